This is an optimization exercise on Yosys and OpenROAD, whose aim is small area, a short achievable clock period and few clock cycles per item, not a production implementation.
Where RTL was checked, it was by simulation tests only, not by an equivalence proof against the original.
The runs stand in the order in which they began. Some may have run side by side, so a run need not build on the results above it, and the first need not be the original design.
The series may have gaps, and a smaller design here may also do less where the tests do not look.
Only the layout flow was run in runs 2 to 6, 9 and 12 to 15; the RTL was not checked for function there.

File: flow/constraint.sdc
create_clock -name core_clock -period 11.0 [get_ports {clk}]
set_input_delay 2.2000 -clock core_clock [delete_from_list [all_inputs] [get_ports {clk}]]
set_output_delay 2.2000 -clock core_clock [all_outputs]
set_load 0.01 [all_outputs]
File: flow/design.v
module tinyenc 
#(
  parameter        SHL   =  4, 
  parameter        SHR   =  5 
)
(
   input     [15:0] delta, 
   input     [ 2:0] round, 
   input     [63:0] key, 
  output            valid,
  output reg [31:0] rdata, 
   input     [31:0] wdata, 
   input            write,
   input            clk, rstb 
);
reg [7:0] i;
assign valid = i == 8'd0;
wire [7:0] i_next = i - 8'd1;
wire valid_next = i_next == 8'd0;
wire [15:0] k0, k1, k2, k3;
reg [15:0] x, y, sum;
wire [ 7:0] ROUND = 1<<round; 
always@(negedge rstb or posedge clk) begin
  if(~rstb) begin
    i <= 8'd0;
  end
  else begin
    if(valid) begin
      if(write) begin
        i <= ROUND;
        sum = 16'd0;
        x = wdata[15: 0];
        y = wdata[31:16];
      end
    end
    else begin
      i <= i_next;
      sum = sum + delta;
      x = x + (((y<<SHL) + k0) ^ (y + sum) ^ ((y>>SHR) + k1));
      y = y + (((x<<SHL) + k2) ^ (x + sum) ^ ((x>>SHR) + k3));
    end
    if(valid_next) begin
      rdata[15: 0] <= x;
      rdata[31:16] <= y;
    end
  end
end
assign {k3,k2,k1,k0} = key;
endmodule
module tinydec 
#(
  parameter        SHL   =  4, 
  parameter        SHR   =  5 
)
(
   input     [15:0] delta, 
   input     [ 2:0] round, 
   input     [63:0] key,
  output            valid,
  output reg [31:0] rdata, 
   input     [31:0] wdata, 
   input            write,
   input            clk, rstb
);
reg [1:0] psel_d;
reg [7:0] i;
assign valid = i == 8'd0;
wire [7:0] i_next = i - 8'd1;
wire valid_next = i_next == 8'd0;
wire [15:0] k0, k1, k2, k3;
reg [15:0] x, y, sum;
wire [ 7:0] ROUND = 1<<round;
always@(negedge rstb or posedge clk) begin
  if(~rstb) begin
    i <= 8'd0;
  end
  else begin
    if(valid) begin
      if(write) begin
        i <= ROUND;
        y = wdata[31:16];
        x = wdata[15: 0];
        sum = delta * ROUND;
      end
    end
    else begin
      i <= i_next;
      y = y - (((x<<SHL) + k2) ^ (x + sum) ^ ((x>>SHR) + k3));
      x = x - (((y<<SHL) + k0) ^ (y + sum) ^ ((y>>SHR) + k1));
      sum = sum - delta;
    end
    if(valid_next) begin
      rdata[31:16] <= y;
      rdata[15: 0] <= x;
    end
  end
end
assign {k3,k2,k1,k0} = key;
endmodule
module tea (
   input        clk,
   input        rstb,
   input [15:0] delta,
   input [ 2:0] round,
   input [63:0] key,
   input        enc_write,
   input [31:0] enc_wdata,
  output        enc_valid,
  output [31:0] enc_rdata,
   input        dec_write,
   input [31:0] dec_wdata,
  output        dec_valid,
  output [31:0] dec_rdata
);
tinyenc #(
  .SHL(4),
  .SHR(5)
)
u_enc (
  .delta(delta),
  .round(round),
  .key(key),
  .valid(enc_valid),
  .rdata(enc_rdata),
  .wdata(enc_wdata),
  .write(enc_write),
  .clk(clk), .rstb(rstb)
);
tinydec #(
  .SHL(4),
  .SHR(5)
)
u_dec (
  .delta(delta),
  .round(round),
  .key(key),
  .valid(dec_valid),
  .rdata(dec_rdata),
  .wdata(dec_wdata),
  .write(dec_write),
  .clk(clk), .rstb(rstb)
);
endmodule
File: flow/config.mk
export PLATFORM = sky130hd
export DESIGN_NAME = tea
export DESIGN_NICKNAME = tea
export VERILOG_FILES = /design/flow/design.v
export SDC_FILE = /design/flow/constraint.sdc
export NUM_CORES = 4
export LEC_CHECK = 0
export CAP_MARGIN = 20
export CORE_MARGIN = 2
export CORE_UTILIZATION = 40
export SLEW_MARGIN = 20
File: flow/run.sh
#!/bin/bash
# synth_recipe.tcl (not shown) runs the flow's synth.tcl, then flattens the netlist and writes it again
# the make line also repeats each setting of config.mk as NAME=value (left out here)
make -C /OpenROAD-flow-scripts/flow DESIGN_CONFIG=/design/flow/config.mk WORK_HOME=/design/flow/orfs CLKGATE_MAP_FILE= SYNTH_SCRIPT=/design/flow/synth_recipe.tcl finish
==> impl_metrics.sql, run 1 <==
INSERT INTO impl_metrics (metric_group, metric, value, unit) VALUES
('run_status', 'status', 'complete, no violations', ''),
('route', 'vias', '17490', ''),
('run', 'drv.max_cap_violation_count', '0', ''),
('floorplan', 'die_w', '233.0', 'µm'),
('placed_design', 'post-place-cells', '3165', ''),
('clocking', 'cts_tree', 'done', ''),
('route', 'routedWlPerCell', '21.37', 'µm'),
('clocking', 'cts_sinks', '176', ''),
('synth', 'synth-main-ff-cell', 'sky130_fd_sc_hd__edfxtp_1', ''),
('sta', 'timing.setup.tns', '0', 'ps'),
('placed_design', 'postPlaceCellArea', '24380', 'µm²'),
('final_layout', 'antenna_cells', '0', ''),
('synth', 'yosysWarnings', '2', ''),
('critical_path', 'critPathLaunchType', 'input pin', ''),
('synth', 'syn_inst', '2243', ''),
('critical_path', 'crit_startpoint', 'delta[0]', ''),
('sta', 'slew_viol_final', '0', ''),
('global_routing', 'antenna_found_initial', '0', ''),
('global_routing', 'largest_net_degree_at_the_start_of_global_routing', '66', ''),
('sta', 'timing.slew.headroom', '27.48', '%'),
('synth', 'netlist_area', '20990', 'µm²'),
('clocking', 'ctsHoldBuffers', '0', ''),
('critical_path', 'timing.critical_path.required', '11300', 'ps'),
('critical_path', 'worst-setup-path-type', 'in -> reg', ''),
('sta', 'rsz0062_at_grt', 'false', ''),
('final_layout', 'flow.area_growth_from_synthesis', '19.38', '%'),
('synth', 'yosys.area.top_type', 'sky130_fd_sc_hd__edfxtp_1', ''),
('synth', 'ys_seq_area_share', '24.80', '%'),
('critical_path', 'critical_path.max_stage_delay', '460', 'ps'),
('route', 'drc', '0', ''),
('synth', 'ys_types', '67', ''),
('placed_design', 'dpl.hpwl', '56530', 'µm'),
('sta', 'layout_min_cycle_time', '10440', 'ps'),
('global_routing', 'wire_length_of_the_first_global_routing_pass', '102500', 'µm'),
('critical_path', 'crit_slowest_cell', 'sky130_fd_sc_hd__clkdlybuf4s50_1', ''),
('synth', 'synthTopCellsByArea', 'sky130_fd_sc_hd__edfxtp_1 (23%), sky130_fd_sc_hd__ha_1 (16%), sky130_fd_sc_hd__xnor2_1 (12%)', ''),
('critical_path', 'type_of_element_capturing_the_critical_path', 'flip-flop', ''),
('sta', 'clock_skew', '8.299', 'ps'),
('floorplan', 'floorplan.die.height', '233.0', 'µm'),
('floorplan', 'number_of_placement_rows', '83', ''),
('sta', 'achievable-frequency', '95.76', 'MHz'),
('sta', 'worstMarginPinSlew', '1084', 'ps'),
('final_layout', 'final_layout_size_suffix_gt1_share', '5.403', '%'),
('critical_path', 'timing.critical_path.arrival', '10740', 'ps'),
('hold_path', 'worstHoldStart', 'u_enc.i[7]', ''),
('clocking', 'h_tree_depth', '4', ''),
('floorplan', 'top_ports', '217', ''),
('synth', 'synth.ff_latch_count', '176', ''),
('clocking', 'clockRootBuffer', 'sky130_fd_sc_hd__clkbuf_16', ''),
('critical_path', 'timing.critical_path.mode_cell', 'sky130_fd_sc_hd__xnor2_1', ''),
('route', 'final_wirelength', '68320', 'µm'),
('floorplan', 'dieArea', '54310', 'µm²'),
('floorplan', 'initial_utilization', '40.66', '%'),
('synth', 'synth_async_sr_flop_share', '9.091', '%'),
('critical_path', 'worst_r2r_startpoint', 'u_enc.sum[0]', ''),
('global_routing', 'grt_use_total', '25.41', '%'),
('synth', 'synth_most_common_cell', 'sky130_fd_sc_hd__xnor2_1', ''),
('placed_design', 'routabilityCongestion', '0.9233', ''),
('clocking', 'clkTransAtPathRegs', '70', 'ps'),
('synth', 'yosys-top-cells-count', 'sky130_fd_sc_hd__xnor2_1 (296), sky130_fd_sc_hd__ha_1 (274), sky130_fd_sc_hd__a21oi_1 (171)', ''),
('final_layout', 'net_count_of_the_finished_layout', '3007', ''),
('final_layout', 'utilization', '48.54', '%'),
('placed_design', 'io_buffer_count', '216', ''),
('synth', 'mappedNetlistNets', '2746', ''),
('synth', 'yosys.area.top_type_share', '22.90', '%'),
('global_routing', 'number_of_global_route_vias_before_repair', '17440', ''),
('sta', 'finalHoldViolations', '0', ''),
('route', 'drt.antenna.violating_nets', '0', ''),
('hold_path', 'worst_hold_path_type', 'reg -> reg', ''),
('route', 'post_dr_vias_cell', '5.469', ''),
('clocking', 'cts_bufs_inserted', '17', '');
[through the flow]
step	hold slack (ps)	worst slack [ps]
6_report	538.1	557.7
5_1_grt	547.9	20.09
4_1_cts	538.4	431.8
3_5_place_dp	526.4	-89.11
3_3_place_gp	510.6	105.4
2_1_floorplan	486.0	1275
[worst max-delay path: cells and delay by family]
family / cells / cell delay, ps
AOI/OAI and AO/OA: 15 / 2730
xor gates and xnor gates: 14 / 2670
adders and majority gates: 6 / 1930
buffers and inverters: 1 / 460
and+or+nand+nor: 6 / 770
[cells by family (layout without fill, tap and decap cells)]
| group | count (synthesis) | count (layout) | synth area share (%) |
|---|---|---|---|
| xor+xnor | 373 | 373 | 15.97 |
| compound gates | 569 | 569 | 17.31 |
| simple gates | 504 | 504 | 11.46 |
| buf+inv | 207 | 481 | 3.703 |
| fa+ha+maj | 352 | 352 | 23.78 |
| mux | 62 | 62 | 2.975 |
| flops | 176 | 176 | 24.80 |
[worst paths after layout]
path / end / slack [ps] / cells past startpoint
max: u_enc.y[15] / 560 / 42
min: u_enc.i[7] / 540 / 1
max reg2reg: u_enc.rdata[31] / 2410 / 41
min reg2reg: u_enc.i[7] / 540 / 1
max in group asynchronous: u_dec.i[5] / 8800 / 1
min in group asynchronous: u_enc.i[3] / 1740 / 1
[final cells by class]
class                   count  area, µm²
flip-flops and latches    176       5205
multi-input cells        1860      15070
well taps                 680      850.8
clock inverters            15      205.2
repair buffers            289       2698
clock buffers              17      425.4
inverters                 160      600.6
fillers                  4874      26560
[cells in the final DEF (no fill, tap or decap), types with 59 or more instances in the layout]
cell and count:
sky130_fd_sc_hd__xnor2_1 293, sky130_fd_sc_hd__ha_1 274, sky130_fd_sc_hd__clkdlybuf4s50_1 213, sky130_fd_sc_hd__a21oi_1 171, sky130_fd_sc_hd__nand2_1 167, sky130_fd_sc_hd__inv_1 160, sky130_fd_sc_hd__edfxtp_1 160, sky130_fd_sc_hd__o21ai_0 119
sky130_fd_sc_hd__nor2_1 117, sky130_fd_sc_hd__a21o_1 109, sky130_fd_sc_hd__fa_1 78, sky130_fd_sc_hd__buf_4 74, sky130_fd_sc_hd__xor2_1 70, sky130_fd_sc_hd__mux2i_1 59
[state kept, by name (all words and copies together), names as in the netlist]
| register | cells |
|---|---|
| u_dec.sum | 16 |
| u_dec.rdata | 32 |
| u_enc.y | 16 |
| u_enc.x | 16 |
| u_enc.rdata | 32 |
| u_enc.sum | 16 |
| u_dec.i | 8 |
| u_dec.x | 16 |
| u_enc.i | 8 |
| u_dec.y | 16 |
[timing repair]
action	in CTS	in global routing
buffers inserted	0	0
gates resized for setup	0	8
endpoints found under the setup margin	0	2
[per-layer routing]
layer | GRT usage, % | routed length (µm) | vias up
li1 | - | - | 8459
met1 | 35.09 | 31900 | 8457
met2 | 41.30 | 31150 | 498
met3 | 3.358 | 3597 | 71
met4 | 7.643 | 1669 | 0
met5 | 0 | 0 | -
Testbench counts, summed over its fixed seeds: cycles 42,852, items 2,560.
Power of run 1 is not shown: default switching activity piles up to over one toggle a cycle in this logic, so the estimate is an artifact.
==> inputs of run 2 (changes only) <==
==> flow/design.v (replaced) <==
module tinyenc
#(
  parameter        SHL   =  4,
  parameter        SHR   =  5
)
(
   input     [15:0] delta,
   input     [ 2:0] round,
   input     [31:0] kh,
   input            g,
  output            valid,
  output     [31:0] rdata,
   input     [31:0] wdata,
   input            write,
   input            clk, rstb
);
reg        busy, wt;
reg [ 7:0] cnt;
reg [15:0] p, q, sum;
assign valid = ~busy;
assign rdata = {q, p};
wire        step = busy & ~wt;
wire [15:0] ka = kh[15:0];
wire [15:0] kb = kh[31:16];
wire [15:0] f  = ((q<<SHL) + ka) ^ (q + sum) ^ ((q>>SHR) + kb);
wire [ 7:0] n2m1 = {round == 3'd7, round >= 3'd6, round >= 3'd5, round >= 3'd4,
                   round >= 3'd3, round >= 3'd2, round >= 3'd1, 1'b1};
always @(negedge rstb or posedge clk) begin
  if (~rstb) busy <= 1'b0;
  else if (~busy) busy <= write;
  else if (step & (cnt == 8'd0)) busy <= 1'b0;
end
always @(posedge clk) begin
  if (~busy) begin
    wt  <= ~g;
    cnt <= n2m1;
    if (write) begin
      p   <= wdata[15:0];
      q   <= wdata[31:16];
      sum <= delta;
    end
  end
  else begin
    wt <= 1'b0;
    if (step) begin
      cnt <= cnt - 8'd1;
      p   <= q;
      q   <= p + f;
      if (g) sum <= sum + delta;
    end
  end
end
endmodule
module tinydec
#(
  parameter        SHL   =  4,
  parameter        SHR   =  5
)
(
   input     [15:0] delta,
   input     [ 2:0] round,
   input     [31:0] kh,
   input            g,
  output            valid,
  output     [31:0] rdata,
   input     [31:0] wdata,
   input            write,
   input            clk, rstb
);
reg        busy, wt;
reg [ 7:0] cnt;
reg [15:0] p, q, sum;
assign valid = ~busy;
assign rdata = {p, q};
wire        step = busy & ~wt;
wire [15:0] ka = kh[15:0];
wire [15:0] kb = kh[31:16];
wire [15:0] f  = ((q<<SHL) + ka) ^ (q + sum) ^ ((q>>SHR) + kb);
wire [ 7:0] n2m1 = {round == 3'd7, round >= 3'd6, round >= 3'd5, round >= 3'd4,
                   round >= 3'd3, round >= 3'd2, round >= 3'd1, 1'b1};
always @(negedge rstb or posedge clk) begin
  if (~rstb) busy <= 1'b0;
  else if (~busy) busy <= write;
  else if (step & (cnt == 8'd0)) busy <= 1'b0;
end
always @(posedge clk) begin
  if (~busy) begin
    wt  <= g;
    cnt <= n2m1;
    if (write) begin
      p   <= wdata[31:16];
      q   <= wdata[15:0];
      sum <= delta << round;
    end
  end
  else begin
    wt <= 1'b0;
    if (step) begin
      cnt <= cnt - 8'd1;
      p   <= q;
      q   <= p - f;
      if (~g) sum <= sum - delta;
    end
  end
end
endmodule
module tea (
   input        clk,
   input        rstb,
   input [15:0] delta,
   input [ 2:0] round,
   input [63:0] key,
   input        enc_write,
   input [31:0] enc_wdata,
  output        enc_valid,
  output [31:0] enc_rdata,
   input        dec_write,
   input [31:0] dec_wdata,
  output        dec_valid,
  output [31:0] dec_rdata
);
reg        g;
reg [31:0] kreg;
always @(negedge rstb or posedge clk) begin
  if (~rstb) g <= 1'b0;
  else       g <= ~g;
end
always @(posedge clk) begin
  kreg <= g ? key[31:0] : key[63:32];
end
tinyenc #(
  .SHL(4),
  .SHR(5)
)
u_enc (
  .delta(delta),
  .round(round),
  .kh(kreg),
  .g(g),
  .valid(enc_valid),
  .rdata(enc_rdata),
  .wdata(enc_wdata),
  .write(enc_write),
  .clk(clk), .rstb(rstb)
);
tinydec #(
  .SHL(4),
  .SHR(5)
)
u_dec (
  .delta(delta),
  .round(round),
  .kh(kreg),
  .g(g),
  .valid(dec_valid),
  .rdata(dec_rdata),
  .wdata(dec_wdata),
  .write(dec_write),
  .clk(clk), .rstb(rstb)
);
endmodule
==> run 2 against run 1 <==
Net effect: wire length decreased by 44%; first-iteration DRC count is 35% lower; clock skew is 2.7 ps higher; worst hold slack worse by 47 ps; clock-buffer cell count is 4 higher; setup slack better by 5400 ps; non-clock buffer count shrank 65; global-route usage down 2.6 points; maximum frequency grew 110%.
==> impl_metrics.sql, run 2 <==
INSERT INTO impl_metrics (metric_group, metric, value, unit) VALUES
('run_status', 'status', 'complete, no violations', ''),
('final_layout', 'net_count_of_the_finished_layout', '1833', ''),
('route', 'vias', '10770', ''),
('clocking', 'ctsHoldBuffers', '0', ''),
('synth', 'synth-main-ff-cell', 'sky130_fd_sc_hd__edfxtp_1', ''),
('critical_path', 'critical_path.max_stage_delay', '570', 'ps'),
('synth', 'synth_most_common_cell', 'sky130_fd_sc_hd__xnor2_1', ''),
('global_routing', 'antenna_found_initial', '0', ''),
('sta', 'rsz0062_at_grt', 'false', ''),
('clocking', 'clockRootBuffer', 'sky130_fd_sc_hd__clkbuf_16', ''),
('global_routing', 'met1_usage', '31.02', '%'),
('synth', 'yosys.area.top_type', 'sky130_fd_sc_hd__edfxtp_1', ''),
('synth', 'synthTopCellsByArea', 'sky130_fd_sc_hd__edfxtp_1 (26%), sky130_fd_sc_hd__ha_1 (13%), sky130_fd_sc_hd__xnor2_1 (10%)', ''),
('placed_design', 'dpl.hpwl', '30580', 'µm'),
('final_layout', 'most-common-layout-cells', 'sky130_fd_sc_hd__clkdlybuf4s50_1 (216), sky130_fd_sc_hd__xnor2_1 (151), sky130_fd_sc_hd__ha_1 (139), sky130_fd_sc_hd__edfxtp_1 (110), sky130_fd_sc_hd__mux2_2 (89)', ''),
('synth', 'syn_inst', '1321', ''),
('critical_path', 'worstPathBufferInverterCount', '1', ''),
('clocking', 'h_tree_depth', '4', ''),
('clocking', 'clkTransAtPathRegs', '70', 'ps'),
('route', 'final_wirelength', '38580', 'µm'),
('sta', 'final-setup-viol-count', '0', ''),
('final_layout', 'antenna_cells', '0', ''),
('clocking', 'max-clock-path-buffers', '2', ''),
('final_layout', 'flip_flop_count_of_the_largest_register_after_layout', '32', ''),
('clocking', 'clk_latency', '440', 'ps'),
('synth', 'netlist_area', '12950', 'µm²'),
('global_routing', 'wire_length_of_the_first_global_routing_pass', '58650', 'µm'),
('critical_path', 'timing.critical_path.arrival', '5190', 'ps'),
('floorplan', 'number_of_placement_rows', '65', ''),
('floorplan', 'top_ports', '217', ''),
('route', 'detailed_route_iter0_violations', '766', ''),
('synth', 'mappedNetlistNets', '1621', ''),
('sta', 'slew_viol_final', '0', ''),
('clocking', 'cts_tree', 'done', ''),
('sta', 'finalHoldViolations', '0', ''),
('floorplan', 'placeable_core_region', '31720', 'µm²'),
('sta', 'clock_skew', '11.01', 'ps'),
('sta', 'timing.slew.headroom', '25.61', '%'),
('critical_path', 'timing.critical_path.required', '11190', 'ps'),
('floorplan', 'floorplan.die.height', '183.9', 'µm'),
('floorplan', 'dieArea', '33830', 'µm²'),
('synth', 'yosys-top-cells-count', 'sky130_fd_sc_hd__xnor2_1 (151), sky130_fd_sc_hd__ha_1 (139), sky130_fd_sc_hd__edfxtp_1 (110)', ''),
('critical_path', 'type_of_element_capturing_the_critical_path', 'flip-flop', ''),
('route', 'drt_pass1_iterations', '7', ''),
('synth', 'synth_async_sr_flop_share', '2.013', '%'),
('global_routing', 'grt-ovfl-total', '0', ''),
('placed_design', 'io_buffer_count', '216', ''),
('final_layout', 'final_layout_size_suffix_gt1_share', '9.638', '%'),
('synth', 'ys_seq_area_share', '31.65', '%'),
('final_layout', 'flow.area_growth_from_synthesis', '24.82', '%'),
('synth', 'synth_edf_count', '110', ''),
('synth', 'synth.ff_latch_count', '149', ''),
('final_layout', 'most_common_cell_after_layout_fill_and_taps_aside', 'sky130_fd_sc_hd__clkdlybuf4s50_1', ''),
('global_routing', 'largest_net_degree_at_the_start_of_global_routing', '69', ''),
('global_routing', 'global_routing_s_busiest_layer', 'met2', ''),
('critical_path', 'crit_slowest_cell', 'sky130_fd_sc_hd__clkdlybuf4s50_1', ''),
('floorplan', 'die_w', '183.9', 'µm'),
('critical_path', 'path_delay_family', 'compound AO/OA/AOI/OAI gates', ''),
('clocking', 'cts_setup_buffers', '0', ''),
('sta', 'timing.setup.tns', '0', 'ps'),
('global_routing', 'grt.met2_usage', '37.45', '%'),
('global_routing', 'number_of_global_route_vias_before_repair', '10460', ''),
('critical_path', 'critPathLaunchType', 'input pin', ''),
('sta', 'achievable-frequency', '199.8', 'MHz'),
('floorplan', 'initial_utilization', '40.83', '%'),
('critical_path', 'worst-setup-path-type', 'in -> reg', ''),
('route', 'post_dr_vias_cell', '5.528', ''),
('synth', 'syn_area_cell', '9.804', 'µm²'),
('placed_design', 'routabilityCongestion', '0.8801', ''),
('final_layout', 'regMostFlops', 'kreg', ''),
('hold_path', 'worst_hold_path_type', 'reg -> reg', ''),
('run', 'drv.max_cap_violation_count', '0', ''),
('route', 'drc', '0', ''),
('global_routing', 'use_met3', '3.843', '%'),
('synth', 'yosys.area.top_type_share', '25.50', '%'),
('sta', 'layout_worst_path_cycle_share', '45.50', '%'),
('clocking', 'cells_resized_by_post_cts_repair', '0', ''),
('sta', 'worstMarginPinSlew', '1112', 'ps'),
('synth', 'yosysWarnings', '3', ''),
('final_layout', 'filler_cell_count', '2969', ''),
('route', 'routedWlPerCell', '19.80', 'µm'),
('global_routing', 'grt_use_total', '22.77', '%'),
('route', 'drt.antenna.violating_nets', '0', ''),
('sta', 'layout_min_cycle_time', '5005', 'ps'),
('critical_path', 'critPathMaxFanout', '7', ''),
('clocking', 'cts_bufs_inserted', '17', ''),
('clocking', 'cts_sinks', '149', ''),
('critical_path', 'crit_path_cell_trace', 'clkdlybuf4s50_1 -> ha_1 -> fa_1 -> nor2b_1 -> o21ai_0 -> a21oi_1 -> o21ai_0 -> a21oi_1 -> o2111ai_1 -> a311oi_1 -> o2111a_1 -> nor3_1', ''),
('synth', 'ys_types', '69', '');
-- run 2: cell types whose count changed in the layout (fill, tap and decap cells not counted), moves of 50 or more --
cell,change
sky130_fd_sc_hd__ha_1,-135
sky130_fd_sc_hd__xnor2_1,-142
sky130_fd_sc_hd__fa_1,-68
sky130_fd_sc_hd__a21oi_1,-84
sky130_fd_sc_hd__mux2_2,+86
sky130_fd_sc_hd__edfxtp_1,-50
sky130_fd_sc_hd__inv_1,-95
sky130_fd_sc_hd__a21o_1,-67
sky130_fd_sc_hd__nand2_1,-89
sky130_fd_sc_hd__buf_4,-66
-- run 2: final cells by class --
type                            count  area, µm²  area share [%]
Sequential cell                   149       4101           25.37
Inverter                           66      247.7           1.533
Timing Repair Buffer              224       2222           13.75
Tap cell                          402      503.0           3.111
Multi-Input combinational cell   1075       8492           52.53
Clock inverter                     11      148.9          0.9211
Clock buffer                       21      450.4           2.786
-- run 2: cell families (layout without fill, tap and decap cells) --
family	Yosys count	after routing	synth area share (%)
compound gates	324	324	16.06
simple gates	298	298	11.19
xor+xnor	193	193	13.26
fa+ha+maj	149	149	14.97
flops	149	149	31.65
mux	111	111	10.06
buf+inv	97	322	2.811
-- run 2: worst reg2reg max path, cell delays in order, from the launching register on --
cell	delay [ps]
sky130_fd_sc_hd__edfxtp_1	490
sky130_fd_sc_hd__ha_1	280
sky130_fd_sc_hd__fa_1	420
sky130_fd_sc_hd__a21o_1	180
sky130_fd_sc_hd__a21o_1	200
sky130_fd_sc_hd__a21o_1	180
sky130_fd_sc_hd__a21oi_1	210
sky130_fd_sc_hd__o21ai_1	150
sky130_fd_sc_hd__or4_1	470
sky130_fd_sc_hd__and3_1	180
sky130_fd_sc_hd__xnor2_1	210
sky130_fd_sc_hd__xnor2_1	120
sky130_fd_sc_hd__ha_1	330
sky130_fd_sc_hd__inv_1	90
sky130_fd_sc_hd__o31a_1	290
sky130_fd_sc_hd__o311ai_0	120
sky130_fd_sc_hd__xnor3_1	290
sky130_fd_sc_hd__xnor2_1	150
sky130_fd_sc_hd__mux2_2	280
-- run 2: path summary, 6_finish.rpt --
check,startpoint,end,slack [ps],cells after the start
hold / removal,g,g,490,1
setup / recovery,delta[0],u_dec.sum[14],6000,12
setup reg to reg,u_enc.q[0],u_enc.q[15],6090,18
hold reg to reg,g,g,490,1
min in group asynchronous,rstb,g,1930,1
max in group asynchronous,rstb,u_dec.busy,8920,1
-- run 2: metal layers --
| metal | share of wire [%] | up-vias |
|---|---|---|
| met5 | 0 | - |
| met4 | 1.6 | 0 |
| met3 | 6.7 | 38 |
| met2 | 46 | 353 |
| met1 | 46 | 5080 |
| li1 | - | 5298 |
-- run 2: metrics by stage --
stage	area, µm²	setup WS [ps]	instances	utilization (%)	hold slack [ps]
2_1_floorplan	12950	6513	1321	-	470.3
3_3_place_gp	15570	5689	1916	49.08	480.9
3_5_place_dp	15570	5604	1916	49.08	487.0
4_1_cts	16170	6053	1948	50.97	495.4
6_report	16170	5995	1948	50.97	491.0
5_1_grt	16170	5748	1948	50.97	534.5
Power of run 2 is left out for the same reason.
==> inputs of run 3 (changes only) <==
--- a/flow/design.v
+++ b/flow/design.v
@@ -15,39 +15,35 @@
    input            clk, rstb
 );
 reg        busy, wt;
-reg [ 7:0] cnt;
+reg [ 6:0] c;             
 reg [15:0] p, q, sum;
 assign valid = ~busy;
 assign rdata = {q, p};
 wire        step = busy & ~wt;
+wire        rend = step & g;                  
+wire [ 6:0] mask = ~(7'h7f << round);          
+wire        last = &(c | ~mask);
 wire [15:0] ka = kh[15:0];
 wire [15:0] kb = kh[31:16];
 wire [15:0] f  = ((q<<SHL) + ka) ^ (q + sum) ^ ((q>>SHR) + kb);
-wire [ 7:0] n2m1 = {round == 3'd7, round >= 3'd6, round >= 3'd5, round >= 3'd4,
-                   round >= 3'd3, round >= 3'd2, round >= 3'd1, 1'b1};
 always @(negedge rstb or posedge clk) begin
   if (~rstb) busy <= 1'b0;
   else if (~busy) busy <= write;
-  else if (step & (cnt == 8'd0)) busy <= 1'b0;
+  else if (rend & last) busy <= 1'b0;
 end
 always @(posedge clk) begin
+  wt  <= ~busy & ~g;
+  c   <= busy ? c + {6'd0, rend} : 7'd0;
+  sum <= busy ? sum + (rend ? delta : 16'd0) : delta;
   if (~busy) begin
-    wt  <= ~g;
-    cnt <= n2m1;
     if (write) begin
-      p   <= wdata[15:0];
-      q   <= wdata[31:16];
-      sum <= delta;
+      p <= wdata[15:0];
+      q <= wdata[31:16];
     end
   end
-  else begin
-    wt <= 1'b0;
-    if (step) begin
-      cnt <= cnt - 8'd1;
-      p   <= q;
-      q   <= p + f;
-      if (g) sum <= sum + delta;
-    end
+  else if (step) begin
+    p <= q;
+    q <= p + f;
   end
 end
 endmodule
@@ -68,39 +64,35 @@
    input            clk, rstb
 );
 reg        busy, wt;
-reg [ 7:0] cnt;
+reg [ 6:0] c;             
 reg [15:0] p, q, sum;
 assign valid = ~busy;
 assign rdata = {p, q};
 wire        step = busy & ~wt;
+wire        rend = step & ~g;                 
+wire [ 6:0] mask = ~(7'h7f << round);          
+wire        last = &(c | ~mask);
 wire [15:0] ka = kh[15:0];
 wire [15:0] kb = kh[31:16];
 wire [15:0] f  = ((q<<SHL) + ka) ^ (q + sum) ^ ((q>>SHR) + kb);
-wire [ 7:0] n2m1 = {round == 3'd7, round >= 3'd6, round >= 3'd5, round >= 3'd4,
-                   round >= 3'd3, round >= 3'd2, round >= 3'd1, 1'b1};
 always @(negedge rstb or posedge clk) begin
   if (~rstb) busy <= 1'b0;
   else if (~busy) busy <= write;
-  else if (step & (cnt == 8'd0)) busy <= 1'b0;
+  else if (rend & last) busy <= 1'b0;
 end
 always @(posedge clk) begin
+  wt  <= ~busy & g;
+  c   <= busy ? c + {6'd0, rend} : 7'd0;
+  sum <= busy ? sum - (rend ? delta : 16'd0) : delta << round;
   if (~busy) begin
-    wt  <= g;
-    cnt <= n2m1;
     if (write) begin
-      p   <= wdata[31:16];
-      q   <= wdata[15:0];
-      sum <= delta << round;
+      p <= wdata[31:16];
+      q <= wdata[15:0];
     end
   end
-  else begin
-    wt <= 1'b0;
-    if (step) begin
-      cnt <= cnt - 8'd1;
-      p   <= q;
-      q   <= p - f;
-      if (~g) sum <= sum - delta;
-    end
+  else if (step) begin
+    p <= q;
+    q <= p - f;
   end
 end
 endmodule
==> flow/flow/run.sh (new file) <==
#!/bin/bash
# Standard ORFS layout, with the port buffers made of buf_1 cells instead of
# the larger, slower cell buffer_ports picks by default.
set -o pipefail
export BUFFER_PORTS_ARGS="-buffer_cell sky130_fd_sc_hd__buf_1"
bash standard.sh > standard.log 2>&1
==> flow/standard.sh (new file) <==
#!/bin/bash
# synth_recipe.tcl (not shown) runs the flow's synth.tcl, then flattens the netlist and writes it again
# the make line also repeats each setting of config.mk as NAME=value (left out here)
make -C /OpenROAD-flow-scripts/flow DESIGN_CONFIG=/design/flow/config.mk WORK_HOME=/design/flow/orfs CLKGATE_MAP_FILE= SYNTH_SCRIPT=/design/flow/synth_recipe.tcl "${@:-finish}"
removed: flow/run.sh
==> run 3 against run 2 <==
Net effect: core utilization down 3.8 points; wire length fell by 6.0%; maximum frequency up 5.3%.
==> impl_metrics.sql, run 3 <==
INSERT INTO impl_metrics (metric_group, metric, value, unit) VALUES
('critical_path', 'crit_slowest_cell', 'sky130_fd_sc_hd__or4_1', ''),
('critical_path', 'worstPathBufferInverterCount', '0', ''),
('synth', 'mappedNetlistNets', '1626', ''),
('route', 'detailed_route_iter0_violations', '640', ''),
('final_layout', 'flip_flop_count_of_the_largest_register_after_layout', '32', ''),
('clocking', 'max-clock-path-buffers', '2', ''),
('hold_path', 'hold_path_endpoint', 'u_dec.wt', ''),
('synth', 'ys_types', '75', ''),
('final_layout', 'most_common_cell_after_layout_fill_and_taps_aside', 'sky130_fd_sc_hd__buf_1', ''),
('final_layout', 'most-common-layout-cells', 'sky130_fd_sc_hd__buf_1 (216), sky130_fd_sc_hd__xnor2_1 (141), sky130_fd_sc_hd__ha_1 (141), sky130_fd_sc_hd__mux2_2 (98), sky130_fd_sc_hd__a21oi_1 (92)', ''),
('clocking', 'h_tree_depth', '4', ''),
('route', 'final_wirelength', '36250', 'µm'),
('final_layout', 'final_layout_size_suffix_gt1_share', '10.70', '%'),
('clocking', 'ctsHoldBuffers', '0', ''),
('clocking', 'clockRootBuffer', 'sky130_fd_sc_hd__clkbuf_16', ''),
('final_layout', 'flow.area_growth_from_synthesis', '15.44', '%'),
('critical_path', 'crit-reg2reg-capture', 'u_enc.q[15]', ''),
('floorplan', 'floorplan.die.height', '181.2', 'µm'),
('floorplan', 'placeable_core_region', '30750', 'µm²'),
('sta', 'finalHoldViolations', '0', ''),
('clocking', 'cts_tree', 'done', ''),
('hold_path', 'worst_hold_path_type', 'reg -> reg', ''),
('critical_path', 'worst_r2r_startpoint', 'u_enc.q[1]', ''),
('route', 'drt.antenna.violating_nets', '0', ''),
('synth', 'ys_seq_area_share', '28.66', '%'),
('synth', 'synth-main-ff-cell', 'sky130_fd_sc_hd__dfxtp_1', ''),
('final_layout', 'regMostFlops', 'kreg', ''),
('critical_path', 'rr_worst_depth', '15', ''),
('floorplan', 'initial_utilization', '40.83', '%'),
('global_routing', 'grt_use_total', '21.88', '%'),
('critical_path', 'critPathLaunchType', 'flip-flop', ''),
('synth', 'syn_area_cell', '9.482', 'µm²'),
('critical_path', 'timing.critical_path.mode_cell', 'sky130_fd_sc_hd__a21o_1', ''),
('synth', 'netlist_area', '12550', 'µm²'),
('synth', 'synth.ff_latch_count', '147', ''),
('synth', 'yosys.area.top_type', 'sky130_fd_sc_hd__edfxtp_1', ''),
('critical_path', 'type_of_element_capturing_the_critical_path', 'flip-flop', ''),
('floorplan', 'die_w', '181.2', 'µm'),
('global_routing', 'largest_net_degree_at_the_start_of_global_routing', '57', ''),
('sta', 'layout_worst_path_cycle_share', '43.23', '%'),
('global_routing', 'number_of_global_route_vias_before_repair', '10180', ''),
('global_routing', 'wire_length_of_the_first_global_routing_pass', '55480', 'µm'),
('global_routing', 'grt-ovfl-total', '0', ''),
('sta', 'layout_min_cycle_time', '4755', 'ps'),
('sta', 'worstMarginPinSlew', '999.5', 'ps'),
('route', 'post_dr_vias_cell', '5.388', ''),
('sta', 'timing.slew.headroom', '33.37', '%'),
('synth', 'yosysWarnings', '3', ''),
('floorplan', 'number_of_placement_rows', '64', ''),
('critical_path', 'timing.critical_path.required', '11200', 'ps'),
('final_layout', 'antenna_cells', '0', ''),
('sta', 'rsz0062_at_grt', 'false', ''),
('clocking', 'cells_resized_by_post_cts_repair', '0', ''),
('route', 'vias', '10490', ''),
('final_layout', 'net_count_of_the_finished_layout', '1840', ''),
('synth', 'synth_async_sr_flop_share', '2.041', '%'),
('final_layout', 'filler_cell_count', '2993', ''),
('sta', 'timing.setup.tns', '0', 'ps'),
('critical_path', 'timing.critical_path.arrival', '4960', 'ps'),
('sta', 'clock_skew', '14.64', 'ps'),
('synth', 'yosys.area.top_type_share', '15.31', '%'),
('route', 'drc', '0', ''),
('placed_design', 'io_buffer_count', '216', ''),
('critical_path', 'critical_path.max_stage_delay', '590', 'ps'),
('synth', 'synthTopCellsByArea', 'sky130_fd_sc_hd__edfxtp_1 (15%), sky130_fd_sc_hd__ha_1 (14%), sky130_fd_sc_hd__dfxtp_1 (13%)', ''),
('clocking', 'clkTransAtPathRegs', '60', 'ps'),
('synth', 'synth_edf_count', '64', ''),
('clocking', 'cts_bufs_inserted', '17', ''),
('route', 'routedWlPerCell', '18.62', 'µm'),
('run', 'drv.max_cap_violation_count', '0', ''),
('floorplan', 'top_ports', '217', ''),
('run_status', 'status', 'complete, no violations', ''),
('critical_path', 'crit_path_cell_trace', 'ha_1 -> a21o_1 -> a21o_1 -> a2111oi_4 -> nor3_2 -> a2111oi_0 -> xnor2_1 -> ha_1 -> nand2_1 -> or4_1 -> a21o_1 -> a21oi_1 -> or3_1 -> a21oi_1 -> a311o_1', ''),
('clocking', 'clk_latency', '450', 'ps'),
('placed_design', 'dpl.hpwl', '28400', 'µm'),
('clocking', 'cts_sinks', '147', ''),
('critical_path', 'reg2reg_slack', '6250', 'ps'),
('clocking', 'cts_setup_buffers', '0', ''),
('critical_path', 'critPathMaxFanout', '6', ''),
('critical_path', 'worst-setup-path-type', 'reg -> reg', ''),
('floorplan', 'dieArea', '32820', 'µm²'),
('global_routing', 'antenna_found_initial', '0', ''),
('sta', 'final-setup-viol-count', '0', ''),
('synth', 'syn_inst', '1324', ''),
('synth', 'yosys-top-cells-count', 'sky130_fd_sc_hd__ha_1 (141), sky130_fd_sc_hd__xnor2_1 (141), sky130_fd_sc_hd__mux2_2 (98)', ''),
('hold_path', 'worst_hold_path.num_cells', '1', ''),
('sta', 'achievable-frequency', '210.3', 'MHz'),
('placed_design', 'routabilityCongestion', '0.9067', ''),
('hold_path', 'worstHoldStart', 'u_dec.busy', ''),
('route', 'drt_pass1_iterations', '5', ''),
('sta', 'slew_viol_final', '0', ''),
('critical_path', 'path_delay_family', 'compound AO/OA/AOI/OAI gates', '');
run 3: worst max-delay path by stage:
stage / startpoint / to / slack (ps) / cells after the start
after global routing: delta[0] / u_enc.sum[14] / 5920 / 14
after global placement: delta[0] / u_enc.sum[14] / 6090 / 14
after detailed placement: delta[0] / u_enc.sum[14] / 5940 / 14
final: u_enc.q[1] / u_enc.q[15] / 6250 / 15
after CTS: u_enc.q[1] / u_enc.q[15] / 6260 / 15
after floorplan: dec_write / u_dec.p[0] / 6020 / 2
run 3: area by class of cell:
type / count / area [µm²] / area share, %
timing repair buffer: 226 / 905.9 / 6.251
clock inverter: 9 / 90.09 / 0.6216
sequential: 147 / 3601 / 24.85
tap: 396 / 495.5 / 3.419
inverter: 44 / 165.2 / 1.140
clock buffer: 23 / 534.3 / 3.686
multi-input combinational: 1102 / 8701 / 60.04
run 3: per-stage QoR:
step | setup WS, ps | hold slack, ps | util [%] | std cells | cell area, µm²
floorplan | 6016 | 473.9 | - | 1324 | 12550
global placement | 6088 | 437.6 | 45.00 | 1914 | 13840
detailed placement | 5935 | 433.6 | 45.00 | 1914 | 13840
CTS | 6258 | 443.5 | 47.03 | 1946 | 14460
global route | 5923 | 470.5 | 47.13 | 1947 | 14490
finish | 6245 | 446.7 | 47.13 | 1947 | 14490
run 3: metal layers:
layer / track usage, % / share of wire, % / wire [µm]
met1: 29.39 / 47 / 17190
met2: 35.94 / 46 / 16640
met3: 4.072 / 5.1 / 1841
met4: 6.081 / 1.6 / 576
met5: 0 / 0 / 0
run 3: kinds of logic after synthesis:
group                    Yosys count  share of synthesized area [%]
AO/OA/AOI/OAI                    325                          17.53
XOR/XNOR                         191                          13.55
adder cells (fa/ha/maj)          151                          15.65
buffers and inverters             75                          2.252
flip-flops                       147                          28.66
multiplexers                     113                          9.986
AND/OR/NAND/NOR                  322                          12.37
Power of run 3 is left out for the same reason.
==> inputs of run 4 (changes only) <==
--- a/flow/config.mk
+++ b/flow/config.mk
@@ -7,5 +7,8 @@
 export LEC_CHECK = 0
 export CAP_MARGIN = 20
 export CORE_MARGIN = 2
-export CORE_UTILIZATION = 40
+export CORE_UTILIZATION = 65
+export CTS_BUF_LIST = sky130_fd_sc_hd__clkbuf_8
+export CTS_CLUSTER_SIZE = 30
+export PLACE_DENSITY = 0.75
 export SLEW_MARGIN = 20
==> run 4 against run 3 <==
Net effect: die area decreased by 38%; final area decreased by 3.0%; core utilization increased by 27 points; clock-buffer cell count decreased by 5; largest cell class unchanged; area after synthesis unchanged; maximum frequency decreased by 11%; setup slack got worse by 590 ps; wire length decreased by 7.4%; sequential cell count unchanged; clock skew increased by 3.0 ps.
==> impl_metrics.sql, run 4 <==
INSERT INTO impl_metrics (metric_group, metric, value, unit) VALUES
('route', 'drt.antenna.violating_nets', '0', ''),
('critical_path', 'reg2reg_slack', '5660', 'ps'),
('synth', 'synth-main-ff-cell', 'sky130_fd_sc_hd__dfxtp_1', ''),
('critical_path', 'crit_path_cell_trace', 'buf_4 -> clkinv_1 -> nor3_1 -> buf_4 -> and2_1 -> ha_1 -> inv_1 -> fa_1 -> nor2b_1 -> o21ai_1 -> a21boi_1 -> o21ai_1 -> a21oi_1 -> o2111ai_1 -> a311oi_1 -> or4_1 -> nand3_1', ''),
('synth', 'yosys.area.top_type_share', '15.31', '%'),
('clocking', 'ctsHoldBuffers', '0', ''),
('clocking', 'cells_resized_by_post_cts_repair', '0', ''),
('synth', 'synth.ff_latch_count', '147', ''),
('hold_path', 'hold_path_endpoint', 'g', ''),
('final_layout', 'flow.area_growth_from_synthesis', '11.92', '%'),
('sta', 'slew_viol_final', '0', ''),
('route', 'drt_pass1_iterations', '5', ''),
('final_layout', 'most_common_cell_after_layout_fill_and_taps_aside', 'sky130_fd_sc_hd__buf_1', ''),
('critical_path', 'rr_worst_depth', '17', ''),
('clocking', 'cts_setup_buffers', '0', ''),
('sta', 'timing.setup.tns', '0', 'ps'),
('critical_path', 'worstPathBufferInverterCount', '4', ''),
('clocking', 'cts_tree', 'done', ''),
('sta', 'rsz0062_at_grt', 'false', ''),
('floorplan', 'dieArea', '20440', 'µm²'),
('synth', 'yosysWarnings', '3', ''),
('clocking', 'max-clock-path-buffers', '2', ''),
('hold_path', 'worstHoldStart', 'g', ''),
('synth', 'synth_edf_count', '64', ''),
('placed_design', 'dpl.hpwl', '25890', 'µm'),
('synth', 'netlist_area', '12550', 'µm²'),
('critical_path', 'worst-setup-path-type', 'reg -> reg', ''),
('final_layout', 'antenna_cells', '0', ''),
('placed_design', 'routabilityCongestion', '0.9061', ''),
('critical_path', 'crit-reg2reg-capture', 'u_enc.sum[14]', ''),
('synth', 'syn_area_cell', '9.482', 'µm²'),
('final_layout', 'flip_flop_count_of_the_largest_register_after_layout', '32', ''),
('synth', 'ys_types', '75', ''),
('final_layout', 'filler_cell_count', '1455', ''),
('critical_path', 'path_delay_family', 'buffers and inverters', ''),
('route', 'drc', '0', ''),
('synth', 'syn_inst', '1324', ''),
('clocking', 'clk_latency', '460', 'ps'),
('route', 'vias', '10670', ''),
('clocking', 'cts_bufs_inserted', '17', ''),
('global_routing', 'global_routing_s_busiest_layer', 'met2', ''),
('floorplan', 'top_ports', '217', ''),
('critical_path', 'crit_slowest_cell', 'sky130_fd_sc_hd__clkinv_1', ''),
('global_routing', 'met1_usage', '43.61', '%'),
('global_routing', 'grt.met2_usage', '54.80', '%'),
('clocking', 'cts_sinks', '147', ''),
('final_layout', 'final-seq-area', '3601', 'µm²'),
('global_routing', 'use_met3', '4.863', '%'),
('route', 'post_dr_vias_cell', '5.893', ''),
('global_routing', 'grt-ovfl-total', '0', ''),
('global_routing', 'number_of_global_route_vias_before_repair', '9706', ''),
('critical_path', 'critPathMaxFanout', '53', ''),
('route', 'final_wirelength', '33590', 'µm'),
('sta', 'final-setup-viol-count', '0', ''),
('floorplan', 'die_w', '143.0', 'µm'),
('hold_path', 'worst_hold_path.num_cells', '1', ''),
('hold_path', 'worst_hold_path_type', 'reg -> reg', ''),
('critical_path', 'type_of_element_capturing_the_critical_path', 'flip-flop', ''),
('synth', 'ys_seq_area_share', '28.66', '%'),
('clocking', 'h_tree_depth', '4', ''),
('route', 'detailed_route_iter0_violations', '721', ''),
('final_layout', 'net_count_of_the_finished_layout', '1839', ''),
('synth', 'yosys-top-cells-count', 'sky130_fd_sc_hd__ha_1 (141), sky130_fd_sc_hd__xnor2_1 (141), sky130_fd_sc_hd__mux2_2 (98)', ''),
('run', 'drv.max_cap_violation_count', '0', ''),
('global_routing', 'wire_length_of_the_first_global_routing_pass', '50640', 'µm'),
('critical_path', 'critPathLaunchType', 'flip-flop', ''),
('critical_path', 'critical_path.max_stage_delay', '810', 'ps'),
('synth', 'yosys.area.top_type', 'sky130_fd_sc_hd__edfxtp_1', ''),
('placed_design', 'io_buffer_count', '216', ''),
('floorplan', 'initial_utilization', '66.67', '%'),
('sta', 'clock_skew', '17.64', 'ps'),
('floorplan', 'number_of_placement_rows', '50', ''),
('critical_path', 'timing.critical_path.arrival', '5700', 'ps'),
('synth', 'synthTopCellsByArea', 'sky130_fd_sc_hd__edfxtp_1 (15%), sky130_fd_sc_hd__ha_1 (14%), sky130_fd_sc_hd__dfxtp_1 (13%)', ''),
('final_layout', 'multi_input_area', '8688', 'µm²'),
('final_layout', 'most-common-layout-cells', 'sky130_fd_sc_hd__buf_1 (216), sky130_fd_sc_hd__xnor2_1 (141), sky130_fd_sc_hd__ha_1 (141), sky130_fd_sc_hd__mux2_2 (98), sky130_fd_sc_hd__a21oi_1 (92)', ''),
('critical_path', 'timing.critical_path.required', '11350', 'ps'),
('synth', 'synth_async_sr_flop_share', '2.041', '%'),
('sta', 'layout_min_cycle_time', '5344', 'ps'),
('final_layout', 'regMostFlops', 'kreg', ''),
('global_routing', 'grt_use_total', '32.42', '%'),
('floorplan', 'floorplan.die.height', '143.0', 'µm'),
('sta', 'worstMarginPinSlew', '922.4', 'ps'),
('sta', 'achievable-frequency', '187.1', 'MHz'),
('run_status', 'status', 'complete, no violations', ''),
('clocking', 'clockRootBuffer', 'sky130_fd_sc_hd__clkbuf_8', ''),
('sta', 'finalHoldViolations', '0', ''),
('sta', 'timing.slew.headroom', '38.51', '%'),
('sta', 'layout_worst_path_cycle_share', '48.58', '%'),
('floorplan', 'placeable_core_region', '18830', 'µm²'),
('route', 'routedWlPerCell', '18.56', 'µm'),
('final_layout', 'final_layout_size_suffix_gt1_share', '10.32', '%'),
('synth', 'mappedNetlistNets', '1626', ''),
('global_routing', 'antenna_found_initial', '0', ''),
('critical_path', 'worst_r2r_startpoint', 'u_enc.busy', ''),
('global_routing', 'largest_net_degree_at_the_start_of_global_routing', '57', ''),
('clocking', 'clkTransAtPathRegs', '90', 'ps');
[run 4: cell types whose count changed in the layout (fill, tap and decap cells not counted), moves of 3 or more]
cell	delta
sky130_fd_sc_hd__clkbuf_16	-21
sky130_fd_sc_hd__clkbuf_8	+18
sky130_fd_sc_hd__inv_1	+5
sky130_fd_sc_hd__clkinv_4	-3
[run 4: worst max-delay path by stage]
stage               startpoint       endpoint  slack [ps]  depth (start not counted)
floorplan            dec_write     u_dec.p[0]        6020                          2
detailed placement  u_enc.busy  u_enc.sum[14]        5730                         17
CTS                 u_enc.busy  u_enc.sum[14]        5740                         17
finish              u_enc.busy  u_enc.sum[14]        5660                         17
global route        u_enc.busy  u_enc.sum[14]        5140                         17
global placement    u_enc.busy  u_enc.sum[14]        5890                         17
[run 4: worst register-to-register path, stage by stage, from the launching register on]
cell	delay (ps)
sky130_fd_sc_hd__dfrtp_2	350
sky130_fd_sc_hd__buf_4	500
sky130_fd_sc_hd__clkinv_1	850
sky130_fd_sc_hd__nor3_1	820
sky130_fd_sc_hd__buf_4	290
sky130_fd_sc_hd__and2_1	140
sky130_fd_sc_hd__ha_1	160
sky130_fd_sc_hd__inv_1	60
sky130_fd_sc_hd__fa_1	420
sky130_fd_sc_hd__nor2b_1	120
sky130_fd_sc_hd__o21ai_1	80
sky130_fd_sc_hd__a21boi_1	210
sky130_fd_sc_hd__o21ai_1	110
sky130_fd_sc_hd__a21oi_1	260
sky130_fd_sc_hd__o2111ai_1	220
sky130_fd_sc_hd__a311oi_1	420
sky130_fd_sc_hd__or4_1	180
sky130_fd_sc_hd__nand3_1	60
[run 4: layer usage]
layer	wire, µm	vias to the layer above
li1	-	5262
met1	14660	4938
met2	15810	419
met3	2502	47
met4	615	0
met5	0	-
[run 4: cell type report]
| cell class | count | share of cell area (%) |
|---|---|---|
| Multi-Input combinational cell | 1102 | 61.83 |
| Tap cell | 260 | 2.315 |
| Clock inverter | 14 | 0.8905 |
| Timing Repair Buffer | 225 | 6.394 |
| Clock buffer | 18 | 1.763 |
| Sequential cell | 147 | 25.63 |
| Inverter | 44 | 1.175 |
[run 4: logic make-up (layout without fill, tap and decap cells)]
logic type / after synthesis / count (layout) / share of synthesized area (%)
AO/OA/AOI/OAI: 325 / 325 / 17.53
AND/OR/NAND/NOR: 322 / 322 / 12.37
XOR/XNOR: 191 / 191 / 13.55
adder cells (fa/ha/maj): 151 / 151 / 15.65
flip-flops: 147 / 147 / 28.66
multiplexers: 113 / 113 / 9.986
buffers and inverters: 75 / 301 / 2.252
[run 4: per-stage QoR]
step                cell area, µm²  utilization, %  instances  setup slack [ps]  hold WS [ps]
floorplan                    12550               -       1324              6016         473.9
global placement             13650           72.49       1777              5889         469.4
detailed placement           13650           72.49       1777              5732         470.8
CTS                          14020           74.47       1809              5738         484.1
global route                 14050           74.62       1810              5140         526.9
finish                       14050           74.62       1810              5656         493.4
Power of run 4 is left out for the same reason.
==> inputs of run 5 (changes only) <==
--- a/flow/flow/run.sh
+++ b/flow/flow/run.sh
@@ -3,4 +3,5 @@
 # the larger, slower cell buffer_ports picks by default.
 set -o pipefail
 export BUFFER_PORTS_ARGS="-buffer_cell sky130_fd_sc_hd__buf_1"
+export SETUP_SLACK_MARGIN=7.5
 bash standard.sh > standard.log 2>&1
==> flow/config.mk (replaced) <==
export PLATFORM = sky130hd
export DESIGN_NAME = tea
export DESIGN_NICKNAME = tea
export VERILOG_FILES = /design/flow/design.v
export SDC_FILE = /design/flow/constraint.sdc
export NUM_CORES = 4
export LEC_CHECK = 0
export CAP_MARGIN = 20
export CORE_MARGIN = 2
export CORE_UTILIZATION = 40
export SLEW_MARGIN = 20
==> run 5 against run 4 <==
Net effect: cell count rose by 14%; clock-buffer cell count grew 2; first-iteration DRC count decreased by 23%; clock skew rose by 1.7 ps; area after synthesis unchanged; core utilization is 21 points lower; critical path depth unchanged; register-to-register slack better by 1200 ps; setup slack gained 1200 ps; die area up 61%; maximum frequency grew 29%; non-clock buffer count grew 116.
==> impl_metrics.sql, run 5 <==
INSERT INTO impl_metrics (metric_group, metric, value, unit) VALUES
('sta', 'worst_slack', '6867', 'ps'),
('synth', 'syn_area_cell', '9.482', 'µm²'),
('sta', 'finalHoldViolations', '0', ''),
('final_layout', 'flow.area_growth_from_synthesis', '31.15', '%'),
('route', 'detailed_route_iter0_violations', '558', ''),
('route', 'drt_pass1_iterations', '5', ''),
('placed_design', 'postPlaceCellArea', '14070', 'µm²'),
('synth', 'synth_area_in_simple_gates', '12.37', '%'),
('synth', 'ys_seq_area_share', '28.66', '%'),
('floorplan', 'number_of_placement_rows', '64', ''),
('floorplan', 'die_w', '181.2', 'µm'),
('critical_path', 'critPathMaxFanout', '4', ''),
('synth', 'yosys-top-cells-count', 'sky130_fd_sc_hd__ha_1 (141), sky130_fd_sc_hd__xnor2_1 (141), sky130_fd_sc_hd__mux2_2 (98)', ''),
('sta', 'timing.slew.headroom', '38.41', '%'),
('sta', 'achievable-frequency', '242.0', 'MHz'),
('floorplan', 'initial_utilization', '40.83', '%'),
('synth', 'post_synth_xor_area_fraction', '13.55', '%'),
('critical_path', 'timing.critical_path.required', '11200', 'ps'),
('final_layout', 'post-route-cell-area', '16470', 'µm²'),
('critical_path', 'rr_worst_depth', '17', ''),
('final_layout', 'net_count_of_the_finished_layout', '1955', ''),
('critical_path', 'worst_r2r_startpoint', 'u_enc.q[1]', ''),
('synth', 'synth_edf_count', '64', ''),
('synth', 'synthTopCellsByArea', 'sky130_fd_sc_hd__edfxtp_1 (15%), sky130_fd_sc_hd__ha_1 (14%), sky130_fd_sc_hd__dfxtp_1 (13%)', ''),
('route', 'vias', '11210', ''),
('synth', 'synth_async_sr_flop_share', '2.041', '%'),
('global_routing', 'antenna_found_initial', '1', ''),
('run', 'drv.max_cap_violation_count', '0', ''),
('global_routing', 'largest_net_degree_at_the_start_of_global_routing', '53', ''),
('final_layout', 'flip_flop_count_of_the_largest_register_after_layout', '32', ''),
('sta', 'layout_worst_path_cycle_share', '37.57', '%'),
('hold_path', 'worst_hold_path_type', 'reg -> reg', ''),
('synth', 'mappedNetlistNets', '1626', ''),
('synth', 'syn_inst', '1324', ''),
('route', 'routedWlPerCell', '19.13', 'µm'),
('critical_path', 'critPathLaunchType', 'flip-flop', ''),
('synth', 'yosys.area.top_type', 'sky130_fd_sc_hd__edfxtp_1', ''),
('route', 'drc', '0', ''),
('synth', 'synth_area_in_compound_gates', '17.53', '%'),
('synth', 'synth-main-ff-cell', 'sky130_fd_sc_hd__dfxtp_1', ''),
('synth', 'yosys.area_share.adder', '15.65', '%'),
('final_layout', 'final-seq-area', '3607', 'µm²'),
('clocking', 'clk_latency', '450', 'ps'),
('clocking', 'cts_bufs_inserted', '17', ''),
('run_status', 'status', 'complete, no violations', ''),
('floorplan', 'floorplan.die.height', '181.2', 'µm'),
('sta', 'layout_min_cycle_time', '4133', 'ps'),
('sta', 'slew_viol_final', '0', ''),
('global_routing', 'grt_use_total', '23.53', '%'),
('synth', 'ys_types', '75', ''),
('synth', 'yosys.area.top_type_share', '15.31', '%'),
('final_layout', 'multi_input_area', '9513', 'µm²'),
('final_layout', 'antenna_cells', '0', ''),
('critical_path', 'type_of_element_capturing_the_critical_path', 'flip-flop', ''),
('global_routing', 'number_of_global_route_vias_before_repair', '11230', ''),
('clocking', 'clockRootBuffer', 'sky130_fd_sc_hd__clkbuf_16', ''),
('global_routing', 'grt-ovfl-total', '0', ''),
('clocking', 'cts_sinks', '147', ''),
('sta', 'clock_skew', '19.30', 'ps'),
('clocking', 'max-clock-path-buffers', '2', ''),
('placed_design', 'routabilityCongestion', '0.8727', ''),
('critical_path', 'timing.critical_path.arrival', '4330', 'ps'),
('clocking', 'cts_tree', 'done', ''),
('floorplan', 'top_ports', '217', ''),
('route', 'post_dr_vias_cell', '5.438', ''),
('final_layout', 'most_common_cell_after_layout_fill_and_taps_aside', 'sky130_fd_sc_hd__buf_1', ''),
('critical_path', 'crit_startpoint', 'u_enc.q[1]', ''),
('critical_path', 'reg2reg_slack', '6870', 'ps'),
('clocking', 'h_tree_depth', '4', ''),
('floorplan', 'placeable_core_region', '30750', 'µm²'),
('final_layout', 'regMostFlops', 'kreg', ''),
('placed_design', 'io_buffer_count', '216', ''),
('route', 'drt.antenna.violating_nets', '0', ''),
('critical_path', 'crit-reg2reg-capture', 'u_enc.q[15]', ''),
('sta', 'worstMarginPinSlew', '922.8', 'ps'),
('placed_design', 'dpl.hpwl', '28860', 'µm'),
('sta', 'timing.setup.tns', '0', 'ps'),
('clocking', 'clkTransAtPathRegs', '70', 'ps'),
('route', 'final_wirelength', '39440', 'µm'),
('placed_design', 'place_ws', '6085', 'ps'),
('final_layout', 'filler_cell_count', '2834', ''),
('synth', 'post_synth_mux_area_share', '9.986', '%'),
('sta', 'final-setup-viol-count', '0', ''),
('synth', 'largest_family_of_logic_cells_by_synthesized_area', 'compound AO/OA/AOI/OAI gates', ''),
('synth', 'synth.ff_latch_count', '147', ''),
('global_routing', 'wire_length_of_the_first_global_routing_pass', '59820', 'µm'),
('final_layout', 'final_layout_size_suffix_gt1_share', '26.47', '%'),
('final_layout', 'most-common-layout-cells', 'sky130_fd_sc_hd__buf_1 (201), sky130_fd_sc_hd__xnor2_1 (131), sky130_fd_sc_hd__ha_1 (120), sky130_fd_sc_hd__mux2_2 (92), sky130_fd_sc_hd__buf_4 (91)', ''),
('critical_path', 'worst-setup-path-type', 'reg -> reg', ''),
('sta', 'rsz0062_at_grt', 'true', ''),
('floorplan', 'dieArea', '32820', 'µm²'),
('critical_path', 'timing.critical_path.to', 'u_enc.q[15]', ''),
('synth', 'netlist_area', '12550', 'µm²'),
('synth', 'yosysWarnings', '3', '');
[run 5: worst max-delay path, cell delays in order, from the launching register on]
cell and delay, ps:
sky130_fd_sc_hd__edfxtp_1 460, sky130_fd_sc_hd__buf_4 180, sky130_fd_sc_hd__fa_2 380, sky130_fd_sc_hd__a21o_1 160, sky130_fd_sc_hd__a21o_1 190, sky130_fd_sc_hd__xnor2_2 140
sky130_fd_sc_hd__xnor2_1 150, sky130_fd_sc_hd__ha_1 340, sky130_fd_sc_hd__nand3_2 90, sky130_fd_sc_hd__o21bai_2 190, sky130_fd_sc_hd__nor4_4 80, sky130_fd_sc_hd__buf_4 140
sky130_fd_sc_hd__or4_4 550, sky130_fd_sc_hd__a21o_1 190, sky130_fd_sc_hd__a21oi_2 150, sky130_fd_sc_hd__or3_4 140, sky130_fd_sc_hd__a21oi_1 50, sky130_fd_sc_hd__a311o_1 310
[run 5: kinds of logic (layout without fill, tap and decap cells)]
kind of cell	Yosys count	after routing
and+or+nand+nor	322	322
muxes	113	113
buffers and inverters	75	417
DFF	147	147
AOI/OAI and AO/OA	325	325
adders and majority gates	151	151
xor gates and xnor gates	191	191
[run 5: routing by layer]
metal | global-route usage (%) | routed length (µm) | vias up
li1 | - | - | 5489
met1 | 30.51 | 17830 | 5343
met2 | 40.21 | 18810 | 331
met3 | 3.709 | 1919 | 51
met4 | 7.122 | 878 | 0
met5 | 0 | 0 | -
[run 5: area by class of cell]
cell class	instances	area share, %
Clock buffer	20	2.713
Clock inverter	12	1.094
Inverter	44	1.140
Multi-Input combinational cell	1102	57.77
Sequential cell	147	21.91
Tap cell	396	3.009
Timing Repair Buffer	341	12.36
[run 5: stage by stage]
step | instances | util (%) | hold WS [ps]
floorplan | 1324 | - | 473.9
CTS | 2036 | 51.83 | 517.4
global placement | 1912 | 45.65 | 489.8
global route | 2062 | 53.55 | 554.7
finish | 2062 | 53.55 | 515.2
detailed placement | 1913 | 45.74 | 503.6
[run 5: timing repair]
action                     4_1_cts  5_1_grt
setup endpoints to repair       45       45
pin swaps                      107       89
hold buffers                     0        0
resized for setup              129       69
gates cloned                     2        0
buffers inserted                89       25
[run 5: how the worst min path moves through the flow]
stage | startpoint | endpoint | slack [ps] | cells after the start
6_report | u_enc.c[6] | u_enc.c[6] | 520 | 2
5_1_grt | u_enc.c[6] | u_enc.c[6] | 550 | 2
4_1_cts | u_enc.c[6] | u_enc.c[6] | 520 | 2
3_5_place_dp | u_enc.c[6] | u_enc.c[6] | 500 | 2
3_3_place_gp | u_enc.c[6] | u_enc.c[6] | 490 | 2
2_1_floorplan | u_enc.c[6] | u_enc.c[6] | 470 | 2
Power of run 5 is left out for the same reason.
==> inputs of run 6 (changes only) <==
==> flow/flow/run.sh (replaced) <==
#!/bin/bash
# Standard ORFS layout, with the port buffers made of buf_1 cells instead of
# the larger, slower cell buffer_ports picks by default.
set -o pipefail
export BUFFER_PORTS_ARGS="-buffer_cell sky130_fd_sc_hd__buf_1"
export SETUP_SLACK_MARGIN=6.9
bash standard.sh > standard.log 2>&1
==> run 6 against run 5 <==
Net effect: core utilization is 3.5 points lower; sequential cell count stayed put; cell count is 2.9% lower; critical path depth is 1 lower; via count is 3.3% lower; final area is 6.5% lower; still clean; global-route usage is 1.2 points lower.
==> impl_metrics.sql, run 6 <==
INSERT INTO impl_metrics (metric_group, metric, value, unit) VALUES
('global_routing', 'grt_use_total', '22.37', '%'),
('sta', 'layout_min_cycle_time', '4162', 'ps'),
('sta', 'timing.setup.tns', '0', 'ps'),
('synth', 'ys_types', '75', ''),
('synth', 'yosysWarnings', '3', ''),
('critical_path', 'crit_path_cell_trace', 'buf_6 -> ha_4 -> fa_2 -> a21o_1 -> a21o_1 -> a21oi_2 -> nor2b_1 -> o41a_1 -> a21o_1 -> a21oi_2 -> xnor2_1 -> xnor2_1 -> ha_1 -> a21o_1 -> or3_4 -> a311o_1', ''),
('floorplan', 'top_ports', '217', ''),
('clocking', 'max-clock-path-buffers', '2', ''),
('clocking', 'clk_latency', '440', 'ps'),
('clocking', 'h_tree_depth', '4', ''),
('route', 'drt.antenna.violating_nets', '0', ''),
('route', 'drc', '0', ''),
('synth', 'synth_edf_count', '64', ''),
('sta', 'worstMarginPinSlew', '997.5', 'ps'),
('final_layout', 'flip_flop_count_of_the_largest_register_after_layout', '32', ''),
('placed_design', 'dpl.hpwl', '28670', 'µm'),
('sta', 'finalHoldViolations', '0', ''),
('global_routing', 'largest_net_degree_at_the_start_of_global_routing', '53', ''),
('final_layout', 'net_count_of_the_finished_layout', '1896', ''),
('synth', 'mappedNetlistNets', '1626', ''),
('hold_path', 'worst_hold_path_type', 'reg -> reg', ''),
('placed_design', 'routabilityCongestion', '0.8756', ''),
('final_layout', 'most_common_cell_after_layout_fill_and_taps_aside', 'sky130_fd_sc_hd__buf_1', ''),
('route', 'detailed_route_iter0_violations', '654', ''),
('clocking', 'clockRootBuffer', 'sky130_fd_sc_hd__clkbuf_16', ''),
('critical_path', 'critPathMaxFanout', '3', ''),
('clocking', 'ctsHoldBuffers', '0', ''),
('sta', 'clock_skew', '12.64', 'ps'),
('run', 'drv.max_cap_violation_count', '0', ''),
('route', 'vias', '10840', ''),
('synth', 'syn_inst', '1324', ''),
('clocking', 'cts_bufs_inserted', '17', ''),
('floorplan', 'placeable_core_region', '30750', 'µm²'),
('floorplan', 'floorplan.die.height', '181.2', 'µm'),
('synth', 'synth_async_sr_flop_share', '2.041', '%'),
('route', 'post_dr_vias_cell', '5.412', ''),
('sta', 'achievable-frequency', '240.3', 'MHz'),
('synth', 'yosys.area.top_type', 'sky130_fd_sc_hd__edfxtp_1', ''),
('final_layout', 'antenna_cells', '0', ''),
('sta', 'rsz0062_at_grt', 'true', ''),
('synth', 'syn_area_cell', '9.482', 'µm²'),
('placed_design', 'io_buffer_count', '216', ''),
('floorplan', 'number_of_placement_rows', '64', ''),
('route', 'final_wirelength', '37590', 'µm'),
('route', 'routedWlPerCell', '18.77', 'µm'),
('floorplan', 'die_w', '181.2', 'µm'),
('sta', 'final-setup-viol-count', '0', ''),
('run_status', 'status', 'complete, no violations', ''),
('synth', 'synth.ff_latch_count', '147', ''),
('synth', 'netlist_area', '12550', 'µm²'),
('synth', 'synth-main-ff-cell', 'sky130_fd_sc_hd__dfxtp_1', ''),
('global_routing', 'grt-ovfl-total', '0', ''),
('critical_path', 'type_of_element_capturing_the_critical_path', 'flip-flop', ''),
('critical_path', 'crit_slowest_cell', 'sky130_fd_sc_hd__edfxtp_1', ''),
('route', 'drt_pass1_iterations', '5', ''),
('critical_path', 'timing.critical_path.required', '11190', 'ps'),
('floorplan', 'initial_utilization', '40.83', '%'),
('synth', 'yosys-top-cells-count', 'sky130_fd_sc_hd__ha_1 (141), sky130_fd_sc_hd__xnor2_1 (141), sky130_fd_sc_hd__mux2_2 (98)', ''),
('floorplan', 'dieArea', '32820', 'µm²'),
('final_layout', 'most-common-layout-cells', 'sky130_fd_sc_hd__buf_1 (207), sky130_fd_sc_hd__xnor2_1 (136), sky130_fd_sc_hd__ha_1 (126), sky130_fd_sc_hd__mux2_2 (98), sky130_fd_sc_hd__nand2_1 (84)', ''),
('clocking', 'cts_tree', 'done', ''),
('final_layout', 'regMostFlops', 'kreg', ''),
('synth', 'yosys.area.top_type_share', '15.31', '%'),
('sta', 'timing.slew.headroom', '33.50', '%'),
('global_routing', 'wire_length_of_the_first_global_routing_pass', '57150', 'µm'),
('clocking', 'cts_sinks', '147', ''),
('sta', 'layout_worst_path_cycle_share', '37.84', '%'),
('synth', 'synthTopCellsByArea', 'sky130_fd_sc_hd__edfxtp_1 (15%), sky130_fd_sc_hd__ha_1 (14%), sky130_fd_sc_hd__dfxtp_1 (13%)', ''),
('critical_path', 'rr_worst_depth', '16', ''),
('critical_path', 'critPathLaunchType', 'flip-flop', ''),
('critical_path', 'critical_path.max_stage_delay', '430', 'ps'),
('synth', 'ys_seq_area_share', '28.66', '%'),
('critical_path', 'worst-setup-path-type', 'reg -> reg', ''),
('global_routing', 'antenna_found_initial', '0', ''),
('sta', 'slew_viol_final', '0', ''),
('final_layout', 'flow.area_growth_from_synthesis', '22.63', '%'),
('clocking', 'clkTransAtPathRegs', '70', 'ps'),
('hold_path', 'worst_hold_path.num_cells', '1', ''),
('final_layout', 'final_layout_size_suffix_gt1_share', '19.60', '%'),
('critical_path', 'timing.critical_path.mode_cell', 'sky130_fd_sc_hd__a21o_1', ''),
('global_routing', 'number_of_global_route_vias_before_repair', '10350', ''),
('critical_path', 'timing.critical_path.arrival', '4350', 'ps');
## run 6: layout make-up
| cell class | instances | area [µm²] |
|---|---|---|
| Fill cell | 2992 | 15350 |
| Multi-Input combinational cell | 1102 | 9117 |
| Sequential cell | 147 | 3607 |
| Timing Repair Buffer | 282 | 1415 |
| Tap cell | 396 | 495.5 |
| Clock buffer | 21 | 470.5 |
| Inverter | 44 | 165.2 |
| Clock inverter | 11 | 125.1 |
## run 6: repair_timing
action                                  4_1_cts  5_1_grt
gates resized for setup                      39       69
gates cloned                                  1        0
endpoints found under the setup margin       21       21
buffers inserted                             23       32
pin swaps                                    35       65
## run 6: metrics by stage
step           area, µm²  hold slack [ps]  cells  setup slack [ps]  utilization [%]
3_5_place_dp       13950            509.6   1914              6251            45.35
2_1_floorplan      12670            473.9   1324              6746                -
5_1_grt            15400            536.5   2003              6687            50.07
3_3_place_gp       13950            496.7   1914              6304            45.35
6_report           15400            510.0   2003              6838            50.07
4_1_cts            14870            521.9   1970              6895            48.36
## run 6: final timing paths
kind	startpoint	to	slack, ps
hold / removal	u_dec.busy	u_dec.wt	510
hold reg to reg	u_dec.busy	u_dec.wt	510
max in group asynchronous	rstb	g	9200
setup / recovery	u_enc.q[0]	u_enc.q[15]	6840
setup reg to reg	u_enc.q[0]	u_enc.q[15]	6840
min in group asynchronous	rstb	u_enc.busy	1590
## run 6: cells by family after synthesis
logic type | synth area share [%]
simple gates | 12.37
compound gates | 17.53
fa+ha+maj | 15.65
xor+xnor | 13.55
flops | 28.66
buf+inv | 2.252
mux | 9.986
## run 6: critical path: cells and delay by family, from the launching register on
| family | cells | cell delay (ps) |
|---|---|---|
| AO/OA/AOI/OAI | 8 | 1680 |
| adder cells (fa/ha/maj) | 3 | 860 |
| buffers and inverters | 1 | 150 |
| flip-flops | 1 | 430 |
| XOR/XNOR | 2 | 340 |
| AND/OR/NAND/NOR | 2 | 450 |
## run 6: metal layers
metal | global-route usage, % | share of wire (%) | wire [µm] | vias up
li1 | - | - | - | 5394
met1 | 30.26 | 47 | 17800 | 5149
met2 | 37.58 | 47 | 17740 | 263
met3 | 3.568 | 4.1 | 1551 | 34
met4 | 4.846 | 1.3 | 497 | 0
met5 | 0 | 0 | 0 | -
Power of run 6 is left out for the same reason.
==> inputs of run 7 (changes only) <==
--- a/flow/design.v
+++ b/flow/design.v
@@ -25,7 +25,31 @@
 wire        last = &(c | ~mask);
 wire [15:0] ka = kh[15:0];
 wire [15:0] kb = kh[31:16];
-wire [15:0] f  = ((q<<SHL) + ka) ^ (q + sum) ^ ((q>>SHR) + kb);
+function [15:0] add16;
+  input [15:0] a, b;
+  input        ci;
+  integer i, l;
+  reg [15:0] g, p, g2, p2, x;
+  begin
+    x = a ^ b;
+    g = a & b;
+    p = x;
+    g[0] = g[0] | (p[0] & ci);
+    for (l = 0; l < 4; l = l + 1) begin
+      g2 = g;
+      p2 = p;
+      for (i = 0; i < 16; i = i + 1)
+        if ((i >> l) & 1) begin
+          g2[i] = g[i] | (p[i] & g[((i >> l) << l) - 1]);
+          p2[i] = p[i] & p[((i >> l) << l) - 1];
+        end
+      g = g2;
+      p = p2;
+    end
+    add16 = x ^ {g[14:0], ci};
+  end
+endfunction
+wire [15:0] f  = add16(q << SHL, ka, 1'b0) ^ add16(q, sum, 1'b0) ^ add16(q >> SHR, kb, 1'b0);
 always @(negedge rstb or posedge clk) begin
   if (~rstb) busy <= 1'b0;
   else if (~busy) busy <= write;
@@ -43,7 +67,7 @@
   end
   else if (step) begin
     p <= q;
-    q <= p + f;
+    q <= add16(p, f, 1'b0);
   end
 end
 endmodule
@@ -74,7 +98,31 @@
 wire        last = &(c | ~mask);
 wire [15:0] ka = kh[15:0];
 wire [15:0] kb = kh[31:16];
-wire [15:0] f  = ((q<<SHL) + ka) ^ (q + sum) ^ ((q>>SHR) + kb);
+function [15:0] add16;
+  input [15:0] a, b;
+  input        ci;
+  integer i, l;
+  reg [15:0] g, p, g2, p2, x;
+  begin
+    x = a ^ b;
+    g = a & b;
+    p = x;
+    g[0] = g[0] | (p[0] & ci);
+    for (l = 0; l < 4; l = l + 1) begin
+      g2 = g;
+      p2 = p;
+      for (i = 0; i < 16; i = i + 1)
+        if ((i >> l) & 1) begin
+          g2[i] = g[i] | (p[i] & g[((i >> l) << l) - 1]);
+          p2[i] = p[i] & p[((i >> l) << l) - 1];
+        end
+      g = g2;
+      p = p2;
+    end
+    add16 = x ^ {g[14:0], ci};
+  end
+endfunction
+wire [15:0] f  = add16(q << SHL, ka, 1'b0) ^ add16(q, sum, 1'b0) ^ add16(q >> SHR, kb, 1'b0);
 always @(negedge rstb or posedge clk) begin
   if (~rstb) busy <= 1'b0;
   else if (~busy) busy <= write;
@@ -92,7 +140,7 @@
   end
   else if (step) begin
     p <= q;
-    q <= p - f;
+    q <= add16(p, ~f, 1'b1);
   end
 end
 endmodule
==> flow/flow/run.sh (replaced) <==
#!/bin/bash
# Standard ORFS layout, with the port buffers made of buf_1 cells instead of
# the larger, slower cell buffer_ports picks by default.
set -o pipefail
export BUFFER_PORTS_ARGS="-buffer_cell sky130_fd_sc_hd__buf_1"
export SETUP_SLACK_MARGIN=6.5
bash standard.sh > standard.log 2>&1
==> run 7 against run 6 <==
Net effect: global-route usage down 0.73 points; core utilization shrank 1.8 points; die area is 5.5% lower; via count down 10%; critical endpoint is now u_dec.q[5]; largest cell class unchanged; highest routed layer unchanged.
==> impl_metrics.sql, run 7 <==
INSERT INTO impl_metrics (metric_group, metric, value, unit) VALUES
('synth', 'syn_area_cell', '9.777', 'µm²'),
('route', 'final_wirelength', '33860', 'µm'),
('floorplan', 'floorplan.die.height', '176.1', 'µm'),
('synth', 'yosysWarnings', '3', ''),
('floorplan', 'placeable_core_region', '29400', 'µm²'),
('floorplan', 'die_w', '176.1', 'µm'),
('sta', 'slew_viol_final', '0', ''),
('run_status', 'status', 'complete, no violations', ''),
('critical_path', 'critPathMaxFanout', '2', ''),
('global_routing', 'grt_use_total', '21.64', '%'),
('synth', 'yosys.area.top_type', 'sky130_fd_sc_hd__edfxtp_1', ''),
('sta', 'final-setup-viol-count', '0', ''),
('synth', 'synth_edf_count', '64', ''),
('clocking', 'cts_sinks', '147', ''),
('synth', 'ys_seq_area_share', '30.37', '%'),
('clocking', 'cts_bufs_inserted', '17', ''),
('critical_path', 'timing.critical_path.arrival', '4710', 'ps'),
('synth', 'mappedNetlistNets', '1525', ''),
('clocking', 'cts_tree', 'done', ''),
('final_layout', 'most-common-layout-cells', 'sky130_fd_sc_hd__buf_1 (214), sky130_fd_sc_hd__xnor2_1 (142), sky130_fd_sc_hd__ha_1 (129), sky130_fd_sc_hd__mux2_2 (100), sky130_fd_sc_hd__nor2_1 (82)', ''),
('hold_path', 'worst_hold_path_type', 'reg -> reg', ''),
('clocking', 'clk_latency', '430', 'ps'),
('synth', 'synth_async_sr_flop_share', '2.041', '%'),
('clocking', 'clkTransAtPathRegs', '70', 'ps'),
('sta', 'timing.slew.headroom', '33.66', '%'),
('final_layout', 'final_layout_size_suffix_gt1_share', '15.38', '%'),
('route', 'post_dr_vias_cell', '5.225', ''),
('sta', 'achievable-frequency', '220.6', 'MHz'),
('sta', 'timing.setup.tns', '0', 'ps'),
('sta', 'layout_min_cycle_time', '4533', 'ps'),
('sta', 'layout_worst_path_cycle_share', '41.20', '%'),
('run', 'drv.max_cap_violation_count', '0', ''),
('global_routing', 'grt-ovfl-total', '0', ''),
('sta', 'finalHoldViolations', '0', ''),
('sta', 'clock_skew', '10.75', 'ps'),
('clocking', 'max-clock-path-buffers', '2', ''),
('global_routing', 'wire_length_of_the_first_global_routing_pass', '50860', 'µm'),
('route', 'drt_pass1_iterations', '6', ''),
('synth', 'yosys.area.top_type_share', '16.22', '%'),
('global_routing', 'number_of_global_route_vias_before_repair', '9242', ''),
('floorplan', 'top_ports', '217', ''),
('final_layout', 'antenna_cells', '0', ''),
('route', 'routedWlPerCell', '18.14', 'µm'),
('global_routing', 'antenna_found_initial', '0', ''),
('clocking', 'h_tree_depth', '4', ''),
('final_layout', 'flip_flop_count_of_the_largest_register_after_layout', '32', ''),
('synth', 'synth.ff_latch_count', '147', ''),
('final_layout', 'net_count_of_the_finished_layout', '1776', ''),
('synth', 'synth_most_common_cell', 'sky130_fd_sc_hd__xnor2_1', ''),
('synth', 'ys_types', '62', ''),
('placed_design', 'dpl.hpwl', '25940', 'µm'),
('sta', 'worstMarginPinSlew', '995.2', 'ps'),
('synth', 'netlist_area', '11850', 'µm²'),
('critical_path', 'timing.critical_path.required', '11180', 'ps'),
('synth', 'synthTopCellsByArea', 'sky130_fd_sc_hd__edfxtp_1 (16%), sky130_fd_sc_hd__ha_1 (14%), sky130_fd_sc_hd__dfxtp_1 (14%)', ''),
('placed_design', 'routabilityCongestion', '0.8776', ''),
('placed_design', 'io_buffer_count', '216', ''),
('critical_path', 'critPathLaunchType', 'flip-flop', ''),
('clocking', 'clockRootBuffer', 'sky130_fd_sc_hd__clkbuf_16', ''),
('route', 'detailed_route_iter0_violations', '531', ''),
('synth', 'synth-main-ff-cell', 'sky130_fd_sc_hd__dfxtp_1', ''),
('route', 'drt.antenna.violating_nets', '0', ''),
('critical_path', 'type_of_element_capturing_the_critical_path', 'flip-flop', ''),
('clocking', 'ctsHoldBuffers', '0', ''),
('floorplan', 'initial_utilization', '40.30', '%'),
('route', 'vias', '9750', ''),
('synth', 'syn_inst', '1212', ''),
('floorplan', 'number_of_placement_rows', '63', ''),
('sta', 'rsz0062_at_grt', 'true', ''),
('route', 'drc', '0', ''),
('floorplan', 'dieArea', '31020', 'µm²'),
('final_layout', 'regMostFlops', 'kreg', ''),
('final_layout', 'most_common_cell_after_layout_fill_and_taps_aside', 'sky130_fd_sc_hd__buf_1', ''),
('synth', 'yosys-top-cells-count', 'sky130_fd_sc_hd__xnor2_1 (147), sky130_fd_sc_hd__ha_1 (130), sky130_fd_sc_hd__mux2_2 (100)', ''),
('final_layout', 'flow.area_growth_from_synthesis', '19.84', '%'),
('critical_path', 'worst-setup-path-type', 'reg -> reg', ''),
('global_routing', 'largest_net_degree_at_the_start_of_global_routing', '57', '');
==> run 7: cell types whose count changed in the layout (fill, tap and decap cells not counted), sizes merged, moves of 12 or more <==
cell   change
a21o      -28
buf       -12
o21ai     -22
xor2      -21
a21oi     -15
inv       +27
fa        +22
==> run 7: repair_timing <==
item,4_1_cts,5_1_grt
setup buffers,26,14
gates cloned,1,0
resized for setup,17,23
setup endpoints to repair,9,16
pin swaps,8,18
==> run 7: cell type report <==
type,instances,area [µm²]
fill,2882,15200
multi-input combinational,959,8043
sequential,147,3603
timing repair buffer,264,1214
tap,390,488.0
clock buffer,19,432.9
inverter,73,277.8
clock inverter,13,137.6
timing repair inverter,1,5.005
==> run 7: worst paths after layout <==
kind | start | endpoint | slack (ps) | cells after the start
worst max-delay path | u_dec.q[5] | u_dec.q[5] | 6470 | 26
worst min-delay path | u_enc.c[6] | u_enc.c[6] | 520 | 2
worst max register to register | u_dec.q[5] | u_dec.q[5] | 6470 | 26
worst min register to register | u_enc.c[6] | u_enc.c[6] | 520 | 2
max in group asynchronous | rstb | g | 9240 | 1
min in group asynchronous | rstb | u_dec.busy | 1580 | 1
==> run 7: kinds of logic (layout without fill, tap and decap cells) <==
| group | Yosys count | in the layout | share of synthesized area [%] |
|---|---|---|---|
| xor+xnor | 175 | 175 | 13.17 |
| simple gates | 285 | 285 | 11.31 |
| fa+ha+maj | 162 | 162 | 19.13 |
| buf+inv | 106 | 370 | 3.358 |
| mux | 114 | 114 | 10.79 |
| compound gates | 223 | 223 | 11.88 |
| flops | 147 | 147 | 30.37 |
==> run 7: stage by stage <==
step | hold slack [ps] | cell area (µm²) | setup slack [ps] | utilization, % | instances
after floorplan | 479.3 | 11850 | 6534 | - | 1212
after global placement | 501.7 | 13100 | 6149 | 44.56 | 1791
after detailed placement | 502.6 | 13100 | 6080 | 44.56 | 1791
after CTS | 521.4 | 13950 | 6501 | 47.44 | 1850
after global routing | 563.6 | 14200 | 6323 | 48.30 | 1866
final | 515.3 | 14200 | 6467 | 48.30 | 1866
==> run 7: critical path, stage by stage (launching register included) <==
cell and delay, ps:
sky130_fd_sc_hd__edfxtp_1 410, sky130_fd_sc_hd__ha_1 170, sky130_fd_sc_hd__inv_1 50, sky130_fd_sc_hd__fa_2 370
sky130_fd_sc_hd__nor2b_4 130, sky130_fd_sc_hd__o21a_1 130, sky130_fd_sc_hd__nor2_2 40, sky130_fd_sc_hd__fa_1 480
sky130_fd_sc_hd__xnor2_2 160, sky130_fd_sc_hd__xor2_2 160, sky130_fd_sc_hd__buf_4 150, sky130_fd_sc_hd__buf_4 120
sky130_fd_sc_hd__buf_4 120, sky130_fd_sc_hd__buf_4 120, sky130_fd_sc_hd__buf_4 120, sky130_fd_sc_hd__buf_4 120
sky130_fd_sc_hd__buf_4 120, sky130_fd_sc_hd__buf_4 120, sky130_fd_sc_hd__buf_4 120, sky130_fd_sc_hd__buf_4 120
sky130_fd_sc_hd__buf_4 120, sky130_fd_sc_hd__buf_4 120, sky130_fd_sc_hd__buf_4 120, sky130_fd_sc_hd__inv_1 70
sky130_fd_sc_hd__fa_1 190, sky130_fd_sc_hd__xnor2_1 80, sky130_fd_sc_hd__mux2_2 260
==> run 7: per-layer routing <==
| layer | track usage [%] | vias up | routed length (µm) |
|---|---|---|---|
| met5 | 0 | - | 0 |
| met4 | 4.649 | 0 | 489 |
| met3 | 3.790 | 25 | 1880 |
| met2 | 36.21 | 289 | 16310 |
| met1 | 29.32 | 4652 | 15180 |
| li1 | - | 4784 | - |
Testbench counts for the RTL of run 7, summed over its fixed seeds: cycles 85,704, items 2,560.
Power of run 7 is left out for the same reason.
==> inputs of run 8 (changes only) <==
==> flow/flow/run.sh (replaced) <==
#!/bin/bash
# Standard ORFS layout, with the port buffers made of buf_1 cells instead of
# the larger, slower cell buffer_ports picks by default.
set -o pipefail
export BUFFER_PORTS_ARGS="-buffer_cell sky130_fd_sc_hd__buf_1"
export SETUP_SLACK_MARGIN=6.9
bash standard.sh > standard.log 2>&1
==> run 8 against run 7 <==
Net effect: still clean; cell count up 0.96%; clock skew is 1.2 ps higher; setup slack improved by 98 ps; global-route usage grew 0.37 points; non-clock buffer count rose by 17; clock-buffer cell count did not move; die area stayed put; critical path type unchanged; largest cell class unchanged; highest routed layer unchanged.
==> impl_metrics.sql, run 8 <==
INSERT INTO impl_metrics (metric_group, metric, value, unit) VALUES
('global_routing', 'antenna_found_initial', '3', ''),
('placed_design', 'postPlaceCellArea', '13240', 'µm²'),
('sta', 'achievable-frequency', '225.5', 'MHz'),
('placed_design', 'routabilityCongestion', '0.8828', ''),
('floorplan', 'dieArea', '31020', 'µm²'),
('final_layout', 'net_count_of_the_finished_layout', '1792', ''),
('synth', 'synthTopCellsByArea', 'sky130_fd_sc_hd__edfxtp_1 (16%), sky130_fd_sc_hd__ha_1 (14%), sky130_fd_sc_hd__dfxtp_1 (14%)', ''),
('final_layout', 'filler_cell_count', '2765', ''),
('final_layout', 'flip_flop_count_of_the_largest_register_after_layout', '32', ''),
('route', 'routedWlPerCell', '18.55', 'µm'),
('clocking', 'clockRootBuffer', 'sky130_fd_sc_hd__clkbuf_16', ''),
('final_layout', 'regMostFlops', 'kreg', ''),
('clocking', 'cts_tree', 'done', ''),
('critical_path', 'critical_path.max_stage_delay', '520', 'ps'),
('clocking', 'h_tree_depth', '4', ''),
('synth', 'synth_async_sr_flop_share', '2.041', '%'),
('synth', 'yosys.area.top_type_share', '16.22', '%'),
('synth', 'synth.ff_latch_count', '147', ''),
('final_layout', 'flow.area_growth_from_synthesis', '23.89', '%'),
('floorplan', 'top_ports', '217', ''),
('sta', 'finalHoldViolations', '0', ''),
('clocking', 'clk_latency', '450', 'ps'),
('final_layout', 'final_layout_size_suffix_gt1_share', '20.11', '%'),
('synth', 'yosys.area.top_type', 'sky130_fd_sc_hd__edfxtp_1', ''),
('global_routing', 'number_of_global_route_vias_before_repair', '9419', ''),
('synth', 'netlist_area', '11850', 'µm²'),
('floorplan', 'die_w', '176.1', 'µm'),
('critical_path', 'crit_path_cell_trace', 'ha_2 -> inv_2 -> fa_2 -> nor2b_2 -> o21a_1 -> nor2_1 -> fa_1 -> xnor2_1 -> xor2_1 -> ha_1 -> o21ai_1 -> o21bai_1 -> or4_4 -> a31o_1 -> o41a_1 -> a21o_1 -> xor2_1 -> mux2_2', ''),
('sta', 'slew_viol_final', '0', ''),
('critical_path', 'critPathLaunchType', 'flip-flop', ''),
('critical_path', 'type_of_element_capturing_the_critical_path', 'flip-flop', ''),
('synth', 'ys_types', '62', ''),
('route', 'drt_pass1_iterations', '5', ''),
('sta', 'clock_skew', '11.95', 'ps'),
('floorplan', 'floorplan.die.height', '176.1', 'µm'),
('sta', 'final.hold.worst_slack', '536.6', 'ps'),
('final_layout', 'final-seq-area', '3603', 'µm²'),
('clocking', 'cts_sinks', '147', ''),
('critical_path', 'timing.critical_path.mode_cell', 'sky130_fd_sc_hd__xor2_1', ''),
('final_layout', 'most_common_cell_after_layout_fill_and_taps_aside', 'sky130_fd_sc_hd__buf_1', ''),
('synth', 'ys_seq_area_share', '30.37', '%'),
('critical_path', 'timing.critical_path.required', '11200', 'ps'),
('synth', 'synth_edf_count', '64', ''),
('final_layout', 'multi_input_area', '8324', 'µm²'),
('synth', 'yosys-top-cells-count', 'sky130_fd_sc_hd__xnor2_1 (147), sky130_fd_sc_hd__ha_1 (130), sky130_fd_sc_hd__mux2_2 (100)', ''),
('hold_path', 'worst_hold_path_type', 'reg -> reg', ''),
('global_routing', 'grt-ovfl-total', '0', ''),
('sta', 'layout_min_cycle_time', '4435', 'ps'),
('clocking', 'cts_bufs_inserted', '17', ''),
('clocking', 'ctsHoldBuffers', '0', ''),
('sta', 'timing.setup.tns', '0', 'ps'),
('run_status', 'status', 'complete, no violations', ''),
('route', 'drt.antenna.violating_nets', '0', ''),
('placed_design', 'io_buffer_count', '216', ''),
('synth', 'syn_area_cell', '9.777', 'µm²'),
('route', 'final_wirelength', '34950', 'µm'),
('synth', 'syn_inst', '1212', ''),
('floorplan', 'initial_utilization', '40.30', '%'),
('global_routing', 'grt_use_total', '22.02', '%'),
('floorplan', 'number_of_placement_rows', '63', ''),
('clocking', 'max-clock-path-buffers', '2', ''),
('route', 'detailed_route_iter0_violations', '538', ''),
('sta', 'final-setup-viol-count', '0', ''),
('critical_path', 'crit_slowest_cell', 'sky130_fd_sc_hd__fa_1', ''),
('sta', 'layout_worst_path_cycle_share', '40.32', '%'),
('placed_design', 'place_ws', '6266', 'ps'),
('sta', 'timing.slew.headroom', '37.99', '%'),
('placed_design', 'dpl.hpwl', '26550', 'µm'),
('critical_path', 'worst-setup-path-type', 'reg -> reg', ''),
('sta', 'rsz0062_at_grt', 'true', ''),
('synth', 'mappedNetlistNets', '1525', ''),
('clocking', 'clkTransAtPathRegs', '70', 'ps'),
('critical_path', 'critPathMaxFanout', '2', ''),
('run', 'drv.max_cap_violation_count', '0', ''),
('sta', 'worst_slack', '6565', 'ps'),
('synth', 'yosysWarnings', '3', ''),
('global_routing', 'wire_length_of_the_first_global_routing_pass', '51720', 'µm'),
('synth', 'synth-main-ff-cell', 'sky130_fd_sc_hd__dfxtp_1', ''),
('final_layout', 'post-route-cell-area', '14680', 'µm²'),
('floorplan', 'placeable_core_region', '29400', 'µm²'),
('global_routing', 'largest_net_degree_at_the_start_of_global_routing', '55', ''),
('route', 'vias', '9783', ''),
('synth', 'synth_most_common_cell', 'sky130_fd_sc_hd__xnor2_1', ''),
('route', 'drc', '0', ''),
('final_layout', 'most-common-layout-cells', 'sky130_fd_sc_hd__buf_1 (210), sky130_fd_sc_hd__xnor2_1 (141), sky130_fd_sc_hd__ha_1 (120), sky130_fd_sc_hd__mux2_2 (97), sky130_fd_sc_hd__nor2_1 (79)', ''),
('sta', 'worstMarginPinSlew', '930.2', 'ps'),
('route', 'post_dr_vias_cell', '5.193', ''),
('critical_path', 'timing.critical_path.arrival', '4630', 'ps');
run 8: cell counts after synthesis:
Identical to the previous run, type by type.
run 8: worst max-delay path, delay by kind of cell, from the launching register on:
kind            cells  cell delay, ps
buf+inv             1              30
compound gates      6            1080
mux                 1             250
xor+xnor            3             500
simple gates        3             620
fa+ha+maj           4            1320
flops               1             370
run 8: per-layer routing:
metal	GRT usage, %	share of wire, %
met2	37.73	48
met4	5.579	1.7
met5	0	0
met3	3.962	5.8
met1	28.68	45
run 8: final timing paths:
path / startpoint / end / slack, ps / cells past startpoint
worst min register to register: u_enc.c[6] / u_enc.c[6] / 540 / 2
worst max-delay path: u_dec.q[5] / u_dec.q[14] / 6570 / 18
min in group asynchronous: rstb / u_dec.busy / 1560 / 1
worst min-delay path: u_enc.c[6] / u_enc.c[6] / 540 / 2
worst max register to register: u_dec.q[5] / u_dec.q[14] / 6570 / 18
max in group asynchronous: rstb / u_enc.busy / 9250 / 1
run 8: stage by stage:
stage / cells / util (%)
2_1_floorplan: 1212 / -
3_3_place_gp: 1793 / 44.94
3_5_place_dp: 1794 / 45.03
4_1_cts: 1859 / 48.11
5_1_grt: 1882 / 49.92
6_report: 1884 / 49.93
run 8: layout make-up:
type,count,share of cell area (%)
Clock inverter,13,0.9374
Multi-Input combinational cell,959,56.70
Sequential cell,147,24.54
Inverter,73,1.883
Timing Repair Buffer,281,9.630
Antenna cell,2,0.03409
Clock buffer,19,2.949
Tap cell,390,3.324
run 8: what timing repair did:
item                       CTS  global route
setup endpoints to repair   16            29
pin swaps                   19            39
resized for setup           24            82
setup buffers               33            22
run 8: cells by family (layout without fill, tap and decap cells):
group	after synthesis	in the layout	share of synthesized area, %
AND/OR/NAND/NOR	285	285	11.31
AO/OA/AOI/OAI	223	223	11.88
XOR/XNOR	175	175	13.17
adder cells (fa/ha/maj)	162	162	19.13
flip-flops	147	147	30.37
multiplexers	114	114	10.79
buffers and inverters	106	386	3.358
other	0	2	0
Power of run 8 is left out for the same reason.
==> inputs of run 9 (changes only) <==
--- a/flow/design.v
+++ b/flow/design.v
@@ -25,31 +25,7 @@
 wire        last = &(c | ~mask);
 wire [15:0] ka = kh[15:0];
 wire [15:0] kb = kh[31:16];
-function [15:0] add16;
-  input [15:0] a, b;
-  input        ci;
-  integer i, l;
-  reg [15:0] g, p, g2, p2, x;
-  begin
-    x = a ^ b;
-    g = a & b;
-    p = x;
-    g[0] = g[0] | (p[0] & ci);
-    for (l = 0; l < 4; l = l + 1) begin
-      g2 = g;
-      p2 = p;
-      for (i = 0; i < 16; i = i + 1)
-        if ((i >> l) & 1) begin
-          g2[i] = g[i] | (p[i] & g[((i >> l) << l) - 1]);
-          p2[i] = p[i] & p[((i >> l) << l) - 1];
-        end
-      g = g2;
-      p = p2;
-    end
-    add16 = x ^ {g[14:0], ci};
-  end
-endfunction
-wire [15:0] f  = add16(q << SHL, ka, 1'b0) ^ add16(q, sum, 1'b0) ^ add16(q >> SHR, kb, 1'b0);
+wire [15:0] f  = ((q<<SHL) + ka) ^ (q + sum) ^ ((q>>SHR) + kb);
 always @(negedge rstb or posedge clk) begin
   if (~rstb) busy <= 1'b0;
   else if (~busy) busy <= write;
@@ -67,7 +43,7 @@
   end
   else if (step) begin
     p <= q;
-    q <= add16(p, f, 1'b0);
+    q <= p + f;
   end
 end
 endmodule
@@ -98,31 +74,7 @@
 wire        last = &(c | ~mask);
 wire [15:0] ka = kh[15:0];
 wire [15:0] kb = kh[31:16];
-function [15:0] add16;
-  input [15:0] a, b;
-  input        ci;
-  integer i, l;
-  reg [15:0] g, p, g2, p2, x;
-  begin
-    x = a ^ b;
-    g = a & b;
-    p = x;
-    g[0] = g[0] | (p[0] & ci);
-    for (l = 0; l < 4; l = l + 1) begin
-      g2 = g;
-      p2 = p;
-      for (i = 0; i < 16; i = i + 1)
-        if ((i >> l) & 1) begin
-          g2[i] = g[i] | (p[i] & g[((i >> l) << l) - 1]);
-          p2[i] = p[i] & p[((i >> l) << l) - 1];
-        end
-      g = g2;
-      p = p2;
-    end
-    add16 = x ^ {g[14:0], ci};
-  end
-endfunction
-wire [15:0] f  = add16(q << SHL, ka, 1'b0) ^ add16(q, sum, 1'b0) ^ add16(q >> SHR, kb, 1'b0);
+wire [15:0] f  = ((q<<SHL) + ka) ^ (q + sum) ^ ((q>>SHR) + kb);
 always @(negedge rstb or posedge clk) begin
   if (~rstb) busy <= 1'b0;
   else if (~busy) busy <= write;
@@ -140,7 +92,7 @@
   end
   else if (step) begin
     p <= q;
-    q <= add16(p, ~f, 1'b1);
+    q <= p - f;
   end
 end
 endmodule
==> flow/flow/run.sh (replaced) <==
#!/bin/bash
# Standard ORFS layout, with the port buffers made of buf_1 cells instead of
# the larger, slower cell buffer_ports picks by default.
set -o pipefail
export BUFFER_PORTS_ARGS="-buffer_cell sky130_fd_sc_hd__buf_1"
export SETUP_SLACK_MARGIN=7.0
bash standard.sh > standard.log 2>&1
--- a/flow/config.mk
+++ b/flow/config.mk
@@ -5,6 +5,7 @@
 export SDC_FILE = /design/flow/constraint.sdc
 export NUM_CORES = 4
 export LEC_CHECK = 0
+export ABC_AREA = 1
 export CAP_MARGIN = 20
 export CORE_MARGIN = 2
 export CORE_UTILIZATION = 40
==> run 9 against run 8 <==
Net effect: clock skew is 0.98 ps higher; first-iteration DRC count is 71% higher; maximum frequency is 17% higher; die area is 13% higher; worst hold slack worse by 69 ps; wire length is 23% higher; critical path type is now in -> reg; synthesized cell count is 57% higher; area after synthesis is 13% higher.
==> impl_metrics.sql, run 9 <==
INSERT INTO impl_metrics (metric_group, metric, value, unit) VALUES
('clocking', 'h_tree_depth', '4', ''),
('critical_path', 'critPathMaxFanout', '4', ''),
('final_layout', 'flow.area_growth_from_synthesis', '15.21', '%'),
('sta', 'final.hold.worst_slack', '467.7', 'ps'),
('route', 'drc', '0', ''),
('sta', 'worstMarginPinSlew', '1055', 'ps'),
('clocking', 'ctsHoldBuffers', '0', ''),
('sta', 'layout_min_cycle_time', '3791', 'ps'),
('synth', 'ys_seq_area_share', '26.81', '%'),
('clocking', 'cts_sinks', '147', ''),
('sta', 'clock_skew', '12.92', 'ps'),
('run', 'drv.max_cap_violation_count', '0', ''),
('route', 'drt_pass1_iterations', '5', ''),
('synth', 'synth_edf_count', '64', ''),
('critical_path', 'worstPathBufferInverterCount', '4', ''),
('critical_path', 'crit_slowest_cell', 'sky130_fd_sc_hd__fa_1', ''),
('critical_path', 'path_delay_family', 'simple AND/OR/NAND/NOR gates', ''),
('final_layout', 'antenna_cells', '0', ''),
('route', 'vias', '13090', ''),
('clocking', 'clkTransAtPathRegs', '70', 'ps'),
('sta', 'timing.setup.tns', '0', 'ps'),
('sta', 'achievable-frequency', '263.8', 'MHz'),
('critical_path', 'crit_path_cell_trace', 'clkbuf_2 -> inv_1 -> nor2_1 -> ha_1 -> inv_1 -> fa_1 -> inv_1 -> nand2_1 -> nand2_1 -> nand2_1 -> nand2_2 -> a21oi_2 -> nor2_1 -> o2bb2ai_1 -> or2_2 -> a31oi_1', ''),
('sta', 'slew_viol_final', '0', ''),
('critical_path', 'critical_path.max_stage_delay', '380', 'ps'),
('sta', 'final-setup-viol-count', '0', ''),
('clocking', 'max-clock-path-buffers', '2', ''),
('floorplan', 'number_of_placement_rows', '67', ''),
('final_layout', 'most_common_cell_after_layout_fill_and_taps_aside', 'sky130_fd_sc_hd__nand2_1', ''),
('synth', 'netlist_area', '13420', 'µm²'),
('synth', 'synth-main-ff-cell', 'sky130_fd_sc_hd__dfxtp_1', ''),
('critical_path', 'type_of_element_capturing_the_critical_path', 'flip-flop', ''),
('route', 'final_wirelength', '43080', 'µm'),
('final_layout', 'most-common-layout-cells', 'sky130_fd_sc_hd__nand2_1 (625), sky130_fd_sc_hd__buf_1 (215), sky130_fd_sc_hd__inv_1 (194), sky130_fd_sc_hd__ha_1 (140)', ''),
('synth', 'yosysWarnings', '3', ''),
('sta', 'timing.slew.headroom', '29.41', '%'),
('floorplan', 'top_ports', '217', ''),
('floorplan', 'placeable_core_region', '33280', 'µm²'),
('route', 'detailed_route_iter0_violations', '920', ''),
('global_routing', 'wire_length_of_the_first_global_routing_pass', '66920', 'µm'),
('global_routing', 'antenna_found_initial', '1', ''),
('synth', 'syn_inst', '1906', ''),
('route', 'post_dr_vias_cell', '5.072', ''),
('floorplan', 'dieArea', '35040', 'µm²'),
('global_routing', 'grt-ovfl-total', '0', ''),
('sta', 'layout_worst_path_cycle_share', '34.47', '%'),
('synth', 'ys_types', '59', ''),
('synth', 'synth.ff_latch_count', '147', ''),
('placed_design', 'io_buffer_count', '216', ''),
('synth', 'yosys.area.top_type_share', '17.51', '%'),
('critical_path', 'critPathLaunchType', 'input pin', ''),
('synth', 'synth_async_sr_flop_share', '2.041', '%'),
('final_layout', 'flip_flop_count_of_the_largest_register_after_layout', '32', ''),
('synth', 'synthTopCellsByArea', 'sky130_fd_sc_hd__nand2_1 (18%), sky130_fd_sc_hd__edfxtp_1 (14%), sky130_fd_sc_hd__ha_1 (13%)', ''),
('clocking', 'clockRootBuffer', 'sky130_fd_sc_hd__clkbuf_16', ''),
('final_layout', 'regMostFlops', 'kreg', ''),
('clocking', 'clk_latency', '460', 'ps'),
('synth', 'mappedNetlistNets', '2208', ''),
('placed_design', 'routabilityCongestion', '0.9042', ''),
('global_routing', 'largest_net_degree_at_the_start_of_global_routing', '57', ''),
('final_layout', 'net_count_of_the_finished_layout', '2422', ''),
('synth', 'syn_area_cell', '7.042', 'µm²'),
('floorplan', 'die_w', '187.2', 'µm'),
('run_status', 'status', 'complete, no violations', ''),
('placed_design', 'dpl.hpwl', '34370', 'µm'),
('global_routing', 'grt_use_total', '24.62', '%'),
('floorplan', 'initial_utilization', '40.33', '%'),
('hold_path', 'worst_hold_path_type', 'reg -> reg', ''),
('final_layout', 'final_layout_size_suffix_gt1_share', '4.970', '%'),
('route', 'routedWlPerCell', '16.69', 'µm'),
('global_routing', 'number_of_global_route_vias_before_repair', '12470', ''),
('floorplan', 'floorplan.die.height', '187.2', 'µm'),
('final_layout', 'filler_cell_count', '3484', ''),
('synth', 'yosys-top-cells-count', 'sky130_fd_sc_hd__nand2_1 (626), sky130_fd_sc_hd__inv_1 (194), sky130_fd_sc_hd__ha_1 (141)', ''),
('clocking', 'cts_bufs_inserted', '17', ''),
('clocking', 'cts_tree', 'done', ''),
('critical_path', 'worst-setup-path-type', 'in -> reg', ''),
('synth', 'synth_most_common_cell', 'sky130_fd_sc_hd__nand2_1', ''),
('synth', 'yosys.area.top_type', 'sky130_fd_sc_hd__nand2_1', ''),
('critical_path', 'timing.critical_path.required', '11380', 'ps'),
('route', 'drt.antenna.violating_nets', '0', ''),
('critical_path', 'timing.critical_path.arrival', '4170', 'ps'),
('sta', 'rsz0062_at_grt', 'true', ''),
('sta', 'finalHoldViolations', '0', '');
## run 9: changes by cell type in the layout (fill, tap and decap cells not counted), moves of 40 or more
| cell | delta |
|---|---|
| sky130_fd_sc_hd__inv_1 | +125 |
| sky130_fd_sc_hd__mux2_2 | -97 |
| sky130_fd_sc_hd__nand3_1 | +93 |
| sky130_fd_sc_hd__xnor2_1 | -78 |
| sky130_fd_sc_hd__a21oi_1 | +40 |
| sky130_fd_sc_hd__nand2_1 | +550 |
| sky130_fd_sc_hd__o21ai_0 | +63 |
| sky130_fd_sc_hd__xor2_1 | +54 |
## run 9: kinds of logic (layout without fill, tap and decap cells)
family | Yosys count | after routing | synth area share (%)
simple gates | 901 | 901 | 27.67
buf+inv | 240 | 467 | 7.010
mux | 1 | 1 | 0.07457
fa+ha+maj | 151 | 151 | 14.63
compound gates | 323 | 323 | 14.36
xor+xnor | 143 | 143 | 9.443
flops | 147 | 147 | 26.81
## run 9: tightest hold or removal path, delay by kind of cell, from the launching register on
| kind | cells | cell delay, ps |
|---|---|---|
| flops | 1 | 300 |
| buf+inv | 1 | 70 |
| compound gates | 1 | 60 |
## run 9: cell type report
class	instances	area (µm²)	share of cell area [%]
clock buffer	21	471.7	3.050
tap	448	560.5	3.625
timing repair buffer	236	962.2	6.222
clock inverter	11	175.2	1.133
inverter	199	749.5	4.846
sequential	147	3598	23.27
multi-input combinational	1519	8947	57.86
## run 9: path summary, 6_finish.rpt
path | from | to | slack [ps] | cells past startpoint
worst max-delay path | delta[0] | u_enc.sum[10] | 7210 | 16
worst min-delay path | u_enc.c[6] | u_enc.c[6] | 470 | 2
worst max register to register | u_enc.q[6] | u_enc.q[15] | 7220 | 18
worst min register to register | u_enc.c[6] | u_enc.c[6] | 470 | 2
max in group asynchronous | rstb | u_enc.busy | 9170 | 1
min in group asynchronous | rstb | u_dec.busy | 1600 | 1
## run 9: metal layers
layer	wire (µm)	global-route usage [%]
met1	19630	32.93
met2	20250	41.18
met3	2285	3.659
met5	0	0
met4	918	7.143
## run 9: through the flow
stage	instances	setup WS, ps	util, %	instance area, µm²
finish	2581	7209	46.47	15460
global route	2581	6919	46.47	15460
CTS	2568	7027	46.02	15320
detailed placement	2536	6650	44.07	14670
global placement	2536	6671	44.07	14670
floorplan	1906	7058	-	13430
## run 9: timing repair
item,4_1_cts,5_1_grt
setup buffers,0,13
setup endpoints to repair,1,11
pin swaps,0,1
resized for setup,1,14
Power of run 9 is left out for the same reason.
==> inputs of run 10 (changes only) <==
--- a/flow/design.v
+++ b/flow/design.v
@@ -25,7 +25,31 @@
 wire        last = &(c | ~mask);
 wire [15:0] ka = kh[15:0];
 wire [15:0] kb = kh[31:16];
-wire [15:0] f  = ((q<<SHL) + ka) ^ (q + sum) ^ ((q>>SHR) + kb);
+function [15:0] add16;
+  input [15:0] a, b;
+  input        ci;
+  integer i, l;
+  reg [15:0] g, p, g2, p2, x;
+  begin
+    x = a ^ b;
+    g = a & b;
+    p = x;
+    g[0] = g[0] | (p[0] & ci);
+    for (l = 0; l < 4; l = l + 1) begin
+      g2 = g;
+      p2 = p;
+      for (i = 0; i < 16; i = i + 1)
+        if ((i >> l) & 1) begin
+          g2[i] = g[i] | (p[i] & g[((i >> l) << l) - 1]);
+          p2[i] = p[i] & p[((i >> l) << l) - 1];
+        end
+      g = g2;
+      p = p2;
+    end
+    add16 = x ^ {g[14:0], ci};
+  end
+endfunction
+wire [15:0] f  = add16(q << SHL, ka, 1'b0) ^ add16(q, sum, 1'b0) ^ add16(q >> SHR, kb, 1'b0);
 always @(negedge rstb or posedge clk) begin
   if (~rstb) busy <= 1'b0;
   else if (~busy) busy <= write;
@@ -43,7 +67,7 @@
   end
   else if (step) begin
     p <= q;
-    q <= p + f;
+    q <= add16(p, f, 1'b0);
   end
 end
 endmodule
@@ -74,7 +98,31 @@
 wire        last = &(c | ~mask);
 wire [15:0] ka = kh[15:0];
 wire [15:0] kb = kh[31:16];
-wire [15:0] f  = ((q<<SHL) + ka) ^ (q + sum) ^ ((q>>SHR) + kb);
+function [15:0] add16;
+  input [15:0] a, b;
+  input        ci;
+  integer i, l;
+  reg [15:0] g, p, g2, p2, x;
+  begin
+    x = a ^ b;
+    g = a & b;
+    p = x;
+    g[0] = g[0] | (p[0] & ci);
+    for (l = 0; l < 4; l = l + 1) begin
+      g2 = g;
+      p2 = p;
+      for (i = 0; i < 16; i = i + 1)
+        if ((i >> l) & 1) begin
+          g2[i] = g[i] | (p[i] & g[((i >> l) << l) - 1]);
+          p2[i] = p[i] & p[((i >> l) << l) - 1];
+        end
+      g = g2;
+      p = p2;
+    end
+    add16 = x ^ {g[14:0], ci};
+  end
+endfunction
+wire [15:0] f  = add16(q << SHL, ka, 1'b0) ^ add16(q, sum, 1'b0) ^ add16(q >> SHR, kb, 1'b0);
 always @(negedge rstb or posedge clk) begin
   if (~rstb) busy <= 1'b0;
   else if (~busy) busy <= write;
@@ -92,7 +140,7 @@
   end
   else if (step) begin
     p <= q;
-    q <= p - f;
+    q <= add16(p, ~f, 1'b1);
   end
 end
 endmodule
==> run 10 against run 9 <==
Net effect: die area fell by 6.7%; still clean; critical path depth did not move; wire length fell by 8.8%; critical endpoint is now u_dec.q[8]; cell count fell by 8.4%; critical path type is now reg -> reg; worst hold slack improved by 53 ps; largest cell class unchanged; global-route usage fell by 0.85 points.
==> impl_metrics.sql, run 10 <==
INSERT INTO impl_metrics (metric_group, metric, value, unit) VALUES
('run_status', 'status', 'complete, no violations', ''),
('hold_path', 'worst_hold_path.num_cells', '2', ''),
('placed_design', 'io_buffer_count', '216', ''),
('synth', 'synth-main-ff-cell', 'sky130_fd_sc_hd__dfxtp_1', ''),
('floorplan', 'number_of_placement_rows', '64', ''),
('final_layout', 'net_count_of_the_finished_layout', '2266', ''),
('floorplan', 'top_ports', '217', ''),
('critical_path', 'path_delay_family', 'adder cells', ''),
('final_layout', 'regMostFlops', 'kreg', ''),
('global_routing', 'grt-ovfl-total', '0', ''),
('sta', 'timing.slew.headroom', '56.83', '%'),
('critical_path', 'timing.critical_path.arrival', '4080', 'ps'),
('sta', 'slew_viol_final', '0', ''),
('sta', 'final-setup-viol-count', '0', ''),
('global_routing', 'antenna_found_initial', '2', ''),
('final_layout', 'filler_cell_count', '3139', ''),
('synth', 'post_synth_xor_area_fraction', '8.752', '%'),
('synth', 'post_synth_mux_area_share', '0.2400', '%'),
('sta', 'worstMarginPinSlew', '647.6', 'ps'),
('synth', 'ys_types', '49', ''),
('sta', 'clock_skew', '17.00', 'ps'),
('synth', 'synth_edf_count', '64', ''),
('critical_path', 'reg2reg_slack', '7110', 'ps'),
('critical_path', 'rr_worst_depth', '16', ''),
('critical_path', 'timing.critical_path.required', '11200', 'ps'),
('clocking', 'h_tree_depth', '4', ''),
('route', 'drt_pass1_iterations', '5', ''),
('clocking', 'cts_tree', 'done', ''),
('global_routing', 'number_of_global_route_vias_before_repair', '11430', ''),
('route', 'post_dr_vias_cell', '5.052', ''),
('critical_path', 'worstPathBufferInverterCount', '3', ''),
('clocking', 'clockRootBuffer', 'sky130_fd_sc_hd__clkbuf_16', ''),
('final_layout', 'utilization', '48.45', '%'),
('critical_path', 'critPathLaunchType', 'flip-flop', ''),
('synth', 'syn_inst', '1712', ''),
('critical_path', 'timing.critical_path.to', 'u_dec.q[8]', ''),
('final_layout', 'most-common-layout-cells', 'sky130_fd_sc_hd__nand2_1 (527), sky130_fd_sc_hd__inv_1 (216), sky130_fd_sc_hd__buf_1 (216), sky130_fd_sc_hd__ha_1 (123), sky130_fd_sc_hd__o21ai_0 (91)', ''),
('critical_path', 'critPathMaxFanout', '5', ''),
('synth', 'syn_area_cell', '7.307', 'µm²'),
('synth', 'yosys.area_share.adder', '18.12', '%'),
('synth', 'mappedNetlistNets', '2025', ''),
('critical_path', 'type_of_element_capturing_the_critical_path', 'flip-flop', ''),
('route', 'routedWlPerCell', '16.63', 'µm'),
('floorplan', 'die_w', '180.8', 'µm'),
('synth', 'netlist_area', '12510', 'µm²'),
('placed_design', 'postPlaceCellArea', '13740', 'µm²'),
('synth', 'ys_seq_area_share', '28.77', '%'),
('global_routing', 'largest_net_degree_at_the_start_of_global_routing', '68', ''),
('hold_path', 'worst_hold_path_type', 'reg -> reg', ''),
('critical_path', 'cp.depth', '16', ''),
('critical_path', 'crit_startpoint', 'u_dec.q[5]', ''),
('sta', 'layout_min_cycle_time', '3887', 'ps'),
('clocking', 'max-clock-path-buffers', '2', ''),
('run', 'drv.max_cap_violation_count', '0', ''),
('synth', 'yosys.area.top_type_share', '16.17', '%'),
('synth', 'synth_area_in_compound_gates', '11.41', '%'),
('route', 'drt.antenna.violating_nets', '0', ''),
('synth', 'yosysWarnings', '3', ''),
('synth', 'largest_family_of_logic_cells_by_synthesized_area', 'simple AND/OR/NAND/NOR gates', ''),
('final_layout', 'most_common_cell_after_layout_fill_and_taps_aside', 'sky130_fd_sc_hd__nand2_1', ''),
('placed_design', 'routabilityCongestion', '0.9233', ''),
('floorplan', 'floorplan.die.height', '180.8', 'µm'),
('placed_design', 'dpl.hpwl', '30980', 'µm'),
('synth', 'synth_area_in_simple_gates', '24.68', '%'),
('sta', 'finalHoldViolations', '0', ''),
('route', 'vias', '11940', ''),
('global_routing', 'grt_use_total', '23.76', '%'),
('clocking', 'clkTransAtPathRegs', '70', 'ps'),
('route', 'final_wirelength', '39300', 'µm'),
('final_layout', 'post-route-cell-area', '14860', 'µm²'),
('clocking', 'cts_bufs_inserted', '17', ''),
('critical_path', 'worst-setup-path-type', 'reg -> reg', ''),
('final_layout', 'flow.area_growth_from_synthesis', '18.78', '%'),
('sta', 'achievable-frequency', '257.3', 'MHz'),
('synth', 'synthTopCellsByArea', 'sky130_fd_sc_hd__nand2_1 (16%), sky130_fd_sc_hd__edfxtp_1 (15%), sky130_fd_sc_hd__ha_1 (13%)', ''),
('synth', 'yosys.area.top_type', 'sky130_fd_sc_hd__nand2_1', ''),
('critical_path', 'worst_r2r_startpoint', 'u_dec.q[5]', ''),
('floorplan', 'initial_utilization', '40.79', '%'),
('critical_path', 'crit_path_cell_trace', 'ha_1 -> inv_1 -> fa_2 -> nand3b_1 -> nand2_1 -> inv_1 -> fa_1 -> xor2_1 -> xor2_1 -> inv_1 -> ha_1 -> nand4_1 -> o211ai_4 -> fa_2 -> nand2_1 -> nand2_1', ''),
('route', 'drc', '0', ''),
('sta', 'layout_worst_path_cycle_share', '35.33', '%'),
('clocking', 'clk_latency', '440', 'ps'),
('synth', 'synth.ff_latch_count', '147', ''),
('synth', 'synth_most_common_cell', 'sky130_fd_sc_hd__nand2_1', ''),
('critical_path', 'crit_slowest_cell', 'sky130_fd_sc_hd__fa_1', ''),
('floorplan', 'placeable_core_region', '30670', 'µm²'),
('clocking', 'cts_sinks', '147', ''),
('global_routing', 'wire_length_of_the_first_global_routing_pass', '60410', 'µm'),
('synth', 'yosys-top-cells-count', 'sky130_fd_sc_hd__nand2_1 (539), sky130_fd_sc_hd__inv_1 (223), sky130_fd_sc_hd__ha_1 (130)', ''),
('sta', 'timing.setup.tns', '0', 'ps'),
('critical_path', 'critical_path.max_stage_delay', '510', 'ps'),
('critical_path', 'crit-reg2reg-capture', 'u_dec.q[8]', ''),
('route', 'detailed_route_iter0_violations', '624', ''),
('synth', 'synth_async_sr_flop_share', '2.041', '%'),
('final_layout', 'final_layout_size_suffix_gt1_share', '7.782', '%'),
('final_layout', 'flip_flop_count_of_the_largest_register_after_layout', '32', ''),
('floorplan', 'dieArea', '32700', 'µm²'),
('sta', 'rsz0062_at_grt', 'true', '');
==> run 10: cell types whose count changed after synthesis, moves of 12 or more <==
cell | previous run | this run
sky130_fd_sc_hd__a31oi_1 | 24 | 6
sky130_fd_sc_hd__a21oi_1 | 108 | 81
sky130_fd_sc_hd__xor2_1 | 78 | 66
sky130_fd_sc_hd__nand2_1 | 626 | 539
sky130_fd_sc_hd__nand3_1 | 107 | 79
sky130_fd_sc_hd__fa_1 | 10 | 32
sky130_fd_sc_hd__inv_1 | 194 | 223
==> run 10: what timing repair did <==
item,CTS,global route
pin swaps,4,41
gates resized for setup,4,55
setup endpoints to repair,13,18
setup buffers,10,27
hold buffers,0,0
==> run 10: through the flow <==
stage          hold WS, ps  std cells  setup slack, ps
6_report             520.5       2363             7113
3_3_place_gp         508.2       2292             6710
2_1_floorplan        474.0       1712             7040
4_1_cts              531.1       2334             6951
3_5_place_dp         522.3       2292             6671
5_1_grt              567.3       2362             6878
==> run 10: final cells by class <==
class / count / area [µm²] / share of cell area, %
multi-input combinational: 1300 / 8133 / 54.73
inverter: 225 / 844.6 / 5.684
clock buffer: 17 / 425.4 / 2.863
tap: 396 / 495.5 / 3.334
antenna: 1 / 2.502 / 0.01684
sequential: 147 / 3600 / 24.23
clock inverter: 15 / 178.9 / 1.204
timing repair buffer: 262 / 1180 / 7.940
==> run 10: layer usage <==
metal	share of wire [%]	vias to the layer above	wire length, µm	track usage [%]
li1	-	6031	-	-
met1	43	5544	17040	29.86
met2	49	313	19370	41.69
met3	5.1	50	2008	3.548
met4	2.3	0	886	7.710
met5	0	-	0	0
==> run 10: worst min path at each step <==
stage,startpoint,to,slack [ps]
floorplan,u_dec.c[4],u_dec.c[4],470
global placement,u_dec.c[2],u_dec.c[2],510
detailed placement,u_dec.c[2],u_dec.c[2],520
CTS,u_dec.c[2],u_dec.c[2],530
global route,u_dec.c[5],u_dec.c[5],570
finish,u_dec.c[2],u_dec.c[2],520
==> run 10: kinds of logic (layout without fill, tap and decap cells) <==
group / after synthesis / in the layout
adders and majority gates: 162 / 162
muxes: 3 / 3
buffers and inverters: 265 / 519
other: 0 / 1
and+or+nand+nor: 764 / 764
DFF: 147 / 147
AOI/OAI and AO/OA: 246 / 246
xor gates and xnor gates: 125 / 125
==> run 10: tightest hold or removal path, delay by kind of cell (launching register included) <==
family,cells,cell delay (ps)
DFF,1,340
and+or+nand+nor,2,140
Testbench counts for the RTL of run 10, summed over its fixed seeds: cycles 85,704, items 2,560.
Power of run 10 is left out for the same reason.
==> inputs of run 11 (changes only) <==
==> flow/flow/run.sh (replaced) <==
#!/bin/bash
# Standard ORFS layout, with the port buffers made of buf_1 cells instead of
# the larger, slower cell buffer_ports picks by default.
set -o pipefail
export BUFFER_PORTS_ARGS="-buffer_cell sky130_fd_sc_hd__buf_1"
export SETUP_SLACK_MARGIN=7.2
bash standard.sh > standard.log 2>&1
--- a/flow/config.mk
+++ b/flow/config.mk
@@ -8,5 +8,7 @@
 export ABC_AREA = 1
 export CAP_MARGIN = 20
 export CORE_MARGIN = 2
-export CORE_UTILIZATION = 40
+export CORE_UTILIZATION = 55
+export CTS_BUF_LIST = sky130_fd_sc_hd__clkbuf_8
+export PLACE_DENSITY = 0.7
 export SLEW_MARGIN = 20
==> run 11 against run 10 <==
Net effect: non-clock buffer count grew 8; area after synthesis is the same; register-to-register slack is essentially flat; largest cell class unchanged; critical endpoint is now u_dec.q[15].
==> impl_metrics.sql, run 11 <==
INSERT INTO impl_metrics (metric_group, metric, value, unit) VALUES
('synth', 'yosys.area.top_type', 'sky130_fd_sc_hd__nand2_1', ''),
('final_layout', 'flow.area_growth_from_synthesis', '18.82', '%'),
('placed_design', 'routabilityCongestion', '0.9375', ''),
('run', 'drv.max_cap_violation_count', '0', ''),
('route', 'detailed_route_iter0_violations', '909', ''),
('clocking', 'h_tree_depth', '4', ''),
('route', 'final_wirelength', '38810', 'µm'),
('final_layout', 'regMostFlops', 'kreg', ''),
('critical_path', 'worst-setup-path-type', 'reg -> reg', ''),
('run_status', 'status', 'complete, no violations', ''),
('synth', 'yosys.area.top_type_share', '16.17', '%'),
('sta', 'timing.setup.tns', '0', 'ps'),
('synth', 'syn_inst', '1712', ''),
('synth', 'netlist_area', '12510', 'µm²'),
('global_routing', 'grt-ovfl-total', '0', ''),
('synth', 'ys_seq_area_share', '28.77', '%'),
('synth', 'mappedNetlistNets', '2025', ''),
('critical_path', 'critPathMaxFanout', '3', ''),
('final_layout', 'most-common-layout-cells', 'sky130_fd_sc_hd__nand2_1 (515), sky130_fd_sc_hd__buf_1 (215), sky130_fd_sc_hd__inv_1 (199), sky130_fd_sc_hd__ha_1 (115), sky130_fd_sc_hd__nor2_1 (88)', ''),
('sta', 'slew_viol_final', '0', ''),
('route', 'drc', '0', ''),
('floorplan', 'top_ports', '217', ''),
('floorplan', 'number_of_placement_rows', '55', ''),
('route', 'routedWlPerCell', '17.18', 'µm'),
('sta', 'timing.slew.headroom', '59.97', '%'),
('sta', 'achievable-frequency', '256.9', 'MHz'),
('floorplan', 'initial_utilization', '55.59', '%'),
('final_layout', 'utilization', '66.05', '%'),
('synth', 'syn_area_cell', '7.307', 'µm²'),
('critical_path', 'type_of_element_capturing_the_critical_path', 'flip-flop', ''),
('clocking', 'max-clock-path-buffers', '2', ''),
('final_layout', 'flip_flop_count_of_the_largest_register_after_layout', '32', ''),
('route', 'vias', '12210', ''),
('sta', 'rsz0062_at_grt', 'true', ''),
('clocking', 'clockRootBuffer', 'sky130_fd_sc_hd__clkbuf_8', ''),
('final_layout', 'filler_cell_count', '2043', ''),
('final_layout', 'antenna_cells', '0', ''),
('synth', 'synthTopCellsByArea', 'sky130_fd_sc_hd__nand2_1 (16%), sky130_fd_sc_hd__edfxtp_1 (15%), sky130_fd_sc_hd__ha_1 (13%)', ''),
('sta', 'clock_skew', '17.44', 'ps'),
('global_routing', 'wire_length_of_the_first_global_routing_pass', '58830', 'µm'),
('clocking', 'cts_sinks', '147', ''),
('floorplan', 'dieArea', '23970', 'µm²'),
('sta', 'layout_min_cycle_time', '3893', 'ps'),
('clocking', 'cts_bufs_inserted', '17', ''),
('floorplan', 'placeable_core_region', '22500', 'µm²'),
('critical_path', 'rr_worst_depth', '22', ''),
('synth', 'synth_edf_count', '64', ''),
('global_routing', 'largest_net_degree_at_the_start_of_global_routing', '67', ''),
('critical_path', 'critPathLaunchType', 'flip-flop', ''),
('synth', 'synth-main-ff-cell', 'sky130_fd_sc_hd__dfxtp_1', ''),
('placed_design', 'dpl.hpwl', '29320', 'µm'),
('placed_design', 'io_buffer_count', '216', ''),
('hold_path', 'worst_hold_path.num_cells', '2', ''),
('global_routing', 'number_of_global_route_vias_before_repair', '11560', ''),
('global_routing', 'grt_use_total', '31.89', '%'),
('route', 'drt_pass1_iterations', '5', ''),
('final_layout', 'net_count_of_the_finished_layout', '2274', ''),
('synth', 'synth_most_common_cell', 'sky130_fd_sc_hd__nand2_1', ''),
('clocking', 'cts_tree', 'done', ''),
('floorplan', 'floorplan.die.height', '154.8', 'µm'),
('placed_design', 'postPlaceCellArea', '13640', 'µm²'),
('route', 'drt.antenna.violating_nets', '0', ''),
('synth', 'yosysWarnings', '3', ''),
('critical_path', 'timing.critical_path.arrival', '4140', 'ps'),
('synth', 'ys_types', '49', ''),
('sta', 'final-setup-viol-count', '0', ''),
('critical_path', 'timing.critical_path.required', '11250', 'ps'),
('route', 'post_dr_vias_cell', '5.405', ''),
('final_layout', 'most_common_cell_after_layout_fill_and_taps_aside', 'sky130_fd_sc_hd__nand2_1', ''),
('sta', 'layout_worst_path_cycle_share', '35.39', '%'),
('final_layout', 'post-route-cell-area', '14860', 'µm²'),
('synth', 'yosys-top-cells-count', 'sky130_fd_sc_hd__nand2_1 (539), sky130_fd_sc_hd__inv_1 (223), sky130_fd_sc_hd__ha_1 (130)', ''),
('sta', 'worstMarginPinSlew', '599.9', 'ps'),
('hold_path', 'worst_hold_path_type', 'reg -> reg', ''),
('synth', 'synth_async_sr_flop_share', '2.041', '%'),
('floorplan', 'die_w', '154.8', 'µm'),
('clocking', 'clk_latency', '490', 'ps'),
('global_routing', 'antenna_found_initial', '0', ''),
('clocking', 'clkTransAtPathRegs', '100', 'ps'),
('synth', 'synth.ff_latch_count', '147', ''),
('final_layout', 'final_layout_size_suffix_gt1_share', '11.85', '%'),
('sta', 'finalHoldViolations', '0', '');
[run 11: cell counts after synthesis]
No cell type changed its count.
[run 11: cells by family (layout without fill, tap and decap cells)]
family	count (synthesis)	count (layout)	synth area share, %
xor gates and xnor gates	125	125	8.752
muxes	3	3	0.2401
adders and majority gates	162	162	18.12
DFF	147	147	28.77
buffers and inverters	265	527	8.022
AOI/OAI and AO/OA	246	246	11.41
and+or+nand+nor	764	764	24.68
[run 11: layout make-up]
type | instances | area [µm²] | share of cell area (%)
clock inverter | 15 | 131.4 | 0.8838
timing repair buffer | 270 | 1276 | 8.586
clock buffer | 17 | 234.0 | 1.574
tap | 285 | 356.6 | 2.399
multi-input combinational | 1300 | 8408 | 56.57
inverter | 225 | 857.1 | 5.766
sequential | 147 | 3601 | 24.23
[run 11: repair_timing]
action / CTS / global route
resized for setup: 35 / 104
hold buffers: 0 / 0
endpoints found under the setup margin: 18 / 25
pin swaps: 29 / 80
setup buffers: 31 / 14
[run 11: final timing paths]
check	end	from	slack [ps]
max	u_dec.q[15]	u_dec.q[5]	7110
min	u_enc.c[6]	u_enc.c[6]	540
max reg2reg	u_dec.q[15]	u_dec.q[5]	7110
min reg2reg	u_enc.c[6]	u_enc.c[6]	540
max in group asynchronous	u_enc.busy	rstb	9280
min in group asynchronous	u_dec.busy	rstb	1530
[run 11: critical path, stage by stage, from the launching register on]
cell                       delay [ps]
sky130_fd_sc_hd__edfxtp_1         450
sky130_fd_sc_hd__ha_2             210
sky130_fd_sc_hd__inv_2             40
sky130_fd_sc_hd__fa_2             340
sky130_fd_sc_hd__nand3b_1         170
sky130_fd_sc_hd__nand2_2           90
sky130_fd_sc_hd__nand2_1           70
sky130_fd_sc_hd__nand2_2           90
sky130_fd_sc_hd__inv_2             50
sky130_fd_sc_hd__fa_2             560
sky130_fd_sc_hd__xnor2_2          150
sky130_fd_sc_hd__xor2_2           240
sky130_fd_sc_hd__ha_2             220
sky130_fd_sc_hd__a21oi_2           50
sky130_fd_sc_hd__nor2_1           110
sky130_fd_sc_hd__nor2_1            70
sky130_fd_sc_hd__nor2_1           160
sky130_fd_sc_hd__nor2_2            70
sky130_fd_sc_hd__o21a_1           190
sky130_fd_sc_hd__nand2_2           80
sky130_fd_sc_hd__nand3_1           80
sky130_fd_sc_hd__nand3_1           90
sky130_fd_sc_hd__nand2_1           50
[run 11: stage by stage]
stage / hold WS (ps) / setup slack [ps] / instances
after CTS: 547.6 / 7178 / 2244
after global placement: 518.2 / 6805 / 2181
after floorplan: 474.0 / 7200 / 1712
final: 543.8 / 7107 / 2259
after detailed placement: 530.9 / 6766 / 2181
after global routing: 583.5 / 6879 / 2259
[run 11: layer usage]
layer,vias up,global-route usage [%],share of wire [%]
met5,-,0,0
met4,0,13.67,4.1
met3,98,4.371,6.3
met2,454,56.19,49
met1,5622,39.13,41
li1,6036,-,-
Power of run 11 is left out for the same reason.
==> inputs of run 12 (changes only) <==
--- a/flow/design.v
+++ b/flow/design.v
@@ -14,10 +14,11 @@
    input            write,
    input            clk, rstb
 );
-reg        busy, wt;
+reg        vld, wt;     
 reg [ 6:0] c;             
 reg [15:0] p, q, sum;
-assign valid = ~busy;
+wire       busy = ~vld;
+assign valid = vld;
 assign rdata = {q, p};
 wire        step = busy & ~wt;
 wire        rend = step & g;                  
@@ -51,14 +52,14 @@
 endfunction
 wire [15:0] f  = add16(q << SHL, ka, 1'b0) ^ add16(q, sum, 1'b0) ^ add16(q >> SHR, kb, 1'b0);
 always @(negedge rstb or posedge clk) begin
-  if (~rstb) busy <= 1'b0;
-  else if (~busy) busy <= write;
-  else if (rend & last) busy <= 1'b0;
+  if (~rstb) vld <= 1'b1;
+  else if (vld) vld <= ~write;
+  else if (rend & last) vld <= 1'b1;
 end
 always @(posedge clk) begin
   wt  <= ~busy & ~g;
   c   <= busy ? c + {6'd0, rend} : 7'd0;
-  sum <= busy ? sum + (rend ? delta : 16'd0) : delta;
+  sum <= (busy ? sum : 16'd0) + ((rend | ~busy) ? delta : 16'd0);
   if (~busy) begin
     if (write) begin
       p <= wdata[15:0];
@@ -87,10 +88,11 @@
    input            write,
    input            clk, rstb
 );
-reg        busy, wt;
+reg        vld, wt;     
 reg [ 6:0] c;             
 reg [15:0] p, q, sum;
-assign valid = ~busy;
+wire       busy = ~vld;
+assign valid = vld;
 assign rdata = {p, q};
 wire        step = busy & ~wt;
 wire        rend = step & ~g;                 
@@ -124,9 +126,9 @@
 endfunction
 wire [15:0] f  = add16(q << SHL, ka, 1'b0) ^ add16(q, sum, 1'b0) ^ add16(q >> SHR, kb, 1'b0);
 always @(negedge rstb or posedge clk) begin
-  if (~rstb) busy <= 1'b0;
-  else if (~busy) busy <= write;
-  else if (rend & last) busy <= 1'b0;
+  if (~rstb) vld <= 1'b1;
+  else if (vld) vld <= ~write;
+  else if (rend & last) vld <= 1'b1;
 end
 always @(posedge clk) begin
   wt  <= ~busy & g;
==> flow/flow/run.sh (replaced) <==
#!/bin/bash
# Standard ORFS layout, with the port buffers made of buf_1 cells instead of
# the larger, slower cell buffer_ports picks by default.
set -o pipefail
export BUFFER_PORTS_ARGS="-buffer_cell sky130_fd_sc_hd__buf_1"
export SETUP_SLACK_MARGIN=7.0
bash standard.sh > standard.log 2>&1
--- a/flow/config.mk
+++ b/flow/config.mk
@@ -8,7 +8,5 @@
 export ABC_AREA = 1
 export CAP_MARGIN = 20
 export CORE_MARGIN = 2
-export CORE_UTILIZATION = 55
-export CTS_BUF_LIST = sky130_fd_sc_hd__clkbuf_8
-export PLACE_DENSITY = 0.7
+export CORE_UTILIZATION = 40
 export SLEW_MARGIN = 20
==> run 12 against run 11 <==
Net effect: worst hold slack worse by 54 ps; global-route usage is 9.1 points lower; maximum frequency is 0.29% higher; non-clock buffer count is 13 lower; critical endpoint is now enc_valid; setup slack better by 11 ps; core utilization is 18 points lower; synthesized cell count is 1.3% lower; register-to-register slack better by 80 ps; critical path depth is 20 lower.
==> impl_metrics.sql, run 12 <==
INSERT INTO impl_metrics (metric_group, metric, value, unit) VALUES
('run', 'drv.max_cap_violation_count', '0', ''),
('clocking', 'max-clock-path-buffers', '2', ''),
('route', 'detailed_route_iter0_violations', '756', ''),
('synth', 'synth_edf_count', '64', ''),
('sta', 'worstMarginPinSlew', '690.7', 'ps'),
('synth', 'ys_types', '54', ''),
('route', 'vias', '11640', ''),
('synth', 'synthTopCellsByArea', 'sky130_fd_sc_hd__nand2_1 (16%), sky130_fd_sc_hd__edfxtp_1 (15%), sky130_fd_sc_hd__ha_1 (13%)', ''),
('route', 'wl_met1', '17350', 'µm'),
('final_layout', 'most-common-layout-cells', 'sky130_fd_sc_hd__nand2_1 (515), sky130_fd_sc_hd__buf_1 (215), sky130_fd_sc_hd__inv_1 (207), sky130_fd_sc_hd__ha_1 (124), sky130_fd_sc_hd__nor2_1 (104)', ''),
('route', 'post_dr_vias_cell', '4.980', ''),
('critical_path', 'critPathMaxFanout', '60', ''),
('sta', 'rsz0062_at_grt', 'true', ''),
('synth', 'netlist_area', '12410', 'µm²'),
('synth', 'synth-main-ff-cell', 'sky130_fd_sc_hd__dfxtp_1', ''),
('sta', 'final-setup-viol-count', '0', ''),
('clocking', 'cts_tree', 'done', ''),
('floorplan', 'initial_utilization', '40.58', '%'),
('sta', 'timing.slew.headroom', '53.96', '%'),
('clocking', 'h_tree_depth', '4', ''),
('clocking', 'clockRootBuffer', 'sky130_fd_sc_hd__clkbuf_16', ''),
('critical_path', 'reg2reg_slack', '7190', 'ps'),
('final_layout', 'antenna_cells', '0', ''),
('final_layout', 'flow.area_growth_from_synthesis', '19.08', '%'),
('global_routing', 'number_of_global_route_vias_before_repair', '11090', ''),
('floorplan', 'top_ports', '217', ''),
('hold_path', 'worstHoldStart', 'u_dec.c[6]', ''),
('sta', 'finalHoldViolations', '0', ''),
('global_routing', 'grt-ovfl-total', '0', ''),
('sta', 'clock_skew', '17.18', 'ps'),
('route', 'routedWlPerCell', '16.01', 'µm'),
('critical_path', 'worst_r2r_startpoint', 'u_enc.q[7]', ''),
('synth', 'yosys.area.top_type', 'sky130_fd_sc_hd__nand2_1', ''),
('final_layout', 'flip_flop_count_of_the_largest_register_after_layout', '32', ''),
('sta', 'layout_worst_path_cycle_share', '35.29', '%'),
('floorplan', 'die_w', '180.2', 'µm'),
('critical_path', 'worstPathBufferInverterCount', '2', ''),
('route', 'drt_pass1_iterations', '5', ''),
('route', 'dr_wl_met2', '17180', 'µm'),
('critical_path', 'crit_path_cell_trace', 'buf_12 -> buf_1', ''),
('final_layout', 'regMostFlops', 'kreg', ''),
('critical_path', 'critPathLaunchType', 'flip-flop', ''),
('synth', 'synth_most_common_cell', 'sky130_fd_sc_hd__nand2_1', ''),
('global_routing', 'antenna_found_initial', '0', ''),
('clocking', 'clkTransAtPathRegs', '70', 'ps'),
('final_layout', 'net_count_of_the_finished_layout', '2241', ''),
('sta', 'layout_min_cycle_time', '3882', 'ps'),
('floorplan', 'number_of_placement_rows', '64', ''),
('synth', 'yosys-top-cells-count', 'sky130_fd_sc_hd__nand2_1 (527), sky130_fd_sc_hd__inv_1 (212), sky130_fd_sc_hd__ha_1 (130)', ''),
('route', 'dr_wl_met3', '2157', 'µm'),
('critical_path', 'timing.critical_path.arrival', '1680', 'ps'),
('synth', 'synth.ff_latch_count', '147', ''),
('clocking', 'cts_sinks', '147', ''),
('critical_path', 'crit-reg2reg-capture', 'u_enc.q[15]', ''),
('final_layout', 'final_layout_size_suffix_gt1_share', '7.883', '%'),
('floorplan', 'dieArea', '32460', 'µm²'),
('final_layout', 'most_common_cell_after_layout_fill_and_taps_aside', 'sky130_fd_sc_hd__nand2_1', ''),
('placed_design', 'routabilityCongestion', '0.8771', ''),
('global_routing', 'largest_net_degree_at_the_start_of_global_routing', '61', ''),
('synth', 'ys_seq_area_share', '29.01', '%'),
('route', 'final_wirelength', '37420', 'µm'),
('hold_path', 'worst_hold_path.num_cells', '2', ''),
('critical_path', 'type_of_element_capturing_the_critical_path', 'output pin', ''),
('synth', 'yosysWarnings', '3', ''),
('placed_design', 'dpl.hpwl', '29700', 'µm'),
('synth', 'yosys.area.top_type_share', '15.93', '%'),
('sta', 'slew_viol_final', '0', ''),
('critical_path', 'crit_slowest_cell', 'sky130_fd_sc_hd__dfstp_4', ''),
('critical_path', 'timing.critical_path.required', '8800', 'ps'),
('floorplan', 'floorplan.die.height', '180.2', 'µm'),
('sta', 'timing.setup.tns', '0', 'ps'),
('global_routing', 'grt_use_total', '22.82', '%'),
('synth', 'mappedNetlistNets', '2002', ''),
('synth', 'synth_async_sr_flop_share', '2.041', '%'),
('route', 'top_metal_layer_carrying_routed_signals', 'met4', ''),
('run_status', 'status', 'complete, no violations', ''),
('hold_path', 'worst_hold_path_type', 'reg -> reg', ''),
('floorplan', 'placeable_core_region', '30590', 'µm²'),
('route', 'drc', '0', ''),
('hold_path', 'hold_path_endpoint', 'u_dec.c[6]', ''),
('synth', 'syn_inst', '1689', ''),
('route', 'drt.antenna.violating_nets', '0', ''),
('sta', 'achievable-frequency', '257.6', 'MHz'),
('clocking', 'clk_latency', '450', 'ps'),
('clocking', 'cts_bufs_inserted', '17', ''),
('critical_path', 'rr_worst_depth', '22', ''),
('synth', 'syn_area_cell', '7.350', 'µm²'),
('critical_path', 'worst-setup-path-type', 'reg -> out', ''),
('critical_path', 'path_delay_family', 'flip-flops', ''),
('global_routing', 'wire_length_of_the_first_global_routing_pass', '58070', 'µm'),
('placed_design', 'io_buffer_count', '216', ''),
('critical_path', 'critical_path.max_stage_delay', '740', 'ps'),
('sta', 'final.hold.worst_slack', '490.3', 'ps');
==> run 12: cell count changes in the layout (fill, tap and decap cells not counted), sizes merged, moves of 5 or more <==
cell	before	now
nand2	541	528
xnor2	59	64
nor2	97	109
o21ai	100	90
nand3	79	70
buf	269	256
==> run 12: worst max-delay path by stage <==
| stage | start | end | slack [ps] | depth (start not counted) |
|---|---|---|---|---|
| final | u_enc.vld | enc_valid | 7120 | 2 |
| after global routing | u_enc.q[7] | u_enc.q[15] | 6950 | 22 |
| after CTS | g | u_enc.sum[12] | 6910 | 14 |
| after detailed placement | delta[0] | u_enc.sum[12] | 6600 | 13 |
| after global placement | delta[0] | u_enc.sum[12] | 6640 | 13 |
| after floorplan | delta[0] | u_enc.sum[12] | 7060 | 12 |
==> run 12: final cells by class <==
type / count / area, µm²
fill: 3069 / 15810
multi-input combinational: 1281 / 8065
tap: 396 / 495.5
inverter: 224 / 859.6
sequential: 147 / 3607
clock inverter: 14 / 156.4
timing repair buffer: 257 / 1160
clock buffer: 18 / 439.2
==> run 12: worst reg2reg max path: stages (launching register included) <==
cell                       delay (ps)
sky130_fd_sc_hd__edfxtp_1         500
sky130_fd_sc_hd__buf_6            180
sky130_fd_sc_hd__ha_4             270
sky130_fd_sc_hd__nand2_2           50
sky130_fd_sc_hd__nor2_1            80
sky130_fd_sc_hd__nand3_1           90
sky130_fd_sc_hd__nand2_2          120
sky130_fd_sc_hd__inv_2             50
sky130_fd_sc_hd__fa_2             350
sky130_fd_sc_hd__xnor2_2          150
sky130_fd_sc_hd__xnor2_1          200
sky130_fd_sc_hd__xor2_1           210
sky130_fd_sc_hd__ha_1             280
sky130_fd_sc_hd__a21o_1           210
sky130_fd_sc_hd__a21oi_2          200
sky130_fd_sc_hd__nor2_2            60
sky130_fd_sc_hd__nor2_2           140
sky130_fd_sc_hd__o21a_1           150
sky130_fd_sc_hd__nand2_2           70
sky130_fd_sc_hd__inv_2             40
sky130_fd_sc_hd__nand2_1           40
sky130_fd_sc_hd__nand3_1           60
sky130_fd_sc_hd__nand2_1           70
==> run 12: logic make-up after synthesis <==
| family | Yosys count | synth area share (%) |
|---|---|---|
| simple gates | 756 | 24.65 |
| buf+inv | 261 | 8.053 |
| compound gates | 233 | 10.82 |
| fa+ha+maj | 162 | 18.26 |
| flops | 147 | 29.01 |
| xor+xnor | 127 | 8.960 |
| mux | 3 | 0.2419 |
==> run 12: routing by layer <==
layer / vias up / global-route usage [%]
met1: 5350 / 30.32
met4: 0 / 6.968
met3: 38 / 4.709
met5: - / 0
met2: 319 / 37.30
li1: 5932 / -
==> run 12: stage by stage <==
stage,setup slack [ps],utilization (%),std cells,cell area [µm²]
global placement,6639,44.59,2271,13640
global route,6947,48.33,2337,14780
finish,7118,48.33,2337,14780
floorplan,7060,-,1689,12410
CTS,6908,46.77,2310,14310
detailed placement,6604,44.59,2271,13640
==> run 12: repair_timing <==
action	4_1_cts	5_1_grt
resized for setup	4	66
buffers inserted	7	26
hold buffers	0	0
pin swaps	3	51
setup endpoints to repair	15	24
Power of run 12 is left out for the same reason.
==> inputs of run 13 (changes only) <==
--- a/flow/design.v
+++ b/flow/design.v
@@ -5,6 +5,7 @@
 )
 (
    input     [15:0] delta,
+   input     [15:0] dreg,
    input     [ 2:0] round,
    input     [31:0] kh,
    input            g,
@@ -59,7 +60,7 @@
 always @(posedge clk) begin
   wt  <= ~busy & ~g;
   c   <= busy ? c + {6'd0, rend} : 7'd0;
-  sum <= (busy ? sum : 16'd0) + ((rend | ~busy) ? delta : 16'd0);
+  sum <= busy ? sum + (rend ? dreg : 16'd0) : delta;
   if (~busy) begin
     if (write) begin
       p <= wdata[15:0];
@@ -79,6 +80,7 @@
 )
 (
    input     [15:0] delta,
+   input     [15:0] dreg,
    input     [ 2:0] round,
    input     [31:0] kh,
    input            g,
@@ -133,7 +135,7 @@
 always @(posedge clk) begin
   wt  <= ~busy & g;
   c   <= busy ? c + {6'd0, rend} : 7'd0;
-  sum <= busy ? sum - (rend ? delta : 16'd0) : delta << round;
+  sum <= busy ? sum - (rend ? dreg : 16'd0) : delta << round;
   if (~busy) begin
     if (write) begin
       p <= wdata[31:16];
@@ -163,12 +165,14 @@
 );
 reg        g;
 reg [31:0] kreg;
+reg [15:0] dreg;    
 always @(negedge rstb or posedge clk) begin
   if (~rstb) g <= 1'b0;
   else       g <= ~g;
 end
 always @(posedge clk) begin
   kreg <= g ? key[31:0] : key[63:32];
+  dreg <= delta;
 end
 tinyenc #(
   .SHL(4),
@@ -176,6 +180,7 @@
 )
 u_enc (
   .delta(delta),
+  .dreg(dreg),
   .round(round),
   .kh(kreg),
   .g(g),
@@ -191,6 +196,7 @@
 )
 u_dec (
   .delta(delta),
+  .dreg(dreg),
   .round(round),
   .kh(kreg),
   .g(g),
==> run 13 against run 12 <==
Net effect: synthesized cell count rose by 3.6%; critical path type is now reg -> reg; largest cell class unchanged; area after synthesis is 3.6% higher; register-to-register slack about the same; maximum frequency rose by 1.5%; non-clock buffer count fell by 9; cell count increased by 2.4%; wire length grew 5.3%; sequential cell count grew 16.
==> impl_metrics.sql, run 13 <==
INSERT INTO impl_metrics (metric_group, metric, value, unit) VALUES
('sta', 'clock_skew', '13.61', 'ps'),
('route', 'drc', '0', ''),
('global_routing', 'grt_use_total', '23.44', '%'),
('synth', 'netlist_area', '12860', 'µm²'),
('clocking', 'h_tree_depth', '4', ''),
('final_layout', 'filler_cell_count', '3197', ''),
('sta', 'finalHoldViolations', '0', ''),
('critical_path', 'timing.critical_path.arrival', '4000', 'ps'),
('sta', 'timing.setup.tns', '0', 'ps'),
('placed_design', 'routabilityCongestion', '0.9163', ''),
('critical_path', 'rr_worst_depth', '18', ''),
('critical_path', 'reg2reg_slack', '7180', 'ps'),
('synth', 'ys_types', '49', ''),
('critical_path', 'critPathLaunchType', 'flip-flop', ''),
('final_layout', 'most-common-layout-cells', 'sky130_fd_sc_hd__nand2_1 (547), sky130_fd_sc_hd__inv_1 (224), sky130_fd_sc_hd__buf_1 (215), sky130_fd_sc_hd__ha_1 (130), sky130_fd_sc_hd__dfxtp_1 (94)', ''),
('critical_path', 'crit-reg2reg-capture', 'u_dec.q[9]', ''),
('floorplan', 'number_of_placement_rows', '65', ''),
('floorplan', 'dieArea', '33600', 'µm²'),
('hold_path', 'worst_hold_path.num_cells', '2', ''),
('critical_path', 'crit_path_cell_trace', 'ha_1 -> a21oi_1 -> nand2_1 -> inv_1 -> nor2_1 -> nor2_1 -> inv_1 -> a21oi_1 -> xor2_1 -> xor2_1 -> ha_1 -> inv_1 -> o21bai_1 -> a31oi_1 -> o21ai_2 -> fa_2 -> xnor2_1 -> o21ai_0', ''),
('synth', 'yosys.area.top_type', 'sky130_fd_sc_hd__nand2_1', ''),
('final_layout', 'flow.area_growth_from_synthesis', '16.39', '%'),
('critical_path', 'critical_path.max_stage_delay', '530', 'ps'),
('sta', 'rsz0062_at_grt', 'true', ''),
('final_layout', 'flip_flop_count_of_the_largest_register_after_layout', '32', ''),
('synth', 'mappedNetlistNets', '2062', ''),
('sta', 'worstMarginPinSlew', '763.1', 'ps'),
('global_routing', 'largest_net_degree_at_the_start_of_global_routing', '73', ''),
('route', 'post_dr_vias_cell', '5.045', ''),
('synth', 'synth.ff_latch_count', '163', ''),
('clocking', 'cts_bufs_inserted', '17', ''),
('run', 'drv.max_cap_violation_count', '0', ''),
('final_layout', 'multi_input_area', '8011', 'µm²'),
('route', 'drt_pass1_iterations', '5', ''),
('synth', 'synthTopCellsByArea', 'sky130_fd_sc_hd__nand2_1 (16%), sky130_fd_sc_hd__dfxtp_1 (15%), sky130_fd_sc_hd__edfxtp_1 (15%)', ''),
('synth', 'yosys-top-cells-count', 'sky130_fd_sc_hd__nand2_1 (552), sky130_fd_sc_hd__inv_1 (225), sky130_fd_sc_hd__ha_1 (130)', ''),
('clocking', 'cts_tree', 'done', ''),
('route', 'final_wirelength', '39410', 'µm'),
('critical_path', 'critPathMaxFanout', '5', ''),
('route', 'detailed_route_iter0_violations', '651', ''),
('critical_path', 'timing.critical_path.mode_cell', 'sky130_fd_sc_hd__inv_1', ''),
('synth', 'synth_async_sr_flop_share', '1.840', '%'),
('critical_path', 'worst-setup-path-type', 'reg -> reg', ''),
('final_layout', 'most_common_cell_after_layout_fill_and_taps_aside', 'sky130_fd_sc_hd__nand2_1', ''),
('placed_design', 'io_buffer_count', '216', ''),
('synth', 'yosysWarnings', '3', ''),
('synth', 'synth_edf_count', '64', ''),
('placed_design', 'dpl.hpwl', '31250', 'µm'),
('synth', 'syn_inst', '1749', ''),
('final_layout', 'final-seq-area', '3924', 'µm²'),
('critical_path', 'path_delay_family', 'adder cells', ''),
('hold_path', 'worst_hold_path_type', 'reg -> reg', ''),
('critical_path', 'cp.depth', '18', ''),
('clocking', 'clk_latency', '460', 'ps'),
('sta', 'layout_min_cycle_time', '3824', 'ps'),
('run_status', 'status', 'complete, no violations', ''),
('synth', 'synth-main-ff-cell', 'sky130_fd_sc_hd__dfxtp_1', ''),
('synth', 'ys_seq_area_share', '30.49', '%'),
('final_layout', 'final_layout_size_suffix_gt1_share', '6.124', '%'),
('final_layout', 'antenna_cells', '0', ''),
('sta', 'final-setup-viol-count', '0', ''),
('sta', 'slew_viol_final', '0', ''),
('route', 'drt.antenna.violating_nets', '0', ''),
('sta', 'achievable-frequency', '261.5', 'MHz'),
('global_routing', 'wire_length_of_the_first_global_routing_pass', '60030', 'µm'),
('synth', 'yosys.area.top_type_share', '16.11', '%'),
('clocking', 'clkTransAtPathRegs', '70', 'ps'),
('clocking', 'max-clock-path-buffers', '2', ''),
('hold_path', 'hold_path_endpoint', 'u_dec.c[6]', ''),
('global_routing', 'number_of_global_route_vias_before_repair', '11530', ''),
('floorplan', 'die_w', '183.3', 'µm'),
('critical_path', 'type_of_element_capturing_the_critical_path', 'flip-flop', ''),
('floorplan', 'initial_utilization', '40.65', '%'),
('synth', 'synth_most_common_cell', 'sky130_fd_sc_hd__nand2_1', ''),
('final_layout', 'net_count_of_the_finished_layout', '2292', ''),
('critical_path', 'worstPathBufferInverterCount', '3', ''),
('sta', 'layout_worst_path_cycle_share', '34.76', '%'),
('floorplan', 'placeable_core_region', '31640', 'µm²'),
('critical_path', 'worst_r2r_startpoint', 'u_dec.q[8]', ''),
('clocking', 'cts_sinks', '163', ''),
('critical_path', 'timing.critical_path.required', '11170', 'ps'),
('sta', 'timing.slew.headroom', '49.06', '%'),
('global_routing', 'antenna_found_initial', '2', ''),
('hold_path', 'worstHoldStart', 'u_dec.c[6]', ''),
('global_routing', 'grt-ovfl-total', '0', ''),
('synth', 'syn_area_cell', '7.353', 'µm²'),
('floorplan', 'top_ports', '217', ''),
('route', 'vias', '12080', ''),
('route', 'routedWlPerCell', '16.46', 'µm'),
('critical_path', 'crit_slowest_cell', 'sky130_fd_sc_hd__edfxtp_1', ''),
('floorplan', 'floorplan.die.height', '183.3', 'µm'),
('final_layout', 'regMostFlops', 'kreg', ''),
('clocking', 'clockRootBuffer', 'sky130_fd_sc_hd__clkbuf_16', '');
## run 13: area by class of cell
class / count / area share [%]
clock inverters: 12 / 0.7439
clock buffers: 20 / 3.193
flip-flops and latches: 163 / 26.21
well taps: 402 / 3.360
inverters: 234 / 5.893
repair buffers: 248 / 7.080
multi-input cells: 1315 / 53.52
## run 13: kinds of logic (layout without fill, tap and decap cells)
kind of cell | Yosys count | in the layout | share of synthesized area [%]
AOI/OAI and AO/OA | 254 | 254 | 11.36
adders and majority gates | 162 | 162 | 17.63
buffers and inverters | 271 | 514 | 7.958
xor gates and xnor gates | 112 | 112 | 7.627
DFF | 163 | 163 | 30.49
and+or+nand+nor | 787 | 787 | 24.93
## run 13: stage by stage
stage	instance area [µm²]	hold slack, ps	setup slack (ps)	instances	util, %
final	14970	477.4	7176	2394	47.32
after global routing	14970	517.4	6935	2394	47.32
after CTS	14750	480.7	6989	2379	46.61
after detailed placement	14080	471.1	6691	2337	44.51
after global placement	14080	465.0	6799	2337	44.51
after floorplan	12860	449.6	7239	1749	-
## run 13: worst max-delay path by stage
stage	from	end	slack (ps)
2_1_floorplan	u_dec.q[0]	u_dec.q[9]	7240
5_1_grt	u_dec.q[5]	u_dec.q[15]	6940
3_3_place_gp	round[0]	u_dec.sum[14]	6800
6_report	u_dec.q[8]	u_dec.q[9]	7180
3_5_place_dp	round[0]	u_dec.sum[12]	6690
4_1_cts	u_enc.q[6]	u_enc.q[15]	6990
## run 13: what timing repair did
action	4_1_cts	5_1_grt
pin swaps	3	16
hold buffers	0	0
gates resized for setup	0	34
buffers inserted	10	15
setup endpoints to repair	8	24
## run 13: tightest hold or removal path: stages, from the launching register on
cell and delay, ps:
sky130_fd_sc_hd__dfxtp_1 310, sky130_fd_sc_hd__o21ai_0 60, sky130_fd_sc_hd__a21oi_1 60
## run 13: routing by layer
layer | routed length (µm) | vias to the layer above | share of wire [%] | GRT usage (%)
met2 | 18680 | 362 | 47 | 40.24
met3 | 1896 | 70 | 4.8 | 3.177
met1 | 17310 | 5529 | 44 | 29.36
met4 | 1522 | 0 | 3.9 | 10.43
li1 | - | 6116 | - | -
met5 | 0 | - | 0 | 0
Power of run 13 is left out for the same reason.
==> inputs of run 14 (changes only) <==
--- a/flow/design.v
+++ b/flow/design.v
@@ -5,7 +5,6 @@
 )
 (
    input     [15:0] delta,
-   input     [15:0] dreg,
    input     [ 2:0] round,
    input     [31:0] kh,
    input            g,
@@ -60,7 +59,7 @@
 always @(posedge clk) begin
   wt  <= ~busy & ~g;
   c   <= busy ? c + {6'd0, rend} : 7'd0;
-  sum <= busy ? sum + (rend ? dreg : 16'd0) : delta;
+  sum <= (busy ? sum : 16'd0) + ((rend | ~busy) ? delta : 16'd0);
   if (~busy) begin
     if (write) begin
       p <= wdata[15:0];
@@ -80,7 +79,6 @@
 )
 (
    input     [15:0] delta,
-   input     [15:0] dreg,
    input     [ 2:0] round,
    input     [31:0] kh,
    input            g,
@@ -135,7 +133,7 @@
 always @(posedge clk) begin
   wt  <= ~busy & g;
   c   <= busy ? c + {6'd0, rend} : 7'd0;
-  sum <= busy ? sum - (rend ? dreg : 16'd0) : delta << round;
+  sum <= busy ? sum - (rend ? delta : 16'd0) : delta << round;
   if (~busy) begin
     if (write) begin
       p <= wdata[31:16];
@@ -165,14 +163,12 @@
 );
 reg        g;
 reg [31:0] kreg;
-reg [15:0] dreg;    
 always @(negedge rstb or posedge clk) begin
   if (~rstb) g <= 1'b0;
   else       g <= ~g;
 end
 always @(posedge clk) begin
   kreg <= g ? key[31:0] : key[63:32];
-  dreg <= delta;
 end
 tinyenc #(
   .SHL(4),
@@ -180,7 +176,6 @@
 )
 u_enc (
   .delta(delta),
-  .dreg(dreg),
   .round(round),
   .kh(kreg),
   .g(g),
@@ -196,7 +191,6 @@
 )
 u_dec (
   .delta(delta),
-  .dreg(dreg),
   .round(round),
   .kh(kreg),
   .g(g),
--- a/flow/config.mk
+++ b/flow/config.mk
@@ -9,4 +9,5 @@
 export CAP_MARGIN = 20
 export CORE_MARGIN = 2
 export CORE_UTILIZATION = 40
+export CTS_BUF_LIST = sky130_fd_sc_hd__clkbuf_8
 export SLEW_MARGIN = 20
==> run 14 against run 13 <==
Net effect: still clean on timing, DRC and antenna; die area is 3.4% lower; clock skew is 9.9 ps higher; final area is 2.3% lower; register-to-register slack worse by 60 ps; sequential cell count is 16 lower; synthesized cell count is 3.4% lower; global-route usage is 0.73 points lower; setup slack worse by 83 ps; critical endpoint is now enc_valid.
==> impl_metrics.sql, run 14 <==
INSERT INTO impl_metrics (metric_group, metric, value, unit) VALUES
('route', 'drt_pass1_iterations', '5', ''),
('global_routing', 'antenna_found_initial', '0', ''),
('synth', 'synthTopCellsByArea', 'sky130_fd_sc_hd__nand2_1 (16%), sky130_fd_sc_hd__edfxtp_1 (15%), sky130_fd_sc_hd__ha_1 (13%)', ''),
('final_layout', 'final_cells', '2341', ''),
('critical_path', 'critPathMaxFanout', '30', ''),
('synth', 'synth_edf_count', '64', ''),
('clocking', 'h_tree_depth', '4', ''),
('final_layout', 'most_common_cell_after_layout_fill_and_taps_aside', 'sky130_fd_sc_hd__nand2_1', ''),
('synth', 'synth_most_common_cell', 'sky130_fd_sc_hd__nand2_1', ''),
('run_status', 'status', 'complete, no violations', ''),
('final_layout', 'net_count_of_the_finished_layout', '2245', ''),
('global_routing', 'use_met3', '4.487', '%'),
('final_layout', 'utilization', '47.80', '%'),
('final_layout', 'filler_cell_count', '3105', ''),
('clocking', 'cts_sinks', '147', ''),
('synth', 'ys_seq_area_share', '29.01', '%'),
('hold_path', 'worst_hold_path_type', 'reg -> reg', ''),
('final_layout', 'flow.area_growth_from_synthesis', '17.78', '%'),
('clocking', 'clkTransAtPathRegs', '100', 'ps'),
('clocking', 'max-clock-path-buffers', '2', ''),
('critical_path', 'reg2reg_slack', '7120', 'ps'),
('global_routing', 'grt_use_total', '22.71', '%'),
('clocking', 'cts_bufs_inserted', '17', ''),
('run', 'drv.max_cap_violation_count', '0', ''),
('final_layout', 'flip_flop_count_of_the_largest_register_after_layout', '32', ''),
('synth', 'yosysWarnings', '3', ''),
('critical_path', 'type_of_element_capturing_the_critical_path', 'output pin', ''),
('global_routing', 'met1_usage', '30.56', '%'),
('clocking', 'cts_tree', 'done', ''),
('synth', 'synth_async_sr_flop_share', '2.041', '%'),
('floorplan', 'top_ports', '217', ''),
('synth', 'yosys.area.top_type_share', '15.93', '%'),
('floorplan', 'floorplan.die.height', '180.2', 'µm'),
('synth', 'mappedNetlistNets', '2002', ''),
('critical_path', 'rr_worst_depth', '23', ''),
('placed_design', 'dpl.hpwl', '29700', 'µm'),
('sta', 'rsz0062_at_grt', 'true', ''),
('sta', 'slew_viol_final', '0', ''),
('global_routing', 'largest_net_degree_at_the_start_of_global_routing', '61', ''),
('synth', 'syn_area_cell', '7.350', 'µm²'),
('final_layout', 'antenna_cells', '0', ''),
('route', 'routedWlPerCell', '16.03', 'µm'),
('sta', 'worst_slack', '7093', 'ps'),
('final_layout', 'most-common-layout-cells', 'sky130_fd_sc_hd__nand2_1 (516), sky130_fd_sc_hd__buf_1 (215), sky130_fd_sc_hd__inv_1 (207), sky130_fd_sc_hd__ha_1 (125), sky130_fd_sc_hd__nor2_1 (104)', ''),
('clocking', 'clockRootBuffer', 'sky130_fd_sc_hd__clkbuf_8', ''),
('floorplan', 'dieArea', '32460', 'µm²'),
('global_routing', 'global_routing_s_busiest_layer', 'met2', ''),
('hold_path', 'worst_hold_path.num_cells', '2', ''),
('route', 'vias', '11680', ''),
('clocking', 'clk_latency', '490', 'ps'),
('route', 'drc', '0', ''),
('final_layout', 'regMostFlops', 'kreg', ''),
('synth', 'yosys.area.top_type', 'sky130_fd_sc_hd__nand2_1', ''),
('floorplan', 'die_w', '180.2', 'µm'),
('global_routing', 'wire_length_of_the_first_global_routing_pass', '57750', 'µm'),
('global_routing', 'number_of_global_route_vias_before_repair', '11010', ''),
('synth', 'yosys-top-cells-count', 'sky130_fd_sc_hd__nand2_1 (527), sky130_fd_sc_hd__inv_1 (212), sky130_fd_sc_hd__ha_1 (130)', ''),
('critical_path', 'critPathLaunchType', 'flip-flop', ''),
('critical_path', 'crit-reg2reg-capture', 'u_enc.q[15]', ''),
('route', 'final_wirelength', '37520', 'µm'),
('sta', 'layout_worst_path_cycle_share', '35.52', '%'),
('critical_path', 'worst-setup-path-type', 'reg -> out', ''),
('hold_path', 'worstHoldStart', 'u_dec.c[6]', ''),
('synth', 'synth-main-ff-cell', 'sky130_fd_sc_hd__dfxtp_1', ''),
('global_routing', 'grt-ovfl-total', '0', ''),
('sta', 'layout_min_cycle_time', '3907', 'ps'),
('critical_path', 'worst_r2r_startpoint', 'u_enc.q[7]', ''),
('sta', 'final-setup-viol-count', '0', ''),
('route', 'post_dr_vias_cell', '4.991', ''),
('sta', 'finalHoldViolations', '0', ''),
('synth', 'synth.ff_latch_count', '147', ''),
('floorplan', 'placeable_core_region', '30590', 'µm²'),
('route', 'drt.antenna.violating_nets', '0', ''),
('placed_design', 'routabilityCongestion', '0.8771', ''),
('critical_path', 'timing.critical_path.arrival', '1710', 'ps'),
('floorplan', 'initial_utilization', '40.58', '%'),
('placed_design', 'place_ws', '6604', 'ps'),
('sta', 'timing.slew.headroom', '50.17', '%'),
('synth', 'ys_types', '54', ''),
('sta', 'clock_skew', '23.47', 'ps'),
('global_routing', 'grt.met2_usage', '37.11', '%'),
('placed_design', 'post-place-cells', '2271', ''),
('critical_path', 'timing.critical_path.required', '8800', 'ps'),
('floorplan', 'number_of_placement_rows', '64', ''),
('sta', 'timing.setup.tns', '0', 'ps'),
('synth', 'netlist_area', '12410', 'µm²'),
('route', 'detailed_route_iter0_violations', '796', ''),
('synth', 'syn_inst', '1689', ''),
('sta', 'worstMarginPinSlew', '747.5', 'ps'),
('final_layout', 'final_layout_size_suffix_gt1_share', '8.072', '%'),
('hold_path', 'hold_path_endpoint', 'u_dec.c[6]', ''),
('sta', 'achievable-frequency', '255.9', 'MHz'),
('placed_design', 'io_buffer_count', '216', '');
-- run 14: cell types whose count changed in the layout (fill, tap and decap cells not counted), moves of 13 or more --
cell	previous run	this run
sky130_fd_sc_hd__clkbuf_16	18	1
sky130_fd_sc_hd__o21ai_0	86	67
sky130_fd_sc_hd__xnor2_1	45	58
sky130_fd_sc_hd__inv_1	224	207
sky130_fd_sc_hd__dfxtp_1	94	78
sky130_fd_sc_hd__nand2_1	547	516
sky130_fd_sc_hd__clkbuf_8	2	18
-- run 14: layout make-up --
type / count / area [µm²] / area share (%)
sequential: 147 / 3607 / 24.67
multi-input combinational: 1281 / 8044 / 55.01
clock inverter: 14 / 156.4 / 1.070
tap: 396 / 495.5 / 3.389
clock buffer: 18 / 247.7 / 1.694
inverter: 224 / 859.6 / 5.879
timing repair buffer: 261 / 1211 / 8.283
-- run 14: timing repair --
| item | 4_1_cts | 5_1_grt |
|---|---|---|
| hold buffers | 0 | 0 |
| resized for setup | 5 | 62 |
| buffers inserted | 7 | 29 |
| hold endpoints to repair | 0 | 0 |
| setup endpoints to repair | 15 | 19 |
| cloned | 0 | 1 |
| pin swaps | 3 | 49 |
-- run 14: worst max path at each step --
stage                from            end  slack [ps]  cells after the start
5_1_grt        u_enc.q[7]    u_enc.q[15]        6920                     22
3_5_place_dp     delta[0]  u_enc.sum[12]        6600                     13
3_3_place_gp     delta[0]  u_enc.sum[12]        6640                     13
6_report        u_enc.vld      enc_valid        7090                      2
2_1_floorplan    delta[0]  u_enc.sum[12]        7060                     12
4_1_cts         u_enc.vld      enc_valid        6920                      2
-- run 14: cells by family (layout without fill, tap and decap cells) --
kind of cell             Yosys count  in the layout  share of synthesized area, %
AND/OR/NAND/NOR                  756            756                         24.65
flip-flops                       147            147                         29.01
adder cells (fa/ha/maj)          162            162                         18.26
multiplexers                       3              3                        0.2419
AO/OA/AOI/OAI                    233            233                         10.82
XOR/XNOR                         127            127                         8.960
buffers and inverters            261            517                         8.053
-- run 14: layer usage --
metal | wire length, µm | part of all wire (%)
met1 | 17350 | 46
met2 | 17320 | 46
met3 | 2129 | 5.7
met4 | 725 | 1.9
met5 | 0 | 0
-- run 14: through the flow --
stage               area [µm²]  hold slack [ps]
floorplan                12410            449.6
global placement         13640            464.5
detailed placement       13640            492.0
CTS                      14120            505.2
global route             14620            535.2
finish                   14620            495.1
-- run 14: worst max-delay path, stage by stage (launching register included) --
cell and delay [ps]:
sky130_fd_sc_hd__dfstp_4 800, sky130_fd_sc_hd__buf_16 220, sky130_fd_sc_hd__buf_1 170
Power of run 14 is left out for the same reason.
==> inputs of run 15 (changes only) <==
==> flow/flow/run.sh (replaced) <==
#!/bin/bash
# Standard ORFS layout, with the port buffers made of buf_1 cells instead of
# the larger, slower cell buffer_ports picks by default.
set -o pipefail
export BUFFER_PORTS_ARGS="-buffer_cell sky130_fd_sc_hd__buf_1"
export SETUP_SLACK_MARGIN=6.8
bash standard.sh > standard.log 2>&1
--- a/flow/config.mk
+++ b/flow/config.mk
@@ -9,5 +9,4 @@
 export CAP_MARGIN = 20
 export CORE_MARGIN = 2
 export CORE_UTILIZATION = 40
-export CTS_BUF_LIST = sky130_fd_sc_hd__clkbuf_8
 export SLEW_MARGIN = 20
==> run 15 against run 14 <==
Net effect: still clean on timing, DRC and antenna; setup slack worse by 160 ps; die area unchanged; non-clock buffer count down 18; worst hold slack lost 4.8 ps; clock skew decreased by 5.4 ps; cell count is 0.77% lower; critical path depth unchanged; global-route usage about the same; critical endpoint unchanged.
==> impl_metrics.sql, run 15 <==
INSERT INTO impl_metrics (metric_group, metric, value, unit) VALUES
('synth', 'yosys-top-cells-count', 'sky130_fd_sc_hd__nand2_1 (527), sky130_fd_sc_hd__inv_1 (212), sky130_fd_sc_hd__ha_1 (130)', ''),
('synth', 'yosys.area.top_type_share', '15.93', '%'),
('critical_path', 'type_of_element_capturing_the_critical_path', 'output pin', ''),
('critical_path', 'rr_worst_depth', '18', ''),
('final_layout', 'net_count_of_the_finished_layout', '2227', ''),
('floorplan', 'initial_utilization', '40.58', '%'),
('route', 'drt_pass1_iterations', '5', ''),
('critical_path', 'worst-setup-path-type', 'reg -> out', ''),
('synth', 'mappedNetlistNets', '2002', ''),
('global_routing', 'number_of_global_route_vias_before_repair', '11070', ''),
('sta', 'rsz0062_at_grt', 'false', ''),
('critical_path', 'critical_path.max_stage_delay', '750', 'ps'),
('sta', 'worstMarginPinSlew', '714.1', 'ps'),
('synth', 'netlist_area', '12410', 'µm²'),
('clocking', 'h_tree_depth', '4', ''),
('sta', 'layout_min_cycle_time', '4064', 'ps'),
('global_routing', 'antenna_found_initial', '0', ''),
('final_layout', 'final_layout_size_suffix_gt1_share', '5.241', '%'),
('critical_path', 'crit-reg2reg-capture', 'u_dec.q[9]', ''),
('critical_path', 'crit_path_cell_trace', 'buf_6 -> buf_1', ''),
('sta', 'clock_skew', '18.04', 'ps'),
('critical_path', 'timing.critical_path.arrival', '1860', 'ps'),
('critical_path', 'path_delay_family', 'flip-flops', ''),
('placed_design', 'io_buffer_count', '216', ''),
('hold_path', 'worst_hold_path_type', 'reg -> reg', ''),
('clocking', 'clkTransAtPathRegs', '70', 'ps'),
('placed_design', 'routabilityCongestion', '0.8771', ''),
('synth', 'ys_seq_area_share', '29.01', '%'),
('synth', 'synth_async_sr_flop_share', '2.041', '%'),
('final_layout', 'regMostFlops', 'kreg', ''),
('final_layout', 'antenna_cells', '0', ''),
('hold_path', 'worst_hold_path.num_cells', '2', ''),
('final_layout', 'most_common_cell_after_layout_fill_and_taps_aside', 'sky130_fd_sc_hd__nand2_1', ''),
('clocking', 'max-clock-path-buffers', '2', ''),
('critical_path', 'reg2reg_slack', '7010', 'ps'),
('final_layout', 'flow.area_growth_from_synthesis', '16.61', '%'),
('floorplan', 'die_w', '180.2', 'µm'),
('synth', 'syn_area_cell', '7.350', 'µm²'),
('route', 'vias', '11540', ''),
('clocking', 'clk_latency', '450', 'ps'),
('synth', 'yosys.area.top_type', 'sky130_fd_sc_hd__nand2_1', ''),
('critical_path', 'timing.critical_path.required', '8800', 'ps'),
('sta', 'timing.slew.headroom', '52.39', '%'),
('critical_path', 'crit_slowest_cell', 'sky130_fd_sc_hd__dfstp_2', ''),
('synth', 'synth_most_common_cell', 'sky130_fd_sc_hd__nand2_1', ''),
('placed_design', 'dpl.hpwl', '29700', 'µm'),
('sta', 'timing.setup.tns', '0', 'ps'),
('sta', 'final.hold.worst_slack', '490.3', 'ps'),
('final_layout', 'flip_flop_count_of_the_largest_register_after_layout', '32', ''),
('clocking', 'ctsHoldBuffers', '0', ''),
('route', 'post_dr_vias_cell', '4.969', ''),
('critical_path', 'critPathMaxFanout', '60', ''),
('critical_path', 'critPathLaunchType', 'flip-flop', ''),
('hold_path', 'hold_path_endpoint', 'u_dec.c[6]', ''),
('route', 'detailed_route_iter0_violations', '707', ''),
('route', 'final_wirelength', '37130', 'µm'),
('synth', 'synth.ff_latch_count', '147', ''),
('floorplan', 'top_ports', '217', ''),
('floorplan', 'dieArea', '32460', 'µm²'),
('sta', 'final-setup-viol-count', '0', ''),
('synth', 'ys_types', '54', ''),
('synth', 'synthTopCellsByArea', 'sky130_fd_sc_hd__nand2_1 (16%), sky130_fd_sc_hd__edfxtp_1 (15%), sky130_fd_sc_hd__ha_1 (13%)', ''),
('global_routing', 'largest_net_degree_at_the_start_of_global_routing', '61', ''),
('final_layout', 'filler_cell_count', '3107', ''),
('run', 'drv.max_cap_violation_count', '0', ''),
('synth', 'yosysWarnings', '3', ''),
('final_layout', 'most-common-layout-cells', 'sky130_fd_sc_hd__nand2_1 (524), sky130_fd_sc_hd__buf_1 (216), sky130_fd_sc_hd__inv_1 (212), sky130_fd_sc_hd__ha_1 (130), sky130_fd_sc_hd__nor2_1 (105)', ''),
('floorplan', 'number_of_placement_rows', '64', ''),
('run_status', 'status', 'complete, no violations', ''),
('global_routing', 'grt-ovfl-total', '0', ''),
('sta', 'layout_worst_path_cycle_share', '36.95', '%'),
('floorplan', 'floorplan.die.height', '180.2', 'µm'),
('clocking', 'cts_bufs_inserted', '17', ''),
('clocking', 'cts_sinks', '147', ''),
('clocking', 'cts_tree', 'done', ''),
('synth', 'syn_inst', '1689', ''),
('route', 'routedWlPerCell', '15.98', 'µm'),
('sta', 'achievable-frequency', '246.1', 'MHz'),
('synth', 'synth-main-ff-cell', 'sky130_fd_sc_hd__dfxtp_1', ''),
('global_routing', 'wire_length_of_the_first_global_routing_pass', '57910', 'µm'),
('sta', 'slew_viol_final', '0', ''),
('critical_path', 'worstPathBufferInverterCount', '2', ''),
('floorplan', 'placeable_core_region', '30590', 'µm²'),
('global_routing', 'grt_use_total', '22.75', '%'),
('critical_path', 'worst_r2r_startpoint', 'u_dec.q[5]', ''),
('route', 'drt.antenna.violating_nets', '0', ''),
('sta', 'finalHoldViolations', '0', ''),
('hold_path', 'worstHoldStart', 'u_dec.c[6]', ''),
('synth', 'synth_edf_count', '64', ''),
('route', 'drc', '0', ''),
('clocking', 'clockRootBuffer', 'sky130_fd_sc_hd__clkbuf_16', '');
[run 15: stage by stage]
stage | util (%) | setup slack (ps) | area (µm²) | instances
2_1_floorplan | - | 7060 | 12410 | 1689
3_3_place_gp | 44.59 | 6639 | 13640 | 2271
3_5_place_dp | 44.59 | 6604 | 13640 | 2271
4_1_cts | 46.57 | 6823 | 14250 | 2304
5_1_grt | 47.32 | 6781 | 14480 | 2323
6_report | 47.32 | 6936 | 14480 | 2323
[run 15: worst min-delay path: stages (launching register included)]
cell and delay [ps]:
sky130_fd_sc_hd__dfxtp_1 310, sky130_fd_sc_hd__o21ai_0 70, sky130_fd_sc_hd__a21oi_1 60
[run 15: worst max-delay path by stage]
stage | slack (ps) | cells past startpoint | to | start
2_1_floorplan | 7060 | 12 | u_enc.sum[12] | delta[0]
3_3_place_gp | 6640 | 13 | u_enc.sum[12] | delta[0]
3_5_place_dp | 6600 | 13 | u_enc.sum[12] | delta[0]
4_1_cts | 6820 | 22 | u_enc.q[15] | u_enc.q[5]
5_1_grt | 6780 | 18 | u_enc.q[9] | u_enc.q[0]
6_report | 6940 | 2 | enc_valid | u_enc.vld
[run 15: layer usage]
metal / vias up / track usage, % / part of all wire [%]
met4: 0 / 6.839 / 2.0
met1: 5249 / 30.17 / 45
li1: 5893 / - / -
met2: 362 / 37.27 / 46
met5: - / 0 / 0
met3: 40 / 4.770 / 6.8
[run 15: cells by family (layout without fill, tap and decap cells)]
logic type      Yosys count  count (layout)  share of synthesized area, %
compound gates          233             233                         10.82
flops                   147             147                         29.01
fa+ha+maj               162             162                         18.26
xor+xnor                127             127                         8.960
simple gates            756             756                         24.65
mux                       3               3                        0.2419
buf+inv                 261             499                         8.053
[run 15: what timing repair did]
action	in CTS	in global routing
endpoints found under the hold margin	0	0
buffers inserted	1	18
pin swaps	0	14
setup endpoints to repair	2	16
gates resized for setup	1	17
[run 15: area by class of cell]
type	count	area [µm²]	share of cell area, %
inverter	224	854.6	5.903
sequential	147	3602	24.88
clock buffer	18	439.2	3.034
tap	396	495.5	3.423
timing repair buffer	243	1037	7.165
clock inverter	14	156.4	1.080
multi-input combinational	1281	7891	54.51
Power of run 15 is left out for the same reason.
==> inputs of run 16 (changes only) <==
--- a/flow/design.v
+++ b/flow/design.v
@@ -50,7 +50,7 @@
     add16 = x ^ {g[14:0], ci};
   end
 endfunction
-wire [15:0] f  = add16(q << SHL, ka, 1'b0) ^ add16(q, sum, 1'b0) ^ add16(q >> SHR, kb, 1'b0);
+wire [15:0] f  = ((q<<SHL) + ka) ^ (q + sum) ^ ((q>>SHR) + kb);
 always @(negedge rstb or posedge clk) begin
   if (~rstb) vld <= 1'b1;
   else if (vld) vld <= ~write;
@@ -124,7 +124,7 @@
     add16 = x ^ {g[14:0], ci};
   end
 endfunction
-wire [15:0] f  = add16(q << SHL, ka, 1'b0) ^ add16(q, sum, 1'b0) ^ add16(q >> SHR, kb, 1'b0);
+wire [15:0] f  = ((q<<SHL) + ka) ^ (q + sum) ^ ((q>>SHR) + kb);
 always @(negedge rstb or posedge clk) begin
   if (~rstb) vld <= 1'b1;
   else if (vld) vld <= ~write;
==> flow/flow/run.sh (replaced) <==
#!/bin/bash
# Standard ORFS layout, with the port buffers made of buf_1 cells instead of
# the larger, slower cell buffer_ports picks by default.
set -o pipefail
export BUFFER_PORTS_ARGS="-buffer_cell sky130_fd_sc_hd__buf_1"
export SETUP_SLACK_MARGIN=7.3
bash standard.sh > standard.log 2>&1
==> run 16 against run 15 <==
Net effect: clock skew is 2.7 ps lower; critical path depth is 10 higher; final area increased by 6.8%; maximum frequency up 13%; core utilization rose by 1.6 points; wire length increased by 13%; die area grew 3.8%; setup slack improved by 460 ps; area after synthesis grew 3.9%; worst hold slack improved by 43 ps; still clean; sequential cell count unchanged; first-iteration DRC count up 44%.
==> impl_metrics.sql, run 16 <==
INSERT INTO impl_metrics (metric_group, metric, value, unit) VALUES
('synth', 'yosys.area.top_type', 'sky130_fd_sc_hd__nand2_1', ''),
('sta', 'timing.slew.headroom', '44.44', '%'),
('global_routing', 'largest_net_degree_at_the_start_of_global_routing', '66', ''),
('final_layout', 'most-common-layout-cells', 'sky130_fd_sc_hd__nand2_1 (579), sky130_fd_sc_hd__buf_1 (214), sky130_fd_sc_hd__inv_1 (191), sky130_fd_sc_hd__nor2_1 (123), sky130_fd_sc_hd__ha_1 (115)', ''),
('synth', 'synth.ff_latch_count', '147', ''),
('route', 'post_dr_vias_cell', '5.095', ''),
('global_routing', 'antenna_found_initial', '0', ''),
('sta', 'layout_min_cycle_time', '3606', 'ps'),
('sta', 'layout_worst_path_cycle_share', '32.78', '%'),
('critical_path', 'timing.critical_path.arrival', '3920', 'ps'),
('final_layout', 'regMostFlops', 'kreg', ''),
('route', 'routedWlPerCell', '16.91', 'µm'),
('sta', 'rsz0062_at_grt', 'true', ''),
('run_status', 'status', 'complete, no violations', ''),
('synth', 'ys_types', '56', ''),
('synth', 'syn_inst', '1809', ''),
('sta', 'finalHoldViolations', '0', ''),
('clocking', 'ctsHoldBuffers', '0', ''),
('route', 'vias', '12610', ''),
('critical_path', 'worst-setup-path-type', 'in -> reg', ''),
('final_layout', 'most_common_cell_after_layout_fill_and_taps_aside', 'sky130_fd_sc_hd__nand2_1', ''),
('synth', 'yosys-top-cells-count', 'sky130_fd_sc_hd__nand2_1 (585), sky130_fd_sc_hd__inv_1 (193), sky130_fd_sc_hd__ha_1 (136)', ''),
('synth', 'synth_edf_count', '64', ''),
('critical_path', 'timing.critical_path.required', '11310', 'ps'),
('global_routing', 'grt_use_total', '24.06', '%'),
('route', 'detailed_route_iter0_violations', '1015', ''),
('sta', 'achievable-frequency', '277.3', 'MHz'),
('clocking', 'max-clock-path-buffers', '2', ''),
('hold_path', 'worst_hold_path_type', 'reg -> reg', ''),
('route', 'drt_pass1_iterations', '7', ''),
('placed_design', 'dpl.hpwl', '32310', 'µm'),
('floorplan', 'floorplan.die.height', '183.6', 'µm'),
('critical_path', 'critPathMaxFanout', '5', ''),
('final_layout', 'flip_flop_count_of_the_largest_register_after_layout', '32', ''),
('final_layout', 'filler_cell_count', '3257', ''),
('sta', 'timing.setup.tns', '0', 'ps'),
('route', 'drt.antenna.violating_nets', '0', ''),
('clocking', 'h_tree_depth', '4', ''),
('synth', 'yosysWarnings', '3', ''),
('final_layout', 'net_count_of_the_finished_layout', '2362', ''),
('clocking', 'clk_latency', '450', 'ps'),
('route', 'drc', '0', ''),
('floorplan', 'die_w', '183.6', 'µm'),
('final_layout', 'final-seq-area', '3603', 'µm²'),
('critical_path', 'critPathLaunchType', 'input pin', ''),
('critical_path', 'type_of_element_capturing_the_critical_path', 'flip-flop', ''),
('synth', 'synth_async_sr_flop_share', '2.041', '%'),
('sta', 'slew_viol_final', '0', ''),
('sta', 'final-setup-viol-count', '0', ''),
('synth', 'netlist_area', '12900', 'µm²'),
('run', 'drv.max_cap_violation_count', '0', ''),
('route', 'final_wirelength', '41830', 'µm'),
('synth', 'syn_area_cell', '7.130', 'µm²'),
('synth', 'ys_seq_area_share', '27.92', '%'),
('clocking', 'cts_bufs_inserted', '17', ''),
('floorplan', 'initial_utilization', '40.77', '%'),
('synth', 'mappedNetlistNets', '2112', ''),
('global_routing', 'wire_length_of_the_first_global_routing_pass', '61380', 'µm'),
('sta', 'clock_skew', '15.39', 'ps'),
('placed_design', 'io_buffer_count', '216', ''),
('floorplan', 'placeable_core_region', '31640', 'µm²'),
('placed_design', 'routabilityCongestion', '0.9827', ''),
('synth', 'synth_most_common_cell', 'sky130_fd_sc_hd__nand2_1', ''),
('final_layout', 'utilization', '48.89', '%'),
('global_routing', 'number_of_global_route_vias_before_repair', '11580', ''),
('synth', 'synth-main-ff-cell', 'sky130_fd_sc_hd__dfxtp_1', ''),
('final_layout', 'antenna_cells', '0', ''),
('floorplan', 'top_ports', '217', ''),
('sta', 'worstMarginPinSlew', '830.4', 'ps'),
('global_routing', 'grt-ovfl-total', '0', ''),
('clocking', 'clockRootBuffer', 'sky130_fd_sc_hd__clkbuf_16', ''),
('clocking', 'cts_sinks', '147', ''),
('synth', 'synthTopCellsByArea', 'sky130_fd_sc_hd__nand2_1 (17%), sky130_fd_sc_hd__edfxtp_1 (15%), sky130_fd_sc_hd__ha_1 (13%)', ''),
('floorplan', 'number_of_placement_rows', '65', ''),
('synth', 'yosys.area.top_type_share', '17.03', '%'),
('final_layout', 'multi_input_area', '8801', 'µm²'),
('clocking', 'cts_tree', 'done', ''),
('final_layout', 'final_layout_size_suffix_gt1_share', '9.411', '%'),
('clocking', 'clkTransAtPathRegs', '70', 'ps'),
('floorplan', 'dieArea', '33700', 'µm²'),
('final_layout', 'flow.area_growth_from_synthesis', '19.92', '%');
==> run 16: cell count changes in the layout (fill, tap and decap cells not counted), sizes merged, moves of 7 or more <==
cell    before  now
nand3       70   88
nor2       109  128
a21oi       81  105
buf        243  264
nand2      528  592
xor2        63   81
fa          32   16
clkbuf      18   25
inv        233  200
==> run 16: stage by stage <==
stage	setup slack (ps)	cells	area, µm²	hold WS, ps
floorplan	7290	1809	12920	468.9
global placement	6733	2396	14140	522.7
detailed placement	6780	2396	14140	523.1
CTS	7166	2434	14730	533.4
global route	7034	2474	15470	585.6
finish	7394	2474	15470	533.8
==> run 16: critical path, cell delays in order <==
cell	delay (ps)
sky130_fd_sc_hd__buf_1	130
sky130_fd_sc_hd__nand2_1	110
sky130_fd_sc_hd__ha_1	370
sky130_fd_sc_hd__a21oi_1	170
sky130_fd_sc_hd__nand2_2	100
sky130_fd_sc_hd__nand3_1	90
sky130_fd_sc_hd__nand2_2	80
sky130_fd_sc_hd__nand2_1	90
sky130_fd_sc_hd__nand2_1	90
sky130_fd_sc_hd__or2_2	290
sky130_fd_sc_hd__nand3_1	90
sky130_fd_sc_hd__o221ai_2	110
==> run 16: logic make-up after synthesis <==
| logic type | share of synthesized area, % |
|---|---|
| AO/OA/AOI/OAI | 12.48 |
| multiplexers | 0.1552 |
| XOR/XNOR | 9.779 |
| buffers and inverters | 6.956 |
| adder cells (fa/ha/maj) | 15.68 |
| flip-flops | 27.92 |
| AND/OR/NAND/NOR | 27.04 |
==> run 16: final cells by class <==
type	count	area share (%)
clock buffer	21	2.929
sequential	147	23.30
timing repair buffer	268	8.236
clock inverter	11	0.5016
tap	402	3.252
multi-input combinational	1426	56.90
inverter	199	4.878
==> run 16: final timing paths <==
path,slack [ps],cells past startpoint,startpoint,to
max in group asynchronous,9090,1,rstb,u_dec.vld
hold / removal,530,2,u_enc.c[5],u_enc.c[5]
min in group asynchronous,1620,1,rstb,g
setup / recovery,7390,12,delta[3],u_dec.sum[8]
setup reg to reg,7420,16,u_dec.q[0],u_dec.q[9]
hold reg to reg,530,2,u_enc.c[5],u_enc.c[5]
==> run 16: what timing repair did <==
item                       in CTS  in global routing
gates resized for setup         6                 77
setup endpoints to repair      15                 30
setup buffers                   6                 37
pin swaps                       1                 32
cloned                          0                  2
==> run 16: routing by layer <==
layer  share of wire [%]  track usage (%)  wire length, µm
met1                  44            30.46            18400
met2                  49            42.11            20450
met3                 4.7            3.447             1964
met4                 2.4            7.712             1013
met5                   0                0                0
Testbench counts for the RTL of run 16, summed over its fixed seeds: cycles 85,704, items 2,560.
Power of run 16 is left out for the same reason.
==> inputs of run 17 (changes only) <==
==> flow/flow/run.sh (replaced) <==
#!/bin/bash
# Standard ORFS layout, with the port buffers made of buf_1 cells instead of
# the larger, slower cell buffer_ports picks by default.
set -o pipefail
export BUFFER_PORTS_ARGS="-buffer_cell sky130_fd_sc_hd__buf_1"
export SETUP_SLACK_MARGIN=7.6
bash standard.sh > standard.log 2>&1
==> run 17 against run 16 <==
Net effect: sequential share of layout area is 2.5 points lower; final area rose by 12%; setup slack improved by 42 ps; non-clock buffer count rose by 64; critical path type is now reg -> reg; critical endpoint is now u_enc.q[15]; highest routed layer unchanged.
==> impl_metrics.sql, run 17 <==
INSERT INTO impl_metrics (metric_group, metric, value, unit) VALUES
('synth', 'synth_area_in_simple_gates', '27.04', '%'),
('critical_path', 'timing.critical_path.arrival', '3780', 'ps'),
('critical_path', 'rr_worst_depth', '22', ''),
('global_routing', 'use_met3', '4.200', '%'),
('sta', 'layout_worst_path_cycle_share', '32.40', '%'),
('final_layout', 'flow.area_growth_from_synthesis', '34.22', '%'),
('global_routing', 'largest_net_degree_at_the_start_of_global_routing', '65', ''),
('synth', 'largest_family_of_logic_cells_by_synthesized_area', 'simple AND/OR/NAND/NOR gates', ''),
('route', 'post_dr_vias_cell', '5.110', ''),
('synth', 'post_synth_xor_area_fraction', '9.779', '%'),
('clocking', 'max-clock-path-buffers', '2', ''),
('critical_path', 'cp.depth', '22', ''),
('synth', 'syn_inst', '1809', ''),
('route', 'detailed_route_iter0_violations', '696', ''),
('synth', 'synth_most_common_cell', 'sky130_fd_sc_hd__nand2_1', ''),
('global_routing', 'antenna_found_initial', '0', ''),
('route', 'drt.antenna.violating_nets', '0', ''),
('floorplan', 'initial_utilization', '40.77', '%'),
('synth', 'synth.ff_latch_count', '147', ''),
('placed_design', 'routabilityCongestion', '0.9439', ''),
('synth', 'syn_area_cell', '7.130', 'µm²'),
('synth', 'ys_types', '56', ''),
('critical_path', 'reg2reg_slack', '7440', 'ps'),
('synth', 'yosys.area.top_type', 'sky130_fd_sc_hd__nand2_1', ''),
('global_routing', 'grt-ovfl-total', '0', ''),
('final_layout', 'final_cells', '2538', ''),
('hold_path', 'worst_hold_path_type', 'reg -> reg', ''),
('synth', 'yosys.area.top_type_share', '17.03', '%'),
('final_layout', 'net_count_of_the_finished_layout', '2426', ''),
('global_routing', 'wire_length_of_the_first_global_routing_pass', '65430', 'µm'),
('synth', 'synth_area_in_compound_gates', '12.48', '%'),
('sta', 'rsz0062_at_grt', 'true', ''),
('floorplan', 'floorplan.die.height', '183.6', 'µm'),
('critical_path', 'path_delay_family', 'simple AND/OR/NAND/NOR gates', ''),
('placed_design', 'dpl.hpwl', '32800', 'µm'),
('critical_path', 'worst-setup-path-type', 'reg -> reg', ''),
('sta', 'layout_min_cycle_time', '3564', 'ps'),
('synth', 'yosysWarnings', '3', ''),
('final_layout', 'final_layout_size_suffix_gt1_share', '21.16', '%'),
('route', 'drc', '0', ''),
('synth', 'yosys.area_share.adder', '15.68', '%'),
('synth', 'yosys-top-cells-count', 'sky130_fd_sc_hd__nand2_1 (585), sky130_fd_sc_hd__inv_1 (193), sky130_fd_sc_hd__ha_1 (136)', ''),
('sta', 'timing.setup.tns', '0', 'ps'),
('critical_path', 'crit_path_cell_trace', 'ha_2 -> fa_2 -> nand3_2 -> nand2_4 -> nand2_1 -> nand2_1 -> nand2_1 -> o21ai_2 -> xor2_1 -> or2_1 -> nand2_2 -> inv_2 -> ha_1 -> nand2_1 -> nor3_2 -> inv_1 -> nor2_1 -> nand2_1 -> o211ai_1 -> nand3_1 -> nand3_1 -> nand2_1', ''),
('synth', 'netlist_area', '12900', 'µm²'),
('clocking', 'cts_sinks', '147', ''),
('critical_path', 'crit-reg2reg-capture', 'u_enc.q[15]', ''),
('critical_path', 'worst_r2r_startpoint', 'u_enc.q[0]', ''),
('synth', 'synth_edf_count', '64', ''),
('critical_path', 'critPathMaxFanout', '3', ''),
('floorplan', 'die_w', '183.6', 'µm'),
('hold_path', 'worstHoldStart', 'u_enc.c[6]', ''),
('global_routing', 'grt.met2_usage', '43.70', '%'),
('synth', 'synth-main-ff-cell', 'sky130_fd_sc_hd__dfxtp_1', ''),
('clocking', 'clkTransAtPathRegs', '70', 'ps'),
('final_layout', 'most-common-layout-cells', 'sky130_fd_sc_hd__nand2_1 (550), sky130_fd_sc_hd__buf_1 (191), sky130_fd_sc_hd__inv_1 (172), sky130_fd_sc_hd__nor2_1 (99), sky130_fd_sc_hd__buf_4 (96)', ''),
('sta', 'worstMarginPinSlew', '708.3', 'ps'),
('sta', 'timing.slew.headroom', '52.78', '%'),
('clocking', 'clockRootBuffer', 'sky130_fd_sc_hd__clkbuf_16', ''),
('sta', 'slew_viol_final', '0', ''),
('clocking', 'clk_latency', '470', 'ps'),
('global_routing', 'global_routing_s_busiest_layer', 'met2', ''),
('synth', 'synthTopCellsByArea', 'sky130_fd_sc_hd__nand2_1 (17%), sky130_fd_sc_hd__edfxtp_1 (15%), sky130_fd_sc_hd__ha_1 (13%)', ''),
('global_routing', 'met1_usage', '31.80', '%'),
('sta', 'finalHoldViolations', '0', ''),
('hold_path', 'worst_hold_path.num_cells', '2', ''),
('critical_path', 'critical_path.max_stage_delay', '480', 'ps'),
('final_layout', 'antenna_cells', '0', ''),
('clocking', 'cts_bufs_inserted', '17', ''),
('placed_design', 'post-place-cells', '2399', ''),
('final_layout', 'flip_flop_count_of_the_largest_register_after_layout', '32', ''),
('global_routing', 'grt_use_total', '25.54', '%'),
('clocking', 'h_tree_depth', '4', ''),
('placed_design', 'io_buffer_count', '216', ''),
('critical_path', 'critPathLaunchType', 'flip-flop', ''),
('critical_path', 'crit_slowest_cell', 'sky130_fd_sc_hd__edfxtp_1', ''),
('synth', 'post_synth_mux_area_share', '0.1552', '%'),
('sta', 'final-setup-viol-count', '0', ''),
('floorplan', 'top_ports', '217', ''),
('run_status', 'status', 'complete, no violations', ''),
('critical_path', 'type_of_element_capturing_the_critical_path', 'flip-flop', ''),
('critical_path', 'timing.critical_path.required', '11220', 'ps'),
('route', 'vias', '12970', ''),
('synth', 'synth_async_sr_flop_share', '2.041', '%'),
('sta', 'clock_skew', '16.28', 'ps'),
('clocking', 'ctsHoldBuffers', '0', ''),
('route', 'routedWlPerCell', '17.35', 'µm'),
('sta', 'achievable-frequency', '280.6', 'MHz'),
('floorplan', 'number_of_placement_rows', '65', ''),
('route', 'final_wirelength', '44030', 'µm'),
('synth', 'mappedNetlistNets', '2112', ''),
('hold_path', 'hold_path_endpoint', 'u_enc.c[6]', ''),
('final_layout', 'filler_cell_count', '3089', ''),
('global_routing', 'number_of_global_route_vias_before_repair', '12350', ''),
('clocking', 'cts_tree', 'done', ''),
('run', 'drv.max_cap_violation_count', '0', ''),
('final_layout', 'most_common_cell_after_layout_fill_and_taps_aside', 'sky130_fd_sc_hd__nand2_1', ''),
('floorplan', 'placeable_core_region', '31640', 'µm²'),
('route', 'drt_pass1_iterations', '5', ''),
('floorplan', 'dieArea', '33700', 'µm²'),
('critical_path', 'worstPathBufferInverterCount', '2', ''),
('synth', 'ys_seq_area_share', '27.92', '%'),
('critical_path', 'timing.critical_path.mode_cell', 'sky130_fd_sc_hd__nand2_1', ''),
('final_layout', 'regMostFlops', 'kreg', '');
run 17: cell counts after synthesis:
No cell type changed its count.
run 17: routing by layer:
metal  wire length (µm)  up-vias
met3               2254       88
met1              18850     5988
met4               1491        0
met2              21430      341
met5                  0        -
li1                   -     6553
run 17: per-stage QoR:
stage	hold WS [ps]	worst slack, ps	utilization (%)	area [µm²]
2_1_floorplan	468.9	7314	-	13100
3_3_place_gp	520.5	6844	45.30	14330
3_5_place_dp	527.0	6805	45.34	14340
4_1_cts	536.9	7464	49.98	15810
5_1_grt	577.4	7213	54.72	17310
6_report	538.3	7436	54.72	17310
run 17: logic make-up after synthesis:
kind of cell    Yosys count
simple gates            856
compound gates          272
flops                   147
xor+xnor                144
fa+ha+maj               152
mux                       2
buf+inv                 236
run 17: area by class of cell:
cell class,count,area [µm²],share of cell area (%)
Multi-Input combinational cell,1426,9937,57.40
Inverter,199,799.5,4.619
Sequential cell,147,3602,20.81
Timing Repair Buffer,332,1883,10.88
Clock buffer,20,466.7,2.696
Tap cell,402,503.0,2.906
Clock inverter,12,118.9,0.6867
run 17: worst max-delay path by stage:
stage / start / to / slack, ps
after CTS: u_enc.q[5] / u_enc.q[15] / 7460
after floorplan: delta[0] / u_dec.sum[10] / 7310
after global placement: round[0] / u_dec.sum[14] / 6840
after detailed placement: delta[2] / u_dec.sum[15] / 6800
final: u_enc.q[0] / u_enc.q[15] / 7440
after global routing: u_enc.q[0] / u_enc.q[15] / 7210
run 17: what timing repair did:
action,CTS,global route
buffers inserted,56,50
setup endpoints to repair,50,43
gates resized for setup,106,233
pin swaps,59,125
run 17: worst register-to-register path, delay by kind of cell (launching register included):
kind	cells	cell delay, ps
and+or+nand+nor	14	1440
DFF	1	480
adders and majority gates	3	870
AOI/OAI and AO/OA	2	210
buffers and inverters	2	140
xor gates and xnor gates	1	160
Power of run 17 is left out for the same reason.
==> inputs of run 18 (changes only) <==
==> flow/flow/run.sh (replaced) <==
#!/bin/bash
# Standard ORFS layout, with the port buffers made of buf_1 cells instead of
# the larger, slower cell buffer_ports picks by default.
set -o pipefail
export BUFFER_PORTS_ARGS="-buffer_cell sky130_fd_sc_hd__buf_1"
export SETUP_SLACK_MARGIN=7.0
bash standard.sh > standard.log 2>&1
--- a/flow/config.mk
+++ b/flow/config.mk
@@ -9,4 +9,5 @@
 export CAP_MARGIN = 20
 export CORE_MARGIN = 2
 export CORE_UTILIZATION = 40
+export CTS_BUF_LIST = sky130_fd_sc_hd__clkbuf_8
 export SLEW_MARGIN = 20
==> run 18 against run 17 <==
Net effect: clock skew rose by 5.3 ps; highest routed layer unchanged; core utilization shrank 8.3 points; sequential share of layout area rose by 3.7 points; final area fell by 15%; setup slack worse by 180 ps; cell count shrank 3.7%; critical path depth fell by 5; first-iteration DRC count grew 28%; maximum frequency is 4.8% lower; critical path type unchanged; largest cell class unchanged.
==> impl_metrics.sql, run 18 <==
INSERT INTO impl_metrics (metric_group, metric, value, unit) VALUES
('run_status', 'status', 'complete, no violations', ''),
('synth', 'syn_inst', '1809', ''),
('critical_path', 'worst-setup-path-type', 'reg -> reg', ''),
('synth', 'ys_types', '56', ''),
('synth', 'yosys.area.top_type', 'sky130_fd_sc_hd__nand2_1', ''),
('sta', 'rsz0062_at_grt', 'true', ''),
('sta', 'timing.slew.headroom', '30.46', '%'),
('synth', 'synth-main-ff-cell', 'sky130_fd_sc_hd__dfxtp_1', ''),
('synth', 'largest_family_of_logic_cells_by_synthesized_area', 'simple AND/OR/NAND/NOR gates', ''),
('global_routing', 'number_of_global_route_vias_before_repair', '11560', ''),
('clocking', 'max-clock-path-buffers', '2', ''),
('sta', 'layout_worst_path_cycle_share', '34.05', '%'),
('critical_path', 'timing.critical_path.required', '11250', 'ps'),
('clocking', 'cts_sinks', '147', ''),
('final_layout', 'most_common_cell_after_layout_fill_and_taps_aside', 'sky130_fd_sc_hd__nand2_1', ''),
('synth', 'synth.ff_latch_count', '147', ''),
('floorplan', 'top_ports', '217', ''),
('floorplan', 'placeable_core_region', '31640', 'µm²'),
('synth', 'yosys.area.top_type_share', '17.03', '%'),
('global_routing', 'grt_use_total', '23.87', '%'),
('hold_path', 'worst_hold_path.num_cells', '2', ''),
('critical_path', 'crit-reg2reg-capture', 'u_enc.q[9]', ''),
('synth', 'synth_most_common_cell', 'sky130_fd_sc_hd__nand2_1', ''),
('final_layout', 'antenna_cells', '0', ''),
('route', 'routedWlPerCell', '16.39', 'µm'),
('hold_path', 'worstHoldStart', 'u_dec.c[6]', ''),
('run', 'drv.max_cap_violation_count', '0', ''),
('synth', 'mappedNetlistNets', '2112', ''),
('sta', 'worst_slack', '7254', 'ps'),
('global_routing', 'antenna_found_initial', '0', ''),
('critical_path', 'rr_worst_depth', '17', ''),
('global_routing', 'wire_length_of_the_first_global_routing_pass', '61200', 'µm'),
('clocking', 'ctsHoldBuffers', '0', ''),
('route', 'final_wirelength', '40030', 'µm'),
('sta', 'achievable-frequency', '267.0', 'MHz'),
('placed_design', 'dpl.hpwl', '32180', 'µm'),
('floorplan', 'floorplan.die.height', '183.6', 'µm'),
('sta', 'slew_viol_final', '0', ''),
('final_layout', 'regMostFlops', 'kreg', ''),
('route', 'drt.antenna.violating_nets', '0', ''),
('floorplan', 'die_w', '183.6', 'µm'),
('critical_path', 'worst_r2r_startpoint', 'u_enc.q[5]', ''),
('route', 'post_dr_vias_cell', '5.047', ''),
('synth', 'synth_area_in_compound_gates', '12.48', '%'),
('placed_design', 'io_buffer_count', '216', ''),
('synth', 'synth_edf_count', '64', ''),
('final_layout', 'flip_flop_count_of_the_largest_register_after_layout', '32', ''),
('synth', 'post_synth_mux_area_share', '0.1552', '%'),
('synth', 'yosys-top-cells-count', 'sky130_fd_sc_hd__nand2_1 (585), sky130_fd_sc_hd__inv_1 (193), sky130_fd_sc_hd__ha_1 (136)', ''),
('critical_path', 'type_of_element_capturing_the_critical_path', 'flip-flop', ''),
('placed_design', 'place_ws', '6733', 'ps'),
('sta', 'timing.setup.tns', '0', 'ps'),
('final_layout', 'final_layout_size_suffix_gt1_share', '4.165', '%'),
('hold_path', 'worst_hold_path_type', 'reg -> reg', ''),
('floorplan', 'dieArea', '33700', 'µm²'),
('final_layout', 'net_count_of_the_finished_layout', '2331', ''),
('placed_design', 'routabilityCongestion', '0.9427', ''),
('clocking', 'cts_tree', 'done', ''),
('critical_path', 'critPathLaunchType', 'flip-flop', ''),
('sta', 'finalHoldViolations', '0', ''),
('synth', 'synthTopCellsByArea', 'sky130_fd_sc_hd__nand2_1 (17%), sky130_fd_sc_hd__edfxtp_1 (15%), sky130_fd_sc_hd__ha_1 (13%)', ''),
('sta', 'clock_skew', '21.60', 'ps'),
('clocking', 'clk_latency', '510', 'ps'),
('synth', 'synth_async_sr_flop_share', '2.041', '%'),
('synth', 'syn_area_cell', '7.130', 'µm²'),
('clocking', 'clkTransAtPathRegs', '100', 'ps'),
('final_layout', 'most-common-layout-cells', 'sky130_fd_sc_hd__nand2_1 (585), sky130_fd_sc_hd__buf_1 (216), sky130_fd_sc_hd__inv_1 (196), sky130_fd_sc_hd__ha_1 (136), sky130_fd_sc_hd__nor2_1 (125)', ''),
('route', 'vias', '12330', ''),
('critical_path', 'reg2reg_slack', '7250', 'ps'),
('global_routing', 'largest_net_degree_at_the_start_of_global_routing', '63', ''),
('sta', 'final-setup-viol-count', '0', ''),
('clocking', 'h_tree_depth', '4', ''),
('synth', 'synth_area_in_simple_gates', '27.04', '%'),
('sta', 'worstMarginPinSlew', '1039', 'ps'),
('route', 'drc', '0', ''),
('sta', 'final.hold.worst_slack', '514.4', 'ps'),
('floorplan', 'number_of_placement_rows', '65', ''),
('hold_path', 'hold_path_endpoint', 'u_dec.c[6]', ''),
('route', 'drt_pass1_iterations', '6', ''),
('route', 'detailed_route_iter0_violations', '892', ''),
('synth', 'ys_seq_area_share', '27.92', '%'),
('clocking', 'clockRootBuffer', 'sky130_fd_sc_hd__clkbuf_8', ''),
('clocking', 'cts_bufs_inserted', '17', ''),
('synth', 'netlist_area', '12900', 'µm²'),
('critical_path', 'critPathMaxFanout', '4', ''),
('synth', 'post_synth_xor_area_fraction', '9.779', '%'),
('final_layout', 'flow.area_growth_from_synthesis', '13.94', '%'),
('critical_path', 'timing.critical_path.arrival', '3990', 'ps'),
('sta', 'layout_min_cycle_time', '3746', 'ps'),
('final_layout', 'utilization', '46.45', '%'),
('global_routing', 'grt-ovfl-total', '0', ''),
('synth', 'yosysWarnings', '3', ''),
('floorplan', 'initial_utilization', '40.77', '%'),
('synth', 'yosys.area_share.adder', '15.68', '%');
## run 18: cell counts after synthesis
No cell type changed its count.
## run 18: metal layers
layer / GRT usage [%] / wire length [µm] / up-vias
met4: 5.984 / 616 / 0
met1: 30.45 / 17970 / 5622
met5: 0 / 0 / -
li1: - / - / 6361
met2: 42.17 / 19540 / 310
met3: 3.566 / 1903 / 37
## run 18: worst max-delay path by stage
stage | depth (start not counted) | end | startpoint | slack, ps
global route | 13 | u_enc.sum[15] | u_enc.vld | 6950
floorplan | 11 | u_enc.sum[12] | delta[0] | 7110
detailed placement | 12 | u_enc.sum[12] | delta[0] | 6730
CTS | 12 | u_enc.sum[11] | u_enc.vld | 7010
global placement | 12 | u_enc.sum[12] | delta[0] | 6750
finish | 17 | u_enc.q[9] | u_enc.q[5] | 7250
## run 18: cells by family (layout without fill, tap and decap cells)
family          after synthesis  in the layout
xor+xnor                    144            144
fa+ha+maj                   152            152
compound gates              272            272
mux                           2              2
simple gates                856            856
buf+inv                     236            468
flops                       147            147
## run 18: metrics by stage
step | instances | area (µm²)
global route | 2443 | 14700
detailed placement | 2397 | 14120
CTS | 2429 | 14570
global placement | 2397 | 14120
finish | 2443 | 14700
floorplan | 1809 | 12900
## run 18: cell type report
cell class,instances,area [µm²]
clock buffer,18,247.7
clock inverter,14,200.2
fill,3297,16940
inverter,199,747.0
multi-input combinational,1426,8424
sequential,147,3601
tap,402,503.0
timing repair buffer,237,972.2
## run 18: critical path, cell delays in order (launching register included)
cell and delay, ps:
sky130_fd_sc_hd__edfxtp_1 480, sky130_fd_sc_hd__ha_1 200, sky130_fd_sc_hd__inv_1 50, sky130_fd_sc_hd__fa_1 430, sky130_fd_sc_hd__o31ai_4 390, sky130_fd_sc_hd__nand2_1 90, sky130_fd_sc_hd__nand2_1 70, sky130_fd_sc_hd__a21oi_1 60
sky130_fd_sc_hd__xor2_1 170, sky130_fd_sc_hd__xor2_1 150, sky130_fd_sc_hd__ha_1 320, sky130_fd_sc_hd__nand2_1 70, sky130_fd_sc_hd__o21ai_0 160, sky130_fd_sc_hd__a21o_2 170, sky130_fd_sc_hd__inv_1 80, sky130_fd_sc_hd__fa_1 370
sky130_fd_sc_hd__xor2_1 130, sky130_fd_sc_hd__o21ai_0 90
## run 18: what timing repair did
| item | CTS | global route |
|---|---|---|
| gates resized for setup | 0 | 4 |
| buffers inserted | 0 | 13 |
| endpoints found under the setup margin | 0 | 14 |
Power of run 18 is left out for the same reason.
==> inputs of run 19 (changes only) <==
==> flow/flow/run.sh (replaced) <==
#!/bin/bash
# Standard ORFS layout, with the port buffers made of buf_1 cells instead of
# the larger, slower cell buffer_ports picks by default.
set -o pipefail
export BUFFER_PORTS_ARGS="-buffer_cell sky130_fd_sc_hd__buf_1"
export SETUP_SLACK_MARGIN=7.3
bash standard.sh > standard.log 2>&1
==> run 19 against run 18 <==
Net effect: first-iteration DRC count is 15% higher; non-clock buffer count is 29 higher; register-to-register slack better by 180 ps; critical path depth is 15 lower; critical path type is now reg -> out.
==> impl_metrics.sql, run 19 <==
INSERT INTO impl_metrics (metric_group, metric, value, unit) VALUES
('final_layout', 'multi_input_area', '8726', 'µm²'),
('run', 'drv.max_cap_violation_count', '0', ''),
('synth', 'yosys.area_share.adder', '15.68', '%'),
('placed_design', 'io_buffer_count', '216', ''),
('sta', 'clock_skew', '26.40', 'ps'),
('floorplan', 'floorplan.die.height', '183.6', 'µm'),
('sta', 'achievable-frequency', '278.0', 'MHz'),
('clocking', 'cts_tree', 'done', ''),
('hold_path', 'worst_hold_path.num_cells', '2', ''),
('clocking', 'h_tree_depth', '4', ''),
('global_routing', 'grt-ovfl-total', '0', ''),
('synth', 'yosys-top-cells-count', 'sky130_fd_sc_hd__nand2_1 (585), sky130_fd_sc_hd__inv_1 (193), sky130_fd_sc_hd__ha_1 (136)', ''),
('route', 'detailed_route_iter0_violations', '1024', ''),
('critical_path', 'timing.critical_path.arrival', '1400', 'ps'),
('clocking', 'cts_sinks', '147', ''),
('global_routing', 'antenna_found_initial', '0', ''),
('hold_path', 'worstHoldStart', 'u_dec.c[3]', ''),
('route', 'drc', '0', ''),
('synth', 'synth_area_in_compound_gates', '12.48', '%'),
('run_status', 'status', 'complete, no violations', ''),
('sta', 'timing.slew.headroom', '46.12', '%'),
('synth', 'synth-main-ff-cell', 'sky130_fd_sc_hd__dfxtp_1', ''),
('synth', 'post_synth_xor_area_fraction', '9.779', '%'),
('sta', 'rsz0062_at_grt', 'true', ''),
('synth', 'synthTopCellsByArea', 'sky130_fd_sc_hd__nand2_1 (17%), sky130_fd_sc_hd__edfxtp_1 (15%), sky130_fd_sc_hd__ha_1 (13%)', ''),
('final_layout', 'regMostFlops', 'kreg', ''),
('synth', 'ys_seq_area_share', '27.92', '%'),
('final_layout', 'net_count_of_the_finished_layout', '2360', ''),
('global_routing', 'wire_length_of_the_first_global_routing_pass', '61240', 'µm'),
('sta', 'worstMarginPinSlew', '805.2', 'ps'),
('critical_path', 'critPathLaunchType', 'flip-flop', ''),
('clocking', 'clk_latency', '510', 'ps'),
('route', 'routedWlPerCell', '16.78', 'µm'),
('global_routing', 'grt_use_total', '24.03', '%'),
('floorplan', 'placeable_core_region', '31640', 'µm²'),
('final_layout', 'flow.area_growth_from_synthesis', '17.74', '%'),
('synth', 'ys_types', '56', ''),
('critical_path', 'rr_worst_depth', '13', ''),
('route', 'post_dr_vias_cell', '5.109', ''),
('placed_design', 'dpl.hpwl', '32310', 'µm'),
('final_layout', 'most-common-layout-cells', 'sky130_fd_sc_hd__nand2_1 (581), sky130_fd_sc_hd__buf_1 (214), sky130_fd_sc_hd__inv_1 (194), sky130_fd_sc_hd__nor2_1 (123), sky130_fd_sc_hd__ha_1 (117)', ''),
('synth', 'netlist_area', '12900', 'µm²'),
('synth', 'yosys.area.top_type', 'sky130_fd_sc_hd__nand2_1', ''),
('global_routing', 'number_of_global_route_vias_before_repair', '11510', ''),
('critical_path', 'worst_r2r_startpoint', 'u_enc.q[0]', ''),
('clocking', 'clkTransAtPathRegs', '90', 'ps'),
('synth', 'synth_area_in_simple_gates', '27.04', '%'),
('sta', 'layout_worst_path_cycle_share', '32.71', '%'),
('clocking', 'clockRootBuffer', 'sky130_fd_sc_hd__clkbuf_8', ''),
('floorplan', 'dieArea', '33700', 'µm²'),
('synth', 'synth_most_common_cell', 'sky130_fd_sc_hd__nand2_1', ''),
('synth', 'largest_family_of_logic_cells_by_synthesized_area', 'simple AND/OR/NAND/NOR gates', ''),
('synth', 'mappedNetlistNets', '2112', ''),
('route', 'drt.antenna.violating_nets', '0', ''),
('critical_path', 'crit-reg2reg-capture', 'u_enc.q[8]', ''),
('route', 'drt_pass1_iterations', '6', ''),
('route', 'final_wirelength', '41480', 'µm'),
('hold_path', 'hold_path_endpoint', 'u_dec.c[3]', ''),
('final_layout', 'flip_flop_count_of_the_largest_register_after_layout', '32', ''),
('sta', 'final-setup-viol-count', '0', ''),
('global_routing', 'largest_net_degree_at_the_start_of_global_routing', '66', ''),
('synth', 'syn_area_cell', '7.130', 'µm²'),
('synth', 'synth.ff_latch_count', '147', ''),
('final_layout', 'filler_cell_count', '3279', ''),
('route', 'vias', '12630', ''),
('synth', 'yosys.area.top_type_share', '17.03', '%'),
('final_layout', 'final-seq-area', '3603', 'µm²'),
('sta', 'finalHoldViolations', '0', ''),
('final_layout', 'most_common_cell_after_layout_fill_and_taps_aside', 'sky130_fd_sc_hd__nand2_1', ''),
('critical_path', 'worst-setup-path-type', 'reg -> out', ''),
('floorplan', 'top_ports', '217', ''),
('final_layout', 'antenna_cells', '0', ''),
('clocking', 'max-clock-path-buffers', '2', ''),
('synth', 'post_synth_mux_area_share', '0.1552', '%'),
('critical_path', 'critPathMaxFanout', '4', ''),
('synth', 'synth_async_sr_flop_share', '2.041', '%'),
('sta', 'timing.setup.tns', '0', 'ps'),
('floorplan', 'initial_utilization', '40.77', '%'),
('critical_path', 'type_of_element_capturing_the_critical_path', 'output pin', ''),
('final_layout', 'final_cells', '2472', ''),
('synth', 'synth_edf_count', '64', ''),
('sta', 'slew_viol_final', '0', ''),
('final_layout', 'utilization', '48.00', '%'),
('placed_design', 'post-place-cells', '2396', ''),
('final_layout', 'final_layout_size_suffix_gt1_share', '8.647', '%'),
('clocking', 'cts_bufs_inserted', '17', ''),
('synth', 'yosysWarnings', '3', ''),
('hold_path', 'worst_hold_path_type', 'reg -> reg', ''),
('placed_design', 'routabilityCongestion', '0.9827', ''),
('critical_path', 'timing.critical_path.required', '8800', 'ps'),
('floorplan', 'number_of_placement_rows', '65', ''),
('sta', 'layout_min_cycle_time', '3598', 'ps'),
('synth', 'syn_inst', '1809', ''),
('floorplan', 'die_w', '183.6', 'µm'),
('critical_path', 'reg2reg_slack', '7430', 'ps');
[run 19: cell types whose count changed in the layout (fill, tap and decap cells not counted), moves of 7 or more]
cell,before,now
sky130_fd_sc_hd__buf_4,20,45
sky130_fd_sc_hd__ha_1,136,117
sky130_fd_sc_hd__ha_2,0,12
sky130_fd_sc_hd__ha_4,0,7
[run 19: area by class of cell]
| cell class | count | share of cell area [%] |
|---|---|---|
| Sequential cell | 147 | 23.73 |
| Inverter | 199 | 4.968 |
| Multi-Input combinational cell | 1426 | 57.46 |
| Timing Repair Buffer | 266 | 8.313 |
| Clock inverter | 14 | 0.5850 |
| Tap cell | 402 | 3.312 |
| Clock buffer | 18 | 1.631 |
[run 19: cells by family (layout without fill, tap and decap cells)]
logic type / count (synthesis) / after routing
AO/OA/AOI/OAI: 272 / 272
XOR/XNOR: 144 / 144
adder cells (fa/ha/maj): 152 / 152
buffers and inverters: 236 / 497
flip-flops: 147 / 147
multiplexers: 2 / 2
AND/OR/NAND/NOR: 856 / 856
[run 19: worst max-delay path by stage]
stage / end / start
CTS: enc_valid / u_enc.vld
global route: u_enc.q[15] / u_enc.q[0]
global placement: u_dec.sum[15] / round[0]
floorplan: u_enc.sum[12] / delta[0]
detailed placement: u_dec.sum[12] / round[0]
finish: dec_rdata[7] / u_dec.q[7]
[run 19: metrics by stage]
| stage | hold WS, ps | area [µm²] | setup WS (ps) |
|---|---|---|---|
| global placement | 522.7 | 14140 | 6733 |
| global route | 589.6 | 15190 | 7192 |
| finish | 534.0 | 15190 | 7402 |
| detailed placement | 523.1 | 14140 | 6780 |
| CTS | 537.0 | 14530 | 7227 |
| floorplan | 468.9 | 12920 | 7290 |
[run 19: what timing repair did]
item / CTS / global route
resized for setup: 5 / 63
hold buffers: 0 / 0
pin swaps: 1 / 31
endpoints found under the setup margin: 13 / 24
gates cloned: 0 / 2
setup buffers: 6 / 35
[run 19: critical path, cell delays in order, from the launching register on]
cell and delay (ps):
sky130_fd_sc_hd__edfxtp_1 560, sky130_fd_sc_hd__buf_4 190, sky130_fd_sc_hd__buf_1 140
[run 19: layer usage]
layer / wire length, µm / vias up / GRT usage (%)
met4: 940 / 0 / 7.872
met2: 20210 / 372 / 42.02
met5: 0 / - / 0
li1: - / 6435 / -
met1: 18190 / 5768 / 30.47
met3: 2138 / 55 / 3.308
Power of run 19 is left out for the same reason.
==> inputs of run 20 (changes only) <==
--- a/flow/config.mk
+++ b/flow/config.mk
@@ -8,6 +8,7 @@
 export ABC_AREA = 1
 export CAP_MARGIN = 20
 export CORE_MARGIN = 2
-export CORE_UTILIZATION = 40
+export CORE_UTILIZATION = 55
 export CTS_BUF_LIST = sky130_fd_sc_hd__clkbuf_8
+export PLACE_DENSITY = 0.7
 export SLEW_MARGIN = 20
==> run 20 against run 19 <==
Net effect: critical path depth is the same; non-clock buffer count increased by 4; global-route usage rose by 7.2 points; synthesized cell count is the same; core utilization increased by 17 points; critical endpoint is now enc_rdata[18].
==> impl_metrics.sql, run 20 <==
INSERT INTO impl_metrics (metric_group, metric, value, unit) VALUES
('final_layout', 'most_common_cell_after_layout_fill_and_taps_aside', 'sky130_fd_sc_hd__nand2_1', ''),
('synth', 'yosys-top-cells-count', 'sky130_fd_sc_hd__nand2_1 (585), sky130_fd_sc_hd__inv_1 (193), sky130_fd_sc_hd__ha_1 (136)', ''),
('run', 'drv.max_cap_violation_count', '0', ''),
('critical_path', 'timing.critical_path.arrival', '1420', 'ps'),
('clocking', 'clockRootBuffer', 'sky130_fd_sc_hd__clkbuf_8', ''),
('synth', 'ys_seq_area_share', '27.92', '%'),
('final_layout', 'final_layout_size_suffix_gt1_share', '8.578', '%'),
('sta', 'timing.slew.headroom', '39.09', '%'),
('sta', 'worstMarginPinSlew', '910.3', 'ps'),
('hold_path', 'worst_hold_path.num_cells', '2', ''),
('critical_path', 'timing.critical_path.required', '8800', 'ps'),
('sta', 'rsz0062_at_grt', 'true', ''),
('final_layout', 'most-common-layout-cells', 'sky130_fd_sc_hd__nand2_1 (580), sky130_fd_sc_hd__buf_1 (214), sky130_fd_sc_hd__inv_1 (191), sky130_fd_sc_hd__nor2_1 (123), sky130_fd_sc_hd__ha_1 (122)', ''),
('critical_path', 'critPathMaxFanout', '4', ''),
('sta', 'layout_min_cycle_time', '3619', 'ps'),
('synth', 'yosys.area.top_type', 'sky130_fd_sc_hd__nand2_1', ''),
('route', 'detailed_route_iter0_violations', '950', ''),
('route', 'routedWlPerCell', '16.41', 'µm'),
('sta', 'layout_worst_path_cycle_share', '32.90', '%'),
('sta', 'timing.setup.tns', '0', 'ps'),
('critical_path', 'reg2reg_slack', '7420', 'ps'),
('final_layout', 'flip_flop_count_of_the_largest_register_after_layout', '32', ''),
('final_layout', 'utilization', '64.94', '%'),
('synth', 'yosysWarnings', '3', ''),
('critical_path', 'crit_startpoint', 'u_enc.q[2]', ''),
('sta', 'finalHoldViolations', '0', ''),
('floorplan', 'number_of_placement_rows', '56', ''),
('sta', 'slew_viol_final', '0', ''),
('route', 'drc', '0', ''),
('sta', 'clock_skew', '25.69', 'ps'),
('final_layout', 'regMostFlops', 'kreg', ''),
('critical_path', 'worst-setup-path-type', 'reg -> out', ''),
('placed_design', 'place_ws', '6765', 'ps'),
('synth', 'synth_most_common_cell', 'sky130_fd_sc_hd__nand2_1', ''),
('route', 'final_wirelength', '39300', 'µm'),
('synth', 'synthTopCellsByArea', 'sky130_fd_sc_hd__nand2_1 (17%), sky130_fd_sc_hd__edfxtp_1 (15%), sky130_fd_sc_hd__ha_1 (13%)', ''),
('synth', 'synth.ff_latch_count', '147', ''),
('critical_path', 'rr_worst_depth', '13', ''),
('placed_design', 'routabilityCongestion', '0.9551', ''),
('synth', 'mappedNetlistNets', '2112', ''),
('clocking', 'clk_latency', '490', 'ps'),
('synth', 'ys_types', '56', ''),
('synth', 'syn_area_cell', '7.130', 'µm²'),
('sta', 'final-setup-viol-count', '0', ''),
('global_routing', 'number_of_global_route_vias_before_repair', '11520', ''),
('run_status', 'status', 'complete, no violations', ''),
('final_layout', 'flow.area_growth_from_synthesis', '17.13', '%'),
('floorplan', 'initial_utilization', '55.44', '%'),
('sta', 'achievable-frequency', '276.3', 'MHz'),
('hold_path', 'hold_path_endpoint', 'u_dec.c[3]', ''),
('final_layout', 'antenna_cells', '0', ''),
('route', 'vias', '12700', ''),
('clocking', 'h_tree_depth', '4', ''),
('sta', 'final.hold.worst_slack', '564.9', 'ps'),
('global_routing', 'wire_length_of_the_first_global_routing_pass', '58860', 'µm'),
('final_layout', 'filler_cell_count', '2216', ''),
('synth', 'synth_edf_count', '64', ''),
('clocking', 'clkTransAtPathRegs', '120', 'ps'),
('route', 'drt_pass1_iterations', '5', ''),
('route', 'drt.antenna.violating_nets', '0', ''),
('global_routing', 'antenna_found_initial', '0', ''),
('floorplan', 'dieArea', '24690', 'µm²'),
('clocking', 'cts_sinks', '147', ''),
('synth', 'netlist_area', '12900', 'µm²'),
('global_routing', 'grt_use_total', '31.23', '%'),
('floorplan', 'top_ports', '217', ''),
('clocking', 'cts_bufs_inserted', '17', ''),
('synth', 'yosys.area.top_type_share', '17.03', '%'),
('floorplan', 'die_w', '157.1', 'µm'),
('hold_path', 'worst_hold_path_type', 'reg -> reg', ''),
('synth', 'synth_async_sr_flop_share', '2.041', '%'),
('route', 'post_dr_vias_cell', '5.307', ''),
('floorplan', 'floorplan.die.height', '157.1', 'µm'),
('clocking', 'max-clock-path-buffers', '2', ''),
('global_routing', 'grt-ovfl-total', '0', ''),
('placed_design', 'dpl.hpwl', '30360', 'µm'),
('final_layout', 'net_count_of_the_finished_layout', '2365', ''),
('clocking', 'ctsHoldBuffers', '0', ''),
('global_routing', 'largest_net_degree_at_the_start_of_global_routing', '62', ''),
('placed_design', 'io_buffer_count', '216', ''),
('hold_path', 'worstHoldStart', 'u_dec.c[3]', ''),
('critical_path', 'worst_r2r_startpoint', 'u_dec.q[0]', ''),
('critical_path', 'crit-reg2reg-capture', 'u_dec.q[9]', ''),
('floorplan', 'placeable_core_region', '23260', 'µm²'),
('critical_path', 'critPathLaunchType', 'flip-flop', ''),
('synth', 'synth-main-ff-cell', 'sky130_fd_sc_hd__dfxtp_1', ''),
('clocking', 'cts_tree', 'done', ''),
('synth', 'syn_inst', '1809', ''),
('sta', 'worst_slack', '7381', 'ps'),
('critical_path', 'type_of_element_capturing_the_critical_path', 'output pin', '');
run 20: cell counts after synthesis:
Identical to the previous run, type by type.
run 20: kinds of logic after synthesis:
family	share of synthesized area (%)
AND/OR/NAND/NOR	27.04
buffers and inverters	6.956
adder cells (fa/ha/maj)	15.68
AO/OA/AOI/OAI	12.48
multiplexers	0.1552
XOR/XNOR	9.779
flip-flops	27.92
run 20: timing repair:
| action | in CTS | in global routing |
|---|---|---|
| cloned | 1 | 0 |
| setup buffers | 8 | 39 |
| gates resized for setup | 5 | 57 |
| endpoints found under the setup margin | 15 | 31 |
| pin swaps | 1 | 30 |
run 20: critical path, cell delays in order (launching register included):
cell and delay (ps):
sky130_fd_sc_hd__edfxtp_1 600, sky130_fd_sc_hd__buf_4 180, sky130_fd_sc_hd__buf_1 140
run 20: per-stage QoR:
stage	std cells	instance area [µm²]
detailed placement	2313	14030
CTS	2354	14530
global route	2394	15110
global placement	2313	14030
floorplan	1809	12920
finish	2394	15110
run 20: final cells by class:
| type | count | area [µm²] | area share [%] |
|---|---|---|---|
| Clock buffer | 17 | 234.0 | 1.549 |
| Tap cell | 319 | 399.1 | 2.642 |
| Timing Repair inverter | 1 | 5.005 | 0.03313 |
| Clock inverter | 15 | 181.4 | 1.201 |
| Multi-Input combinational cell | 1426 | 8675 | 57.42 |
| Timing Repair Buffer | 270 | 1246 | 8.249 |
| Sequential cell | 147 | 3607 | 23.88 |
| Inverter | 199 | 759.5 | 5.027 |
run 20: how the worst max path moves through the flow:
stage / to
detailed placement: u_dec.sum[12]
global placement: u_dec.sum[12]
CTS: u_enc.sum[12]
global route: u_enc.q[15]
floorplan: u_enc.sum[12]
finish: enc_rdata[18]
run 20: per-layer routing:
layer	up-vias	GRT usage [%]	routed length, µm
met4	0	12.12	1203
met1	5733	40.66	17140
met5	-	0	0
met3	74	4.653	2454
met2	459	52.36	18500
li1	6438	-	-
Power of run 20 is left out for the same reason.
==> inputs of run 21 (changes only) <==
==> flow/flow/run.sh (replaced) <==
#!/bin/bash
# Standard ORFS layout, with the port buffers made of buf_1 cells instead of
# the larger, slower cell buffer_ports picks by default.
set -o pipefail
export BUFFER_PORTS_ARGS="-buffer_cell sky130_fd_sc_hd__buf_1"
export SETUP_SLACK_MARGIN=7.45
bash standard.sh > standard.log 2>&1
--- a/flow/config.mk
+++ b/flow/config.mk
@@ -8,7 +8,6 @@
 export ABC_AREA = 1
 export CAP_MARGIN = 20
 export CORE_MARGIN = 2
-export CORE_UTILIZATION = 55
+export CORE_UTILIZATION = 40
 export CTS_BUF_LIST = sky130_fd_sc_hd__clkbuf_8
-export PLACE_DENSITY = 0.7
 export SLEW_MARGIN = 20
==> run 21 against run 20 <==
Net effect: still clean on timing, DRC and antenna; maximum frequency rose by 0.40%; via count fell by 0.49%; register-to-register slack got worse by 20 ps.
==> impl_metrics.sql, run 21 <==
INSERT INTO impl_metrics (metric_group, metric, value, unit) VALUES
('critical_path', 'worstPathBufferInverterCount', '6', ''),
('critical_path', 'timing.critical_path.required', '11240', 'ps'),
('global_routing', 'number_of_global_route_vias_before_repair', '12040', ''),
('critical_path', 'critical_path.max_stage_delay', '520', 'ps'),
('synth', 'synth-main-ff-cell', 'sky130_fd_sc_hd__dfxtp_1', ''),
('clocking', 'clkTransAtPathRegs', '100', 'ps'),
('placed_design', 'routabilityCongestion', '0.8971', ''),
('synth', 'yosysWarnings', '3', ''),
('route', 'drc', '0', ''),
('global_routing', 'grt_use_total', '24.74', '%'),
('floorplan', 'top_ports', '217', ''),
('critical_path', 'type_of_element_capturing_the_critical_path', 'flip-flop', ''),
('critical_path', 'path_delay_family', 'adder cells', ''),
('sta', 'layout_min_cycle_time', '3604', 'ps'),
('floorplan', 'placeable_core_region', '31640', 'µm²'),
('critical_path', 'timing.critical_path.arrival', '3840', 'ps'),
('clocking', 'h_tree_depth', '4', ''),
('placed_design', 'io_buffer_count', '216', ''),
('synth', 'netlist_area', '12900', 'µm²'),
('final_layout', 'regMostFlops', 'kreg', ''),
('final_layout', 'net_count_of_the_finished_layout', '2385', ''),
('global_routing', 'grt-ovfl-total', '0', ''),
('synth', 'synth_most_common_cell', 'sky130_fd_sc_hd__nand2_1', ''),
('synth', 'synth_async_sr_flop_share', '2.041', '%'),
('floorplan', 'die_w', '183.6', 'µm'),
('floorplan', 'number_of_placement_rows', '65', ''),
('critical_path', 'crit_path_cell_trace', 'buf_6 -> ha_4 -> inv_2 -> fa_2 -> o31ai_4 -> buf_4 -> buf_6 -> xor2_4 -> xor2_2 -> inv_2 -> ha_4 -> nand2_2 -> nor2_2 -> a21o_2 -> inv_2 -> fa_2 -> o21ai_1', ''),
('final_layout', 'final-seq-area', '3606', 'µm²'),
('synth', 'synthTopCellsByArea', 'sky130_fd_sc_hd__nand2_1 (17%), sky130_fd_sc_hd__edfxtp_1 (15%), sky130_fd_sc_hd__ha_1 (13%)', ''),
('floorplan', 'dieArea', '33700', 'µm²'),
('global_routing', 'largest_net_degree_at_the_start_of_global_routing', '63', ''),
('final_layout', 'final_layout_size_suffix_gt1_share', '13.79', '%'),
('hold_path', 'worst_hold_path_type', 'reg -> reg', ''),
('sta', 'achievable-frequency', '277.5', 'MHz'),
('final_layout', 'multi_input_area', '9160', 'µm²'),
('critical_path', 'critPathMaxFanout', '4', ''),
('sta', 'final-setup-viol-count', '0', ''),
('final_layout', 'flip_flop_count_of_the_largest_register_after_layout', '32', ''),
('route', 'drt.antenna.violating_nets', '0', ''),
('route', 'post_dr_vias_cell', '5.063', ''),
('critical_path', 'worst-setup-path-type', 'reg -> reg', ''),
('route', 'drt_pass1_iterations', '6', ''),
('synth', 'synth.ff_latch_count', '147', ''),
('clocking', 'cts_bufs_inserted', '17', ''),
('synth', 'syn_area_cell', '7.130', 'µm²'),
('final_layout', 'most-common-layout-cells', 'sky130_fd_sc_hd__nand2_1 (566), sky130_fd_sc_hd__buf_1 (208), sky130_fd_sc_hd__inv_1 (181), sky130_fd_sc_hd__nor2_1 (111), sky130_fd_sc_hd__ha_1 (109)', ''),
('run_status', 'status', 'complete, no violations', ''),
('final_layout', 'flow.area_growth_from_synthesis', '22.89', '%'),
('route', 'detailed_route_iter0_violations', '826', ''),
('floorplan', 'floorplan.die.height', '183.6', 'µm'),
('clocking', 'ctsHoldBuffers', '0', ''),
('clocking', 'cts_sinks', '147', ''),
('global_routing', 'antenna_found_initial', '0', ''),
('placed_design', 'postPlaceCellArea', '14250', 'µm²'),
('route', 'vias', '12640', ''),
('clocking', 'max-clock-path-buffers', '2', ''),
('route', 'final_wirelength', '42470', 'µm'),
('placed_design', 'dpl.hpwl', '32770', 'µm'),
('synth', 'yosys.area.top_type', 'sky130_fd_sc_hd__nand2_1', ''),
('floorplan', 'initial_utilization', '40.77', '%'),
('sta', 'timing.slew.headroom', '47.81', '%'),
('sta', 'timing.setup.tns', '0', 'ps'),
('final_layout', 'filler_cell_count', '3183', ''),
('final_layout', 'post-route-cell-area', '15850', 'µm²'),
('synth', 'synth_edf_count', '64', ''),
('synth', 'ys_types', '56', ''),
('clocking', 'clockRootBuffer', 'sky130_fd_sc_hd__clkbuf_8', ''),
('sta', 'clock_skew', '21.79', 'ps'),
('critical_path', 'crit_slowest_cell', 'sky130_fd_sc_hd__fa_2', ''),
('critical_path', 'timing.critical_path.mode_cell', 'sky130_fd_sc_hd__inv_2', ''),
('global_routing', 'wire_length_of_the_first_global_routing_pass', '63300', 'µm'),
('route', 'routedWlPerCell', '17.01', 'µm'),
('clocking', 'clk_latency', '510', 'ps'),
('run', 'drv.max_cap_violation_count', '0', ''),
('sta', 'finalHoldViolations', '0', ''),
('synth', 'ys_seq_area_share', '27.92', '%'),
('synth', 'yosys.area.top_type_share', '17.03', '%'),
('final_layout', 'most_common_cell_after_layout_fill_and_taps_aside', 'sky130_fd_sc_hd__nand2_1', ''),
('critical_path', 'critPathLaunchType', 'flip-flop', ''),
('synth', 'syn_inst', '1809', ''),
('final_layout', 'antenna_cells', '0', ''),
('sta', 'worstMarginPinSlew', '778.6', 'ps'),
('synth', 'yosys-top-cells-count', 'sky130_fd_sc_hd__nand2_1 (585), sky130_fd_sc_hd__inv_1 (193), sky130_fd_sc_hd__ha_1 (136)', ''),
('sta', 'rsz0062_at_grt', 'true', ''),
('sta', 'layout_worst_path_cycle_share', '32.77', '%'),
('clocking', 'cts_tree', 'done', ''),
('sta', 'slew_viol_final', '0', ''),
('synth', 'mappedNetlistNets', '2112', '');
run 21: routing by layer:
layer	wire length (µm)	up-vias	global-route usage, %
met3	1926	66	4.160
li1	-	6489	-
met2	20430	308	42.38
met5	0	-	0
met4	1282	0	9.472
met1	18830	5779	31.08
run 21: area by class of cell:
type	count	share of cell area, %
clock inverters	15	0.7816
multi-input cells	1426	57.80
inverters	199	4.910
clock buffers	17	1.476
well taps	402	3.174
flip-flops and latches	147	22.75
repair inverters	1	0.03158
repair buffers	290	9.079
run 21: stage by stage:
step | util, % | hold WS [ps] | instances | worst slack, ps
3_3_place_gp | 45.05 | 493.1 | 2397 | 6874
6_report | 50.10 | 515.7 | 2497 | 7396
5_1_grt | 50.10 | 559.1 | 2497 | 7186
2_1_floorplan | - | 468.9 | 1809 | 7307
4_1_cts | 47.17 | 516.6 | 2454 | 7401
3_5_place_dp | 45.05 | 501.9 | 2397 | 6831
run 21: final timing paths:
check	to	startpoint	cells past startpoint	slack, ps
min reg2reg	u_dec.c[3]	u_dec.c[3]	2	520
max	u_enc.q[8]	u_enc.q[5]	17	7400
min in group asynchronous	g	rstb	1	1530
max in group asynchronous	u_enc.vld	rstb	1	9210
max reg2reg	u_enc.q[8]	u_enc.q[5]	17	7400
min	u_dec.c[3]	u_dec.c[3]	2	520
run 21: tightest hold or removal path, cell delays in order (launching register included):
cell,delay (ps)
sky130_fd_sc_hd__dfxtp_1,320
sky130_fd_sc_hd__inv_1,90
sky130_fd_sc_hd__a21oi_1,70
run 21: logic make-up after synthesis:
family | after synthesis | synth area share, %
simple gates | 856 | 27.04
compound gates | 272 | 12.48
xor+xnor | 144 | 9.779
mux | 2 | 0.1552
buf+inv | 236 | 6.956
flops | 147 | 27.92
fa+ha+maj | 152 | 15.68
run 21: timing repair:
item	CTS	global route
endpoints found under the setup margin	29	42
cloned	0	1
gates resized for setup	30	130
pin swaps	22	62
setup buffers	25	41
Power of run 21 is left out for the same reason.
==> inputs of run 22 (changes only) <==
==> flow/flow/run.sh (replaced) <==
#!/bin/bash
# Standard ORFS layout, with the port buffers made of buf_1 cells instead of
# the larger, slower cell buffer_ports picks by default.
set -o pipefail
export BUFFER_PORTS_ARGS="-buffer_cell sky130_fd_sc_hd__buf_1"
export SETUP_SLACK_MARGIN=7.2
bash standard.sh > standard.log 2>&1
==> run 22 against run 21 <==
Net effect: still clean; global-route usage fell by 0.45 points; cell count fell by 1.5%; register-to-register slack barely moved; critical path depth fell by 15; wire length fell by 3.8%; highest routed layer unchanged; non-clock buffer count fell by 36; area after synthesis did not move; clock-buffer cell count did not move; die area did not move.
==> impl_metrics.sql, run 22 <==
INSERT INTO impl_metrics (metric_group, metric, value, unit) VALUES
('hold_path', 'worst_hold_path_type', 'reg -> reg', ''),
('critical_path', 'worst_r2r_startpoint', 'u_enc.q[5]', ''),
('hold_path', 'worst_hold_path.num_cells', '2', ''),
('critical_path', 'timing.critical_path.arrival', '1500', 'ps'),
('floorplan', 'number_of_placement_rows', '65', ''),
('critical_path', 'crit_slowest_cell', 'sky130_fd_sc_hd__dfstp_2', ''),
('hold_path', 'hold_path_endpoint', 'u_dec.c[6]', ''),
('critical_path', 'reg2reg_slack', '7400', 'ps'),
('sta', 'timing.slew.headroom', '41.76', '%'),
('route', 'final_wirelength', '40850', 'µm'),
('placed_design', 'routabilityCongestion', '0.9254', ''),
('synth', 'yosys-top-cells-count', 'sky130_fd_sc_hd__nand2_1 (585), sky130_fd_sc_hd__inv_1 (193), sky130_fd_sc_hd__ha_1 (136)', ''),
('critical_path', 'worst-setup-path-type', 'reg -> out', ''),
('sta', 'layout_min_cycle_time', '3703', 'ps'),
('synth', 'largest_family_of_logic_cells_by_synthesized_area', 'simple AND/OR/NAND/NOR gates', ''),
('floorplan', 'floorplan.die.height', '183.6', 'µm'),
('critical_path', 'crit_path_cell_trace', 'buf_12 -> buf_1', ''),
('synth', 'ys_types', '56', ''),
('critical_path', 'timing.critical_path.required', '8800', 'ps'),
('sta', 'layout_worst_path_cycle_share', '33.66', '%'),
('route', 'routedWlPerCell', '16.61', 'µm'),
('final_layout', 'most-common-layout-cells', 'sky130_fd_sc_hd__nand2_1 (583), sky130_fd_sc_hd__buf_1 (214), sky130_fd_sc_hd__inv_1 (192), sky130_fd_sc_hd__ha_1 (129), sky130_fd_sc_hd__nor2_1 (126)', ''),
('final_layout', 'most_common_cell_after_layout_fill_and_taps_aside', 'sky130_fd_sc_hd__nand2_1', ''),
('route', 'post_dr_vias_cell', '5.021', ''),
('final_layout', 'flip_flop_count_of_the_largest_register_after_layout', '32', ''),
('placed_design', 'postPlaceCellArea', '14130', 'µm²'),
('route', 'drt.antenna.violating_nets', '0', ''),
('synth', 'post_synth_mux_area_share', '0.1552', '%'),
('final_layout', 'antenna_cells', '0', ''),
('sta', 'final-setup-viol-count', '0', ''),
('sta', 'worstMarginPinSlew', '870.4', 'ps'),
('final_layout', 'flow.area_growth_from_synthesis', '15.11', '%'),
('final_layout', 'regMostFlops', 'kreg', ''),
('clocking', 'clkTransAtPathRegs', '100', 'ps'),
('synth', 'yosysWarnings', '3', ''),
('final_layout', 'final_layout_size_suffix_gt1_share', '6.074', '%'),
('critical_path', 'path_delay_family', 'flip-flops', ''),
('synth', 'synth_async_sr_flop_share', '2.041', '%'),
('synth', 'syn_area_cell', '7.130', 'µm²'),
('critical_path', 'critical_path.max_stage_delay', '550', 'ps'),
('sta', 'rsz0062_at_grt', 'true', ''),
('route', 'drc', '0', ''),
('run_status', 'status', 'complete, no violations', ''),
('synth', 'mappedNetlistNets', '2112', ''),
('floorplan', 'placeable_core_region', '31640', 'µm²'),
('placed_design', 'place_ws', '6766', 'ps'),
('sta', 'timing.setup.tns', '0', 'ps'),
('synth', 'synth_edf_count', '64', ''),
('critical_path', 'critPathLaunchType', 'flip-flop', ''),
('route', 'top_metal_layer_carrying_routed_signals', 'met4', ''),
('clocking', 'cts_bufs_inserted', '17', ''),
('clocking', 'cts_sinks', '147', ''),
('global_routing', 'antenna_found_initial', '0', ''),
('synth', 'syn_inst', '1809', ''),
('global_routing', 'number_of_global_route_vias_before_repair', '11740', ''),
('synth', 'yosys.area.top_type', 'sky130_fd_sc_hd__nand2_1', ''),
('clocking', 'clk_latency', '500', 'ps'),
('floorplan', 'die_w', '183.6', 'µm'),
('sta', 'clock_skew', '22.32', 'ps'),
('synth', 'synth.ff_latch_count', '147', ''),
('synth', 'yosys.area_share.adder', '15.68', '%'),
('synth', 'synth_area_in_compound_gates', '12.48', '%'),
('route', 'drt_pass1_iterations', '6', ''),
('synth', 'yosys.area.top_type_share', '17.03', '%'),
('clocking', 'ctsHoldBuffers', '0', ''),
('synth', 'synth_area_in_simple_gates', '27.04', '%'),
('run', 'drv.max_cap_violation_count', '0', ''),
('route', 'dr_wl_met2', '19800', 'µm'),
('hold_path', 'worstHoldStart', 'u_dec.c[6]', ''),
('sta', 'worst_slack', '7297', 'ps'),
('clocking', 'cts_tree', 'done', ''),
('critical_path', 'rr_worst_depth', '19', ''),
('synth', 'synthTopCellsByArea', 'sky130_fd_sc_hd__nand2_1 (17%), sky130_fd_sc_hd__edfxtp_1 (15%), sky130_fd_sc_hd__ha_1 (13%)', ''),
('global_routing', 'wire_length_of_the_first_global_routing_pass', '62570', 'µm'),
('synth', 'post_synth_xor_area_fraction', '9.779', '%'),
('global_routing', 'grt_use_total', '24.29', '%'),
('sta', 'slew_viol_final', '0', ''),
('synth', 'synth-main-ff-cell', 'sky130_fd_sc_hd__dfxtp_1', ''),
('critical_path', 'type_of_element_capturing_the_critical_path', 'output pin', ''),
('clocking', 'clockRootBuffer', 'sky130_fd_sc_hd__clkbuf_8', ''),
('critical_path', 'crit_startpoint', 'u_enc.vld', ''),
('route', 'vias', '12350', ''),
('critical_path', 'worstPathBufferInverterCount', '2', ''),
('route', 'detailed_route_iter0_violations', '783', ''),
('final_layout', 'post-route-cell-area', '14850', 'µm²'),
('global_routing', 'grt-ovfl-total', '0', ''),
('placed_design', 'io_buffer_count', '216', ''),
('clocking', 'h_tree_depth', '4', ''),
('synth', 'ys_seq_area_share', '27.92', '%'),
('global_routing', 'largest_net_degree_at_the_start_of_global_routing', '66', ''),
('synth', 'netlist_area', '12900', 'µm²'),
('clocking', 'max-clock-path-buffers', '2', ''),
('route', 'dr_wl_met3', '1704', 'µm'),
('synth', 'synth_most_common_cell', 'sky130_fd_sc_hd__nand2_1', ''),
('critical_path', 'crit-reg2reg-capture', 'u_enc.q[13]', ''),
('sta', 'achievable-frequency', '270.0', 'MHz'),
('floorplan', 'top_ports', '217', ''),
('critical_path', 'critPathMaxFanout', '65', ''),
('sta', 'finalHoldViolations', '0', ''),
('floorplan', 'initial_utilization', '40.77', '%'),
('placed_design', 'dpl.hpwl', '32320', 'µm'),
('route', 'wl_met1', '18680', 'µm'),
('floorplan', 'dieArea', '33700', 'µm²'),
('final_layout', 'net_count_of_the_finished_layout', '2348', '');
[run 22: worst max-delay path by stage]
stage                          endpoint  cells past startpoint  slack (ps)
final                         enc_valid                      2        7300
after global routing        u_dec.q[13]                     19        7180
after CTS                     enc_valid                      2        7230
after detailed placement  u_enc.sum[12]                     12        6770
after global placement    u_enc.sum[12]                     12        6800
after floorplan           u_enc.sum[12]                     11        7150
[run 22: worst min-delay path: stages (launching register included)]
cell and delay (ps):
sky130_fd_sc_hd__dfxtp_1 330, sky130_fd_sc_hd__a21oi_1 110, sky130_fd_sc_hd__nor2_1 50
[run 22: repair_timing]
item / in CTS / in global routing
setup endpoints to repair: 6 / 20
pin swaps: 0 / 10
gates resized for setup: 4 / 22
buffers inserted: 4 / 26
[run 22: stage by stage]
step                instances  utilization, %  hold WS [ps]
detailed placement       2398           44.67         513.6
CTS                      2434           46.04         526.7
floorplan                1809               -         468.9
finish                   2460           46.93         523.2
global placement         2398           44.67         497.1
global route             2460           46.93         560.0
[run 22: layout make-up]
type                       count  area, µm²
inverter                     199      747.0
sequential                   147       3602
fill                        3347      16790
clock buffer                  17      234.0
clock inverter                15      155.1
timing repair buffer         254       1111
tap                          402      503.0
multi-input combinational   1426       8494
[run 22: routing by layer]
metal	vias up	global-route usage, %
li1	6412	-
met1	5607	31.56
met2	295	42.34
met3	38	3.090
met4	0	6.656
met5	-	0
[run 22: logic make-up (layout without fill, tap and decap cells)]
kind of cell | Yosys count | after routing
fa+ha+maj | 152 | 152
compound gates | 272 | 272
xor+xnor | 144 | 144
flops | 147 | 147
mux | 2 | 2
simple gates | 856 | 856
buf+inv | 236 | 485
Power of run 22 is left out for the same reason.
==> inputs of run 23 (changes only) <==
--- a/flow/config.mk
+++ b/flow/config.mk
@@ -10,4 +10,6 @@
 export CORE_MARGIN = 2
 export CORE_UTILIZATION = 40
 export CTS_BUF_LIST = sky130_fd_sc_hd__clkbuf_8
+export CTS_CLUSTER_DIAMETER = 60
+export CTS_CLUSTER_SIZE = 30
 export SLEW_MARGIN = 20
==> run 23 against run 22 <==
Net effect: critical path depth unchanged; area after synthesis unchanged; sequential cell count did not move; global-route usage unchanged; setup slack did not move; synthesized cell count is the same; sequential share of layout area is the same; maximum frequency unchanged; worst hold slack stayed put; largest cell class unchanged.
==> impl_metrics.sql, run 23 <==
INSERT INTO impl_metrics (metric_group, metric, value, unit) VALUES
('critical_path', 'critical_path.max_stage_delay', '550', 'ps'),
('placed_design', 'routabilityCongestion', '0.9254', ''),
('floorplan', 'initial_utilization', '40.77', '%'),
('sta', 'timing.slew.headroom', '41.76', '%'),
('route', 'drt_pass1_iterations', '6', ''),
('final_layout', 'multi_input_area', '8494', 'µm²'),
('sta', 'slew_viol_final', '0', ''),
('clocking', 'cts_bufs_inserted', '17', ''),
('clocking', 'ctsHoldBuffers', '0', ''),
('clocking', 'clk_latency', '500', 'ps'),
('clocking', 'h_tree_depth', '4', ''),
('final_layout', 'most_common_cell_after_layout_fill_and_taps_aside', 'sky130_fd_sc_hd__nand2_1', ''),
('placed_design', 'io_buffer_count', '216', ''),
('synth', 'yosysWarnings', '3', ''),
('critical_path', 'crit_path_cell_trace', 'buf_12 -> buf_1', ''),
('sta', 'final-setup-viol-count', '0', ''),
('clocking', 'clkTransAtPathRegs', '100', 'ps'),
('route', 'post_dr_vias_cell', '5.021', ''),
('global_routing', 'grt-ovfl-total', '0', ''),
('synth', 'synth_async_sr_flop_share', '2.041', '%'),
('route', 'final_wirelength', '40850', 'µm'),
('synth', 'netlist_area', '12900', 'µm²'),
('synth', 'yosys-top-cells-count', 'sky130_fd_sc_hd__nand2_1 (585), sky130_fd_sc_hd__inv_1 (193), sky130_fd_sc_hd__ha_1 (136)', ''),
('final_layout', 'flow.area_growth_from_synthesis', '15.11', '%'),
('sta', 'timing.setup.tns', '0', 'ps'),
('synth', 'synthTopCellsByArea', 'sky130_fd_sc_hd__nand2_1 (17%), sky130_fd_sc_hd__edfxtp_1 (15%), sky130_fd_sc_hd__ha_1 (13%)', ''),
('synth', 'yosys.area.top_type', 'sky130_fd_sc_hd__nand2_1', ''),
('final_layout', 'final-seq-area', '3602', 'µm²'),
('sta', 'rsz0062_at_grt', 'true', ''),
('final_layout', 'regMostFlops', 'kreg', ''),
('sta', 'achievable-frequency', '270.0', 'MHz'),
('floorplan', 'top_ports', '217', ''),
('global_routing', 'number_of_global_route_vias_before_repair', '11740', ''),
('clocking', 'max-clock-path-buffers', '2', ''),
('clocking', 'clockRootBuffer', 'sky130_fd_sc_hd__clkbuf_8', ''),
('hold_path', 'worst_hold_path.num_cells', '2', ''),
('placed_design', 'dpl.hpwl', '32320', 'µm'),
('final_layout', 'flip_flop_count_of_the_largest_register_after_layout', '32', ''),
('critical_path', 'path_delay_family', 'flip-flops', ''),
('synth', 'syn_inst', '1809', ''),
('critical_path', 'worst-setup-path-type', 'reg -> out', ''),
('final_layout', 'utilization', '46.93', '%'),
('run_status', 'status', 'complete, no violations', ''),
('synth', 'syn_area_cell', '7.130', 'µm²'),
('sta', 'finalHoldViolations', '0', ''),
('floorplan', 'dieArea', '33700', 'µm²'),
('critical_path', 'critPathMaxFanout', '65', ''),
('global_routing', 'largest_net_degree_at_the_start_of_global_routing', '66', ''),
('synth', 'synth_edf_count', '64', ''),
('synth', 'synth_most_common_cell', 'sky130_fd_sc_hd__nand2_1', ''),
('sta', 'worstMarginPinSlew', '870.4', 'ps'),
('final_layout', 'final_layout_size_suffix_gt1_share', '6.074', '%'),
('synth', 'ys_types', '56', ''),
('final_layout', 'antenna_cells', '0', ''),
('final_layout', 'filler_cell_count', '3347', ''),
('critical_path', 'crit_slowest_cell', 'sky130_fd_sc_hd__dfstp_2', ''),
('route', 'routedWlPerCell', '16.61', 'µm'),
('route', 'drt.antenna.violating_nets', '0', ''),
('synth', 'yosys.area.top_type_share', '17.03', '%'),
('synth', 'synth.ff_latch_count', '147', ''),
('global_routing', 'wire_length_of_the_first_global_routing_pass', '62570', 'µm'),
('global_routing', 'antenna_found_initial', '0', ''),
('floorplan', 'die_w', '183.6', 'µm'),
('run', 'drv.max_cap_violation_count', '0', ''),
('clocking', 'cts_sinks', '147', ''),
('critical_path', 'worstPathBufferInverterCount', '2', ''),
('critical_path', 'timing.critical_path.arrival', '1500', 'ps'),
('placed_design', 'post-place-cells', '2398', ''),
('final_layout', 'net_count_of_the_finished_layout', '2348', ''),
('floorplan', 'floorplan.die.height', '183.6', 'µm'),
('route', 'vias', '12350', ''),
('synth', 'ys_seq_area_share', '27.92', '%'),
('critical_path', 'reg2reg_slack', '7400', 'ps'),
('critical_path', 'timing.critical_path.required', '8800', 'ps'),
('critical_path', 'cp.depth', '2', ''),
('synth', 'synth-main-ff-cell', 'sky130_fd_sc_hd__dfxtp_1', ''),
('clocking', 'cts_tree', 'done', ''),
('critical_path', 'rr_worst_depth', '19', ''),
('sta', 'layout_worst_path_cycle_share', '33.66', '%'),
('route', 'drc', '0', ''),
('synth', 'mappedNetlistNets', '2112', ''),
('sta', 'layout_min_cycle_time', '3703', 'ps'),
('final_layout', 'most-common-layout-cells', 'sky130_fd_sc_hd__nand2_1 (583), sky130_fd_sc_hd__buf_1 (214), sky130_fd_sc_hd__inv_1 (192), sky130_fd_sc_hd__ha_1 (129), sky130_fd_sc_hd__nor2_1 (126)', ''),
('critical_path', 'type_of_element_capturing_the_critical_path', 'output pin', ''),
('final_layout', 'final_cells', '2460', ''),
('global_routing', 'grt_use_total', '24.29', '%'),
('floorplan', 'number_of_placement_rows', '65', ''),
('sta', 'clock_skew', '22.32', 'ps'),
('critical_path', 'critPathLaunchType', 'flip-flop', ''),
('hold_path', 'worst_hold_path_type', 'reg -> reg', ''),
('route', 'detailed_route_iter0_violations', '783', ''),
('floorplan', 'placeable_core_region', '31640', 'µm²');
## run 23: cell counts in the layout (fill, tap and decap cells not counted)
No cell type changed its count.
## run 23: final timing paths
check | start | end
max in group asynchronous | rstb | u_dec.vld
min in group asynchronous | rstb | g
setup reg to reg | u_enc.q[5] | u_enc.q[13]
hold / removal | u_dec.c[6] | u_dec.c[6]
hold reg to reg | u_dec.c[6] | u_dec.c[6]
setup / recovery | u_enc.vld | enc_valid
## run 23: what timing repair did
action,4_1_cts,5_1_grt
gates cloned,0,0
pin swaps,0,10
gates resized for setup,4,22
setup buffers,4,26
endpoints found under the setup margin,6,20
## run 23: per-stage QoR
step | area (µm²) | hold slack, ps | setup slack (ps)
after floorplan | 12900 | 468.9 | 7148
after global placement | 14130 | 497.1 | 6798
after detailed placement | 14130 | 513.6 | 6766
after CTS | 14560 | 526.7 | 7227
after global routing | 14850 | 560.0 | 7175
final | 14850 | 523.2 | 7297
## run 23: worst register-to-register path, cell delays in order (launching register included)
cell and delay, ps:
sky130_fd_sc_hd__edfxtp_1 470, sky130_fd_sc_hd__buf_4 210, sky130_fd_sc_hd__ha_2 330, sky130_fd_sc_hd__nand2_1 100, sky130_fd_sc_hd__inv_1 50, sky130_fd_sc_hd__a21oi_2 140
sky130_fd_sc_hd__nand2_2 120, sky130_fd_sc_hd__a31oi_2 200, sky130_fd_sc_hd__xor2_1 210, sky130_fd_sc_hd__xor2_1 230, sky130_fd_sc_hd__ha_1 300, sky130_fd_sc_hd__a21o_1 200
sky130_fd_sc_hd__a21oi_1 180, sky130_fd_sc_hd__nor2_1 70, sky130_fd_sc_hd__nor2_1 120, sky130_fd_sc_hd__o21ai_1 140, sky130_fd_sc_hd__nand2_1 100, sky130_fd_sc_hd__nand2_1 50
sky130_fd_sc_hd__nand3_1 60, sky130_fd_sc_hd__nand2_1 60
## run 23: area by class of cell
class                   count  area share (%)
multi-input cells        1426           57.21
well taps                 402           3.388
clock buffers              17           1.576
inverters                 199           5.031
flip-flops and latches    147           24.26
clock inverters            15           1.045
repair buffers            254           7.484
## run 23: kinds of logic after synthesis
family	synth area share, %
mux	0.1552
simple gates	27.04
fa+ha+maj	15.68
flops	27.92
compound gates	12.48
buf+inv	6.956
xor+xnor	9.779
## run 23: layer usage
layer / up-vias / wire length [µm] / global-route usage, %
met5: - / 0 / 0
met4: 0 / 665 / 6.656
met3: 38 / 1704 / 3.090
met2: 295 / 19800 / 42.34
met1: 5607 / 18680 / 31.56
li1: 6412 / - / -
Power of run 23 is left out for the same reason.

-- separate check: timing with driven ports --
No port has a modelled driver above. Below, the same layouts with a new extraction and two added sets of constraints. Step 1 (the two cells are an assumption about what drives the block):
set clk [get_ports {clk}]
set_driving_cell -lib_cell sky130_fd_sc_hd__clkbuf_16 $clk
set_driving_cell -lib_cell sky130_fd_sc_hd__buf_2 [delete_from_list [all_inputs] $clk]
Step 2 also shifts input and output timing later by t, the mid clock arrival at the registers, as if the neighbouring blocks saw the same clock. a / b / c = ideal / step 1 / step 2; a / b = the first two.
| run | t (ns) | setup slack, ns | worst hold slack (ns) |
|---|---|---|---|
| run 1 | 0.544 | 0.558 / 0.592 / 0.047 | 0.538 / 0.538 / 0.538 |
| run 2 | 0.488 | 5.995 / 6.024 / 5.535 | 0.491 / 0.491 / 0.491 |
| run 3 | 0.492 | 6.245 / 6.245 / 5.845 | 0.447 / 0.447 / 0.447 |
| run 4 | 0.502 | 5.656 / 5.656 / 5.656 | 0.493 / 0.493 / 0.493 |
| run 5 | 0.490 | 6.867 / 6.867 / 6.379 | 0.515 / 0.515 / 0.515 |
| run 6 | 0.487 | 6.838 / 6.838 / 6.369 | 0.510 / 0.510 / 0.510 |
| run 7 | 0.472 | 6.467 / 6.467 / 6.278 | 0.515 / 0.515 / 0.515 |
| run 8 | 0.489 | 6.565 / 6.565 / 6.489 | 0.537 / 0.537 / 0.537 |
| run 9 | 0.500 | 7.209 / 7.199 / 6.730 | 0.468 / 0.468 / 0.468 |
| run 10 | 0.479 | 7.113 / 7.113 / 6.677 | 0.521 / 0.521 / 0.521 |
| run 11 | 0.526 | 7.107 / 7.107 / 6.798 | 0.544 / 0.544 / 0.544 |
| run 12 | 0.492 | 7.118 / 7.067 / 6.681 | 0.490 / 0.490 / 0.490 |
| run 13 | 0.496 | 7.176 / 7.144 / 6.997 | 0.477 / 0.477 / 0.477 |
| run 14 | 0.524 | 7.093 / 7.050 / 6.679 | 0.495 / 0.495 / 0.495 |
| run 15 | 0.494 | 6.936 / 6.884 / 6.541 | 0.490 / 0.490 / 0.490 |
| run 16 | 0.491 | 7.394 / 7.406 / 6.924 | 0.534 / 0.534 / 0.534 |
| run 17 | 0.507 | 7.436 / 7.407 / 7.119 | 0.538 / 0.538 / 0.538 |
| run 18 | 0.542 | 7.254 / 7.208 / 6.787 | 0.514 / 0.514 / 0.514 |
| run 19 | 0.552 | 7.402 / 7.351 / 6.917 | 0.534 / 0.534 / 0.534 |
| run 20 | 0.524 | 7.381 / 7.335 / 6.912 | 0.565 / 0.565 / 0.565 |
| run 21 | 0.546 | 7.396 / 7.392 / 6.942 | 0.516 / 0.516 / 0.516 |
| run 22 | 0.540 | 7.297 / 7.250 / 6.869 | 0.523 / 0.523 / 0.523 |
| run 23 | 0.540 | 7.297 / 7.250 / 6.869 | 0.523 / 0.523 / 0.523 |
After both steps setup and hold are still met in every run listed. The setup slack of run 1, which loses most, moves by +0.034 ns with the drivers and by -0.511 ns with both steps.
